Context: an optimization exercise on an open-source flow, tuned for a short achievable clock period and few clock cycles. The choices shown serve that exercise and are no tape-out recipe.
At most, simulation tests tie the RTL to the original design; equivalence was not proved.
Order is by start time. A run may have started before the one above it ended, and the first run may already hold edits.
Some runs may be left out. An edit can pass the tests and still lose a function that they never use.
No functional check of the RTL was part of runs 3, 5 to 9, 12, 14 and 15.

[flow/config.mk]
export PLATFORM = sky130hd
export DESIGN_NAME = simproc
export DESIGN_NICKNAME = simproc
export VERILOG_FILES = /design/flow/design.v
export SDC_FILE = /design/flow/constraint.sdc
export NUM_CORES = 4
export LEC_CHECK = 0
export CAP_MARGIN = 20
export CORE_MARGIN = 2
export CORE_UTILIZATION = 45
export SLEW_MARGIN = 20
[flow/constraint.sdc]
create_clock -name core_clock -period 10.0 [get_ports {clk}]
set_input_delay 2.0000 -clock core_clock [delete_from_list [all_inputs] [get_ports {clk}]]
set_output_delay 2.0000 -clock core_clock [all_outputs]
set_load 0.01 [all_outputs]
[flow/design.v]
module simproc (
    input  logic            clk,
    input  logic            rst,
    output logic    [7:0]   mem_din,
    output logic    [7:0]   mem_addr,
    output logic            mem_we,
    input  logic    [7:0]   mem_dout,
    input  logic    [7:0]   pc_set_val,
    input  logic            pc_set_wr,
    input  logic            run,
    output logic    [7:0]   pc_val,
    output logic            halt,
    output logic            done
);
    logic [2:0] alu_op;
    logic [7:0] alu_in_a;
    logic [7:0] alu_in_b;
    logic       alu_n, alu_z;
    logic [7:0] alu_out;
    logic       rf_write;
    logic [1:0] rf_reg_a_in;
    logic [1:0] rf_reg_b_in;
    logic [1:0] rf_reg_w_in;
    logic [7:0] rf_data_w_in;
    logic [7:0] rf_data_a_out;
    logic [7:0] rf_data_b_out;
    logic [7:0] pc_in;
    logic       pc_wr;
    logic [7:0] pc_out;
    ALU ALU1 (
        .ALUop(alu_op),
        .A(alu_in_a),
        .B(alu_in_b),
        .N(alu_n),
        .Z(alu_z),
        .ALUout(alu_out)
    );
    register_file RF1 (
        .clk(clk),
        .rst(rst),
        .RFWrite(rf_write),
        .regA(rf_reg_a_in),
        .regB(rf_reg_b_in),
        .regW(rf_reg_w_in),
        .dataW(rf_data_w_in),
        .dataA(rf_data_a_out),
        .dataB(rf_data_b_out)
    );
    program_counter PC1 (
        .clk(clk),
        .rst(rst),
        .pc_in(pc_in),
        .pc_wr(pc_wr),
        .pc_out(pc_out)
    );
    logic [7:0] instr_reg_in;
    logic [7:0] instr_reg_out;
    logic [7:0] mdr_in;
    logic [7:0] mdr_out;
    logic [7:0] reg_a_in;
    logic [7:0] reg_a_out;
    logic [7:0] reg_b_in;
    logic [7:0] reg_b_out;
    logic [7:0] alu_reg_in;
    logic [7:0] alu_reg_out;
    logic       n_flag_in, z_flag_in;
    logic       n_flag_out, z_flag_out;
    logic       ir_load;
    logic       mdr_load;
    logic       ab_load;
    logic       alu_out_load;
    logic       flag_wr;
    always_comb begin
        n_flag_in       = alu_n;
        z_flag_in       = alu_z;
        alu_reg_in      = alu_out;
        reg_a_in        = rf_data_a_out;
        reg_b_in        = rf_data_b_out;
        mdr_in          = mem_dout;
        instr_reg_in    = mem_dout;
        pc_val          = pc_out;
    end
    typedef enum logic[2:0] { 
        IDLE, CYCLE_1, CYCLE_2, CYCLE_3, CYCLE_4, CYCLE_5
    } state_t;
    typedef enum logic [2:0] {
        ALU_ADD  = 3'b000,
        ALU_SUB  = 3'b001,
        ALU_OR   = 3'b010,
        ALU_NAND = 3'b011,
        ALU_SHL  = 3'b100,
        ALU_SHR  = 3'b101
    } aluop_t;
    typedef enum logic [3:0] {
        OP_ADD   = 4'b0100,
        OP_SUB   = 4'b0110,
        OP_NAND  = 4'b1000,
        OP_ORI   = 4'b0111,   
        OP_LOAD  = 4'b0000,
        OP_STORE = 4'b0010,
        OP_BNZ   = 4'b1001,
        OP_BPZ   = 4'b0101,
        OP_BZ    = 4'b1010,
        OP_SHIFT = 4'b0011,   
        OP_JUMP  = 4'b0001    
    } opcode_t;
    typedef enum logic {
        SHIFT_R  = 1'b0,
        SHIFT_L  = 1'b1
    } shift_t;
    state_t curr_state, next_state;
    always_comb begin
        next_state      = curr_state;
        done            = 0;
        halt            = 0;
        pc_in           = 8'b0;
        pc_wr           = 0;
        alu_in_a        = 8'b0;
        alu_in_b        = 8'b0;
        mem_addr        = 8'b0;
        mem_we          = 0;
        mem_din         = 8'b0;
        ir_load         = 0;
        rf_write        = 0;
        rf_data_w_in    = 8'b0;
        alu_op          = ALU_ADD;
        alu_out_load    = 0;
        flag_wr         = 0;
        rf_reg_a_in     = 2'b0;
        rf_reg_b_in     = 2'b0;
        ab_load         = 0;
        mdr_load        = 0;
        rf_reg_w_in     = 2'b0;
        case (curr_state)
            IDLE: begin
                halt = 1;
                pc_in = pc_set_val;
                pc_wr = pc_set_wr;
                if (run) begin
                    next_state = CYCLE_1;
                end
                else begin
                    next_state = IDLE;
                end
            end
            CYCLE_1: begin
                mem_addr        = pc_out;
                ir_load         = 1;
                alu_in_a        = pc_out;
                alu_in_b        = 8'h01;
                alu_op          = ALU_ADD;
                pc_in           = alu_out;
                pc_wr           = 1;
                next_state      = CYCLE_2;
            end
            CYCLE_2: begin
                rf_reg_a_in     = instr_reg_out[7:6];
                rf_reg_b_in     = instr_reg_out[5:4];
                ab_load         = 1;
                next_state      = CYCLE_3;
            end
            CYCLE_3: begin
                next_state = IDLE;
                if (instr_reg_out[3:0] == OP_ADD || instr_reg_out[3:0] == OP_SUB ||
                    instr_reg_out[3:0] == OP_NAND) begin
                    case (instr_reg_out[3:0])
                        OP_ADD:  alu_op = ALU_ADD;
                        OP_SUB:  alu_op = ALU_SUB;
                        OP_NAND: alu_op = ALU_NAND;
                        default: alu_op = ALU_ADD;
                    endcase
                    alu_in_a        = reg_a_out;
                    alu_in_b        = reg_b_out;
                    alu_out_load    = 1;
                    flag_wr         = 1;
                    next_state = CYCLE_4;
                end
                else if (instr_reg_out[2:0] == OP_SHIFT[2:0]) begin
                    if (instr_reg_out[5] == 1)
                        alu_op = ALU_SHL;
                    else
                        alu_op = ALU_SHR;
                    alu_in_a        = reg_a_out;
                    alu_in_b        = {6'b0, instr_reg_out[4:3]};
                    alu_out_load    = 1;
                    flag_wr         = 1;
                    next_state      = CYCLE_4;
                end
                else if (instr_reg_out[3:0] == OP_LOAD) begin
                    mem_addr        = reg_b_out;
                    mdr_load        = 1;
                    next_state      = CYCLE_4;
                end
                else if (instr_reg_out[3:0] == OP_STORE) begin
                    mem_addr        = reg_b_out;
                    mem_din         = reg_a_out;
                    mem_we          = 1;
                    done            = 1;
                    if (run)
                        next_state = CYCLE_1;
                    else
                        next_state = IDLE;
                end
                else if (instr_reg_out[3:0] == OP_BNZ || instr_reg_out[3:0] == OP_BPZ ||
                    instr_reg_out[3:0] == OP_BZ || instr_reg_out[3:0] == OP_JUMP) begin
                    case (instr_reg_out[3:0])
                        OP_BNZ: if (!z_flag_out) pc_wr = 1;
                        OP_BPZ: if (!n_flag_out) pc_wr = 1;
                        OP_BZ:  if (z_flag_out)  pc_wr = 1;
                        OP_JUMP:                 pc_wr = 1;
                    endcase
                    alu_in_a        = pc_out;
                    alu_in_b        = {{4{instr_reg_out[7]}}, instr_reg_out[7:4]};
                    alu_op          = ALU_ADD;
                    pc_in           = alu_out;
                    done            = 1;
                    if (run)
                        next_state = CYCLE_1;
                    else
                        next_state = IDLE;
                end
                else if (instr_reg_out[2:0] == OP_ORI[2:0]) begin
                    rf_reg_a_in     = 2'b0;  
                    ab_load         = 1;
                    next_state      = CYCLE_4;
                end
            end
            CYCLE_4: begin
                next_state = IDLE;
                if (instr_reg_out[3:0] == OP_ADD || instr_reg_out[3:0] == OP_SUB ||
                    instr_reg_out[3:0] == OP_NAND || instr_reg_out[2:0] == OP_SHIFT[2:0]) 
                    begin
                    rf_reg_w_in     = instr_reg_out[7:6];
                    rf_data_w_in    = alu_reg_out;
                    rf_write        = 1;
                    done            = 1;
                    if (run)
                        next_state = CYCLE_1;
                    else
                        next_state = IDLE;
                end
                else if (instr_reg_out[3:0] == OP_LOAD) begin
                    rf_reg_w_in     = instr_reg_out[7:6];
                    rf_data_w_in    = mdr_out;
                    rf_write        = 1;
                    done            = 1;
                    if (run)
                        next_state = CYCLE_1;
                    else
                        next_state = IDLE;
                end
                else if (instr_reg_out[2:0] == OP_ORI[2:0]) begin
                    alu_in_a        = reg_a_out;
                    alu_in_b        = {3'b0, instr_reg_out[7:3]};
                    alu_op          = ALU_OR;
                    alu_out_load    = 1;
                    flag_wr         = 1;
                    next_state      = CYCLE_5;
                end
            end
            CYCLE_5: begin
                    rf_reg_w_in     = 2'b0;  
                    rf_data_w_in    = alu_reg_out;
                    rf_write        = 1;
                    done            = 1;
                    if (run)
                        next_state = CYCLE_1;
                    else
                        next_state = IDLE;
            end
            default: next_state = IDLE;
        endcase
    end
    always_ff @(posedge clk) begin
        if (rst) begin
            curr_state      <= IDLE;
            instr_reg_out   <= 8'b0;
            mdr_out         <= 8'b0;
            reg_a_out       <= 8'b0;
            reg_b_out       <= 8'b0;
            alu_reg_out     <= 8'b0;
            n_flag_out      <= 0;
            z_flag_out      <= 0;
        end
        else begin
            curr_state <= next_state;
            if (ir_load) begin
                instr_reg_out   <= instr_reg_in;
            end
            if (mdr_load) begin
                mdr_out         <= mdr_in;
            end
            if (ab_load) begin
                reg_a_out       <= reg_a_in;
                reg_b_out       <= reg_b_in;
            end
            if (alu_out_load) begin
                alu_reg_out     <= alu_reg_in;
            end
            if (flag_wr) begin
                n_flag_out      <= n_flag_in;
                z_flag_out      <= z_flag_in;
            end
        end
    end
endmodule
module register_file (
	input  logic            clk,
    input  logic            rst,
	input  logic            RFWrite,
	input  logic    [1:0]   regA,
	input  logic    [1:0]   regB,
	input  logic    [1:0]   regW,
	input  logic    [7:0]   dataW,
	output logic    [7:0]   dataA,
	output logic    [7:0]   dataB
);
    logic [7:0] rf[0:3];
	always_ff @ (posedge clk) begin
        if (rst) begin
            rf[0] <= 8'b0;
            rf[1] <= 8'b0;
            rf[2] <= 8'b0;
            rf[3] <= 8'b0;
        end
		else if (RFWrite) begin
            rf[regW] <= dataW;
		end
	end
	always_comb begin
        dataA = rf[regA];
        dataB = rf[regB];
    end
endmodule
module program_counter (
    input  logic            clk,
    input  logic            rst,
    input  logic    [7:0]   pc_in,
    input  logic            pc_wr,
    output logic    [7:0]   pc_out
); 
    always_ff @ (posedge clk) begin
        if (rst) begin
            pc_out <= 8'b0;
        end
        else if (pc_wr) begin
            pc_out <= pc_in;
        end
    end
endmodule
module ALU (
    input  logic    [2:0]   ALUop,
    input  logic    [7:0]   A,
    input  logic    [7:0]   B,
    output logic            N,
    output logic            Z,
    output logic    [7:0]   ALUout
);
    typedef enum logic [2:0] {
        ADD  = 3'b000,
        SUB  = 3'b001,
        OR   = 3'b010,
        NAND = 3'b011,
        SHL  = 3'b100,
        SHR  = 3'b101
    } aluop_t;
    always @ (*) begin
        case(ALUop) 
            ADD:        ALUout = A + B;
            SUB:        ALUout = A - B;
            OR:         ALUout = A | B;
            NAND:       ALUout = ~(A & B);
            SHL:        ALUout = A << B[1:0];
            SHR:        ALUout = A >> B[1:0];
            default:    ALUout = 8'h00; 
        endcase
    end
    assign N = ALUout[7];
    assign Z = ~(|ALUout);
endmodule
[flow/run.sh]
#!/bin/bash
# synth_recipe.tcl (not shown) runs the flow's synth.tcl, then flattens the netlist and writes it again
# the make line also repeats each setting of config.mk as NAME=value (left out here)
make -C /OpenROAD-flow-scripts/flow DESIGN_CONFIG=/design/flow/config.mk WORK_HOME=/design/flow/orfs CLKGATE_MAP_FILE= SYNTH_SCRIPT=/design/flow/synth_recipe.tcl finish
==> flow_summary_export.csv, run 1 <==
group,metric,value,unit
sta,timing.fmax,183,MHz
routing,violation_count_after_the_first_detailed_routing_iteration,482,
clock_network,clk_latency,0.35,ns
die,design.core.area,0.0121,sq mm
hold_path,holdPathStages,2,
synthesis,synth-async-reset-ratio,0,%
sta,finClkSkew,0.0113,ns
layout,final_net_count,727,
critical_path,critical_path_source_type,"register",
sta,tightest_slew,1.12,ns
outcome,outcome,"timing/DRC/antenna clean",
clock_network,post_cts.resized_instances,0,
die,ios,47,
placement,port_buffers,46,
grt,global_route_wire_length_before_repair,29300,microns
layout,num_antenna_cells,0,
layout,multiInputGateArea,0.00334,sq mm
synthesis,synth-edff-count,32,
hold_path,timing.hold.worst.class,"reg2reg",
sta,timing.final.hold_violations,0,
grt,grt_antenna_before_repair,0,
synthesis,synth-seq-area-share,35.6,%
synthesis,post_synthesis_cell_type_count,84,
routing,post_drt_wl_per_cell,22.0,microns
die,num_rows,40,
sta,finalCritPeriodShare,54.5,%
sta,report.final.slew_viol_count,0,
critical_path,arrival,5.71,ns
synthesis,post_synth_instance_area,0.00562,sq mm
clock_network,num_cts_buffers,9,
synthesis,synthCells,678,
critical_path,cp-end-kind,"register",
grt,grt_pass1_vias,5011,
layout,synth_to_layout_area_growth,13.5,%
clock_network,postCtsSetupBuffers,0,
die,die_x,116,microns
synthesis,synth_simple_gate_area_share,24.9,%
synthesis,syn_avg_cell_area,8.29,sq um
clock_network,maximum_root_to_sink_buffer_count,2,
clock_network,hold_buffers_post_cts,0,
sta,rsz0062_at_grt,"no",
clock_network,clkSinkCount,84,
synthesis,yosys_register_bits,84,
layout,finish.utilization,52.7,%
grt,global_route.usage.total,29.2,%
layout,sequential_cell_area,0.00200,sq mm
routing,routed_wl,19100,microns
critical_path,timing.reg2reg.worst_path_depth,15,
die,die_area,0.0134,sq mm
placement,dp_hpwl,14300,microns
critical_path,timing_worst_setup_path_type,"reg2reg",
clock_network,root_buffer,"clkbuf_16",
sta,fin_setup_tns,0,ns
grt,grt_start_max_net_pins,60,
sta,slew-limit-headroom,25.0,%
synthesis,dominantRegCellSynth,"dfxtp_1",
sta,report.final.setup_viol,0,
critical_path,cp_data_required_time,10.26,ns
job,number_of_maximum_capacitance_constraint_violations,0,
synthesis,synthAdderAreaFrac,2.80,%
placement,finalWeightedCongestion,0.957,
synthesis,synth.area.mux_share,3.03,%
synthesis,synth-warning-count,4,
layout,drive_above_1_share,6.57,%
synthesis,combinational_family_with_the_most_area_after_synthesis,"compound AO/OA/AOI/OAI gates",
grt,globalRouteOverflowTotal,0,
clock_network,cts_htree_levels,3,
routing,route.antenna.remaining_nets,0,
synthesis,synth_compound_area_share,26.5,%
synthesis,net_count_after_synthesis,710,
synthesis,post_synth_xor_area_fraction,2.27,%
layout,nFillCells,1221,
routing,drc,0,
clock_network,worst_setup_hold_path_clk_slew,0.07,ns
routing,num_vias,5421,
sta,finalWorstPathRequiredPeriod,5.45,ns
die,start_util,46.4,%
clock_network,tritoncts,"yes",
routing,detail_route.vias_per_cell,6.25,
die,die_h,116,microns
routing,firstDrtPassIters,5,
critical_path,crit_fanout,25,
==> stage by stage <==
stage | std cells | hold WS (ns) | cell area, sq um | setup WS (ns)
after detailed placement | 851 | 0.490 | 6110 | 4.56
after CTS | 867 | 0.500 | 6380 | 4.53
after global placement | 851 | 0.475 | 6110 | 4.69
after floorplan | 678 | 0.461 | 5620 | 6.01
after global routing | 868 | 0.523 | 6380 | 4.14
final | 868 | 0.502 | 6380 | 4.55
==> kinds of logic after synthesis <==
| logic type | count (synthesis) |
|---|---|
| and+or+nand+nor | 291 |
| AOI/OAI and AO/OA | 202 |
| DFF | 84 |
| buffers and inverters | 59 |
| muxes | 17 |
| xor gates and xnor gates | 13 |
| adders and majority gates | 12 |
==> critical path, stage by stage, from the launching register on <==
cell and delay [ns]:
dfxtp_1 0.81, nor2b_1 0.42, o311ai_1 0.18, o21ai_2 0.72, inv_2 0.27, ha_1 0.36, o21ai_0 0.32, ha_1 0.30
a21o_1 0.15, a21o_1 0.20, a311oi_1 0.33, xnor2_1 0.11, a221o_1 0.35, nor3_1 0.42, nand4_1 0.17, o31ai_2 0.23
==> final timing paths <==
path | startpoint | to | slack [ns]
max reg2reg | instr_reg_out[1]$_SDFFE_PP0N_ | z_flag_out$_SDFFE_PP0P_ | 4.55
max | instr_reg_out[1]$_SDFFE_PP0N_ | z_flag_out$_SDFFE_PP0P_ | 4.55
min reg2reg | alu_reg_out[0]$_SDFFE_PP0P_ | alu_reg_out[0]$_SDFFE_PP0P_ | 0.50
min | alu_reg_out[0]$_SDFFE_PP0P_ | alu_reg_out[0]$_SDFFE_PP0P_ | 0.50
==> final cells by class <==
| class | instances | area share, % |
|---|---|---|
| Clock buffer | 10 | 3.59 |
| Inverter | 10 | 0.588 |
| Timing Repair Buffer | 55 | 8.19 |
| Clock inverter | 6 | 0.627 |
| Tap cell | 168 | 3.29 |
| Sequential cell | 84 | 31.4 |
| Multi-Input combinational cell | 535 | 52.4 |
==> cells in the mapped netlist, types with 4 or more instances <==
cell type	number	area (sq um)
a211oi_1	32	240
a21o_1	9	67.6
a21oi_1	44	220
a22o_1	12	105
a22oi_1	13	97.6
a2bb2oi_1	7	61.3
a311oi_1	18	158
a31oi_1	6	37.5
and2_1	14	87.6
and3_1	12	75.1
buf_2	10	50.1
buf_4	4	30.0
buf_6	4	45.0
clkbuf_1	30	113
dfxtp_1	52	1040
edfxtp_1	32	961
ha_1	11	138
inv_1	8	30.0
mux2i_1	17	170
nand2_1	72	270
nand2b_1	8	50.1
nand3_1	11	55.1
nor2_1	111	417
nor2b_1	17	106
nor3_1	15	75.1
o21ai_0	13	65.1
o21ai_1	5	25.0
xnor2_1	9	78.8
==> layer usage <==
metal	global-route usage (%)	part of all wire, %	vias to the layer above
met5	0	0	-
met4	13.8	4.4	0
met3	4.65	6.0	52
met2	47.3	47	214
met1	38.4	43	2619
li1	-	-	2536
==> placed cells by master, fill, tap and decap left out, drive strengths merged, types with 4 or more instances in the layout <==
| cell type | Yosys | routed |
|---|---|---|
| a211oi | 33 | 33 |
| nor2b | 17 | 17 |
| dfxtp | 52 | 52 |
| and3 | 12 | 12 |
| nor2 | 111 | 111 |
| a31oi | 6 | 6 |
| nand3 | 11 | 11 |
| buf | 19 | 10 |
| edfxtp | 32 | 32 |
| xnor2 | 9 | 9 |
| clkdlybuf4s50 | 0 | 45 |
| o311ai | 4 | 4 |
| and2 | 15 | 15 |
| clkbuf | 30 | 10 |
| a22o | 15 | 15 |
| a21o | 9 | 9 |
| mux2i | 17 | 17 |
| a2bb2oi | 7 | 7 |
| a21oi | 45 | 45 |
| nor4 | 5 | 5 |
| o21ai | 19 | 19 |
| a311oi | 18 | 18 |
| nand2b | 8 | 8 |
| ha | 11 | 11 |
| a22oi | 14 | 14 |
| nand2 | 75 | 75 |
| nor3 | 16 | 16 |
| inv | 10 | 11 |
==> flip-flops by register name, indices dropped and copies added (netlist names) <==
register       cells
alu_reg_out        8
PC1.pc_out         8
instr_reg_out      8
mdr_out            8
RF1.rf            32
curr_state         3
reg_a_out          8
z_flag_out         1
reg_b_out          8
Testbench counts, summed over its fixed seeds: cycles 184,814.
Power of run 1 is not shown: the default activity estimate is doubtful for this run.
==> run 2: changes to the inputs <==
==> flow/design.v (replaced) <==
module simproc (
    input  logic            clk,
    input  logic            rst,
    output logic    [7:0]   mem_din,
    output logic    [7:0]   mem_addr,
    output logic            mem_we,
    input  logic    [7:0]   mem_dout,
    input  logic    [7:0]   pc_set_val,
    input  logic            pc_set_wr,
    input  logic            run,
    output logic    [7:0]   pc_val,
    output logic            halt,
    output logic            done
);
    logic [7:0] r0, r1, r2, r3;
    logic       n_flag, z_flag;
    logic [7:0] ir;          
    logic       v;           
    logic [7:0] fpc;         
    logic [7:0] tpc;         
    logic       halt_q;
    logic d_load, d_store, d_ls;
    logic d_bnz, d_bpz, d_bz, d_jmp;
    logic d_add, d_sub, d_nand, d_shift, d_ori;
    logic [3:0] f_op;
    logic f_load, f_store, f_bnz, f_bpz, f_bz, f_jmp, f_add, f_sub, f_nand, f_shift, f_ori;
    always_comb begin
        f_op    = mem_dout[3:0];
        f_load  = (f_op == 4'b0000);
        f_store = (f_op == 4'b0010);
        f_bnz   = (f_op == 4'b1001);
        f_bpz   = (f_op == 4'b0101);
        f_bz    = (f_op == 4'b1010);
        f_jmp   = (f_op == 4'b0001);
        f_add   = (f_op == 4'b0100);
        f_sub   = (f_op == 4'b0110);
        f_nand  = (f_op == 4'b1000);
        f_shift = (f_op[2:0] == 3'b011);
        f_ori   = (f_op[2:0] == 3'b111);
    end
    logic [7:0] ra, rb;
    always_comb begin
        case (ir[7:6])
            2'd0: ra = r0;
            2'd1: ra = r1;
            2'd2: ra = r2;
            default: ra = r3;
        endcase
        case (ir[5:4])
            2'd0: rb = r0;
            2'd1: rb = r1;
            2'd2: rb = r2;
            default: rb = r3;
        endcase
    end
    logic taken;
    assign taken = d_jmp | (d_bnz & ~z_flag) | (d_bz & z_flag) | (d_bpz & ~n_flag);
    logic [7:0] fa;
    assign fa = taken ? tpc : fpc;
    logic [7:0] res;
    logic       alu_wr;
    always_comb begin
        res = 8'h00;
        if (d_add)        res = ra + rb;
        else if (d_sub)   res = ra - rb;
        else if (d_nand)  res = ~(ra & rb);
        else if (d_shift) res = ir[5] ? (ra << ir[4:3]) : (ra >> ir[4:3]);
        else if (d_ori)   res = r0 | {3'b000, ir[7:3]};
        alu_wr = d_add | d_sub | d_nand | d_shift | d_ori;
    end
    logic [1:0] wsel;
    assign wsel = d_ori ? 2'd0 : ir[7:6];
    assign mem_addr = d_ls ? rb : fa;
    assign mem_din  = ra;
    assign mem_we   = d_store;
    assign done     = v;
    assign halt     = halt_q;
    assign pc_val   = fpc;
    logic fetch;         
    assign fetch = run & ~d_ls & ~pc_set_wr;
    logic [7:0] fa1;
    assign fa1 = fa + 8'd1;
    always_ff @(posedge clk) begin
        if (rst) begin
            r0 <= 8'h00; r1 <= 8'h00; r2 <= 8'h00; r3 <= 8'h00;
            n_flag <= 1'b0; z_flag <= 1'b0;
            v <= 1'b0;
            fpc <= 8'h00;
            halt_q <= 1'b1;
            d_load <= 1'b0; d_store <= 1'b0; d_ls <= 1'b0;
            d_bnz <= 1'b0; d_bpz <= 1'b0; d_bz <= 1'b0; d_jmp <= 1'b0;
            d_add <= 1'b0; d_sub <= 1'b0; d_nand <= 1'b0; d_shift <= 1'b0; d_ori <= 1'b0;
        end else begin
            halt_q <= ~run;
            if (alu_wr) begin
                case (wsel)
                    2'd0: r0 <= res;
                    2'd1: r1 <= res;
                    2'd2: r2 <= res;
                    default: r3 <= res;
                endcase
                n_flag <= res[7];
                z_flag <= (res == 8'h00);
            end else if (d_load) begin
                case (ir[7:6])
                    2'd0: r0 <= mem_dout;
                    2'd1: r1 <= mem_dout;
                    2'd2: r2 <= mem_dout;
                    default: r3 <= mem_dout;
                endcase
            end
            v <= fetch;
            d_load  <= fetch & f_load;
            d_store <= fetch & f_store;
            d_ls    <= fetch & (f_load | f_store);
            d_bnz   <= fetch & f_bnz;
            d_bpz   <= fetch & f_bpz;
            d_bz    <= fetch & f_bz;
            d_jmp   <= fetch & f_jmp;
            d_add   <= fetch & f_add;
            d_sub   <= fetch & f_sub;
            d_nand  <= fetch & f_nand;
            d_shift <= fetch & f_shift;
            d_ori   <= fetch & f_ori;
            if (fetch) begin
                ir  <= mem_dout;
                tpc <= fa1 + {{4{mem_dout[7]}}, mem_dout[7:4]};
            end
            if (pc_set_wr)
                fpc <= pc_set_val;
            else if (!d_ls)
                fpc <= run ? fa1 : fa;
        end
    end
endmodule
==> run 2 against run 1 <==
- hold slack worse by 0.033 ns
- first-iteration DRC count decreased by 8.5%
- clock skew decreased by 0.0032 ns
- sequential share of layout area down 6.5 points
- critical path type is now reg2out
- global-route usage down 4.4 points
==> flow_summary_export.csv, run 2 <==
group,metric,value,unit
routing,firstDrtPassIters,5,
layout,most-common-layout-cells,"nor2_1 (64), dfxtp_1 (56), clkdlybuf4s50_1 (46), a21oi_1 (40), nand2_1 (36)",
sta,tightest_slew,0.987,ns
hold_path,holdPathStages,2,
die,die_area,0.0124,sq mm
sta,timing.final.hold_violations,0,
critical_path,arrival,2.75,ns
critical_path,critical_path.top_delay_family,"multiplexers",
sta,report.final.slew_viol_count,0,
layout,final_net_count,642,
routing,route.antenna.remaining_nets,0,
synthesis,synthCells,567,
synthesis,yosys_register_bits,69,
synthesis,synth-warning-count,1,
critical_path,cpMaxStageDelayCell,"mux2i_1",
die,ios,47,
critical_path,critical_path_source_type,"register",
die,die_x,111,microns
clock_network,tritoncts,"yes",
clock_network,num_cts_buffers,9,
routing,detail_route.vias_per_cell,6.20,
clock_network,maximum_root_to_sink_buffer_count,2,
grt,grt_start_max_net_pins,48,
sta,report.final.setup_viol,0,
clock_network,post_cts.resized_instances,0,
hold_path,timing.hold.worst.class,"reg2reg",
layout,num_antenna_cells,0,
synthesis,post_synth_xor_area_fraction,5.08,%
critical_path,cp_data_required_time,8.00,ns
critical_path,timing.reg2reg.worst_path_depth,10,
clock_network,clkSinkCount,69,
sta,finClkSkew,0.00812,ns
grt,globalRouteOverflowTotal,0,
synthesis,syn_avg_cell_area,9.12,sq um
clock_network,root_buffer,"clkbuf_16",
layout,multiInputGateArea,0.00342,sq mm
synthesis,post_synth_instance_area,0.00517,sq mm
sta,finalWorstPathRequiredPeriod,4.75,ns
outcome,outcome,"timing/DRC/antenna clean",
sta,timing.fmax,210,MHz
routing,violation_count_after_the_first_detailed_routing_iteration,441,
grt,grt_antenna_before_repair,0,
clock_network,postCtsSetupBuffers,0,
die,design.core.area,0.0113,sq mm
critical_path,regToRegSetupSlack,5.71,ns
synthesis,netlist_top_cells_count,"nor2_1 (64), dfxtp_1 (56), a21oi_1 (40)",
placement,finalWeightedCongestion,0.930,
synthesis,synth-async-reset-ratio,0,%
die,num_rows,39,
hold_path,min_to,"n_flag$_SDFFE_PP0N_",
synthesis,post_synthesis_cell_type_count,58,
grt,global_route_wire_length_before_repair,23900,microns
routing,num_vias,4609,
placement,dp_hpwl,11200,microns
layout,synth_to_layout_area_growth,17.3,%
critical_path,timing_worst_setup_path_type,"reg2out",
clock_network,hold_buffers_post_cts,0,
sta,slew-limit-headroom,33.9,%
synthesis,synthAdderAreaFrac,6.96,%
layout,final_common_cell,"nor2_1",
synthesis,synth.area.mux_share,19.2,%
critical_path,crit-reg2reg-launch,"ir[4]$_DFFE_PP_",
sta,rsz0062_at_grt,"no",
critical_path,crit_path_cell_trace,"mux2_4 -> nor3_4 -> mux2i_1 -> a21oi_1 -> clkdlybuf4s50_1",
layout,sequential_cell_area,0.00151,sq mm
critical_path,rr_endpoint,"z_flag$_SDFFE_PP0N_",
routing,drc,0,
grt,grt_pass1_vias,4402,
critical_path,crit_fanout,8,
grt,global_route.usage.total,24.8,%
synthesis,synth-seq-area-share,29.2,%
synthesis,synth_compound_area_share,17.3,%
synthesis,post-synth-top-area-fraction,21.7,%
critical_path,critical_path.max_stage_delay,0.58,ns
synthesis,synth-edff-count,13,
job,number_of_maximum_capacitance_constraint_violations,0,
synthesis,synth_simple_gate_area_share,17.2,%
placement,port_buffers,46,
routing,routed_wl,15000,microns
clock_network,worst_setup_hold_path_clk_slew,0.06,ns
die,start_util,45.7,%
clock_network,clk_latency,0.34,ns
clock_network,cts_htree_levels,3,
critical_path,cp.buffers_inverters,1,
synthesis,synth_top_cell_by_area,"dfxtp_1",
routing,post_drt_wl_per_cell,20.2,microns
synthesis,net_count_after_synthesis,614,
layout,nFillCells,1017,
synthesis,post-synth-top-count-cell,"nor2_1",
sta,finalCritPeriodShare,47.5,%
die,die_h,111,microns
synthesis,dominantRegCellSynth,"dfxtp_1",
synthesis,yosys-top-cells-area,"dfxtp_1 (22%), mux4_2 (12%), edfxtp_1 (7.5%), ha_1 (5.8%), mux2i_1 (5.4%)",
sta,fin_setup_tns,0,ns
synthesis,combinational_family_with_the_most_area_after_synthesis,"multiplexers",
layout,drive_above_1_share,11.5,%
critical_path,cp-end-kind,"output pin",
hold_path,worstHoldStart,"n_flag$_SDFFE_PP0N_",
run 2: per-layer routing:
layer	wire length [microns]	vias up	GRT usage, %
li1	-	2135	-
met2	6740	183	37.1
met5	0	-	0
met4	340	0	8.56
met1	6590	2265	34.2
met3	1300	26	7.55
run 2: worst max path at each step:
stage,startpoint,to,slack [ns],depth (start not counted)
global placement,ir[5]$_DFFE_PP_,mem_addr[2],5.46,4
finish,z_flag$_SDFFE_PP0N_,mem_addr[5],5.25,5
floorplan,ir[5]$_DFFE_PP_,z_flag$_SDFFE_PP0N_,5.64,13
CTS,ir[5]$_DFFE_PP_,mem_addr[2],5.08,4
global route,z_flag$_SDFFE_PP0N_,mem_addr[0],5.06,5
detailed placement,ir[7]$_DFFE_PP_,z_flag$_SDFFE_PP0N_,5.36,10
run 2: metrics by stage:
stage          cells  util (%)  hold WS, ns  setup WS, ns  instance area [sq um]
4_1_cts          741      53.4        0.471          5.08                   6040
5_1_grt          743      53.6        0.502          5.06                   6070
3_5_place_dp     725      50.7        0.466          5.36                   5740
2_1_floorplan    567         -        0.437          5.64                   5170
3_3_place_gp     725      50.7        0.459          5.46                   5740
6_report         743      53.6        0.469          5.25                   6070
run 2: cells by family (layout without fill, tap and decap cells):
family	Yosys count	count (layout)
compound gates	132	132
xor+xnor	30	30
fa+ha+maj	27	27
buf+inv	68	101
flops	69	69
mux	63	63
simple gates	178	178
run 2: cell type report:
class | count | area share [%]
multi-input cells | 430 | 56.4
flip-flops and latches | 69 | 24.9
repair buffers | 55 | 8.94
clock buffers | 11 | 4.35
well taps | 143 | 2.95
inverters | 30 | 1.85
clock inverters | 5 | 0.618
run 2: worst register-to-register path: stages, from the launching register on:
cell       delay (ns)
edfxtp_1         0.96
mux4_2           0.47
ha_1             0.47
nor3_1           0.09
a2111oi_0        0.74
o21bai_1         0.12
a21o_1           0.21
xnor2_1          0.12
a221oi_1         0.68
inv_1            0.09
o31ai_1          0.24
Testbench counts for the RTL of run 2, summed over its fixed seeds: cycles 59,725.
Power of run 2 is not shown: the default activity estimate is doubtful for this run.
==> run 3: changes to the inputs <==
==> flow/design.v (replaced) <==
module simproc (
    input  logic            clk,
    input  logic            rst,
    output logic    [7:0]   mem_din,
    output logic    [7:0]   mem_addr,
    output logic            mem_we,
    input  logic    [7:0]   mem_dout,
    input  logic    [7:0]   pc_set_val,
    input  logic            pc_set_wr,
    input  logic            run,
    output logic    [7:0]   pc_val,
    output logic            halt,
    output logic            done
);
    logic [7:0] r0, r1, r2, r3;
    logic       n_flag, z_flag;
    logic [7:0] maddr;       
    logic [7:0] fpc;         
    logic       v;           
    logic       halt_q;
    logic       we_q;
    logic [7:0] op_a, op_b;  
    logic e_ls;                          
    logic e_add, e_sub, e_nand, e_ori;
    logic e_shl, e_shr;
    logic [1:0] e_sh;                    
    logic [4:0] e_imm;                   
    logic [3:0] e_wr;                    
    logic [3:0] e_ld;                    
    logic [7:0] b_eff, sum, res;
    always_comb begin
        b_eff = op_b ^ {8{e_sub}};
        sum   = op_a + b_eff + {7'b0, e_sub};
        res   = ({8{e_add | e_sub}} & sum)
              | ({8{e_nand}} & ~(op_a & op_b))
              | ({8{e_shl}} & (op_a << e_sh))
              | ({8{e_shr}} & (op_a >> e_sh))
              | ({8{e_ori}} & (op_a | {3'b000, e_imm}));
    end
    logic e_flags;
    assign e_flags = e_add | e_sub | e_nand | e_shl | e_shr | e_ori;
    logic [7:0] r0_f, r1_f, r2_f, r3_f;
    logic       n_f, z_f;
    always_comb begin
        r0_f = e_wr[0] ? res : r0;
        r1_f = e_wr[1] ? res : r1;
        r2_f = e_wr[2] ? res : r2;
        r3_f = e_wr[3] ? res : r3;
        n_f  = e_flags ? res[7] : n_flag;
        z_f  = e_flags ? (res == 8'h00) : z_flag;
    end
    logic [7:0] i;
    logic [3:0] f_op;
    logic f_load, f_store, f_bnz, f_bpz, f_bz, f_jmp, f_add, f_sub, f_nand, f_shift, f_ori;
    always_comb begin
        i       = mem_dout;
        f_op    = i[3:0];
        f_load  = (f_op == 4'b0000);
        f_store = (f_op == 4'b0010);
        f_bnz   = (f_op == 4'b1001);
        f_bpz   = (f_op == 4'b0101);
        f_bz    = (f_op == 4'b1010);
        f_jmp   = (f_op == 4'b0001);
        f_add   = (f_op == 4'b0100);
        f_sub   = (f_op == 4'b0110);
        f_nand  = (f_op == 4'b1000);
        f_shift = (f_op[2:0] == 3'b011);
        f_ori   = (f_op[2:0] == 3'b111);
    end
    function automatic logic [7:0] rsel(input logic [1:0] s, input logic [7:0] a0,
                                        input logic [7:0] a1, input logic [7:0] a2,
                                        input logic [7:0] a3);
        case (s)
            2'd0: rsel = a0;
            2'd1: rsel = a1;
            2'd2: rsel = a2;
            default: rsel = a3;
        endcase
    endfunction
    logic [1:0] f_ai;
    logic [7:0] f_a, f_b;
    assign f_ai = f_ori ? 2'd0 : i[7:6];
    assign f_a  = rsel(f_ai,   r0_f, r1_f, r2_f, r3_f);
    assign f_b  = rsel(i[5:4], r0_f, r1_f, r2_f, r3_f);
    logic f_taken;
    assign f_taken = f_jmp | (f_bnz & ~z_f) | (f_bz & z_f) | (f_bpz & ~n_f);
    logic [7:0] seq, tgt, f_next;
    assign seq    = maddr + 8'd1;
    assign tgt    = seq + {{4{i[7]}}, i[7:4]};
    assign f_next = (f_load | f_store) ? f_b : (f_taken ? tgt : seq);
    logic fetch;
    assign fetch = run & ~e_ls & ~pc_set_wr;
    assign mem_addr = maddr;
    assign pc_val   = maddr;
    assign mem_din  = op_a;
    assign mem_we   = we_q;
    assign done     = v;
    assign halt     = halt_q;
    always_ff @(posedge clk) begin
        if (rst) begin
            r0 <= 8'h00; r1 <= 8'h00; r2 <= 8'h00; r3 <= 8'h00;
            n_flag <= 1'b0; z_flag <= 1'b0;
        end else begin
            r0 <= e_ld[0] ? mem_dout : r0_f;
            r1 <= e_ld[1] ? mem_dout : r1_f;
            r2 <= e_ld[2] ? mem_dout : r2_f;
            r3 <= e_ld[3] ? mem_dout : r3_f;
            n_flag <= n_f;
            z_flag <= z_f;
        end
    end
    always_ff @(posedge clk) begin
        if (rst) begin
            maddr  <= 8'h00;
            v      <= 1'b0;
            halt_q <= 1'b1;
            we_q   <= 1'b0;
            e_ls   <= 1'b0;
            e_add  <= 1'b0; e_sub <= 1'b0; e_nand <= 1'b0; e_ori <= 1'b0;
            e_shl  <= 1'b0; e_shr <= 1'b0;
            e_wr   <= 4'b0;
            e_ld   <= 4'b0;
        end else begin
            halt_q <= ~run;
            v      <= fetch;
            we_q   <= fetch & f_store;
            e_ls   <= fetch & (f_load | f_store);
            e_add  <= fetch & f_add;
            e_sub  <= fetch & f_sub;
            e_nand <= fetch & f_nand;
            e_ori  <= fetch & f_ori;
            e_shl  <= fetch & f_shift & i[5];
            e_shr  <= fetch & f_shift & ~i[5];
            e_wr   <= (fetch & (f_add | f_sub | f_nand | f_shift)) ? (4'b0001 << i[7:6])
                    : (fetch & f_ori) ? 4'b0001 : 4'b0000;
            e_ld   <= (fetch & f_load) ? (4'b0001 << i[7:6]) : 4'b0000;
            if (pc_set_wr)  maddr <= pc_set_val;
            else if (e_ls)  maddr <= fpc;
            else if (run)   maddr <= f_next;
        end
    end
    always_ff @(posedge clk) begin
        if (fetch) begin
            op_a  <= f_a;
            op_b  <= f_b;
            e_sh  <= i[4:3];
            e_imm <= i[7:3];
            fpc   <= seq;
        end
    end
endmodule
--- a/flow/config.mk
+++ b/flow/config.mk
@@ -7,2 +7,3 @@
 export LEC_CHECK = 0
+export ABC_CLOCK_PERIOD_IN_PS = 2800
 export CAP_MARGIN = 20
@@ -10,2 +11,3 @@
 export CORE_UTILIZATION = 45
+export SETUP_SLACK_MARGIN = 5
 export SLEW_MARGIN = 20
==> run 3 against run 2 <==
- critical endpoint is now maddr[6]$_SDFFE_PP0P_
- register-to-register slack better by 0.12 ns
- clock skew increased by 0.0030 ns
- via count increased by 13%
- routed wire length grew 13%
- still clean on timing, DRC and antenna
- final area is 7.8% higher
==> flow_summary_export.csv, run 3 <==
group,metric,value,unit
routing,violation_count_after_the_first_detailed_routing_iteration,468,
routing,routed_wl,17000,microns
critical_path,arrival,5.00,ns
synthesis,syn_avg_cell_area,8.77,sq um
routing,num_vias,5193,
sta,timing.fmax,210,MHz
critical_path,timing_worst_setup_path_type,"in2reg",
hold_path,min_to,"n_flag$_SDFF_PP0_",
synthesis,netlist_top_cells_count,"nor2_1 (115), a21oi_1 (76), dfxtp_1 (60)",
routing,firstDrtPassIters,5,
critical_path,crit-reg2reg-launch,"e_sub$_SDFF_PP0_",
placement,port_buffers,46,
critical_path,critical_path_source_type,"input pin",
clock_network,maximum_root_to_sink_buffer_count,2,
sta,finalCritPeriodShare,47.6,%
clock_network,cts_htree_levels,3,
die,die_area,0.0138,sq mm
synthesis,synth-edff-count,29,
grt,globalRouteOverflowTotal,0,
critical_path,cp-end-kind,"register",
hold_path,holdPathStages,2,
sta,postLayoutSetupSlackWorst,5.24,ns
synthesis,synthCells,662,
die,start_util,46.0,%
layout,final_common_cell,"nor2_1",
sta,report.final.slew_viol_count,0,
critical_path,rr_endpoint,"maddr[5]$_SDFFE_PP0P_",
routing,post_drt_wl_per_cell,20.0,microns
sta,fin_hold_ws,0.483,ns
synthesis,post-synth-top-count-cell,"nor2_1",
clock_network,num_cts_buffers,9,
grt,grt_antenna_before_repair,0,
sta,timing.final.hold_violations,0,
synthesis,yosys_register_bits,89,
clock_network,root_buffer,"clkbuf_16",
die,die_x,118,microns
die,design.core.area,0.0126,sq mm
synthesis,post-synth-top-area-fraction,20.7,%
die,die_h,118,microns
sta,finalWorstPathRequiredPeriod,4.76,ns
sta,fin_setup_tns,0,ns
routing,detail_route.vias_per_cell,6.12,
layout,finish.utilization,51.9,%
placement,finalWeightedCongestion,0.898,
sta,finClkSkew,0.0111,ns
critical_path,worstSetupStartpoint,"mem_dout[4]",
critical_path,timing.reg2reg.worst_path_depth,11,
synthesis,synth-async-reset-ratio,0,%
critical_path,crit_fanout,7,
placement,dp_hpwl,12000,microns
routing,route.antenna.remaining_nets,0,
outcome,outcome,"timing/DRC/antenna clean",
clock_network,hold_buffers_post_cts,0,
synthesis,dominantRegCellSynth,"dfxtp_1",
synthesis,net_count_after_synthesis,700,
layout,most-common-layout-cells,"nor2_1 (115), a21oi_1 (76), dfxtp_1 (60), clkdlybuf4s50_1 (46), nand2_1 (34)",
layout,nFillCells,1246,
synthesis,synth-seq-area-share,35.7,%
layout,multiInputGateArea,0.00339,sq mm
clock_network,postCtsSetupBuffers,0,
grt,grt_pass1_vias,5096,
clock_network,clk_latency,0.35,ns
grt,global_route.usage.total,25.0,%
layout,num_antenna_cells,0,
sta,rsz0062_at_grt,"no",
hold_path,worstHoldStart,"n_flag$_SDFF_PP0_",
critical_path,cp_data_required_time,10.24,ns
die,ios,47,
routing,drc,0,
clock_network,worst_setup_hold_path_clk_slew,0.06,ns
grt,global_route_wire_length_before_repair,27400,microns
grt,grt_start_max_net_pins,47,
sta,tightest_slew,1.08,ns
job,number_of_maximum_capacitance_constraint_violations,0,
clock_network,post_cts.resized_instances,0,
clock_network,clkSinkCount,89,
layout,drive_above_1_share,9.16,%
synthesis,post_synth_instance_area,0.00581,sq mm
layout,final_net_count,710,
synthesis,synth_top_cell_by_area,"dfxtp_1",
die,num_rows,41,
synthesis,synth-warning-count,1,
clock_network,tritoncts,"yes",
synthesis,yosys-top-cells-area,"dfxtp_1 (21%), edfxtp_1 (15%), nor2_1 (7.4%), a21oi_1 (6.5%), mux2i_1 (5.5%)",
synthesis,post_synthesis_cell_type_count,82,
layout,sequential_cell_area,0.00207,sq mm
layout,synth_to_layout_area_growth,12.7,%
sta,report.final.setup_viol,0,
sta,slew-limit-headroom,27.8,%
placement,pre_cts_ws,5.00,ns
critical_path,regToRegSetupSlack,5.83,ns
hold_path,timing.hold.worst.class,"reg2reg",
run 3: cell count changes in the layout (fill, tap and decap cells not counted), moves of 6 or more:
cell      previous run  this run
nor3b_1             13         1
a311oi_1             8         0
xnor2_1             24        10
nand3_1              6        14
nor2_1              64       115
o22ai_1              1        10
edfxtp_1            13        29
inv_1               29        23
nand2b_1            10         2
a211oi_1            10         2
mux4_2              28        12
o21ai_0             18        24
ha_1                24        16
a21oi_1             40        76
run 3: stage by stage:
step | instance area, sq um | instances
2_1_floorplan | 5810 | 662
3_3_place_gp | 6250 | 832
3_5_place_dp | 6250 | 832
4_1_cts | 6540 | 848
5_1_grt | 6550 | 849
6_report | 6550 | 849
run 3: worst max-delay path by stage:
stage / to / cells past startpoint
CTS: maddr[6]$_SDFFE_PP0P_ / 12
global placement: maddr[6]$_SDFFE_PP0P_ / 12
detailed placement: maddr[6]$_SDFFE_PP0P_ / 12
global route: maddr[6]$_SDFFE_PP0P_ / 12
finish: maddr[6]$_SDFFE_PP0P_ / 12
floorplan: maddr[6]$_SDFFE_PP0P_ / 11
run 3: layout make-up:
type	count	area share, %
timing repair buffer	50	7.46
multi-input combinational	497	51.8
clock buffer	9	3.44
clock inverter	7	0.937
tap	172	3.29
sequential	89	31.7
inverter	25	1.43
run 3: critical path, stage by stage:
cell and delay (ns):
clkdlybuf4s50_1 0.63, ha_1 0.34, fa_1 0.44, a21o_1 0.18
a21oi_1 0.22, o21bai_1 0.09, a21oi_1 0.18, xnor2_1 0.16
nor3_1 0.08, nor4_1 0.24, o21ai_0 0.13, o32ai_1 0.31
run 3: per-layer routing:
layer	part of all wire [%]	GRT usage [%]
met1	45	34.0
met2	46	39.5
met3	5.6	4.36
met4	2.5	10.3
met5	0	0
run 3: kinds of logic after synthesis:
family                   Yosys count  share of synthesized area [%]
adder cells (fa/ha/maj)           18                           4.14
multiplexers                      49                           11.4
flip-flops                        89                           35.7
AO/OA/AOI/OAI                    181                           20.7
AND/OR/NAND/NOR                  228                           19.0
buffers and inverters             76                           5.97
XOR/XNOR                          21                           3.17
Power of run 3 is not shown: the default activity estimate is doubtful for this run.
==> run 4: changes to the inputs <==
==> flow/design.v (replaced) <==
module simproc (
    input  logic            clk,
    input  logic            rst,
    output logic    [7:0]   mem_din,
    output logic    [7:0]   mem_addr,
    output logic            mem_we,
    input  logic    [7:0]   mem_dout,
    input  logic    [7:0]   pc_set_val,
    input  logic            pc_set_wr,
    input  logic            run,
    output logic    [7:0]   pc_val,
    output logic            halt,
    output logic            done
);
    logic [7:0] r0, r1, r2, r3;
    logic       n_flag, z_flag;
    logic [7:0] maddr;       
    logic [7:0] pc_q;        
    logic [7:0] fpc;         
    logic       v;           
    logic       halt_q;
    logic       we_q;
    logic [7:0] op_a, op_b, op_0;    
    logic e_ls, e_ld;                    
    logic e_add, e_sub, e_nand, e_ori;
    logic e_shl, e_shr;
    logic e_alu;                         
    logic [1:0] e_sh;                    
    logic [4:0] e_imm;                   
    logic [1:0] e_w;                     
    logic [7:0] b_eff, sum, res_sh, res;
    always_comb begin
        b_eff  = op_b ^ {8{e_sub}};
        sum    = op_a + b_eff + {7'b0, e_sub};
        res_sh = e_shl ? (op_a << e_sh) : (op_a >> e_sh);
        res    = ({8{e_add | e_sub}} & sum)
               | ({8{e_nand}} & ~(op_a & op_b))
               | ({8{e_shl | e_shr}} & res_sh)
               | ({8{e_ori}} & (op_0 | {3'b000, e_imm}));
    end
    logic z_add, z_sub, z_nand, z_sh, z_ori, z_res;
    always_comb begin
        z_add  = ((op_a ^ op_b) == {op_a[6:0] | op_b[6:0], 1'b0});
        z_sub  = (op_a == op_b);
        z_nand = ((op_a & op_b) == 8'hFF);
        z_sh   = (res_sh == 8'h00);
        z_ori  = ((op_0 | {3'b000, e_imm}) == 8'h00);
        z_res  = (e_add & z_add) | (e_sub & z_sub) | (e_nand & z_nand)
               | ((e_shl | e_shr) & z_sh) | (e_ori & z_ori);
    end
    logic e_flags, e_busy, e_load;
    logic [3:0] e_wr;
    assign e_flags = v & e_alu;
    assign e_busy  = v & e_ls;
    assign e_load  = v & e_ld;
    assign e_wr    = {4{e_flags}} & (4'b0001 << e_w);
    logic [7:0] r0_f, r1_f, r2_f, r3_f;
    logic       n_f, z_f;
    always_comb begin
        r0_f = e_wr[0] ? res : r0;
        r1_f = e_wr[1] ? res : r1;
        r2_f = e_wr[2] ? res : r2;
        r3_f = e_wr[3] ? res : r3;
        n_f  = e_flags ? res[7] : n_flag;
        z_f  = e_flags ? z_res : z_flag;
    end
    logic [7:0] i;
    logic [3:0] f_op;
    logic f_load, f_store, f_ls, f_bnz, f_bpz, f_bz, f_jmp, f_add, f_sub, f_nand, f_shift, f_ori;
    always_comb begin
        i       = mem_dout;
        f_op    = i[3:0];
        f_load  = (f_op == 4'b0000);
        f_store = (f_op == 4'b0010);
        f_ls    = (f_op[3:2] == 2'b00) & ~f_op[0];
        f_bnz   = (f_op == 4'b1001);
        f_bpz   = (f_op == 4'b0101);
        f_bz    = (f_op == 4'b1010);
        f_jmp   = (f_op == 4'b0001);
        f_add   = (f_op == 4'b0100);
        f_sub   = (f_op == 4'b0110);
        f_nand  = (f_op == 4'b1000);
        f_shift = (f_op[2:0] == 3'b011);
        f_ori   = (f_op[2:0] == 3'b111);
    end
    function automatic logic [7:0] rsel(input logic [1:0] s, input logic [7:0] a0,
                                        input logic [7:0] a1, input logic [7:0] a2,
                                        input logic [7:0] a3);
        case (s)
            2'd0: rsel = a0;
            2'd1: rsel = a1;
            2'd2: rsel = a2;
            default: rsel = a3;
        endcase
    endfunction
    logic [7:0] f_a, f_b;
    assign f_a = rsel(i[7:6], r0_f, r1_f, r2_f, r3_f);
    assign f_b = rsel(i[5:4], r0_f, r1_f, r2_f, r3_f);
    logic f_taken;
    assign f_taken = f_jmp | (f_bnz & ~z_f) | (f_bz & z_f) | (f_bpz & ~n_f);
    logic [7:0] seq;
    logic [127:0] cand;
    assign seq = maddr + 8'd1;
    always_comb
        for (int k = 0; k < 16; k++)
            cand[8*k +: 8] = seq + {{4{k[3]}}, k[3:0]};
    logic [7:0] tgt;
    addr_mux16 TGT (.cand(cand), .sel(i[7:4]), .y(tgt));
    logic fetch;
    assign fetch = run & ~pc_set_wr & ~rst & ~e_busy;
    logic [7:0] hold;
    always_comb begin
        if (rst)             hold = 8'h00;
        else if (pc_set_wr)  hold = pc_set_val;
        else if (e_busy)     hold = fpc;
        else                 hold = maddr;
    end
    logic       s_tgt, s_ls;
    logic [7:0] other, maddr_d;
    always_comb begin
        s_tgt = fetch & f_taken;
        s_ls  = fetch & f_ls;
        other = fetch ? seq : hold;
    end
    addr_sel SEL (.s_tgt(s_tgt), .tgt(tgt), .s_ls(s_ls), .ls(f_b), .other(other), .y(maddr_d));
    assign mem_addr = maddr;
    assign pc_val   = pc_q;
    assign mem_din  = op_a;
    assign mem_we   = we_q;
    assign done     = v;
    assign halt     = halt_q;
    always_ff @(posedge clk) begin
        if (rst) begin
            r0 <= 8'h00; r1 <= 8'h00; r2 <= 8'h00; r3 <= 8'h00;
            n_flag <= 1'b0; z_flag <= 1'b0;
        end else begin
            if (e_load) begin
                case (e_w)
                    2'd0: r0 <= mem_dout;
                    2'd1: r1 <= mem_dout;
                    2'd2: r2 <= mem_dout;
                    default: r3 <= mem_dout;
                endcase
            end else begin
                r0 <= r0_f;
                r1 <= r1_f;
                r2 <= r2_f;
                r3 <= r3_f;
            end
            n_flag <= n_f;
            z_flag <= z_f;
        end
    end
    always_ff @(posedge clk) begin
        if (rst) begin
            v      <= 1'b0;
            halt_q <= 1'b1;
            we_q   <= 1'b0;
            pc_q   <= 8'h00;
        end else begin
            v      <= fetch;
            halt_q <= ~run;
            we_q   <= fetch & f_store;
            if (pc_set_wr || !run)
                pc_q <= hold;
        end
    end
    always_ff @(posedge clk) begin
        maddr  <= maddr_d;
        op_a   <= f_a;
        op_b   <= f_b;
        op_0   <= r0_f;
        e_ls   <= f_ls;
        e_ld   <= f_load;
        e_add  <= f_add;
        e_sub  <= f_sub;
        e_nand <= f_nand;
        e_ori  <= f_ori;
        e_shl  <= f_shift & i[5];
        e_shr  <= f_shift & ~i[5];
        e_alu  <= f_add | f_sub | f_nand | f_shift | f_ori;
        e_sh   <= i[4:3];
        e_imm  <= i[7:3];
        e_w    <= f_ori ? 2'd0 : i[7:6];
        if (!e_busy)
            fpc <= seq;
    end
endmodule
module addr_mux16 (
    input  logic [127:0] cand,
    input  logic [3:0]   sel,
    output logic [7:0]   y
);
    assign y = cand[8*sel +: 8];
endmodule
module addr_sel (
    input  logic       s_tgt,
    input  logic [7:0] tgt,
    input  logic       s_ls,
    input  logic [7:0] ls,
    input  logic [7:0] other,
    output logic [7:0] y
);
    assign y = s_tgt ? tgt : (s_ls ? ls : other);
endmodule
==> flow/flow/run.sh (new file) <==
#!/bin/bash
set -o pipefail
bash standard.sh SETUP_SLACK_MARGIN=7.2 finish > standard.log 2>&1
==> flow/standard.sh (new file) <==
#!/bin/bash
# synth_recipe.tcl (not shown) runs the flow's synth.tcl, then flattens the netlist and writes it again
# the make line also repeats each setting of config.mk as NAME=value (left out here)
make -C /OpenROAD-flow-scripts/flow DESIGN_CONFIG=/design/flow/config.mk WORK_HOME=/design/flow/orfs CLKGATE_MAP_FILE= SYNTH_SCRIPT=/design/flow/synth_recipe.tcl "${@:-finish}"
--- a/flow/config.mk
+++ b/flow/config.mk
@@ -11,3 +11,3 @@
 export CORE_UTILIZATION = 45
-export SETUP_SLACK_MARGIN = 5
 export SLEW_MARGIN = 20
+export SYNTH_HIERARCHICAL = 1
removed: flow/run.sh
==> run 4 against run 3 <==
- via count up 51%
- worst setup slack better by 1.6 ns
- fmax up 53%
- count of clock-buffer cells in the layout up 4
- non-clock buffer count up 81
- critical path depth down 5
- routed wire length up 63%
- global-route usage up 3.2 points
- utilization up 4.9 points
- flip-flop and latch count up 12
- highest routed layer unchanged
==> flow_summary_export.csv, run 4 <==
group,metric,value,unit
clock_network,clkSinkCount,101,
grt,global_route.peak_usage_layer,"met2",
sta,finClkSkew,0.00712,ns
sta,slew-limit-headroom,47.2,%
sta,timing.fmax,322,MHz
synthesis,synth-edff-count,8,
die,die_x,140,microns
routing,routed_wl,27800,microns
sta,report.final.setup_viol,0,
synthesis,post_synth_instance_area,0.00828,sq mm
routing,drc,0,
sta,finalCritPeriodShare,31.1,%
die,design.core.area,0.0180,sq mm
synthesis,synth-warning-count,7,
critical_path,cpMaxStageDelayCell,"mux4_1",
sta,tightest_slew,0.790,ns
synthesis,post-synth-top-area-fraction,22.5,%
critical_path,critical_path_source_type,"input pin",
placement,dp_hpwl,17700,microns
grt,global_route.usage.met2,47.4,%
critical_path,crit-reg2reg-launch,"op_b[0]$_DFF_P_",
layout,synth_to_layout_area_growth,23.6,%
critical_path,cp_data_required_time,10.24,ns
sta,timing.final.hold_violations,0,
hold_path,min_to,"r3[1]$_SDFFE_PP0P_",
clock_network,hold_buffers_post_cts,0,
die,start_util,46.0,%
layout,final_common_cell,"nand2_1",
critical_path,critical_path.max_stage_delay,0.57,ns
critical_path,regToRegSetupSlack,6.95,ns
hold_path,holdPathStages,2,
layout,final_net_count,1117,
grt,met3_routing_resource_usage_after_global_routing,4.65,%
clock_network,root_buffer,"clkbuf_16",
grt,global_route.usage.total,28.2,%
routing,num_vias,7848,
synthesis,post_synthesis_cell_type_count,69,
sta,postLayoutSetupSlackWorst,6.89,ns
routing,violation_count_after_the_first_detailed_routing_iteration,626,
die,die_area,0.0195,sq mm
sta,finalWorstPathRequiredPeriod,3.11,ns
synthesis,netlist_top_cells_count,"nand2_1 (107), nor2_1 (105), dfxtp_1 (93)",
placement,finalWeightedCongestion,0.869,
grt,grt_pass1_vias,7403,
placement,dp_cells,1208,
routing,post_drt_wl_per_cell,21.4,microns
sta,report.final.slew_viol_count,0,
synthesis,dominantRegCellSynth,"dfxtp_1",
hold_path,timing.hold.worst.class,"reg2reg",
die,num_rows,49,
synthesis,synthCells,991,
critical_path,timing.reg2reg.worst_path_depth,12,
die,die_h,140,microns
clock_network,worst_setup_hold_path_clk_slew,0.07,ns
outcome,outcome,"timing/DRC/antenna clean",
placement,port_buffers,46,
synthesis,yosys-top-cells-area,"dfxtp_1 (22%), mux4_2 (7.3%), xnor2_1 (6.2%), ha_1 (5.4%), nand2_1 (4.8%)",
routing,detail_route.vias_per_cell,6.06,
layout,num_antenna_cells,0,
sta,rsz0062_at_grt,"yes",
critical_path,timing_worst_setup_path_type,"in2reg",
clock_network,clk_latency,0.35,ns
grt,grt_antenna_before_repair,0,
synthesis,synth-seq-area-share,25.4,%
clock_network,maximum_root_to_sink_buffer_count,2,
layout,most-common-layout-cells,"nand2_1 (107), nor2_1 (98), buf_4 (67), dfxtp_1 (60), xnor2_1 (58)",
clock_network,num_cts_buffers,9,
clock_network,cts_htree_levels,3,
die,ios,47,
synthesis,syn_avg_cell_area,8.36,sq um
placement,pre_cts_ws,5.18,ns
synthesis,post-synth-top-count-cell,"nand2_1",
routing,route.antenna.remaining_nets,0,
hold_path,worstHoldStart,"r3[1]$_SDFFE_PP0P_",
critical_path,arrival,3.35,ns
layout,final_cells,1294,
routing,firstDrtPassIters,5,
layout,drive_above_1_share,25.7,%
synthesis,synth_top_cell_by_area,"dfxtp_1",
synthesis,synth-async-reset-ratio,0,%
grt,globalRouteMet1Util,35.8,%
synthesis,yosys_register_bits,101,
job,number_of_maximum_capacitance_constraint_violations,0,
grt,global_route_wire_length_before_repair,42900,microns
sta,fin_setup_tns,0,ns
critical_path,rr_endpoint,"maddr[4]$_DFF_P_",
critical_path,crit_fanout,7,
critical_path,cp-end-kind,"register",
grt,globalRouteOverflowTotal,0,
grt,grt_start_max_net_pins,56,
clock_network,tritoncts,"yes",
critical_path,crit_path_cell_trace,"buf_12 -> buf_12 -> mux4_1 -> a22oi_1 -> nand2_1 -> nand2_1 -> o21ai_1",
synthesis,net_count_after_synthesis,1048,
run 4: changes by cell type after synthesis, sizes merged, moves of 20 or more:
cell / delta
ha: +20
nand2: +73
xor2: +20
xnor2: +49
dfxtp: +33
nor2b: +22
a21oi: -26
mux4: +28
nand3: +21
o21ai: +39
a22oi: +20
edfxtp: -21
run 4: per-module statistics from Yosys, one instance, submodules excluded:
module	cell area, sq um	flops+latches	cells	copies in the design
addr_sel	173	0	26	1
simproc	7080	101	895	1
addr_mux16	1030	0	70	1
run 4: critical path, delay by kind of cell:
kind / cells / cell delay, ns
mux: 1 / 0.57
buf+inv: 2 / 0.27
simple gates: 2 / 0.21
compound gates: 2 / 0.27
run 4: what timing repair did:
item / 4_1_cts / 5_1_grt
cloned: 7 / 0
gates resized for setup: 294 / 42
setup endpoints to repair: 108 / 59
setup buffers: 55 / 8
pin swaps: 17 / 11
run 4: worst max path at each step:
stage                      startpoint                to  slack (ns)  cells after the start
final                     mem_dout[4]  maddr[4]$_DFF_P_        6.89                      7
after floorplan             pc_set_wr  maddr[0]$_DFF_P_        6.60                     11
after global placement      pc_set_wr  maddr[2]$_DFF_P_        5.22                      6
after detailed placement    pc_set_wr  maddr[4]$_DFF_P_        5.18                      6
after CTS                 mem_dout[4]  maddr[4]$_DFF_P_        6.98                      7
after global routing      mem_dout[4]  maddr[4]$_DFF_P_        6.83                      7
run 4: cell type report:
cell class / instances / area (sq um)
Tap cell: 229 / 287
Multi-Input combinational cell: 774 / 5940
Fill cell: 1637 / 7780
Inverter: 43 / 170
Sequential cell: 101 / 2190
Timing Repair Buffer: 131 / 1350
Clock inverter: 3 / 43.8
Clock buffer: 13 / 260
run 4: per-layer routing:
metal | vias up | share of wire (%)
met4 | 0 | 4.3
met2 | 308 | 48
met3 | 78 | 6.0
met5 | - | 0
li1 | 3679 | -
met1 | 3783 | 41
run 4: kinds of logic (layout without fill, tap and decap cells):
family                   Yosys count  count (layout)  synth area share (%)
multiplexers                      87              87                  17.5
buffers and inverters            116             190                  6.28
adder cells (fa/ha/maj)           37              37                  5.68
AO/OA/AOI/OAI                    216             216                  16.4
flip-flops                       101             101                  25.4
XOR/XNOR                          90              90                  9.52
AND/OR/NAND/NOR                  344             344                  19.2
run 4: metrics by stage:
| step | cell area [sq um] | hold slack [ns] | util (%) |
|---|---|---|---|
| after floorplan | 8370 | 0.459 | - |
| after global placement | 8800 | 0.475 | 48.8 |
| after detailed placement | 8800 | 0.476 | 48.8 |
| after CTS | 10100 | 0.490 | 55.8 |
| after global routing | 10200 | 0.522 | 56.8 |
| final | 10200 | 0.491 | 56.8 |
Testbench counts for the RTL of run 4, summed over its fixed seeds: cycles 59,725.
Power of run 4 is not shown: the default activity estimate is doubtful for this run.
==> run 5: changes to the inputs <==
--- a/flow/design.v
+++ b/flow/design.v
@@ -22,3 +22,3 @@
     logic       we_q;
-    logic [7:0] op_a, op_b, op_0;    
+    logic [7:0] op_a, op_bx, op_0;   
     logic e_ls, e_ld;                    
@@ -30,9 +30,8 @@
     logic [1:0] e_w;                     
-    logic [7:0] b_eff, sum, res_sh, res;
-    always_comb begin
-        b_eff  = op_b ^ {8{e_sub}};
-        sum    = op_a + b_eff + {7'b0, e_sub};
+    logic [7:0] sum, res_sh, res;
+    always_comb begin
+        sum    = op_a + op_bx + {7'b0, e_sub};
         res_sh = e_shl ? (op_a << e_sh) : (op_a >> e_sh);
         res    = ({8{e_add | e_sub}} & sum)
-               | ({8{e_nand}} & ~(op_a & op_b))
+               | ({8{e_nand}} & ~(op_a & op_bx))
                | ({8{e_shl | e_shr}} & res_sh)
@@ -42,5 +41,5 @@
     always_comb begin
-        z_add  = ((op_a ^ op_b) == {op_a[6:0] | op_b[6:0], 1'b0});
-        z_sub  = (op_a == op_b);
-        z_nand = ((op_a & op_b) == 8'hFF);
+        z_add  = ((op_a ^ op_bx) == {op_a[6:0] | op_bx[6:0], e_sub});
+        z_sub  = z_add;
+        z_nand = ((op_a & op_bx) == 8'hFF);
         z_sh   = (res_sh == 8'h00);
@@ -95,5 +94,8 @@
     endfunction
+    logic       hit_a, hit_b;
     logic [7:0] f_a, f_b;
-    assign f_a = rsel(i[7:6], r0_f, r1_f, r2_f, r3_f);
-    assign f_b = rsel(i[5:4], r0_f, r1_f, r2_f, r3_f);
+    assign hit_a = e_flags & (e_w == i[7:6]);
+    assign hit_b = e_flags & (e_w == i[5:4]);
+    assign f_a = hit_a ? res : rsel(i[7:6], r0, r1, r2, r3);
+    assign f_b = hit_b ? res : rsel(i[5:4], r0, r1, r2, r3);
     logic f_taken;
@@ -170,3 +172,3 @@
         op_a   <= f_a;
-        op_b   <= f_b;
+        op_bx  <= f_b ^ {8{f_sub}};
         op_0   <= r0_f;
==> flow/flow/run.sh (replaced) <==
#!/bin/bash
set -o pipefail
bash standard.sh SETUP_SLACK_MARGIN=7.2 MATCH_CELL_FOOTPRINT=0 finish > standard.log 2>&1
==> run 5 against run 4 <==
- still clean on timing, DRC and antenna
- count of clock-buffer cells in the layout fell by 4
- non-clock buffer count rose by 14
- global-route usage decreased by 0.16 points
- cell count down 5.7%
- largest cell class unchanged
- highest routed layer unchanged
==> flow_summary_export.csv, run 5 <==
group,metric,value,unit
hold_path,min_to,"r3[1]$_SDFFE_PP0P_",
die,ios,47,
synthesis,yosys_register_bits,101,
critical_path,rr_endpoint,"maddr[3]$_DFF_P_",
synthesis,net_count_after_synthesis,950,
synthesis,syn_avg_cell_area,9.20,sq um
die,design.core.area,0.0180,sq mm
clock_network,maximum_root_to_sink_buffer_count,2,
critical_path,cp_data_required_time,10.24,ns
die,num_rows,49,
synthesis,dominantRegCellSynth,"dfxtp_1",
clock_network,root_buffer,"clkbuf_16",
grt,grt_start_max_net_pins,55,
critical_path,crit_fanout,6,
synthesis,synth-seq-area-share,25.5,%
critical_path,regToRegSetupSlack,7.00,ns
hold_path,timing.hold.worst.class,"reg2reg",
synthesis,synth-edff-count,8,
synthesis,post-synth-top-count-cell,"nand2_1",
critical_path,arrival,3.36,ns
sta,timing.final.hold_violations,0,
synthesis,post_synth_instance_area,0.00823,sq mm
clock_network,worst_setup_hold_path_clk_slew,0.08,ns
clock_network,tritoncts,"yes",
hold_path,holdPathStages,2,
routing,detail_route.vias_per_cell,6.21,
sta,slew-limit-headroom,40.7,%
sta,finalCritPeriodShare,31.2,%
critical_path,critical_path_source_type,"input pin",
layout,final_common_cell,"nand2_1",
placement,dp_hpwl,17100,microns
routing,post_drt_wl_per_cell,23.0,microns
placement,port_buffers,46,
grt,grt_antenna_before_repair,0,
grt,global_route_wire_length_before_repair,42500,microns
grt,globalRouteOverflowTotal,0,
synthesis,synthCells,895,
hold_path,worstHoldStart,"r3[1]$_SDFFE_PP0P_",
synthesis,netlist_top_cells_count,"nand2_1 (107), dfxtp_1 (93), nor2_1 (53), xnor2_1 (53), clkbuf_1 (40)",
critical_path,timing_worst_setup_path_type,"in2reg",
routing,violation_count_after_the_first_detailed_routing_iteration,682,
outcome,outcome,"timing/DRC/antenna clean",
synthesis,post_synthesis_cell_type_count,72,
sta,rsz0062_at_grt,"yes",
synthesis,synth-async-reset-ratio,0,%
sta,timing.fmax,321,MHz
grt,grt_pass1_vias,7106,
clock_network,clk_latency,0.36,ns
synthesis,synth-warning-count,7,
die,die_x,139,microns
layout,drive_above_1_share,34.2,%
synthesis,synth_top_cell_by_area,"dfxtp_1",
routing,drc,0,
synthesis,post-synth-top-area-fraction,22.6,%
layout,num_antenna_cells,0,
sta,finClkSkew,0.0138,ns
layout,postLayoutCellArea,0.0107,sq mm
grt,global_route.usage.total,28.0,%
placement,finalWeightedCongestion,0.945,
sta,report.final.slew_viol_count,0,
job,number_of_maximum_capacitance_constraint_violations,0,
routing,routed_wl,28100,microns
clock_network,clkSinkCount,101,
die,start_util,45.8,%
layout,final_net_count,1041,
layout,most-common-layout-cells,"nand2_1 (102), buf_4 (70), dfxtp_1 (66), nor2_1 (50), xnor2_1 (50)",
routing,firstDrtPassIters,5,
clock_network,num_cts_buffers,9,
layout,synth_to_layout_area_growth,29.9,%
die,die_h,139,microns
critical_path,crit-reg2reg-launch,"maddr[0]$_DFF_P_",
sta,report.final.setup_viol,0,
sta,tightest_slew,0.889,ns
clock_network,cts_htree_levels,3,
sta,fin_setup_tns,0,ns
routing,num_vias,7581,
routing,route.antenna.remaining_nets,0,
placement,placedInstanceArea,0.00882,sq mm
critical_path,cp-end-kind,"register",
sta,finalWorstPathRequiredPeriod,3.12,ns
die,die_area,0.0194,sq mm
synthesis,yosys-top-cells-area,"dfxtp_1 (23%), mux4_2 (11%), xnor2_1 (5.6%), ha_1 (5.0%), nand2_1 (4.9%)",
critical_path,timing.reg2reg.worst_path_depth,14,
## run 5: cell types whose count changed after synthesis, sizes merged, moves of 11 or more
cell / delta
a211oi: -11
a21oi: -18
mux2: +18
mux2i: -12
mux4: +12
nand3: -16
nand3b: +15
nor2: -53
nor2b: -15
o21ai: -31
## run 5: kinds of logic after synthesis
family | synth area share, %
buffers and inverters | 6.20
flip-flops | 25.5
XOR/XNOR | 9.88
adder cells (fa/ha/maj) | 5.50
multiplexers | 21.9
AO/OA/AOI/OAI | 14.2
AND/OR/NAND/NOR | 16.8
## run 5: final cells by class
cell class                      count  area (sq um)
Clock buffer                        9           225
Sequential cell                   101          2180
Multi-Input combinational cell    685          6210
Clock inverter                      7          91.3
Fill cell                        1520          7270
Timing Repair Buffer              145          1520
Tap cell                          229           287
Inverter                           44           185
## run 5: how the worst max path moves through the flow
stage | slack [ns] | depth (start not counted) | startpoint | endpoint
3_5_place_dp | 5.52 | 7 | pc_set_wr | maddr[4]$_DFF_P_
3_3_place_gp | 5.57 | 7 | pc_set_wr | maddr[4]$_DFF_P_
2_1_floorplan | 6.70 | 10 | run | maddr[4]$_DFF_P_
4_1_cts | 6.90 | 6 | mem_dout[4] | maddr[1]$_DFF_P_
5_1_grt | 6.87 | 6 | mem_dout[4] | maddr[4]$_DFF_P_
6_report | 6.88 | 6 | mem_dout[4] | maddr[3]$_DFF_P_
## run 5: layer usage
metal | track usage, % | vias up | wire length [microns]
li1 | - | 3433 | -
met1 | 42.3 | 3725 | 12600
met2 | 41.2 | 359 | 12400
met3 | 3.68 | 64 | 2220
met4 | 9.73 | 0 | 850
met5 | 0 | - | 0
## run 5: stage by stage
stage	utilization, %	worst slack, ns	instances	hold WS [ns]
global route	59.5	6.87	1220	0.508
finish	59.5	6.88	1220	0.476
floorplan	-	6.70	895	0.443
global placement	49.1	5.57	1115	0.455
detailed placement	49.1	5.52	1115	0.461
CTS	56.7	6.90	1196	0.472
## run 5: Yosys stat by module (local to each module, per instance)
module	cells	copies in the design	cell area, sq um
simproc	799	1	7030
addr_mux16	70	1	1030
addr_sel	26	1	173
## run 5: repair_timing
action / 4_1_cts / 5_1_grt
gates resized for setup: 254 / 66
setup buffers: 55 / 22
hold buffers: 0 / 0
pin swaps: 16 / 16
cloned: 10 / 2
setup endpoints to repair: 108 / 68
## run 5: critical path: stages
cell	delay (ns)
buf_12	0.11
buf_16	0.14
mux4_2	0.51
mux2_4	0.32
mux2i_2	0.19
o21ai_1	0.08
Power of run 5 is not shown: the default activity estimate is doubtful for this run.
==> run 6: changes to the inputs <==
--- a/flow/design.v
+++ b/flow/design.v
@@ -22,3 +22,3 @@
     logic       we_q;
-    logic [7:0] op_a, op_bx, op_0;   
+    logic [7:0] op_a, op_b, op_0;    
     logic e_ls, e_ld;                    
@@ -30,8 +30,9 @@
     logic [1:0] e_w;                     
-    logic [7:0] sum, res_sh, res;
-    always_comb begin
-        sum    = op_a + op_bx + {7'b0, e_sub};
+    logic [7:0] b_eff, sum, res_sh, res;
+    always_comb begin
+        b_eff  = op_b ^ {8{e_sub}};
+        sum    = op_a + b_eff + {7'b0, e_sub};
         res_sh = e_shl ? (op_a << e_sh) : (op_a >> e_sh);
         res    = ({8{e_add | e_sub}} & sum)
-               | ({8{e_nand}} & ~(op_a & op_bx))
+               | ({8{e_nand}} & ~(op_a & op_b))
                | ({8{e_shl | e_shr}} & res_sh)
@@ -41,5 +42,5 @@
     always_comb begin
-        z_add  = ((op_a ^ op_bx) == {op_a[6:0] | op_bx[6:0], e_sub});
-        z_sub  = z_add;
-        z_nand = ((op_a & op_bx) == 8'hFF);
+        z_add  = ((op_a ^ op_b) == {op_a[6:0] | op_b[6:0], 1'b0});
+        z_sub  = (op_a == op_b);
+        z_nand = ((op_a & op_b) == 8'hFF);
         z_sh   = (res_sh == 8'h00);
@@ -49,2 +50,8 @@
     end
+    logic n_as, n_res;
+    add_msb NAS (.a(op_a), .b(op_b), .sub(e_sub), .y(n_as));
+    assign n_res = ((e_add | e_sub) & n_as)
+                 | (e_nand & ~(op_a[7] & op_b[7]))
+                 | ((e_shl | e_shr) & res_sh[7])
+                 | (e_ori & op_0[7]);
     logic e_flags, e_busy, e_load;
@@ -62,3 +69,3 @@
         r3_f = e_wr[3] ? res : r3;
-        n_f  = e_flags ? res[7] : n_flag;
+        n_f  = e_flags ? n_res : n_flag;
         z_f  = e_flags ? z_res : z_flag;
@@ -94,10 +101,5 @@
     endfunction
-    logic       hit_a, hit_b;
     logic [7:0] f_a, f_b;
-    assign hit_a = e_flags & (e_w == i[7:6]);
-    assign hit_b = e_flags & (e_w == i[5:4]);
-    assign f_a = hit_a ? res : rsel(i[7:6], r0, r1, r2, r3);
-    assign f_b = hit_b ? res : rsel(i[5:4], r0, r1, r2, r3);
-    logic f_taken;
-    assign f_taken = f_jmp | (f_bnz & ~z_f) | (f_bz & z_f) | (f_bpz & ~n_f);
+    assign f_a = rsel(i[7:6], r0_f, r1_f, r2_f, r3_f);
+    assign f_b = rsel(i[5:4], r0_f, r1_f, r2_f, r3_f);
     logic [7:0] seq;
@@ -122,3 +124,2 @@
     always_comb begin
-        s_tgt = fetch & f_taken;
         s_ls  = fetch & f_ls;
@@ -126,2 +127,4 @@
     end
+    branch_sel TKN (.fetch(fetch), .jmp(f_jmp), .bnz(f_bnz), .bz(f_bz), .bpz(f_bpz),
+                    .ef(e_flags), .zr(z_res), .zq(z_flag), .nr(n_res), .nq(n_flag), .y(s_tgt));
     addr_sel SEL (.s_tgt(s_tgt), .tgt(tgt), .s_ls(s_ls), .ls(f_b), .other(other), .y(maddr_d));
@@ -172,3 +175,3 @@
         op_a   <= f_a;
-        op_bx  <= f_b ^ {8{f_sub}};
+        op_b   <= f_b;
         op_0   <= r0_f;
@@ -207 +210,20 @@
 endmodule
+module add_msb (
+    input  logic [7:0] a, b,
+    input  logic       sub,
+    output logic       y
+);
+    logic [7:0] s;
+    assign s = a + (b ^ {8{sub}}) + {7'b0, sub};
+    assign y = s[7];
+endmodule
+module branch_sel (
+    input  logic fetch, jmp, bnz, bz, bpz,
+    input  logic ef, zr, zq, nr, nq,
+    output logic y
+);
+    logic z, n;
+    assign z = ef ? zr : zq;
+    assign n = ef ? nr : nq;
+    assign y = fetch & (jmp | (bnz & ~z) | (bz & z) | (bpz & ~n));
+endmodule
==> flow/flow/run.sh (replaced) <==
#!/bin/bash
set -o pipefail
bash standard.sh SETUP_SLACK_MARGIN=7.2 finish > standard.log 2>&1
==> run 6 against run 5 <==
- synthesized area rose by 3.0%
- non-clock buffer count rose by 9
- flip-flop and latch count is the same
- fmax shrank 1.8%
- register-to-register slack got worse by 0.18 ns
- die area rose by 3.0%
- sequential share of layout area fell by 0.38 points
- utilization down 0.49 points
- cell count up 8.3%
- synthesized cell count is 10% higher
==> flow_summary_export.csv, run 6 <==
group,metric,value,unit
routing,violation_count_after_the_first_detailed_routing_iteration,796,
die,die_h,141,microns
clock_network,maximum_root_to_sink_buffer_count,2,
grt,global_route.usage.total,28.8,%
hold_path,timing.hold.worst.class,"reg2reg",
layout,synth_to_layout_area_growth,29.4,%
critical_path,cp-end-kind,"register",
critical_path,cp_data_required_time,10.23,ns
synthesis,post-synth-top-area-fraction,21.9,%
critical_path,timing_worst_setup_path_type,"reg2reg",
grt,grt_pass1_vias,7546,
outcome,outcome,"timing/DRC/antenna clean",
clock_network,root_buffer,"clkbuf_16",
layout,postLayoutCellArea,0.0110,sq mm
routing,post_drt_wl_per_cell,22.2,microns
critical_path,critical_path_source_type,"register",
critical_path,critical_path.max_stage_delay,0.58,ns
die,die_x,141,microns
synthesis,synth_top_cell_by_area,"dfxtp_1",
synthesis,synthCells,987,
synthesis,net_count_after_synthesis,1054,
sta,slew-limit-headroom,31.4,%
synthesis,synth-edff-count,8,
routing,routed_wl,29300,microns
job,number_of_maximum_capacitance_constraint_violations,0,
layout,drive_above_1_share,30.1,%
placement,port_buffers,46,
layout,final_cells,1321,
grt,grt_antenna_before_repair,0,
routing,firstDrtPassIters,6,
die,ios,47,
sta,timing.final.hold_violations,0,
routing,route.antenna.remaining_nets,0,
synthesis,yosys-top-cells-area,"dfxtp_1 (22%), mux4_2 (9.3%), nand2_1 (7.0%), ha_1 (6.8%), xnor2_1 (6.3%)",
layout,final_net_count,1149,
layout,final_common_cell,"nand2_1",
critical_path,critical_path.top_delay_family,"multiplexers",
synthesis,post_synthesis_cell_type_count,62,
placement,placedInstanceArea,0.00901,sq mm
synthesis,synth-seq-area-share,24.8,%
layout,num_antenna_cells,0,
synthesis,synth-warning-count,7,
sta,postLayoutSetupSlackWorst,6.82,ns
grt,grt_start_max_net_pins,57,
sta,rsz0062_at_grt,"yes",
synthesis,yosys_register_bits,101,
critical_path,cpMaxStageDelayCell,"mux4_2",
critical_path,crit_fanout,8,
placement,finalWeightedCongestion,0.887,
routing,drc,0,
sta,timing.fmax,315,MHz
die,design.core.area,0.0186,sq mm
critical_path,arrival,3.41,ns
synthesis,netlist_top_cells_count,"nand2_1 (158), dfxtp_1 (93), nor2_1 (91)",
routing,num_vias,8086,
placement,dp_hpwl,17400,microns
die,die_area,0.0200,sq mm
critical_path,timing.reg2reg.worst_path_depth,11,
clock_network,cts_htree_levels,3,
critical_path,cp.buffers_inverters,1,
sta,finalCritPeriodShare,31.8,%
clock_network,hold_buffers_post_cts,0,
clock_network,tritoncts,"yes",
clock_network,num_cts_buffers,9,
critical_path,crit_path_cell_trace,"xor2_2 -> ha_1 -> a21o_1 -> o41ai_2 -> xnor2_1 -> mux2i_2 -> buf_6 -> a31oi_4 -> mux4_2 -> mux2i_1 -> o21ai_1",
sta,fin_setup_tns,0,ns
sta,finClkSkew,0.0115,ns
hold_path,holdPathStages,2,
grt,global_route_wire_length_before_repair,44000,microns
die,num_rows,50,
clock_network,worst_setup_hold_path_clk_slew,0.07,ns
clock_network,clk_latency,0.36,ns
critical_path,critical_path_cell_count,11,
sta,finalWorstPathRequiredPeriod,3.18,ns
die,start_util,45.7,%
placement,dp_cells,1210,
grt,globalRouteOverflowTotal,0,
synthesis,post-synth-top-count-cell,"nand2_1",
sta,tightest_slew,1.03,ns
layout,most-common-layout-cells,"nand2_1 (156), nor2_1 (90), buf_4 (79), xnor2_1 (60), dfxtp_1 (58)",
synthesis,post_synth_instance_area,0.00848,sq mm
sta,report.final.setup_viol,0,
clock_network,clkSinkCount,101,
critical_path,regToRegSetupSlack,6.82,ns
synthesis,dominantRegCellSynth,"dfxtp_1",
placement,pre_cts_ws,5.63,ns
sta,report.final.slew_viol_count,0,
synthesis,syn_avg_cell_area,8.59,sq um
routing,detail_route.vias_per_cell,6.12,
synthesis,synth-async-reset-ratio,0,%
==> run 6: cell types whose count changed in the layout (fill, tap and decap cells not counted), sizes merged, moves of 14 or more <==
cell	delta
o21ai	+25
nor2	+38
mux2	-24
mux2i	+14
a311oi	+14
nand3b	-16
nand2	+51
==> run 6: layout make-up <==
| class | count | area, sq um |
|---|---|---|
| clock buffers | 10 | 229 |
| clock inverters | 6 | 83.8 |
| fillers | 1554 | 7610 |
| inverters | 46 | 230 |
| multi-input cells | 770 | 6250 |
| flip-flops and latches | 101 | 2190 |
| well taps | 234 | 293 |
| repair buffers | 154 | 1700 |
==> run 6: modules after synthesis (local to each module, per instance) <==
module,area [sq um],times used,flops+latches
addr_mux16,1030,1,0
addr_sel,173,1,0
simproc,7010,1,101
branch_sel,42.5,1,0
add_msb,226,1,0
==> run 6: layer usage <==
| layer | GRT usage, % | vias up | share of wire [%] |
|---|---|---|---|
| met5 | 0 | - | 0 |
| met1 | 40.9 | 3866 | 43 |
| met2 | 42.5 | 470 | 44 |
| met4 | 11.1 | 0 | 2.8 |
| met3 | 6.78 | 60 | 10 |
| li1 | - | 3690 | - |
==> run 6: worst register-to-register path, cell delays in order, from the launching register on <==
cell     delay, ns
dfxtp_4       0.48
xor2_2        0.18
ha_1          0.27
a21o_1        0.19
o41ai_2       0.33
xnor2_1       0.20
mux2i_2       0.25
buf_6         0.18
a31oi_4       0.12
mux4_2        0.58
mux2i_1       0.19
o21ai_1       0.09
==> run 6: per-stage QoR <==
stage | hold slack, ns | util (%)
final | 0.482 | 59.1
after global routing | 0.499 | 59.1
after detailed placement | 0.449 | 48.5
after floorplan | 0.436 | -
after CTS | 0.458 | 57.2
after global placement | 0.445 | 48.5
==> run 6: timing repair <==
action,CTS,global route
cloned,13,0
buffers inserted,66,16
endpoints found under the setup margin,110,56
resized for setup,307,52
endpoints found under the hold margin,0,0
pin swaps,27,25
==> run 6: logic make-up (layout without fill, tap and decap cells) <==
logic type	count (synthesis)	count (layout)	synth area share, %
flip-flops	101	101	24.8
XOR/XNOR	99	99	10.2
multiplexers	93	93	19.3
AO/OA/AOI/OAI	185	185	14.7
AND/OR/NAND/NOR	345	346	17.7
adder cells (fa/ha/maj)	47	47	7.02
buffers and inverters	117	216	6.27
==> run 6: worst paths after layout <==
check / from / to
hold / removal: r2[4]$_SDFFE_PP0P_ / r2[4]$_SDFFE_PP0P_
setup reg to reg: e_sub$_DFF_P_ / maddr[7]$_DFF_P_
hold reg to reg: r2[4]$_SDFFE_PP0P_ / r2[4]$_SDFFE_PP0P_
setup / recovery: e_sub$_DFF_P_ / maddr[7]$_DFF_P_
Power of run 6 is not shown: the default activity estimate is doubtful for this run.
==> run 7: changes to the inputs <==
==> flow/flow/run.sh (replaced) <==
#!/bin/bash
set -o pipefail
bash standard.sh SETUP_SLACK_MARGIN=7.2 MATCH_CELL_FOOTPRINT=0 finish > standard.log 2>&1
==> run 7 against run 6 <==
- clock skew barely moved
- die area unchanged
- flip-flop and latch count unchanged
- routed wire length decreased by 4.5%
- fmax up 1.7%
- final area is 0.10% lower
- cell count is 0.68% higher
- via count fell by 1.1%
- non-clock buffer count up 9
- critical endpoint is now maddr[4]$_DFF_P_
- largest cell class unchanged
==> flow_summary_export.csv, run 7 <==
group,metric,value,unit
critical_path,cp-end-kind,"register",
grt,globalRouteOverflowTotal,0,
die,die_h,141,microns
clock_network,clkSinkCount,101,
synthesis,synth-edff-count,8,
sta,report.final.slew_viol_count,0,
synthesis,synth-seq-area-share,24.8,%
clock_network,maximum_root_to_sink_buffer_count,2,
critical_path,cp_data_required_time,10.24,ns
synthesis,post-synth-top-count-cell,"nand2_1",
synthesis,synthCells,987,
clock_network,tritoncts,"yes",
sta,tightest_slew,0.999,ns
critical_path,crit_fanout,6,
routing,num_vias,8000,
die,design.core.area,0.0186,sq mm
placement,dp_hpwl,17300,microns
synthesis,dominantRegCellSynth,"dfxtp_1",
synthesis,syn_avg_cell_area,8.59,sq um
die,num_rows,50,
sta,timing.final.hold_violations,0,
routing,detail_route.vias_per_cell,6.02,
sta,finalCritPeriodShare,31.2,%
placement,port_buffers,46,
sta,finClkSkew,0.0113,ns
sta,rsz0062_at_grt,"yes",
sta,slew-limit-headroom,33.4,%
sta,fin_setup_tns,0,ns
die,start_util,45.7,%
sta,timing.fmax,320,MHz
job,number_of_maximum_capacitance_constraint_violations,0,
die,ios,47,
synthesis,yosys-top-cells-area,"dfxtp_1 (22%), mux4_2 (9.3%), nand2_1 (7.0%), ha_1 (6.8%), xnor2_1 (6.3%)",
routing,firstDrtPassIters,6,
synthesis,net_count_after_synthesis,1054,
die,die_area,0.0200,sq mm
routing,route.antenna.remaining_nets,0,
grt,grt_start_max_net_pins,57,
grt,global_route.usage.total,28.0,%
layout,final_net_count,1158,
clock_network,cts_htree_levels,3,
grt,global_route_wire_length_before_repair,43100,microns
layout,num_antenna_cells,0,
routing,violation_count_after_the_first_detailed_routing_iteration,736,
outcome,outcome,"timing/DRC/antenna clean",
hold_path,timing.hold.worst.class,"reg2reg",
layout,final_common_cell,"nand2_1",
sta,report.final.setup_viol,0,
placement,dp_cells,1210,
clock_network,clk_latency,0.35,ns
synthesis,post_synth_instance_area,0.00848,sq mm
synthesis,post_synthesis_cell_type_count,62,
synthesis,netlist_top_cells_count,"nand2_1 (158), dfxtp_1 (93), nor2_1 (91)",
critical_path,timing_worst_setup_path_type,"reg2reg",
routing,drc,0,
critical_path,critical_path_source_type,"register",
layout,most-common-layout-cells,"nand2_1 (154), nor2_1 (88), buf_4 (87), xnor2_1 (60), dfxtp_1 (58)",
die,die_x,141,microns
critical_path,arrival,3.36,ns
clock_network,worst_setup_hold_path_clk_slew,0.07,ns
routing,routed_wl,28000,microns
grt,grt_pass1_vias,7580,
layout,synth_to_layout_area_growth,29.2,%
synthesis,post-synth-top-area-fraction,21.9,%
routing,post_drt_wl_per_cell,21.1,microns
synthesis,yosys_register_bits,101,
synthesis,synth-async-reset-ratio,0,%
clock_network,num_cts_buffers,9,
clock_network,root_buffer,"clkbuf_16",
placement,finalWeightedCongestion,0.883,
sta,finalWorstPathRequiredPeriod,3.12,ns
layout,drive_above_1_share,32.1,%
layout,final_cells,1330,
synthesis,synth-warning-count,7,
synthesis,synth_top_cell_by_area,"dfxtp_1",
grt,grt_antenna_before_repair,0,
[run 7: cell counts after synthesis]
No cell type changed its count.
[run 7: area by class of cell]
| type | instances | area [sq um] |
|---|---|---|
| fill | 1584 | 7620 |
| multi-input combinational | 770 | 6290 |
| sequential | 101 | 2200 |
| timing repair buffer | 163 | 1660 |
| tap | 234 | 293 |
| clock buffer | 9 | 225 |
| inverter | 46 | 204 |
| clock inverter | 7 | 91.3 |
[run 7: kinds of logic after synthesis]
| kind of cell | count (synthesis) | share of synthesized area, % |
|---|---|---|
| adder cells (fa/ha/maj) | 47 | 7.02 |
| multiplexers | 93 | 19.3 |
| flip-flops | 101 | 24.8 |
| buffers and inverters | 117 | 6.27 |
| AO/OA/AOI/OAI | 185 | 14.7 |
| XOR/XNOR | 99 | 10.2 |
| AND/OR/NAND/NOR | 345 | 17.7 |
[run 7: critical path, cell delays in order (launching register included)]
cell and delay (ns):
dfxtp_4 0.40, buf_4 0.16, mux2i_4 0.16, inv_2 0.05, fa_2 0.34, a21o_1 0.18
a21o_1 0.20, xor2_2 0.18, a221oi_4 0.28, buf_6 0.18, o21ai_2 0.08, mux4_2 0.55
mux2i_1 0.17, o21ai_1 0.07
[run 7: modules after synthesis (local to each module, per instance)]
module,cells,times used
addr_mux16,70,1
addr_sel,26,1
simproc,861,1
add_msb,25,1
branch_sel,5,1
[run 7: routing by layer]
layer,global-route usage (%),vias up,routed length [microns]
li1,-,3718,-
met1,38.0,3837,11700
met2,46.4,371,13100
met3,3.64,74,2300
met4,9.42,0,970
met5,0,-,0
[run 7: path summary, 6_finish.rpt]
path | cells after the start | slack [ns] | end | from
max | 13 | 6.88 | maddr[4]$_DFF_P_ | e_sub$_DFF_P_
min | 2 | 0.47 | n_flag$_SDFFE_PP0P_ | n_flag$_SDFFE_PP0P_
max reg2reg | 13 | 6.88 | maddr[4]$_DFF_P_ | e_sub$_DFF_P_
min reg2reg | 2 | 0.47 | n_flag$_SDFFE_PP0P_ | n_flag$_SDFFE_PP0P_
[run 7: what timing repair did]
item,CTS,global route
endpoints found under the hold margin,0,0
hold buffers,0,0
gates resized for setup,279,62
setup buffers,72,19
gates cloned,12,1
setup endpoints to repair,109,51
pin swaps,27,27
[run 7: through the flow]
step	hold slack, ns	cell area (sq um)	utilization, %	worst slack, ns
2_1_floorplan	0.436	8570	-	6.74
3_3_place_gp	0.443	9010	48.5	5.12
3_5_place_dp	0.453	9010	48.5	5.05
4_1_cts	0.463	10600	57.0	6.93
5_1_grt	0.488	11000	59.0	6.79
6_report	0.467	11000	59.0	6.88
Power of run 7 is not shown: the default activity estimate is doubtful for this run.
==> run 8: changes to the inputs <==
--- a/flow/design.v
+++ b/flow/design.v
@@ -91,15 +91,14 @@
     end
-    function automatic logic [7:0] rsel(input logic [1:0] s, input logic [7:0] a0,
-                                        input logic [7:0] a1, input logic [7:0] a2,
-                                        input logic [7:0] a3);
-        case (s)
-            2'd0: rsel = a0;
-            2'd1: rsel = a1;
-            2'd2: rsel = a2;
-            default: rsel = a3;
-        endcase
-    endfunction
+    logic [4:0] sa, sb;
     logic [7:0] f_a, f_b;
-    assign f_a = rsel(i[7:6], r0_f, r1_f, r2_f, r3_f);
-    assign f_b = rsel(i[5:4], r0_f, r1_f, r2_f, r3_f);
+    always_comb begin
+        sa[4] = e_flags & (e_w == i[7:6]);
+        sb[4] = e_flags & (e_w == i[5:4]);
+        for (int k = 0; k < 4; k++) begin
+            sa[k] = ~sa[4] & (i[7:6] == k[1:0]);
+            sb[k] = ~sb[4] & (i[5:4] == k[1:0]);
+        end
+    end
+    sel5x8 OPA (.s(sa), .d0(r0), .d1(r1), .d2(r2), .d3(r3), .d4(res), .y(f_a));
+    sel5x8 OPB (.s(sb), .d0(r0), .d1(r1), .d2(r2), .d3(r3), .d4(res), .y(f_b));
     logic [7:0] seq;
@@ -229 +228,9 @@
 endmodule
+module sel5x8 (
+    input  logic [4:0] s,
+    input  logic [7:0] d0, d1, d2, d3, d4,
+    output logic [7:0] y
+);
+    assign y = ({8{s[0]}} & d0) | ({8{s[1]}} & d1) | ({8{s[2]}} & d2)
+             | ({8{s[3]}} & d3) | ({8{s[4]}} & d4);
+endmodule
==> flow/flow/run.sh (replaced) <==
#!/bin/bash
set -o pipefail
bash standard.sh SETUP_SLACK_MARGIN=7.2 finish > standard.log 2>&1
==> run 8 against run 7 <==
- critical endpoint is now maddr[0]$_DFF_P_
- sequential share of layout area increased by 0.88 points
- hold slack improved by 0.0029 ns
- non-clock buffer count decreased by 38
- still clean on timing, DRC and antenna
==> flow_summary_export.csv, run 8 <==
group,metric,value,unit
critical_path,regToRegSetupSlack,6.87,ns
synthesis,synth-warning-count,7,
routing,violation_count_after_the_first_detailed_routing_iteration,790,
layout,synth_to_layout_area_growth,22.1,%
hold_path,holdPathStages,2,
synthesis,syn_avg_cell_area,8.60,sq um
critical_path,rr_endpoint,"maddr[7]$_DFF_P_",
routing,route.met2.wl,12300,microns
sta,finClkSkew,0.0112,ns
routing,wl_met1,12500,microns
clock_network,worst_setup_hold_path_clk_slew,0.07,ns
grt,grt_pass1_vias,7446,
hold_path,timing.hold.worst.class,"reg2reg",
critical_path,critical_path.max_stage_delay,0.28,ns
placement,port_buffers,46,
grt,global_route.usage.total,27.7,%
clock_network,hold_buffers_post_cts,0,
die,die_area,0.0201,sq mm
clock_network,maximum_root_to_sink_buffer_count,2,
synthesis,synth_simple_gate_area_share,17.2,%
critical_path,cp_data_required_time,10.24,ns
synthesis,synth.area.mux_share,15.0,%
placement,finalWeightedCongestion,0.920,
sta,report.final.slew_viol_count,0,
hold_path,min_to,"n_flag$_SDFFE_PP0P_",
sta,timing.final.hold_violations,0,
critical_path,critical_path_source_type,"input pin",
synthesis,yosys-top-cells-area,"dfxtp_1 (22%), ha_1 (6.3%), xnor2_1 (6.1%), mux4_2 (5.5%), nand2_1 (4.9%)",
synthesis,post_synth_xor_area_fraction,10.8,%
sta,finalCritPeriodShare,33.2,%
die,start_util,45.8,%
die,num_rows,50,
grt,grt_antenna_before_repair,0,
critical_path,timing_worst_setup_path_type,"in2reg",
die,ios,47,
layout,drive_above_1_share,25.5,%
critical_path,cp-end-kind,"register",
sta,fin_hold_ws,0.469,ns
sta,timing.fmax,301,MHz
synthesis,post_synthesis_cell_type_count,71,
die,die_x,142,microns
synthesis,synth-async-reset-ratio,0,%
die,die_h,142,microns
layout,final_net_count,1121,
synthesis,synth_compound_area_share,18.8,%
routing,post_drt_wl_per_cell,21.4,microns
synthesis,synthCells,992,
critical_path,crit_path_cell_trace,"buf_12 -> buf_12 -> xnor2_4 -> nand3_2 -> and3_4 -> buf_6 -> a222oi_1 -> nand2_1 -> mux2i_1 -> o21ai_1",
clock_network,num_cts_buffers,9,
layout,final_common_cell,"nand2_1",
routing,top_layer_used,"met4",
synthesis,synth_top_cell_by_area,"dfxtp_1",
die,design.core.area,0.0186,sq mm
routing,routed_wl,27700,microns
sta,tightest_slew,0.991,ns
critical_path,cpMaxStageDelayCell,"a222oi_1",
routing,firstDrtPassIters,6,
clock_network,tritoncts,"yes",
synthesis,post_synth_instance_area,0.00853,sq mm
outcome,outcome,"timing/DRC/antenna clean",
routing,drc,0,
placement,dp_hpwl,18100,microns
synthesis,combinational_family_with_the_most_area_after_synthesis,"compound AO/OA/AOI/OAI gates",
critical_path,timing.reg2reg.worst_path_depth,13,
clock_network,root_buffer,"clkbuf_16",
clock_network,cts_htree_levels,3,
synthesis,synth-edff-count,8,
critical_path,crit_fanout,7,
critical_path,crit_top_cell,"buf_12",
synthesis,post-synth-top-count-cell,"nand2_1",
synthesis,netlist_top_cells_count,"nand2_1 (112), dfxtp_1 (93), nor2_1 (68)",
layout,most-common-layout-cells,"nand2_1 (112), dfxtp_1 (64), nor2_1 (63), buf_4 (63), xnor2_1 (55)",
routing,detail_route.vias_per_cell,6.09,
sta,slew-limit-headroom,33.9,%
layout,num_antenna_cells,0,
sta,rsz0062_at_grt,"yes",
grt,grt_start_max_net_pins,26,
synthesis,yosys_register_bits,101,
clock_network,clkSinkCount,101,
synthesis,net_count_after_synthesis,1056,
clock_network,clk_latency,0.35,ns
sta,report.final.setup_viol,0,
routing,route.antenna.remaining_nets,0,
sta,finalWorstPathRequiredPeriod,3.32,ns
synthesis,dominantRegCellSynth,"dfxtp_1",
hold_path,worstHoldStart,"n_flag$_SDFFE_PP0P_",
job,number_of_maximum_capacitance_constraint_violations,0,
grt,global_route_wire_length_before_repair,42800,microns
routing,num_vias,7887,
sta,fin_setup_tns,0,ns
synthesis,synthAdderAreaFrac,6.54,%
routing,met3RoutedLength,1900,microns
synthesis,synth-seq-area-share,24.6,%
critical_path,crit-reg2reg-launch,"maddr[0]$_DFF_P_",
critical_path,arrival,3.56,ns
grt,globalRouteOverflowTotal,0,
synthesis,post-synth-top-area-fraction,21.8,%
-- run 8: cell count changes in the layout (fill, tap and decap cells not counted), sizes merged, moves of 10 or more --
| cell | before | now |
|---|---|---|
| nand2 | 158 | 112 |
| buf | 135 | 109 |
| nor2 | 91 | 68 |
| a22oi | 16 | 33 |
| and3 | 3 | 19 |
| mux4 | 51 | 35 |
| a222oi | 1 | 16 |
| nand2b | 8 | 19 |
| a311oi | 20 | 10 |
| clkbuf | 26 | 16 |
| mux2 | 1 | 11 |
| mux2i | 41 | 31 |
-- run 8: how the worst max path moves through the flow --
stage | from | end | slack, ns | cells after the start
4_1_cts | mem_dout[4] | maddr[2]$_DFF_P_ | 6.79 | 10
6_report | mem_dout[4] | maddr[0]$_DFF_P_ | 6.68 | 10
3_3_place_gp | rst | maddr[0]$_DFF_P_ | 5.34 | 7
3_5_place_dp | rst | maddr[3]$_DFF_P_ | 5.25 | 8
5_1_grt | mem_dout[4] | maddr[0]$_DFF_P_ | 6.60 | 10
2_1_floorplan | mem_dout[5] | maddr[6]$_DFF_P_ | 6.66 | 9
-- run 8: per-module statistics from Yosys, one instance, submodules excluded --
module,copies in the design,flip-flops and latches,cell area (sq um)
addr_sel,1,0,173
add_msb,1,0,226
branch_sel,1,0,42.5
addr_mux16,1,0,1030
sel5x8,2,0,193
simproc,1,101,6670
-- run 8: metrics by stage --
| step | instance area (sq um) | instances | worst slack [ns] | util, % |
|---|---|---|---|---|
| 6_report | 10400 | 1296 | 6.68 | 55.9 |
| 4_1_cts | 10300 | 1286 | 6.79 | 55.1 |
| 5_1_grt | 10400 | 1296 | 6.60 | 55.9 |
| 2_1_floorplan | 8610 | 992 | 6.66 | - |
| 3_5_place_dp | 9000 | 1211 | 5.25 | 48.3 |
| 3_3_place_gp | 9000 | 1211 | 5.34 | 48.3 |
-- run 8: what timing repair did --
action	CTS	global route
buffers inserted	52	10
cloned	7	0
pin swaps	23	20
endpoints found under the setup margin	100	64
resized for setup	289	33
-- run 8: worst max-delay path, delay by kind of cell --
| kind | cells | cell delay (ns) |
|---|---|---|
| AOI/OAI and AO/OA | 2 | 0.37 |
| xor gates and xnor gates | 1 | 0.13 |
| buffers and inverters | 3 | 0.37 |
| muxes | 1 | 0.21 |
| and+or+nand+nor | 3 | 0.47 |
-- run 8: cells by family after synthesis --
family                   after synthesis
XOR/XNOR                             102
multiplexers                          77
adder cells (fa/ha/maj)               44
flip-flops                           101
AO/OA/AOI/OAI                        233
buffers and inverters                125
AND/OR/NAND/NOR                      310
-- run 8: cell type report --
| type | count | area [sq um] |
|---|---|---|
| clock buffer | 13 | 250 |
| timing repair buffer | 125 | 1300 |
| fill | 1705 | 8230 |
| clock inverter | 3 | 20.0 |
| sequential | 101 | 2180 |
| timing repair inverter | 1 | 7.51 |
| tap | 234 | 293 |
| multi-input combinational | 767 | 6140 |
| inverter | 52 | 218 |
-- run 8: routing by layer --
metal,track usage [%],vias up
met2,42.6,325
met4,10.5,0
met5,0,-
met3,3.37,55
li1,-,3725
met1,40.0,3782
Power of run 8 is not shown: the default activity estimate is doubtful for this run.
==> run 9: changes to the inputs <==
==> flow/flow/run.sh (replaced) <==
#!/bin/bash
set -o pipefail
bash standard.sh SETUP_SLACK_MARGIN=7.2 MATCH_CELL_FOOTPRINT=0 finish > standard.log 2>&1
==> run 9 against run 8 <==
- clock skew down 0.0027 ns
- worst setup slack got worse by 0.062 ns
- flip-flop and latch count stayed put
- sequential share of layout area fell by 0.079 points
- fmax decreased by 1.8%
- critical endpoint is now maddr[2]$_DFF_P_
- highest routed layer unchanged
- first-iteration DRC count down 18%
- cell count barely moved
- final area increased by 0.49%
- synthesized cell count did not move
==> flow_summary_export.csv, run 9 <==
group,metric,value,unit
die,ios,47,
routing,detail_route.vias_per_cell,6.15,
sta,finalCritPeriodShare,33.9,%
synthesis,netlist_top_cells_count,"nand2_1 (112), dfxtp_1 (93), nor2_1 (68)",
synthesis,yosys-top-cells-area,"dfxtp_1 (22%), ha_1 (6.3%), xnor2_1 (6.1%), mux4_2 (5.5%), nand2_1 (4.9%)",
clock_network,clk_latency,0.35,ns
synthesis,synth-async-reset-ratio,0,%
grt,globalRouteOverflowTotal,0,
routing,firstDrtPassIters,6,
synthesis,combinational_family_with_the_most_area_after_synthesis,"compound AO/OA/AOI/OAI gates",
sta,timing.fmax,295,MHz
placement,finalWeightedCongestion,0.863,
routing,violation_count_after_the_first_detailed_routing_iteration,650,
layout,synth_to_layout_area_growth,22.7,%
hold_path,holdPathStages,2,
synthesis,syn_avg_cell_area,8.60,sq um
grt,grt_antenna_before_repair,1,
synthesis,synth_simple_gate_area_share,17.2,%
layout,most-common-layout-cells,"nand2_1 (111), nor2_1 (63), dfxtp_1 (62), buf_4 (59), xnor2_1 (54)",
synthesis,synthAdderAreaFrac,6.54,%
synthesis,synth_top_cell_by_area,"dfxtp_1",
sta,rsz0062_at_grt,"yes",
grt,grt_pass1_vias,7293,
sta,slew-limit-headroom,38.1,%
clock_network,clkSinkCount,101,
sta,fin_hold_ws,0.474,ns
critical_path,rr_endpoint,"maddr[6]$_DFF_P_",
clock_network,worst_setup_hold_path_clk_slew,0.08,ns
die,die_area,0.0201,sq mm
die,start_util,45.8,%
sta,fin_setup_tns,0,ns
clock_network,cts_htree_levels,3,
synthesis,yosys_register_bits,101,
synthesis,synth-edff-count,8,
sta,tightest_slew,0.929,ns
layout,final_cells,1295,
synthesis,post_synth_instance_area,0.00853,sq mm
synthesis,post_synthesis_cell_type_count,71,
sta,finClkSkew,0.00843,ns
synthesis,post-synth-top-count-cell,"nand2_1",
synthesis,synth-seq-area-share,24.6,%
critical_path,crit-reg2reg-launch,"op_a[0]$_DFF_P_",
synthesis,post_synth_xor_area_fraction,10.8,%
clock_network,maximum_root_to_sink_buffer_count,2,
routing,num_vias,7960,
die,die_x,142,microns
synthesis,synthCells,992,
critical_path,regToRegSetupSlack,6.90,ns
routing,drc,0,
grt,global_route_wire_length_before_repair,42200,microns
critical_path,crit_fanout,8,
critical_path,cp_data_required_time,10.23,ns
synthesis,dominantRegCellSynth,"dfxtp_1",
layout,final_common_cell,"nand2_1",
placement,port_buffers,46,
layout,nFillCells,1740,
routing,route.antenna.remaining_nets,0,
placement,dp_hpwl,18200,microns
hold_path,worstHoldStart,"n_flag$_SDFFE_PP0P_",
clock_network,tritoncts,"yes",
critical_path,cp-end-kind,"register",
die,num_rows,50,
die,die_h,142,microns
synthesis,net_count_after_synthesis,1056,
sta,report.final.setup_viol,0,
routing,routed_wl,27700,microns
synthesis,synth-warning-count,7,
sta,report.final.slew_viol_count,0,
critical_path,timing_worst_setup_path_type,"in2reg",
clock_network,num_cts_buffers,9,
layout,final_net_count,1119,
routing,post_drt_wl_per_cell,21.4,microns
synthesis,synth_compound_area_share,18.8,%
critical_path,critical_path_source_type,"input pin",
job,number_of_maximum_capacitance_constraint_violations,0,
die,design.core.area,0.0186,sq mm
clock_network,root_buffer,"clkbuf_16",
layout,drive_above_1_share,25.8,%
outcome,outcome,"timing/DRC/antenna clean",
sta,timing.final.hold_violations,0,
critical_path,timing.reg2reg.worst_path_depth,12,
hold_path,timing.hold.worst.class,"reg2reg",
grt,global_route.usage.total,27.3,%
critical_path,arrival,3.62,ns
grt,grt_start_max_net_pins,29,
sta,finalWorstPathRequiredPeriod,3.39,ns
synthesis,synth.area.mux_share,15.0,%
placement,dp_cells,1209,
hold_path,min_to,"n_flag$_SDFFE_PP0P_",
synthesis,post-synth-top-area-fraction,21.8,%
[run 9: cell counts after synthesis]
Identical to the previous run, type by type.
[run 9: through the flow]
| step | utilization (%) | instance area (sq um) | setup WS, ns |
|---|---|---|---|
| global placement | 48.2 | 8990 | 5.69 |
| global route | 56.1 | 10500 | 6.63 |
| CTS | 54.6 | 10200 | 6.77 |
| detailed placement | 48.2 | 8990 | 5.62 |
| floorplan | - | 8610 | 6.69 |
| finish | 56.1 | 10500 | 6.61 |
[run 9: worst max-delay path: stages]
cell	delay (ns)
buf_12	0.12
buf_12	0.13
xnor2_4	0.12
nand3_2	0.11
buf_4	0.11
inv_1	0.12
a222oi_1	0.37
nand2_1	0.20
mux2i_1	0.23
o21ai_1	0.11
[run 9: area by class of cell]
class | instances | area (sq um) | area share [%]
Multi-Input combinational cell | 767 | 6190 | 59.1
Sequential cell | 101 | 2180 | 20.9
Timing Repair Buffer | 124 | 1300 | 12.4
Tap cell | 234 | 293 | 2.80
Clock buffer | 9 | 225 | 2.15
Inverter | 52 | 214 | 2.04
Clock inverter | 7 | 62.6 | 0.598
Antenna cell | 1 | 2.50 | 0.0239
[run 9: modules after synthesis (local to each module, per instance)]
| module | cells | flip-flops and latches | times used | area, sq um |
|---|---|---|---|---|
| add_msb | 25 | 0 | 1 | 226 |
| sel5x8 | 28 | 0 | 2 | 193 |
| addr_sel | 26 | 0 | 1 | 173 |
| simproc | 810 | 101 | 1 | 6670 |
| addr_mux16 | 70 | 0 | 1 | 1030 |
| branch_sel | 5 | 0 | 1 | 42.5 |
[run 9: cell families (layout without fill, tap and decap cells)]
kind of cell,count (synthesis),after routing
other,0,1
adders and majority gates,44,44
buffers and inverters,125,192
xor gates and xnor gates,102,102
DFF,101,101
muxes,77,77
AOI/OAI and AO/OA,233,233
and+or+nand+nor,310,311
[run 9: how the worst max path moves through the flow]
stage / startpoint / slack [ns] / endpoint
after detailed placement: pc_set_wr / 5.62 / maddr[5]$_DFF_P_
after global routing: mem_dout[4] / 6.63 / maddr[6]$_DFF_P_
after global placement: pc_set_wr / 5.69 / maddr[5]$_DFF_P_
after floorplan: maddr[1]$_DFF_P_ / 6.69 / maddr[7]$_DFF_P_
final: mem_dout[4] / 6.61 / maddr[2]$_DFF_P_
after CTS: mem_dout[4] / 6.77 / maddr[2]$_DFF_P_
[run 9: timing repair]
| item | in CTS | in global routing |
|---|---|---|
| cloned | 7 | 1 |
| resized for setup | 238 | 49 |
| setup endpoints to repair | 104 | 74 |
| buffers inserted | 43 | 18 |
| pin swaps | 16 | 22 |
| hold endpoints to repair | 0 | 0 |
| hold buffers | 0 | 0 |
[run 9: metal layers]
| layer | vias up | GRT usage, % | share of wire [%] |
|---|---|---|---|
| li1 | 3740 | - | - |
| met1 | 3810 | 38.7 | 44 |
| met2 | 350 | 42.6 | 46 |
| met3 | 60 | 3.44 | 7.0 |
| met4 | 0 | 10.4 | 3.4 |
| met5 | - | 0 | 0 |
Power of run 9 is not shown: the default activity estimate is doubtful for this run.
==> run 10: changes to the inputs <==
==> flow/design.v: back to that of run 4 <==
==> flow/flow/run.sh (replaced) <==
#!/bin/bash
set -o pipefail
bash standard.sh SETUP_SLACK_MARGIN=7.5 MATCH_CELL_FOOTPRINT=0 finish > standard.log 2>&1
==> run 10 against run 9 <==
- still clean
- via count grew 4.5%
- critical path depth is 3 higher
- hold slack gained 0.014 ns
- cell count grew 4.0%
- sequential share of layout area shrank 1.9 points
- flip-flop and latch count unchanged
- non-clock buffer count grew 59
- first-iteration DRC count rose by 19%
- synthesized cell count decreased by 0.10%
- die area decreased by 2.8%
- worst setup slack better by 0.32 ns
- critical endpoint is now maddr[7]$_DFF_P_
==> flow_summary_export.csv, run 10 <==
group,metric,value,unit
die,design.core.area,0.0180,sq mm
critical_path,cp-end-kind,"register",
routing,firstDrtPassIters,7,
routing,drc,0,
clock_network,clkSinkCount,101,
die,num_rows,49,
synthesis,synth-warning-count,7,
grt,globalRouteOverflowTotal,0,
synthesis,post_synth_instance_area,0.00828,sq mm
critical_path,timing.reg2reg.worst_path_depth,13,
layout,multiInputGateArea,0.00655,sq mm
critical_path,rr_endpoint,"maddr[7]$_DFF_P_",
grt,grt_antenna_before_repair,0,
placement,dp_hpwl,17400,microns
routing,route.antenna.remaining_nets,0,
routing,post_drt_wl_per_cell,22.1,microns
hold_path,min_to,"r3[0]$_SDFFE_PP0P_",
synthesis,netlist_top_cells_count,"nand2_1 (107), nor2_1 (105), dfxtp_1 (93)",
critical_path,crit_fanout,16,
synthesis,dominantRegCellSynth,"dfxtp_1",
critical_path,critical_path_source_type,"register",
job,number_of_maximum_capacitance_constraint_violations,0,
synthesis,post_synthesis_cell_type_count,69,
layout,drive_above_1_share,37.7,%
sta,report.final.setup_viol,0,
die,die_h,140,microns
sta,report.final.slew_viol_count,0,
clock_network,clk_latency,0.36,ns
critical_path,cpMaxStageDelayCell,"or4b_4",
layout,final_net_count,1170,
grt,global_route_wire_length_before_repair,45900,microns
layout,most-common-layout-cells,"nand2_1 (102), nor2_1 (89), buf_4 (78), dfxtp_1 (62), xnor2_1 (56)",
synthesis,synth_top_cell_by_area,"dfxtp_1",
critical_path,arrival,3.34,ns
clock_network,num_cts_buffers,9,
placement,port_buffers,46,
sta,fin_setup_tns,0,ns
clock_network,tritoncts,"yes",
critical_path,cp.buffers_inverters,1,
routing,routed_wl,29700,microns
sta,finClkSkew,0.0104,ns
synthesis,net_count_after_synthesis,1048,
outcome,outcome,"timing/DRC/antenna clean",
critical_path,timing_worst_setup_path_type,"reg2reg",
clock_network,hold_buffers_post_cts,0,
critical_path,regToRegSetupSlack,6.94,ns
die,ios,47,
layout,sequential_cell_area,0.00219,sq mm
sta,timing.fmax,327,MHz
die,start_util,46.0,%
layout,nFillCells,1479,
synthesis,synth-seq-area-share,25.4,%
critical_path,critical_path.top_delay_family,"compound AO/OA/AOI/OAI gates",
sta,finalWorstPathRequiredPeriod,3.06,ns
critical_path,crit-reg2reg-launch,"e_sub$_DFF_P_",
critical_path,cp_data_required_time,10.28,ns
hold_path,timing.hold.worst.class,"reg2reg",
routing,detail_route.vias_per_cell,6.17,
layout,final_common_cell,"nand2_1",
sta,tightest_slew,0.815,ns
clock_network,worst_setup_hold_path_clk_slew,0.08,ns
synthesis,yosys_register_bits,101,
placement,finalWeightedCongestion,0.857,
sta,rsz0062_at_grt,"yes",
sta,timing.final.hold_violations,0,
clock_network,maximum_root_to_sink_buffer_count,2,
layout,num_antenna_cells,0,
synthesis,yosys-top-cells-area,"dfxtp_1 (22%), mux4_2 (7.3%), xnor2_1 (6.2%), ha_1 (5.4%), nand2_1 (4.8%)",
critical_path,critical_path.max_stage_delay,0.52,ns
grt,grt_pass1_vias,7920,
synthesis,synth-async-reset-ratio,0,%
die,die_x,140,microns
routing,violation_count_after_the_first_detailed_routing_iteration,773,
routing,num_vias,8317,
layout,synth_to_layout_area_growth,39.8,%
hold_path,holdPathStages,2,
grt,grt_start_max_net_pins,47,
grt,global_route.usage.total,29.9,%
synthesis,post-synth-top-count-cell,"nand2_1",
hold_path,worstHoldStart,"r3[0]$_SDFFE_PP0P_",
critical_path,crit_path_cell_trace,"xor2_2 -> ha_1 -> a21o_1 -> a2111oi_4 -> a21oi_2 -> mux2i_2 -> nor2_2 -> a21oi_1 -> or4b_4 -> a21oi_4 -> buf_12 -> nand2_1 -> o21ai_1",
synthesis,synthCells,991,
synthesis,syn_avg_cell_area,8.36,sq um
clock_network,root_buffer,"clkbuf_16",
sta,slew-limit-headroom,45.5,%
synthesis,synth-edff-count,8,
clock_network,cts_htree_levels,3,
sta,finalCritPeriodShare,30.6,%
synthesis,post-synth-top-area-fraction,22.5,%
die,die_area,0.0195,sq mm
==> run 10: cell types whose count changed in the layout (fill, tap and decap cells not counted), sizes merged, moves of 10 or more <==
cell,change
buf,+60
nor2,+38
nor2b,+17
a222oi,-16
and3,-12
a211oi,+11
inv,-10
xor2,-10
==> run 10: repair_timing <==
action,CTS,global route
pin swaps,54,32
endpoints found under the setup margin,118,86
gates resized for setup,395,80
gates cloned,18,0
buffers inserted,80,22
==> run 10: worst max-delay path by stage <==
| stage | start | end | slack (ns) | cells past startpoint |
|---|---|---|---|---|
| after floorplan | pc_set_wr | maddr[0]$_DFF_P_ | 6.66 | 11 |
| after global placement | mem_dout[2] | maddr[5]$_DFF_P_ | 5.77 | 6 |
| after detailed placement | mem_dout[2] | maddr[6]$_DFF_P_ | 5.72 | 6 |
| after CTS | mem_dout[0] | maddr[7]$_DFF_P_ | 7.03 | 6 |
| after global routing | e_sub$_DFF_P_ | maddr[7]$_DFF_P_ | 6.85 | 13 |
| final | e_sub$_DFF_P_ | maddr[7]$_DFF_P_ | 6.94 | 13 |
==> run 10: worst reg2reg max path, cell delays in order (launching register included) <==
cell       delay (ns)
dfxtp_4          0.39
xor2_2           0.15
ha_1             0.31
a21o_1           0.25
a2111oi_4        0.34
a21oi_2          0.12
mux2i_2          0.19
nor2_2           0.19
a21oi_1          0.09
or4b_4           0.52
a21oi_4          0.16
buf_12           0.15
nand2_1          0.06
o21ai_1          0.08
==> run 10: layout make-up <==
type | instances | share of cell area (%)
clock buffers | 9 | 1.94
clock inverters | 7 | 0.724
inverters | 43 | 1.54
multi-input cells | 774 | 56.5
flip-flops and latches | 101 | 18.9
well taps | 229 | 2.47
repair buffers | 183 | 17.8
repair inverters | 1 | 0.0648
==> run 10: cell families (layout without fill, tap and decap cells) <==
| logic type | Yosys count | count (layout) | synth area share [%] |
|---|---|---|---|
| XOR/XNOR | 90 | 90 | 9.52 |
| AO/OA/AOI/OAI | 216 | 216 | 16.4 |
| AND/OR/NAND/NOR | 344 | 344 | 19.2 |
| flip-flops | 101 | 101 | 25.4 |
| adder cells (fa/ha/maj) | 37 | 37 | 5.68 |
| buffers and inverters | 116 | 243 | 6.28 |
| multiplexers | 87 | 87 | 17.5 |
==> run 10: metal layers <==
metal	vias to the layer above	global-route usage [%]	share of wire, %
li1	3768	-	-
met3	75	3.51	8.6
met4	0	9.26	3.5
met5	-	0	0
met2	464	47.2	46
met1	4010	43.0	42
==> run 10: per-stage QoR <==
stage | utilization (%) | cells | worst slack [ns] | hold slack (ns) | cell area (sq um)
global route | 64.3 | 1347 | 6.85 | 0.506 | 11600
finish | 64.3 | 1347 | 6.94 | 0.488 | 11600
global placement | 49.6 | 1211 | 5.77 | 0.473 | 8940
detailed placement | 49.6 | 1211 | 5.72 | 0.476 | 8940
floorplan | - | 991 | 6.66 | 0.453 | 8610
CTS | 61.2 | 1325 | 7.03 | 0.487 | 11000
==> run 10: modules after synthesis (local to each module, per instance) <==
module / flip-flops and latches / cells
simproc: 101 / 895
addr_mux16: 0 / 70
addr_sel: 0 / 26
Testbench counts for the RTL of run 10, summed over its fixed seeds: cycles 59,725.
Power of run 10 is not shown: the default activity estimate is doubtful for this run.
==> run 11: changes to the inputs <==
==> flow/flow/run.sh (replaced) <==
#!/bin/bash
set -o pipefail
bash standard.sh SETUP_SLACK_MARGIN=7.2 MATCH_CELL_FOOTPRINT=0 finish > standard.log 2>&1
--- a/flow/config.mk
+++ b/flow/config.mk
@@ -10,3 +10,3 @@
 export CORE_MARGIN = 2
-export CORE_UTILIZATION = 45
+export CORE_UTILIZATION = 65
 export SLEW_MARGIN = 20
==> run 11 against run 10 <==
- still clean on timing, DRC and antenna
- global-route usage up 11 points
- clock skew down 0.00078 ns
- register-to-register slack worse by 0.07 ns
- routed wire length down 6.5%
- synthesized cell count unchanged
- worst setup slack worse by 0.074 ns
- critical endpoint is now maddr[1]$_DFF_P_
==> flow_summary_export.csv, run 11 <==
group,metric,value,unit
sta,fin_setup_tns,0,ns
critical_path,regToRegSetupSlack,6.87,ns
die,die_h,117,microns
synthesis,synth-edff-count,8,
synthesis,synth-seq-area-share,25.4,%
sta,finalCritPeriodShare,31.3,%
sta,timing.final.hold_violations,0,
synthesis,netlist_top_cells_count,"nand2_1 (107), nor2_1 (105), dfxtp_1 (93)",
placement,finalWeightedCongestion,0.987,
outcome,outcome,"timing/DRC/antenna clean",
critical_path,timing.reg2reg.worst_path_depth,13,
layout,final_common_cell,"nand2_1",
placement,dp_hpwl,16700,microns
sta,rsz0062_at_grt,"yes",
grt,global_route_wire_length_before_repair,42700,microns
hold_path,timing.hold.worst.class,"reg2reg",
sta,finalWorstPathRequiredPeriod,3.13,ns
critical_path,worstSetupStartpoint,"e_sub$_DFF_P_",
grt,global_route.usage.total,41.2,%
routing,drc,0,
critical_path,cp_data_required_time,10.28,ns
critical_path,critical_path_source_type,"register",
layout,most-common-layout-cells,"nand2_1 (104), nor2_1 (101), buf_4 (69), dfxtp_1 (61), xnor2_1 (58)",
clock_network,cts_htree_levels,3,
layout,synth_to_layout_area_growth,26.1,%
job,number_of_maximum_capacitance_constraint_violations,0,
sta,timing.fmax,319,MHz
synthesis,synth-warning-count,7,
grt,grt_start_max_net_pins,56,
critical_path,timing_worst_setup_path_type,"reg2reg",
synthesis,yosys_register_bits,101,
critical_path,cp-end-kind,"register",
critical_path,crit_fanout,8,
clock_network,maximum_root_to_sink_buffer_count,2,
clock_network,clkSinkCount,101,
clock_network,worst_setup_hold_path_clk_slew,0.07,ns
routing,routed_wl,27800,microns
sta,tightest_slew,0.788,ns
sta,slew-limit-headroom,47.4,%
layout,final_net_count,1127,
clock_network,clk_latency,0.35,ns
layout,drive_above_1_share,28.3,%
die,die_area,0.0137,sq mm
clock_network,tritoncts,"yes",
die,design.core.area,0.0125,sq mm
critical_path,crit-reg2reg-launch,"e_sub$_DFF_P_",
sta,report.final.slew_viol_count,0,
synthesis,post-synth-top-count-cell,"nand2_1",
sta,finClkSkew,0.00961,ns
die,ios,47,
critical_path,timing.critical_path.to,"maddr[1]$_DFF_P_",
critical_path,arrival,3.42,ns
hold_path,holdPathStages,2,
routing,post_drt_wl_per_cell,22.3,microns
grt,grt_pass1_vias,7898,
grt,grt_antenna_before_repair,0,
sta,report.final.setup_viol,0,
clock_network,num_cts_buffers,9,
grt,globalRouteOverflowTotal,0,
layout,nFillCells,780,
synthesis,synth_top_cell_by_area,"dfxtp_1",
synthesis,net_count_after_synthesis,1048,
synthesis,synthCells,991,
synthesis,dominantRegCellSynth,"dfxtp_1",
synthesis,post-synth-top-area-fraction,22.5,%
die,num_rows,41,
routing,route.antenna.remaining_nets,0,
die,die_x,117,microns
routing,num_vias,8285,
routing,violation_count_after_the_first_detailed_routing_iteration,966,
layout,num_antenna_cells,0,
clock_network,root_buffer,"clkbuf_16",
synthesis,yosys-top-cells-area,"dfxtp_1 (22%), mux4_2 (7.3%), xnor2_1 (6.2%), ha_1 (5.4%), nand2_1 (4.8%)",
die,start_util,66.2,%
synthesis,post_synth_instance_area,0.00828,sq mm
critical_path,rr_endpoint,"maddr[1]$_DFF_P_",
routing,detail_route.vias_per_cell,6.64,
synthesis,post_synthesis_cell_type_count,69,
synthesis,synth-async-reset-ratio,0,%
synthesis,syn_avg_cell_area,8.36,sq um
placement,port_buffers,46,
routing,firstDrtPassIters,5,
run 11: cell counts after synthesis:
Identical to the previous run, type by type.
run 11: layer usage:
| metal | track usage (%) | part of all wire, % | vias to the layer above |
|---|---|---|---|
| li1 | - | - | 3691 |
| met2 | 68.1 | 48 | 511 |
| met4 | 25.7 | 6.6 | 0 |
| met3 | 8.29 | 8.8 | 155 |
| met1 | 49.5 | 36 | 3928 |
| met5 | 0 | 0 | - |
run 11: how the worst min path moves through the flow:
| stage | from | to | slack, ns |
|---|---|---|---|
| after floorplan | r3[2]$_SDFFE_PP0P_ | r3[2]$_SDFFE_PP0P_ | 0.46 |
| after global placement | r3[0]$_SDFFE_PP0P_ | r3[0]$_SDFFE_PP0P_ | 0.47 |
| after detailed placement | r3[4]$_SDFFE_PP0P_ | r3[4]$_SDFFE_PP0P_ | 0.48 |
| after CTS | r3[4]$_SDFFE_PP0P_ | r3[4]$_SDFFE_PP0P_ | 0.49 |
| after global routing | r3[3]$_SDFFE_PP0P_ | r3[3]$_SDFFE_PP0P_ | 0.51 |
| final | r3[0]$_SDFFE_PP0P_ | r3[0]$_SDFFE_PP0P_ | 0.49 |
run 11: area by class of cell:
| cell class | count | area (sq um) | area share (%) |
|---|---|---|---|
| clock buffer | 11 | 253 | 2.42 |
| clock inverter | 5 | 56.3 | 0.539 |
| inverter | 43 | 173 | 1.65 |
| multi-input combinational | 774 | 6030 | 57.8 |
| sequential | 101 | 2190 | 21.0 |
| tap | 172 | 215 | 2.06 |
| timing repair buffer | 141 | 1520 | 14.6 |
run 11: critical path, stage by stage (launching register included):
cell       delay, ns
dfxtp_4         0.41
xor2_1          0.18
ha_1            0.28
a21o_1          0.25
a2111oi_4       0.35
a21oi_2         0.11
mux2i_2         0.19
nor2_2          0.15
a21oi_1         0.08
or4b_4          0.55
a21oi_4         0.21
clkbuf_16       0.20
nand2_2         0.04
o21ai_1         0.06
run 11: metrics by stage:
| step | utilization (%) | hold WS, ns | area [sq um] | instances | worst slack (ns) |
|---|---|---|---|---|---|
| floorplan | - | 0.459 | 8360 | 991 | 6.65 |
| global placement | 69.8 | 0.470 | 8730 | 1151 | 5.32 |
| detailed placement | 69.8 | 0.479 | 8730 | 1151 | 5.16 |
| CTS | 81.3 | 0.490 | 10200 | 1232 | 7.02 |
| global route | 83.4 | 0.510 | 10400 | 1247 | 6.76 |
| finish | 83.4 | 0.490 | 10400 | 1247 | 6.87 |
run 11: timing repair:
item                       CTS  global route
gates resized for setup    281            40
setup endpoints to repair  106            50
setup buffers               55            15
hold buffers                 0             0
pin swaps                   30             7
gates cloned                10             0
run 11: modules after synthesis, one instance, submodules excluded:
| module | flip-flops and latches | cells |
|---|---|---|
| addr_mux16 | 0 | 70 |
| simproc | 101 | 895 |
| addr_sel | 0 | 26 |
run 11: kinds of logic (layout without fill, tap and decap cells):
logic type / count (synthesis) / in the layout / synth area share (%)
muxes: 87 / 87 / 17.5
xor gates and xnor gates: 90 / 90 / 9.52
AOI/OAI and AO/OA: 216 / 216 / 16.4
buffers and inverters: 116 / 200 / 6.28
DFF: 101 / 101 / 25.4
and+or+nand+nor: 344 / 344 / 19.2
adders and majority gates: 37 / 37 / 5.68
Power of run 11 is not shown: the default activity estimate is doubtful for this run.
==> run 12: changes to the inputs <==
--- a/flow/design.v
+++ b/flow/design.v
@@ -30,6 +30,5 @@
     logic [1:0] e_w;                     
-    logic [7:0] b_eff, sum, res_sh, res;
-    always_comb begin
-        b_eff  = op_b ^ {8{e_sub}};
-        sum    = op_a + b_eff + {7'b0, e_sub};
+    logic [7:0] sum, res_sh, res;
+    add8 ADD (.a(op_a), .b(op_b), .sub(e_sub), .s(sum));
+    always_comb begin
         res_sh = e_shl ? (op_a << e_sh) : (op_a >> e_sh);
@@ -205 +204,38 @@
 endmodule
+module add8 (
+    input  logic [7:0] a, b,
+    input  logic       sub,
+    output logic [7:0] s
+);
+    logic [7:0] p, g, c;
+    add8_pg  PG (.a(a), .b(b), .sub(sub), .p(p), .g(g));
+    add8_cla CL (.p(p), .g(g), .cin(sub), .c(c));
+    add8_sum SM (.p(p), .c(c), .s(s));
+endmodule
+module add8_pg (
+    input  logic [7:0] a, b,
+    input  logic       sub,
+    output logic [7:0] p, g
+);
+    logic [7:0] bx;
+    assign bx = b ^ {8{sub}};
+    assign p  = a ^ bx;
+    assign g  = a & bx;
+endmodule
+module add8_cla (
+    input  logic [7:0] p, g,
+    input  logic       cin,
+    output logic [7:0] c
+);
+    always_comb begin
+        c[0] = cin;
+        for (int k = 1; k < 8; k++)
+            c[k] = g[k-1] | (p[k-1] & c[k-1]);
+    end
+endmodule
+module add8_sum (
+    input  logic [7:0] p, c,
+    output logic [7:0] s
+);
+    assign s = p ^ c;
+endmodule
--- a/flow/config.mk
+++ b/flow/config.mk
@@ -10,3 +10,3 @@
 export CORE_MARGIN = 2
-export CORE_UTILIZATION = 65
+export CORE_UTILIZATION = 45
 export SLEW_MARGIN = 20
==> run 12 against run 11 <==
- still clean on timing, DRC and antenna
- critical path depth up 1
- worst setup slack lost 0.30 ns
- first-iteration DRC count fell by 7.7%
- highest routed layer unchanged
==> flow_summary_export.csv, run 12 <==
group,metric,value,unit
outcome,outcome,"timing/DRC/antenna clean",
synthesis,synth-edff-count,8,
die,start_util,46.1,%
synthesis,synth_top_cell_by_area,"dfxtp_1",
placement,finalWeightedCongestion,0.893,
sta,report.final.setup_viol,0,
clock_network,clkSinkCount,101,
routing,detail_route.vias_per_cell,6.09,
sta,tightest_slew,0.921,ns
sta,slew-limit-headroom,38.3,%
routing,violation_count_after_the_first_detailed_routing_iteration,892,
sta,finalCritPeriodShare,34.4,%
placement,dp_hpwl,17400,microns
critical_path,timing_worst_setup_path_type,"reg2reg",
synthesis,synth-seq-area-share,25.2,%
synthesis,netlist_top_cells_count,"nor2_1 (98), dfxtp_1 (93), nand2_1 (89)",
clock_network,root_buffer,"clkbuf_16",
placement,port_buffers,46,
clock_network,worst_setup_hold_path_clk_slew,0.08,ns
sta,timing.fmax,291,MHz
synthesis,post-synth-top-count-cell,"nor2_1",
sta,postLayoutSetupSlackWorst,6.56,ns
grt,globalRouteOverflowTotal,0,
routing,routed_wl,28700,microns
synthesis,dominantRegCellSynth,"dfxtp_1",
sta,finalWorstPathRequiredPeriod,3.44,ns
layout,finish.utilization,59.0,%
clock_network,maximum_root_to_sink_buffer_count,2,
layout,most-common-layout-cells,"nor2_1 (90), nand2_1 (82), buf_4 (77), dfxtp_1 (64), xnor2_1 (54)",
die,die_x,140,microns
clock_network,tritoncts,"yes",
sta,report.final.slew_viol_count,0,
synthesis,syn_avg_cell_area,8.75,sq um
synthesis,synth-warning-count,8,
sta,fin_setup_tns,0,ns
layout,drive_above_1_share,32.0,%
critical_path,crit_fanout,7,
sta,finClkSkew,0.0137,ns
synthesis,synthCells,952,
die,num_rows,49,
clock_network,clk_latency,0.36,ns
die,design.core.area,0.0181,sq mm
synthesis,post_synthesis_cell_type_count,68,
grt,global_route.usage.total,28.5,%
synthesis,yosys-top-cells-area,"dfxtp_1 (22%), mux4_2 (8.1%), ha_1 (6.2%), xnor2_1 (5.7%), mux2i_1 (4.7%)",
critical_path,cp_data_required_time,10.25,ns
routing,route.antenna.remaining_nets,0,
clock_network,cts_htree_levels,3,
placement,placedInstanceArea,0.00888,sq mm
placement,pre_cts_ws,5.58,ns
synthesis,yosys_register_bits,101,
critical_path,critical_path_source_type,"register",
critical_path,cp-end-kind,"register",
synthesis,post-synth-top-area-fraction,22.3,%
die,die_h,140,microns
clock_network,num_cts_buffers,9,
layout,final_common_cell,"nor2_1",
routing,firstDrtPassIters,18,
layout,synth_to_layout_area_growth,28.1,%
grt,global_route_wire_length_before_repair,43100,microns
sta,timing.final.hold_violations,0,
routing,num_vias,7784,
sta,rsz0062_at_grt,"yes",
layout,final_net_count,1105,
job,number_of_maximum_capacitance_constraint_violations,0,
critical_path,arrival,3.69,ns
hold_path,timing.hold.worst.class,"reg2reg",
synthesis,post_synth_instance_area,0.00833,sq mm
die,ios,47,
grt,grt_start_max_net_pins,48,
die,die_area,0.0196,sq mm
synthesis,net_count_after_synthesis,1013,
layout,postLayoutCellArea,0.0107,sq mm
grt,grt_antenna_before_repair,0,
synthesis,synth-async-reset-ratio,0,%
routing,post_drt_wl_per_cell,22.4,microns
routing,drc,0,
layout,num_antenna_cells,0,
grt,grt_pass1_vias,7385,
-- run 12: cell count changes after synthesis, sizes merged, moves of 7 or more --
| cell | change |
|---|---|
| a211oi | +19 |
| mux2 | +7 |
| a22oi | -7 |
| o21ai | -29 |
| nand2 | -18 |
| nand3 | -12 |
| xor2 | +8 |
| nor2 | -8 |
| a21oi | -21 |
-- run 12: per-stage QoR --
stage / hold WS, ns / instances
after floorplan: 0.454 / 952
final: 0.486 / 1278
after detailed placement: 0.474 / 1168
after global placement: 0.471 / 1168
after global routing: 0.504 / 1278
after CTS: 0.485 / 1245
-- run 12: modules after synthesis (local to each module, per instance), a selection --
module / times used / cells / flip-flops and latches
add8_sum: 1 / 8 / 0
addr_sel: 1 / 26 / 0
add8_cla: 1 / 17 / 0
simproc: 1 / 814 / 101
addr_mux16: 1 / 70 / 0
add8_pg: 1 / 17 / 0
-- run 12: per-layer routing --
| metal | global-route usage [%] | vias up | share of wire, % |
|---|---|---|---|
| met5 | 0 | - | 0 |
| met4 | 9.94 | 0 | 2.9 |
| met2 | 41.4 | 392 | 44 |
| met3 | 6.15 | 56 | 8.6 |
| met1 | 41.8 | 3735 | 45 |
| li1 | - | 3601 | - |
-- run 12: final timing paths --
check / start / endpoint / slack [ns] / cells after the start
max reg2reg: e_sub$_DFF_P_ / maddr[6]$_DFF_P_ / 6.56 / 14
min: r3[2]$_SDFFE_PP0P_ / r3[2]$_SDFFE_PP0P_ / 0.49 / 2
min reg2reg: r3[2]$_SDFFE_PP0P_ / r3[2]$_SDFFE_PP0P_ / 0.49 / 2
max: e_sub$_DFF_P_ / maddr[6]$_DFF_P_ / 6.56 / 14
-- run 12: timing repair --
| action | CTS | global route |
|---|---|---|
| pin swaps | 21 | 35 |
| endpoints found under the setup margin | 106 | 81 |
| gates resized for setup | 225 | 76 |
| setup buffers | 53 | 29 |
| hold buffers | 0 | 0 |
| cloned | 8 | 4 |
-- run 12: logic make-up after synthesis --
family | Yosys count | share of synthesized area (%)
flops | 101 | 25.2
compound gates | 190 | 15.6
fa+ha+maj | 41 | 6.16
xor+xnor | 93 | 9.86
simple gates | 305 | 17.3
mux | 97 | 19.1
buf+inv | 125 | 6.76
-- run 12: layout make-up --
class	count	area, sq um
Clock buffer	9	225
Clock inverter	7	78.8
Fill cell	1561	7410
Inverter	51	205
Multi-Input combinational cell	727	6170
Sequential cell	101	2180
Tap cell	229	287
Timing Repair Buffer	154	1520
-- run 12: critical path, stage by stage (launching register included) --
cell	delay (ns)
dfxtp_4	0.39
xor2_1	0.17
ha_1	0.33
a211oi_2	0.23
o21a_2	0.22
buf_4	0.14
o21bai_4	0.05
xor2_1	0.16
a221o_1	0.37
a31oi_4	0.19
buf_12	0.14
a21oi_2	0.06
mux4_2	0.58
mux2i_2	0.22
o21ai_1	0.08
Power of run 12 is not shown: the default activity estimate is doubtful for this run.
==> run 13: changes to the inputs <==
--- a/flow/design.v
+++ b/flow/design.v
@@ -30,5 +30,6 @@
     logic [1:0] e_w;                     
-    logic [7:0] sum, res_sh, res;
-    add8 ADD (.a(op_a), .b(op_b), .sub(e_sub), .s(sum));
-    always_comb begin
+    logic [7:0] b_eff, sum, res_sh, res;
+    always_comb begin
+        b_eff  = op_b ^ {8{e_sub}};
+        sum    = op_a + b_eff + {7'b0, e_sub};
         res_sh = e_shl ? (op_a << e_sh) : (op_a >> e_sh);
@@ -204,38 +205 @@
 endmodule
-module add8 (
-    input  logic [7:0] a, b,
-    input  logic       sub,
-    output logic [7:0] s
-);
-    logic [7:0] p, g, c;
-    add8_pg  PG (.a(a), .b(b), .sub(sub), .p(p), .g(g));
-    add8_cla CL (.p(p), .g(g), .cin(sub), .c(c));
-    add8_sum SM (.p(p), .c(c), .s(s));
-endmodule
-module add8_pg (
-    input  logic [7:0] a, b,
-    input  logic       sub,
-    output logic [7:0] p, g
-);
-    logic [7:0] bx;
-    assign bx = b ^ {8{sub}};
-    assign p  = a ^ bx;
-    assign g  = a & bx;
-endmodule
-module add8_cla (
-    input  logic [7:0] p, g,
-    input  logic       cin,
-    output logic [7:0] c
-);
-    always_comb begin
-        c[0] = cin;
-        for (int k = 1; k < 8; k++)
-            c[k] = g[k-1] | (p[k-1] & c[k-1]);
-    end
-endmodule
-module add8_sum (
-    input  logic [7:0] p, c,
-    output logic [7:0] s
-);
-    assign s = p ^ c;
-endmodule
==> run 13 against run 12 <==
- via count down 2.0%
- hold slack better by 0.0039 ns
- flip-flop and latch count unchanged
- routed wire length down 7.8%
- synthesized cell count up 4.1%
- largest cell class unchanged
- highest routed layer unchanged
==> flow_summary_export.csv, run 13 <==
group,metric,value,unit
outcome,outcome,"timing/DRC/antenna clean",
routing,detail_route.vias_per_cell,5.94,
critical_path,arrival,3.30,ns
critical_path,critical_path.top_delay_family,"multiplexers",
sta,fin_setup_tns,0,ns
placement,finalWeightedCongestion,0.887,
routing,post_drt_wl_per_cell,20.6,microns
critical_path,critical_path.max_stage_delay,0.53,ns
layout,final_common_cell,"nand2_1",
sta,rsz0062_at_grt,"yes",
sta,timing.final.hold_violations,0,
synthesis,synth-seq-area-share,25.4,%
critical_path,crit_path_cell_trace,"buf_12 -> clkbuf_16 -> mux4_2 -> a22oi_1 -> nand2_1 -> nand2_4 -> o21ai_2",
sta,tightest_slew,0.769,ns
layout,most-common-layout-cells,"nand2_1 (103), nor2_1 (101), dfxtp_1 (60), xnor2_1 (59), buf_4 (55)",
clock_network,num_cts_buffers,9,
placement,port_buffers,46,
die,die_x,140,microns
grt,globalRouteOverflowTotal,0,
synthesis,syn_avg_cell_area,8.36,sq um
critical_path,cpMaxStageDelayCell,"mux4_2",
layout,num_antenna_cells,0,
die,die_area,0.0195,sq mm
sta,slew-limit-headroom,48.7,%
routing,firstDrtPassIters,5,
synthesis,net_count_after_synthesis,1048,
critical_path,cp-end-kind,"register",
synthesis,post_synth_instance_area,0.00828,sq mm
sta,finalCritPeriodShare,30.7,%
clock_network,root_buffer,"clkbuf_16",
sta,report.final.slew_viol_count,0,
synthesis,yosys_register_bits,101,
die,num_rows,49,
hold_path,timing.hold.worst.class,"reg2reg",
die,start_util,46.0,%
grt,global_route_wire_length_before_repair,41400,microns
layout,finish.utilization,56.6,%
synthesis,synth-warning-count,7,
synthesis,synth_top_cell_by_area,"dfxtp_1",
die,design.core.area,0.0180,sq mm
synthesis,yosys-top-cells-area,"dfxtp_1 (22%), mux4_2 (7.3%), xnor2_1 (6.2%), ha_1 (5.4%), nand2_1 (4.8%)",
clock_network,tritoncts,"yes",
synthesis,synthCells,991,
grt,grt_antenna_before_repair,0,
critical_path,cp_data_required_time,10.23,ns
routing,num_vias,7628,
critical_path,crit_fanout,7,
sta,timing.fmax,326,MHz
clock_network,cts_htree_levels,3,
critical_path,cp.buffers_inverters,2,
routing,routed_wl,26400,microns
critical_path,timing_worst_setup_path_type,"in2reg",
synthesis,post-synth-top-count-cell,"nand2_1",
placement,dp_hpwl,17300,microns
die,ios,47,
layout,final_net_count,1108,
layout,nFillCells,1713,
sta,finClkSkew,0.00768,ns
synthesis,dominantRegCellSynth,"dfxtp_1",
clock_network,worst_setup_hold_path_clk_slew,0.07,ns
job,number_of_maximum_capacitance_constraint_violations,0,
clock_network,clk_latency,0.34,ns
sta,report.final.setup_viol,0,
routing,route.antenna.remaining_nets,0,
grt,grt_pass1_vias,7298,
sta,finalWorstPathRequiredPeriod,3.07,ns
critical_path,regToRegSetupSlack,6.95,ns
layout,synth_to_layout_area_growth,23.1,%
routing,violation_count_after_the_first_detailed_routing_iteration,731,
synthesis,synth-edff-count,8,
clock_network,clkSinkCount,101,
grt,global_route.usage.total,27.0,%
clock_network,maximum_root_to_sink_buffer_count,2,
routing,drc,0,
synthesis,post-synth-top-area-fraction,22.5,%
synthesis,post_synthesis_cell_type_count,69,
grt,grt_start_max_net_pins,56,
layout,drive_above_1_share,26.9,%
die,die_h,140,microns
synthesis,synth-async-reset-ratio,0,%
critical_path,critical_path_source_type,"input pin",
synthesis,netlist_top_cells_count,"nand2_1 (107), nor2_1 (105), dfxtp_1 (93)",
## run 13: per-layer routing
layer  vias up  GRT usage, %  share of wire (%)
li1       3655             -                  -
met1      3639          36.3                 43
met2       283          44.6                 48
met3        51          4.03                6.3
met4         0          8.79                2.9
met5         -             0                  0
## run 13: metrics by stage
| step | hold WS (ns) | setup WS, ns | instances | cell area (sq um) |
|---|---|---|---|---|
| finish | 0.490 | 6.93 | 1284 | 10200 |
| detailed placement | 0.475 | 5.13 | 1207 | 8800 |
| CTS | 0.481 | 6.99 | 1276 | 9960 |
| floorplan | 0.459 | 6.65 | 991 | 8360 |
| global placement | 0.469 | 5.24 | 1207 | 8800 |
| global route | 0.512 | 6.85 | 1284 | 10200 |
## run 13: worst reg2reg max path, delay by kind of cell (launching register included)
family | cells | cell delay, ns
buffers and inverters | 1 | 0.16
adders and majority gates | 1 | 0.22
AOI/OAI and AO/OA | 6 | 1.02
and+or+nand+nor | 3 | 0.77
xor gates and xnor gates | 1 | 0.18
DFF | 1 | 0.42
muxes | 1 | 0.19
## run 13: modules after synthesis, one instance, submodules excluded
module	area, sq um	flops+latches
addr_sel	173	0
addr_mux16	1030	0
simproc	7080	101
## run 13: cell type report
cell class                      count  area (sq um)  share of cell area (%)
Inverter                           43           173                    1.69
Sequential cell                   101          2190                    21.5
Tap cell                          229           287                    2.81
Timing Repair Buffer              122          1220                    12.0
Clock buffer                       10           229                    2.24
Multi-Input combinational cell    774          6040                    59.2
Clock inverter                      5          60.1                   0.589
## run 13: cell families after synthesis
logic type	synth area share, %
simple gates	19.2
compound gates	16.4
buf+inv	6.28
flops	25.4
xor+xnor	9.52
mux	17.5
fa+ha+maj	5.68
## run 13: worst paths after layout
path | startpoint | end | cells after the start
worst max-delay path | mem_dout[4] | maddr[5]$_DFF_P_ | 7
worst min-delay path | r3[3]$_SDFFE_PP0P_ | r3[3]$_SDFFE_PP0P_ | 2
worst max register to register | e_sub$_DFF_P_ | maddr[7]$_DFF_P_ | 13
worst min register to register | r3[3]$_SDFFE_PP0P_ | r3[3]$_SDFFE_PP0P_ | 2
## run 13: what timing repair did
| action | 4_1_cts | 5_1_grt |
|---|---|---|
| buffers inserted | 47 | 8 |
| pin swaps | 24 | 15 |
| endpoints found under the setup margin | 111 | 52 |
| hold buffers | 0 | 0 |
| cloned | 7 | 0 |
| resized for setup | 268 | 49 |
Testbench counts for the RTL of run 13, summed over its fixed seeds: cycles 59,725.
Power of run 13 is not shown: the default activity estimate is doubtful for this run.
==> run 14: changes to the inputs <==
--- a/flow/design.v
+++ b/flow/design.v
@@ -95,5 +95,10 @@
     endfunction
-    logic [7:0] f_a, f_b;
-    assign f_a = rsel(i[7:6], r0_f, r1_f, r2_f, r3_f);
-    assign f_b = rsel(i[5:4], r0_f, r1_f, r2_f, r3_f);
+    logic       hit_a, hit_b;
+    logic [7:0] rf_a, rf_b, f_a, f_b;
+    assign hit_a = e_flags & (e_w == i[7:6]);
+    assign hit_b = e_flags & (e_w == i[5:4]);
+    assign rf_a  = rsel(i[7:6], r0, r1, r2, r3);
+    assign rf_b  = rsel(i[5:4], r0, r1, r2, r3);
+    assign f_a   = hit_a ? res : rf_a;
+    assign f_b   = hit_b ? res : rf_b;
     logic f_taken;
@@ -117,3 +122,3 @@
     end
-    logic       s_tgt, s_ls;
+    logic       s_tgt, s_lsh, s_lsr, s_oth;
     logic [7:0] other, maddr_d;
@@ -121,6 +126,9 @@
         s_tgt = fetch & f_taken;
-        s_ls  = fetch & f_ls;
+        s_lsh = fetch & f_ls & hit_b;
+        s_lsr = fetch & f_ls & ~hit_b;
+        s_oth = ~(fetch & f_ls);
         other = fetch ? seq : hold;
     end
-    addr_sel SEL (.s_tgt(s_tgt), .tgt(tgt), .s_ls(s_ls), .ls(f_b), .other(other), .y(maddr_d));
+    addr_sel SEL (.s_tgt(s_tgt), .tgt(tgt), .s_lsh(s_lsh), .res(res), .s_lsr(s_lsr), .rb(rf_b),
+                  .s_oth(s_oth), .other(other), .y(maddr_d));
     assign mem_addr = maddr;
@@ -198,4 +206,7 @@
     input  logic [7:0] tgt,
-    input  logic       s_ls,
-    input  logic [7:0] ls,
+    input  logic       s_lsh,
+    input  logic [7:0] res,
+    input  logic       s_lsr,
+    input  logic [7:0] rb,
+    input  logic       s_oth,
     input  logic [7:0] other,
@@ -203,3 +214,3 @@
 );
-    assign y = s_tgt ? tgt : (s_ls ? ls : other);
+    assign y = s_tgt ? tgt : (({8{s_lsh}} & res) | ({8{s_lsr}} & rb) | ({8{s_oth}} & other));
 endmodule
==> run 14 against run 13 <==
- synthesized cell count down 8.9%
- cell count down 3.7%
- synthesized area down 0.77%
- flip-flop and latch count unchanged
- worst setup slack worse by 0.060 ns
- via count down 2.1%
==> flow_summary_export.csv, run 14 <==
group,metric,value,unit
outcome,outcome,"timing/DRC/antenna clean",
routing,drc,0,
critical_path,arrival,3.36,ns
placement,finalWeightedCongestion,0.896,
synthesis,synth-edff-count,8,
hold_path,holdPathStages,2,
synthesis,post-synth-top-area-fraction,22.6,%
grt,global_route.usage.total,26.0,%
critical_path,crit_top_cell,"buf_12",
synthesis,synth-seq-area-share,25.6,%
sta,fin_setup_tns,0,ns
synthesis,synth.area.mux_share,23.4,%
critical_path,crit_path_cell_trace,"buf_12 -> buf_12 -> buf_4 -> mux4_2 -> a222oi_1 -> mux2i_1",
sta,rsz0062_at_grt,"yes",
grt,grt_pass1_vias,6904,
synthesis,post-synth-top-count-cell,"dfxtp_1",
routing,routed_wl,26100,microns
clock_network,cts_htree_levels,3,
sta,fin_hold_ws,0.485,ns
routing,route.antenna.remaining_nets,0,
synthesis,post_synthesis_cell_type_count,72,
synthesis,combinational_family_with_the_most_area_after_synthesis,"multiplexers",
grt,grt_start_max_net_pins,34,
job,number_of_maximum_capacitance_constraint_violations,0,
routing,firstDrtPassIters,6,
critical_path,crit_fanout,6,
clock_network,root_buffer,"clkbuf_16",
sta,slew-limit-headroom,39.9,%
placement,pre_cts_ws,4.97,ns
die,die_h,139,microns
die,design.core.area,0.0180,sq mm
sta,report.final.setup_viol,0,
critical_path,cpMaxStageDelayCell,"mux4_2",
layout,multiInputGateArea,0.00606,sq mm
synthesis,synth_compound_area_share,13.7,%
placement,port_buffers,46,
placement,dp_hpwl,16500,microns
critical_path,cp-end-kind,"register",
layout,synth_to_layout_area_growth,30.4,%
die,num_rows,49,
layout,postLayoutCellArea,0.0107,sq mm
layout,final_common_cell,"buf_4",
synthesis,synthAdderAreaFrac,5.72,%
die,die_x,139,microns
synthesis,post_synth_instance_area,0.00822,sq mm
sta,finalWorstPathRequiredPeriod,3.13,ns
die,die_area,0.0194,sq mm
routing,num_vias,7470,
critical_path,timing_worst_setup_path_type,"in2reg",
grt,globalRouteOverflowTotal,0,
synthesis,synth_top_cell_by_area,"dfxtp_1",
clock_network,num_cts_buffers,9,
synthesis,synth_simple_gate_area_share,14.7,%
hold_path,timing.hold.worst.class,"reg2reg",
grt,grt_antenna_before_repair,0,
sta,report.final.slew_viol_count,0,
sta,timing.fmax,320,MHz
synthesis,syn_avg_cell_area,9.10,sq um
layout,drive_above_1_share,32.5,%
sta,finalCritPeriodShare,31.3,%
synthesis,synthCells,903,
critical_path,critical_path_source_type,"input pin",
sta,finClkSkew,0.0127,ns
placement,placedInstanceArea,0.00882,sq mm
layout,final_net_count,1059,
layout,nFillCells,1507,
sta,tightest_slew,0.897,ns
clock_network,maximum_root_to_sink_buffer_count,2,
sta,timing.final.hold_violations,0,
synthesis,synth-warning-count,7,
layout,most-common-layout-cells,"buf_4 (79), nor2_1 (75), nand2_1 (70), dfxtp_1 (62), xnor2_1 (50)",
clock_network,tritoncts,"yes",
synthesis,post_synth_xor_area_fraction,10.3,%
critical_path,regToRegSetupSlack,6.98,ns
synthesis,net_count_after_synthesis,960,
clock_network,clk_latency,0.36,ns
grt,global_route_wire_length_before_repair,39500,microns
clock_network,worst_setup_hold_path_clk_slew,0.07,ns
synthesis,yosys-top-cells-area,"dfxtp_1 (23%), mux4_2 (9.6%), mux2i_1 (5.7%), xnor2_1 (5.5%), ha_1 (5.5%)",
routing,post_drt_wl_per_cell,21.1,microns
synthesis,netlist_top_cells_count,"dfxtp_1 (93), nor2_1 (82), nand2_1 (74)",
sta,postLayoutSetupSlackWorst,6.87,ns
routing,violation_count_after_the_first_detailed_routing_iteration,658,
synthesis,synth-async-reset-ratio,0,%
layout,num_antenna_cells,0,
critical_path,critical_path.max_stage_delay,0.58,ns
layout,sequential_cell_area,0.00219,sq mm
routing,detail_route.vias_per_cell,6.04,
die,start_util,45.8,%
die,ios,47,
synthesis,dominantRegCellSynth,"dfxtp_1",
clock_network,clkSinkCount,101,
critical_path,timing.reg2reg.worst_path_depth,14,
synthesis,yosys_register_bits,101,
critical_path,cp_data_required_time,10.23,ns
run 14: changes by cell type after synthesis, sizes merged, moves of 9 or more:
cell	delta
xor2	+14
clkbuf	-11
nand2	-33
a21oi	-12
a311oi	-9
o21ai	-27
nor2b	-16
a211oi	-16
inv	+12
nor2	-23
mux2	+19
run 14: area by class of cell:
type	count	share of cell area (%)
Sequential cell	101	20.4
Inverter	56	2.21
Timing Repair inverter	2	0.140
Clock buffer	13	2.63
Timing Repair Buffer	153	15.0
Clock inverter	3	0.444
Tap cell	229	2.67
Multi-Input combinational cell	679	56.5
run 14: modules after synthesis, one instance, submodules excluded:
module,flops+latches,cells inside,times used
addr_mux16,0,70,1
simproc,101,806,1
addr_sel,0,27,1
run 14: stage by stage:
step | utilization [%] | cells
6_report | 59.7 | 1236
2_1_floorplan | - | 903
5_1_grt | 59.7 | 1236
3_3_place_gp | 49.1 | 1123
4_1_cts | 56.5 | 1201
3_5_place_dp | 49.1 | 1123
run 14: cell families (layout without fill, tap and decap cells):
group                    Yosys count  count (layout)
AO/OA/AOI/OAI                    164             164
XOR/XNOR                          97              97
adder cells (fa/ha/maj)           37              37
buffers and inverters            123             227
flip-flops                       101             101
multiplexers                     122             122
AND/OR/NAND/NOR                  259             259
run 14: worst paths after layout:
kind | start | to
worst min register to register | r1[5]$_SDFFE_PP0P_ | r1[5]$_SDFFE_PP0P_
worst max register to register | maddr[0]$_DFF_P_ | maddr[3]$_DFF_P_
worst max-delay path | mem_dout[4] | maddr[0]$_DFF_P_
worst min-delay path | r1[5]$_SDFFE_PP0P_ | r1[5]$_SDFFE_PP0P_
run 14: worst max-delay path, delay by kind of cell:
family / cells / cell delay (ns)
compound gates: 1 / 0.31
buf+inv: 3 / 0.35
mux: 2 / 0.69
run 14: metal layers:
metal	up-vias	track usage (%)	share of wire, %
met5	-	0	0
met4	0	8.19	2.0
met3	34	3.00	5.5
met2	267	41.6	47
met1	3712	37.0	45
li1	3457	-	-
run 14: repair_timing:
| action | 4_1_cts | 5_1_grt |
|---|---|---|
| endpoints found under the setup margin | 108 | 68 |
| hold buffers | 0 | 0 |
| gates resized for setup | 248 | 76 |
| setup buffers | 51 | 34 |
| pin swaps | 18 | 18 |
| gates cloned | 11 | 1 |
| endpoints found under the hold margin | 0 | 0 |
Power of run 14 is not shown: the default activity estimate is doubtful for this run.
==> run 15: changes to the inputs <==
--- a/flow/design.v
+++ b/flow/design.v
@@ -50,2 +50,8 @@
     end
+    logic n_as, n_res;
+    add_msb NAS (.a(op_a), .b(op_b), .sub(e_sub), .y(n_as));
+    assign n_res = ((e_add | e_sub) & n_as)
+                 | (e_nand & ~(op_a[7] & op_b[7]))
+                 | ((e_shl | e_shr) & res_sh[7])
+                 | (e_ori & op_0[7]);
     logic e_flags, e_busy, e_load;
@@ -63,3 +69,3 @@
         r3_f = e_wr[3] ? res : r3;
-        n_f  = e_flags ? res[7] : n_flag;
+        n_f  = e_flags ? n_res : n_flag;
         z_f  = e_flags ? z_res : z_flag;
@@ -103,4 +109,2 @@
     assign f_b   = hit_b ? res : rf_b;
-    logic f_taken;
-    assign f_taken = f_jmp | (f_bnz & ~z_f) | (f_bz & z_f) | (f_bpz & ~n_f);
     logic [7:0] seq;
@@ -125,3 +129,2 @@
     always_comb begin
-        s_tgt = fetch & f_taken;
         s_lsh = fetch & f_ls & hit_b;
@@ -131,2 +134,4 @@
     end
+    branch_sel TKN (.fetch(fetch), .jmp(f_jmp), .bnz(f_bnz), .bz(f_bz), .bpz(f_bpz),
+                    .ef(e_flags), .zr(z_res), .zq(z_flag), .nr(n_res), .nq(n_flag), .y(s_tgt));
     addr_sel SEL (.s_tgt(s_tgt), .tgt(tgt), .s_lsh(s_lsh), .res(res), .s_lsr(s_lsr), .rb(rf_b),
@@ -216 +221,20 @@
 endmodule
+module add_msb (
+    input  logic [7:0] a, b,
+    input  logic       sub,
+    output logic       y
+);
+    logic [7:0] s;
+    assign s = a + (b ^ {8{sub}}) + {7'b0, sub};
+    assign y = s[7];
+endmodule
+module branch_sel (
+    input  logic fetch, jmp, bnz, bz, bpz,
+    input  logic ef, zr, zq, nr, nq,
+    output logic y
+);
+    logic z, n;
+    assign z = ef ? zr : zq;
+    assign n = ef ? nr : nq;
+    assign y = fetch & (jmp | (bnz & ~z) | (bz & z) | (bpz & ~n));
+endmodule
==> run 15 against run 14 <==
- global-route usage rose by 1.8 points
- worst setup slack improved by 0.013 ns
- utilization fell by 0.24 points
- synthesized cell count rose by 3.9%
- synthesized area rose by 4.4%
- flip-flop and latch count did not move
- non-clock buffer count did not move
- count of clock-buffer cells in the layout fell by 4
- final area rose by 3.7%
- clock skew fell by 0.0011 ns
- fmax rose by 0.43%
- sequential share of layout area fell by 0.77 points
- highest routed layer unchanged
==> flow_summary_export.csv, run 15 <==
group,metric,value,unit
outcome,outcome,"timing/DRC/antenna clean",
clock_network,cts_htree_levels,3,
routing,routed_wl,28600,microns
synthesis,synth-warning-count,7,
synthesis,combinational_family_with_the_most_area_after_synthesis,"multiplexers",
routing,firstDrtPassIters,7,
sta,timing.final.hold_violations,0,
sta,timing.fmax,321,MHz
sta,fin_setup_tns,0,ns
layout,final_cells,1280,
hold_path,timing.hold.worst.class,"reg2reg",
routing,violation_count_after_the_first_detailed_routing_iteration,723,
synthesis,synth_top_cell_by_area,"dfxtp_1",
placement,dp_cells,1166,
critical_path,critical_path_source_type,"input pin",
synthesis,synth_simple_gate_area_share,15.6,%
grt,global_route.usage.total,27.8,%
sta,report.final.setup_viol,0,
clock_network,maximum_root_to_sink_buffer_count,2,
routing,drc,0,
sta,tightest_slew,0.936,ns
layout,most-common-layout-cells,"nand2_1 (87), buf_4 (80), nor2_1 (64), xnor2_1 (64), dfxtp_1 (64)",
layout,final_common_cell,"nand2_1",
placement,dp_hpwl,17800,microns
placement,finalWeightedCongestion,0.905,
sta,rsz0062_at_grt,"yes",
critical_path,arrival,3.35,ns
layout,nFillCells,1569,
synthesis,post_synth_xor_area_fraction,10.8,%
sta,finalCritPeriodShare,31.1,%
synthesis,yosys_register_bits,101,
synthesis,post_synthesis_cell_type_count,78,
grt,grt_antenna_before_repair,0,
routing,num_vias,7788,
clock_network,clk_latency,0.37,ns
die,die_h,142,microns
routing,route.antenna.remaining_nets,0,
sta,report.final.slew_viol_count,0,
grt,global_route_wire_length_before_repair,42400,microns
layout,num_antenna_cells,0,
layout,drive_above_1_share,33.6,%
clock_network,root_buffer,"clkbuf_16",
layout,multiInputGateArea,0.00642,sq mm
synthesis,synthCells,938,
die,die_x,142,microns
sta,finalWorstPathRequiredPeriod,3.11,ns
synthesis,synth-edff-count,8,
synthesis,synth-async-reset-ratio,0,%
clock_network,worst_setup_hold_path_clk_slew,0.07,ns
synthesis,synth.area.mux_share,20.4,%
clock_network,clkSinkCount,101,
clock_network,tritoncts,"yes",
job,number_of_maximum_capacitance_constraint_violations,0,
die,design.core.area,0.0187,sq mm
layout,final_net_count,1107,
routing,detail_route.vias_per_cell,6.08,
sta,slew-limit-headroom,37.6,%
die,die_area,0.0202,sq mm
synthesis,post_synth_instance_area,0.00858,sq mm
synthesis,synth_compound_area_share,15.3,%
critical_path,crit_fanout,7,
synthesis,post-synth-top-area-fraction,21.7,%
layout,synth_to_layout_area_growth,29.6,%
clock_network,hold_buffers_post_cts,0,
grt,globalRouteOverflowTotal,0,
synthesis,dominantRegCellSynth,"dfxtp_1",
synthesis,syn_avg_cell_area,9.15,sq um
routing,post_drt_wl_per_cell,22.3,microns
grt,grt_start_max_net_pins,29,
synthesis,yosys-top-cells-area,"dfxtp_1 (22%), mux4_2 (9.4%), xnor2_1 (6.7%), ha_1 (6.6%), mux4_1 (4.3%)",
placement,port_buffers,46,
die,ios,47,
sta,finClkSkew,0.0116,ns
clock_network,num_cts_buffers,9,
synthesis,net_count_after_synthesis,1004,
critical_path,cp-end-kind,"register",
placement,pre_cts_ws,4.68,ns
synthesis,synthAdderAreaFrac,6.79,%
critical_path,cp_data_required_time,10.24,ns
synthesis,synth-seq-area-share,24.5,%
synthesis,netlist_top_cells_count,"dfxtp_1 (93), nand2_1 (93), nor2_1 (70)",
grt,grt_pass1_vias,7172,
sta,postLayoutSetupSlackWorst,6.89,ns
die,start_util,45.9,%
die,num_rows,50,
critical_path,timing_worst_setup_path_type,"in2reg",
layout,sequential_cell_area,0.00218,sq mm
layout,finish.utilization,59.4,%
-- run 15: per-module statistics from Yosys, one instance, submodules excluded --
module | cells | flops+latches | cell area [sq um] | times used
add_msb | 25 | 0 | 226 | 1
addr_mux16 | 70 | 0 | 1030 | 1
addr_sel | 27 | 0 | 205 | 1
simproc | 811 | 101 | 7070 | 1
branch_sel | 5 | 0 | 42.5 | 1
-- run 15: what timing repair did --
item                                   in CTS  in global routing
setup endpoints to repair                 102                 62
gates cloned                               10                  3
setup buffers                              57                 28
pin swaps                                  21                 28
gates resized for setup                   264                 58
endpoints found under the hold margin       0                  0
-- run 15: metrics by stage --
| step | hold WS [ns] | area [sq um] |
|---|---|---|
| after global routing | 0.493 | 11100 |
| after detailed placement | 0.459 | 9130 |
| after CTS | 0.468 | 10600 |
| after floorplan | 0.443 | 8720 |
| after global placement | 0.452 | 9130 |
| final | 0.466 | 11100 |
-- run 15: worst paths after layout --
check | from | endpoint | slack [ns] | cells past startpoint
worst max-delay path | mem_dout[4] | maddr[7]$_DFF_P_ | 6.89 | 6
worst max register to register | maddr[1]$_DFF_P_ | maddr[3]$_DFF_P_ | 6.99 | 14
worst min-delay path | r1[3]$_SDFFE_PP0P_ | r1[3]$_SDFFE_PP0P_ | 0.47 | 2
worst min register to register | r1[3]$_SDFFE_PP0P_ | r1[3]$_SDFFE_PP0P_ | 0.47 | 2
-- run 15: worst max-delay path, cell delays in order --
cell      delay [ns]
buf_12          0.12
buf_16          0.13
buf_4           0.11
mux4_2          0.56
a222oi_1        0.30
mux2i_1         0.13
-- run 15: cell families after synthesis --
| family | Yosys count |
|---|---|
| adder cells (fa/ha/maj) | 46 |
| flip-flops | 101 |
| multiplexers | 104 |
| AND/OR/NAND/NOR | 276 |
| AO/OA/AOI/OAI | 183 |
| XOR/XNOR | 102 |
| buffers and inverters | 126 |
-- run 15: metal layers --
layer | global-route usage [%] | routed length (microns)
met1 | 39.4 | 12400
met2 | 44.0 | 13400
met3 | 3.94 | 2100
met4 | 8.89 | 690
met5 | 0 | 0
-- run 15: cell type report --
cell class | count | area share (%)
inverters | 65 | 2.42
multi-input cells | 711 | 57.7
clock inverters | 7 | 0.754
well taps | 234 | 2.63
repair buffers | 153 | 14.8
flip-flops and latches | 101 | 19.6
clock buffers | 9 | 2.03
Power of run 15 is not shown: the default activity estimate is doubtful for this run.
==> run 16: changes to the inputs <==
==> flow/design.v: back to that of run 4 <==
--- a/flow/config.mk
+++ b/flow/config.mk
@@ -11,2 +11,3 @@
 export CORE_UTILIZATION = 45
+export PLACE_DENSITY = 0.75
 export SLEW_MARGIN = 20
==> run 16 against run 15 <==
- still clean
- cell count up 0.86%
- via count up 2.2%
- die area down 3.4%
- clock skew down 0.00095 ns
- first-iteration DRC count up 7.5%
- flip-flop and latch count unchanged
- synthesized cell count up 5.7%
- fmax up 2.5%
- register-to-register slack worse by 0.03 ns
- count of clock-buffer cells in the layout up 2
- critical path depth up 7
- critical endpoint is now maddr[3]$_DFF_P_
- highest routed layer unchanged
==> flow_summary_export.csv, run 16 <==
group,metric,value,unit
synthesis,synthCells,991,
synthesis,synth_top_cell_by_area,"dfxtp_1",
routing,violation_count_after_the_first_detailed_routing_iteration,777,
synthesis,synth-seq-area-share,25.4,%
synthesis,post_synth_instance_area,0.00828,sq mm
layout,final_common_cell,"nand2_1",
sta,fin_setup_tns,0,ns
clock_network,root_buffer,"clkbuf_16",
synthesis,syn_avg_cell_area,8.36,sq um
grt,global_route.usage.total,26.0,%
placement,dp_hpwl,16200,microns
sta,finalCritPeriodShare,30.4,%
synthesis,post-synth-top-area-fraction,22.5,%
sta,timing.fmax,329,MHz
sta,finClkSkew,0.0106,ns
synthesis,dominantRegCellSynth,"dfxtp_1",
critical_path,timing_worst_setup_path_type,"reg2reg",
clock_network,hold_buffers_post_cts,0,
sta,tightest_slew,0.795,ns
critical_path,arrival,3.32,ns
placement,placedInstanceArea,0.00878,sq mm
grt,grt_pass1_vias,7564,
grt,grt_start_max_net_pins,56,
grt,global_route_wire_length_before_repair,40800,microns
placement,finalWeightedCongestion,0.896,
routing,routed_wl,25900,microns
clock_network,cts_htree_levels,3,
synthesis,post_synthesis_cell_type_count,69,
placement,port_buffers,46,
layout,final_net_count,1114,
die,start_util,46.0,%
outcome,outcome,"timing/DRC/antenna clean",
routing,post_drt_wl_per_cell,20.0,microns
layout,synth_to_layout_area_growth,23.3,%
die,die_area,0.0195,sq mm
clock_network,worst_setup_hold_path_clk_slew,0.07,ns
synthesis,synth-async-reset-ratio,0,%
synthesis,netlist_top_cells_count,"nand2_1 (107), nor2_1 (105), dfxtp_1 (93)",
die,design.core.area,0.0180,sq mm
critical_path,crit_fanout,7,
synthesis,yosys-top-cells-area,"dfxtp_1 (22%), mux4_2 (7.3%), xnor2_1 (6.2%), ha_1 (5.4%), nand2_1 (4.8%)",
sta,timing.final.hold_violations,0,
layout,most-common-layout-cells,"nand2_1 (100), nor2_1 (98), buf_4 (63), dfxtp_1 (62), xnor2_1 (58)",
layout,drive_above_1_share,26.6,%
die,die_x,140,microns
die,num_rows,49,
sta,report.final.slew_viol_count,0,
clock_network,num_cts_buffers,9,
grt,globalRouteOverflowTotal,0,
clock_network,clkSinkCount,101,
clock_network,clk_latency,0.36,ns
synthesis,synth-warning-count,7,
routing,firstDrtPassIters,5,
synthesis,net_count_after_synthesis,1048,
clock_network,maximum_root_to_sink_buffer_count,2,
sta,rsz0062_at_grt,"yes",
critical_path,critical_path_source_type,"register",
routing,num_vias,7961,
die,ios,47,
layout,postLayoutCellArea,0.0102,sq mm
die,die_h,140,microns
job,number_of_maximum_capacitance_constraint_violations,0,
critical_path,cp_data_required_time,10.28,ns
sta,slew-limit-headroom,46.9,%
synthesis,synth-edff-count,8,
synthesis,yosys_register_bits,101,
hold_path,timing.hold.worst.class,"reg2reg",
routing,drc,0,
synthesis,post-synth-top-count-cell,"nand2_1",
clock_network,tritoncts,"yes",
critical_path,cp-end-kind,"register",
sta,finalWorstPathRequiredPeriod,3.04,ns
routing,detail_route.vias_per_cell,6.17,
layout,multiInputGateArea,0.00599,sq mm
sta,report.final.setup_viol,0,
grt,grt_antenna_before_repair,1,
layout,sequential_cell_area,0.00219,sq mm
layout,num_antenna_cells,0,
layout,nFillCells,1541,
routing,route.antenna.remaining_nets,0,
## run 16: cell types whose count changed in the layout (fill, tap and decap cells not counted), moves of 11 or more
cell / before / now
nor2_1: 64 / 98
nand3_1: 9 / 34
buf_4: 80 / 63
nand3b_1: 19 / 2
nor2b_1: 6 / 23
inv_1: 50 / 34
nand2_1: 87 / 100
o21ai_0: 25 / 37
o21ai_1: 10 / 21
o221ai_1: 15 / 4
## run 16: cell families (layout without fill, tap and decap cells)
kind of cell             after synthesis  after routing  synth area share, %
XOR/XNOR                              90             90                 9.52
AO/OA/AOI/OAI                        216            216                 16.4
buffers and inverters                116            187                 6.28
AND/OR/NAND/NOR                      344            344                 19.2
flip-flops                           101            101                 25.4
multiplexers                          87             87                 17.5
adder cells (fa/ha/maj)               37             37                 5.68
## run 16: critical path: stages (launching register included)
cell and delay [ns]:
dfxtp_4 0.38, xor2_1 0.15, ha_1 0.31, a21o_1 0.21, a2111oi_4 0.30, a21oi_2 0.11
mux2i_2 0.18, nor2_2 0.22, a21oi_2 0.09, or4b_4 0.51, a21oi_4 0.22, buf_6 0.16
nand2_1 0.06, o21ai_1 0.07
## run 16: area by class of cell
cell class	count	area share [%]
clock inverters	5	0.416
multi-input cells	774	58.7
well taps	229	2.80
repair buffers	128	12.7
flip-flops and latches	101	21.4
clock buffers	11	2.28
inverters	43	1.73
## run 16: path summary, 6_finish.rpt
kind                            from                  to  slack (ns)  depth (start not counted)
setup / recovery       e_sub$_DFF_P_    maddr[3]$_DFF_P_        6.96                         13
hold / removal    r3[2]$_SDFFE_PP0P_  r3[2]$_SDFFE_PP0P_        0.49                          2
setup reg to reg       e_sub$_DFF_P_    maddr[3]$_DFF_P_        6.96                         13
hold reg to reg   r3[2]$_SDFFE_PP0P_  r3[2]$_SDFFE_PP0P_        0.49                          2
## run 16: stage by stage
step / util (%) / std cells / hold WS, ns / worst slack [ns]
finish: 56.7 / 1291 / 0.493 / 6.96
global route: 56.7 / 1291 / 0.513 / 6.87
CTS: 55.5 / 1279 / 0.491 / 7.03
detailed placement: 48.7 / 1205 / 0.476 / 5.21
global placement: 48.7 / 1205 / 0.475 / 5.29
floorplan: - / 991 / 0.459 / 6.65
## run 16: layer usage
| metal | track usage (%) | wire, microns |
|---|---|---|
| met1 | 33.6 | 10400 |
| met2 | 42.7 | 12200 |
| met3 | 4.89 | 2150 |
| met4 | 10.7 | 1090 |
| met5 | 0 | 0 |
## run 16: modules after synthesis, one instance, submodules excluded
module | flip-flops and latches | area, sq um | copies in the design | cells inside
addr_mux16 | 0 | 1030 | 1 | 70
addr_sel | 0 | 173 | 1 | 26
simproc | 101 | 7080 | 1 | 895
## run 16: what timing repair did
action                                  CTS  global route
resized for setup                       280            32
setup buffers                            48            12
endpoints found under the hold margin     0             0
pin swaps                                26            11
endpoints found under the setup margin  107            49
gates cloned                             10             0
Testbench counts for the RTL of run 16, summed over its fixed seeds: cycles 59,725.
Power of run 16 is not shown: the default activity estimate is doubtful for this run.
==> run 17: changes to the inputs <==
--- a/flow/config.mk
+++ b/flow/config.mk
@@ -8,7 +8,6 @@
 export ABC_CLOCK_PERIOD_IN_PS = 2800
-export CAP_MARGIN = 20
+export CAP_MARGIN = 50
 export CORE_MARGIN = 2
 export CORE_UTILIZATION = 45
-export PLACE_DENSITY = 0.75
-export SLEW_MARGIN = 20
+export SLEW_MARGIN = 50
 export SYNTH_HIERARCHICAL = 1
==> run 17 against run 16 <==
- sequential share of layout area shrank 0.059 points
- largest cell class unchanged
- flip-flop and latch count unchanged
- utilization barely moved
- critical path depth did not move
- count of clock-buffer cells in the layout unchanged
- critical path type unchanged
==> flow_summary_export.csv, run 17 <==
group,metric,value,unit
outcome,outcome,"timing/DRC/antenna clean",
critical_path,cp-end-kind,"register",
grt,global_route_wire_length_before_repair,41800,microns
synthesis,post-synth-top-area-fraction,22.5,%
layout,final_net_count,1109,
critical_path,crit-reg2reg-launch,"e_sub$_DFF_P_",
synthesis,netlist_top_cells_count,"nand2_1 (107), nor2_1 (105), dfxtp_1 (93)",
routing,violation_count_after_the_first_detailed_routing_iteration,705,
layout,final_common_cell,"nand2_1",
routing,firstDrtPassIters,5,
clock_network,clk_latency,0.34,ns
synthesis,post_synth_instance_area,0.00828,sq mm
synthesis,dominantRegCellSynth,"dfxtp_1",
synthesis,synthCells,991,
sta,rsz0062_at_grt,"yes",
grt,global_route.usage.total,27.1,%
sta,timing.fmax,321,MHz
grt,grt_start_max_net_pins,56,
die,num_rows,49,
critical_path,cp_data_required_time,10.27,ns
sta,report.final.setup_viol,0,
routing,routed_wl,26800,microns
critical_path,cpMaxStageDelayCell,"or4b_4",
critical_path,crit_path_cell_trace,"xor2_4 -> ha_4 -> a21o_1 -> a2111oi_4 -> a21oi_2 -> mux2i_2 -> nor2_2 -> a21oi_1 -> or4b_4 -> a21oi_4 -> clkbuf_16 -> nand2_1 -> o21ai_1",
clock_network,num_cts_buffers,9,
synthesis,syn_avg_cell_area,8.36,sq um
routing,num_vias,7721,
clock_network,clkSinkCount,101,
layout,drive_above_1_share,26.4,%
synthesis,synth-async-reset-ratio,0,%
layout,multiInputGateArea,0.00603,sq mm
die,ios,47,
layout,synth_to_layout_area_growth,23.4,%
placement,dp_hpwl,17400,microns
layout,nFillCells,1697,
grt,globalRouteOverflowTotal,0,
synthesis,post-synth-top-count-cell,"nand2_1",
job,number_of_maximum_capacitance_constraint_violations,0,
grt,grt_antenna_before_repair,0,
critical_path,cp.buffers_inverters,1,
sta,report.final.slew_viol_count,0,
sta,slew-limit-headroom,58.2,%
clock_network,worst_setup_hold_path_clk_slew,0.07,ns
synthesis,net_count_after_synthesis,1048,
sta,tightest_slew,0.625,ns
synthesis,synth-edff-count,8,
grt,grt_pass1_vias,7396,
layout,sequential_cell_area,0.00219,sq mm
critical_path,crit_fanout,7,
clock_network,maximum_root_to_sink_buffer_count,2,
synthesis,yosys_register_bits,101,
die,start_util,46.0,%
die,die_area,0.0195,sq mm
routing,post_drt_wl_per_cell,20.8,microns
routing,drc,0,
synthesis,yosys-top-cells-area,"dfxtp_1 (22%), mux4_2 (7.3%), xnor2_1 (6.2%), ha_1 (5.4%), nand2_1 (4.8%)",
critical_path,worstSetupStartpoint,"e_sub$_DFF_P_",
routing,route.antenna.remaining_nets,0,
critical_path,arrival,3.38,ns
die,die_x,140,microns
synthesis,synth-warning-count,7,
critical_path,critical_path_source_type,"register",
hold_path,worstHoldStart,"pc_q[7]$_SDFFE_PP0P_",
routing,detail_route.vias_per_cell,6.01,
layout,num_antenna_cells,0,
die,die_h,140,microns
die,design.core.area,0.0180,sq mm
clock_network,cts_htree_levels,3,
layout,most-common-layout-cells,"nand2_1 (106), nor2_1 (100), dfxtp_1 (60), xnor2_1 (59), buf_4 (55)",
hold_path,timing.hold.worst.class,"reg2reg",
sta,finalWorstPathRequiredPeriod,3.12,ns
placement,port_buffers,46,
critical_path,critical_path.max_stage_delay,0.52,ns
critical_path,timing_worst_setup_path_type,"reg2reg",
sta,finalCritPeriodShare,31.2,%
synthesis,synth_top_cell_by_area,"dfxtp_1",
clock_network,root_buffer,"clkbuf_16",
synthesis,post_synthesis_cell_type_count,69,
critical_path,critical_path.top_delay_family,"compound AO/OA/AOI/OAI gates",
clock_network,tritoncts,"yes",
synthesis,synth-seq-area-share,25.4,%
sta,timing.final.hold_violations,0,
sta,fin_setup_tns,0,ns
placement,finalWeightedCongestion,0.887,
sta,finClkSkew,0.00567,ns
[run 17: cell counts after synthesis]
Identical to the previous run, type by type.
[run 17: per-module statistics from Yosys, one instance, submodules excluded]
module,times used,cells inside,cell area [sq um]
addr_mux16,1,70,1030
addr_sel,1,26,173
simproc,1,895,7080
[run 17: area by class of cell]
cell class              count  area share [%]
flip-flops and latches    101            21.4
clock inverters             4           0.331
clock buffers              11            2.28
multi-input cells         774            59.0
well taps                 229            2.80
repair buffers            123            12.4
inverters                  43            1.73
[run 17: cells by family after synthesis]
group                    synth area share [%]
AO/OA/AOI/OAI                            16.4
XOR/XNOR                                 9.52
adder cells (fa/ha/maj)                  5.68
buffers and inverters                    6.28
flip-flops                               25.4
multiplexers                             17.5
AND/OR/NAND/NOR                          19.2
[run 17: per-stage QoR]
stage | cell area, sq um | std cells | utilization (%) | hold WS [ns] | worst slack (ns)
3_3_place_gp | 8800 | 1207 | 48.8 | 0.469 | 5.24
3_5_place_dp | 8830 | 1208 | 49.0 | 0.475 | 5.50
4_1_cts | 9980 | 1275 | 55.4 | 0.490 | 6.99
2_1_floorplan | 8360 | 991 | - | 0.459 | 6.65
5_1_grt | 10200 | 1285 | 56.7 | 0.512 | 6.79
6_report | 10200 | 1285 | 56.7 | 0.488 | 6.88
[run 17: final timing paths]
check	end	slack, ns	depth (start not counted)
setup / recovery	maddr[0]$_DFF_P_	6.88	13
hold / removal	pc_q[7]$_SDFFE_PP0P_	0.49	2
setup reg to reg	maddr[0]$_DFF_P_	6.88	13
hold reg to reg	pc_q[7]$_SDFFE_PP0P_	0.49	2
[run 17: worst reg2reg max path, stage by stage (launching register included)]
cell and delay, ns:
dfxtp_4 0.40, xor2_4 0.20, ha_4 0.25, a21o_1 0.20, a2111oi_4 0.32, a21oi_2 0.13, mux2i_2 0.20, nor2_2 0.19
a21oi_1 0.09, or4b_4 0.52, a21oi_4 0.24, clkbuf_16 0.18, nand2_1 0.05, o21ai_1 0.08
[run 17: what timing repair did]
action	in CTS	in global routing
cloned	7	1
setup endpoints to repair	109	54
pin swaps	19	11
hold buffers	0	0
setup buffers	45	9
gates resized for setup	256	42
[run 17: layer usage]
metal	vias to the layer above	global-route usage [%]	part of all wire [%]
met5	-	0	0
met4	0	9.68	2.9
met3	51	4.54	5.8
met2	266	44.0	48
met1	3753	36.6	43
li1	3651	-	-
Power of run 17 is not shown: the default activity estimate is doubtful for this run.

static timing again, ports no longer ideal:
The results above use ideal ports. As a check the final layouts listed here were re-extracted and re-timed, cells and wires unchanged.
Step 1 sets driving cells, clkbuf_16 on the clock port and buf_2 on the other inputs (assumed; they add their load-dependent delay and slew).
Step 2 moves the port delays by t, midway between the first and last clock arrival at a register: inputs arrive t later, outputs are due t later. That takes back most of the time a late clock gives input paths.
Three values: ideal ports, drivers, drivers and shift; two values: the first two.
| run | shift t [ns] | setup slack, ns | hold WS [ns] | worst slew at a driven data input, ns | cell pins on the clock port's net |
|---|---|---|---|---|---|
| run 1 | 0.384 | 4.550 / 4.550 / 4.550 | 0.502 / 0.502 / 0.502 | 0.05 | 1 |
| run 2 | 0.376 | 5.247 / 5.208 / 5.583 | 0.469 / 0.469 / 0.469 | 0.03 | 1 |
| run 3 | 0.388 | 5.245 / 5.264 / 4.877 | 0.483 / 0.483 / 0.483 | 0.03 | 1 |
| run 4 | 0.393 | 6.891 / 6.872 / 6.480 | 0.491 / 0.491 / 0.491 | 0.06 | 1 |
| run 5 | 0.387 | 6.881 / 6.859 / 6.472 | 0.476 / 0.476 / 0.476 | 0.06 | 1 |
| run 6 | 0.393 | 6.824 / 6.824 / 6.483 | 0.482 / 0.482 / 0.482 | 0.08 | 1 |
| run 7 | 0.380 | 6.875 / 6.873 / 6.493 | 0.467 / 0.467 / 0.467 | 0.07 | 1 |
| run 8 | 0.386 | 6.677 / 6.669 / 6.284 | 0.469 / 0.469 / 0.469 | 0.11 | 1 |
| run 9 | 0.380 | 6.614 / 6.606 / 6.226 | 0.474 / 0.474 / 0.474 | 0.07 | 1 |
| run 10 | 0.396 | 6.939 / 6.939 / 6.569 | 0.488 / 0.488 / 0.488 | 0.07 | 1 |
| run 11 | 0.387 | 6.865 / 6.865 / 6.496 | 0.490 / 0.490 / 0.490 | 0.08 | 1 |
| run 12 | 0.401 | 6.561 / 6.561 / 6.231 | 0.486 / 0.486 / 0.486 | 0.06 | 1 |
| run 13 | 0.384 | 6.933 / 6.916 / 6.532 | 0.490 / 0.490 / 0.490 | 0.06 | 1 |
| run 14 | 0.400 | 6.873 / 6.856 / 6.456 | 0.485 / 0.485 / 0.485 | 0.07 | 1 |
| run 15 | 0.401 | 6.886 / 6.865 / 6.464 | 0.466 / 0.466 / 0.466 | 0.06 | 1 |
| run 16 | 0.388 | 6.963 / 6.960 / 6.572 | 0.493 / 0.493 / 0.493 | 0.06 | 1 |
| run 17 | 0.384 | 6.882 / 6.882 / 6.548 | 0.488 / 0.488 / 0.488 | 0.06 | 1 |
After both steps setup and hold are still met in every run listed. For run 15, which loses most, drivers alone change the setup slack by -0.021 ns; drivers and shift together by -0.422 ns.
